This is an optimization exercise on Yosys and OpenROAD, whose aim is small area, not a production implementation.
At most, simulation tests tie the RTL to the original design; equivalence was not proved.
The runs stand in the order in which they began. Some may have run side by side, so a run need not build on the results above it, and the first need not be the original design.
Not every run is shown, and edits may drop behaviour that the tests do not exercise.
Function not checked in runs 1 and 7 to 15: the RTL went through the layout flow alone.
In runs 26 and 28 to 31 the design's own scripts or RTL, not TritonCTS, make the clock network.
The clock input has no modelled driver; a real chip could not lean on it and would need a root buffer or a full tree.
Power and IR drop assume default switching activity.

### design.v
module crc_check(
input [56:0] in,
input start,
input clk,
input rstn,
output reg out,
output reg clr
);
parameter [7:0] poly = 8'b0000_0111;
reg [56:0]din_temp;
reg crc_en;
reg [5:0]crc_cnt;
always@(posedge clk or negedge rstn)
if(~rstn)
        din_temp <= 57'b0;
else if(start)
        din_temp <= in;
else if(crc_en)
begin
        din_temp[56:49] <= din_temp[56]? din_temp[55:48]^poly : din_temp[55:48];
        din_temp[48:0] <= { din_temp[47:0],1'b0};
end
always@(posedge clk or negedge rstn)
if(~rstn)
        crc_en <= 1'b0;
else if(start)
        crc_en <= 1'b1;
else if(crc_cnt == 6'd56)
        crc_en <= 1'b0;
always@(posedge clk or negedge rstn)
if(~rstn)
        crc_cnt <= 6'd0;
else if(start)
        crc_cnt <= 6'd0;
else if(crc_en)
        crc_cnt <= crc_cnt +1'b1;
always@(posedge clk or negedge rstn)
if(~rstn)
        out <= 1'b0;
else if(crc_en && crc_cnt == 6'd56)
        out <= (din_temp[56:49] == 8'd0);
else
        out <= 1'b0;
always@(posedge clk or negedge rstn)
if(~rstn)
        clr <= 1'b0;
else if(crc_en && crc_cnt == 6'd56)
        clr <= 1'b1;
else
        clr <= 1'b0;
endmodule
module Protocol_analysis(
input sck,
input [80:0] datain,
input vld,
input rstn,
output [40:0] payload,
output pvld
);
reg [48:0] payload_r;
reg vld_r;
wire crc_check_result;
wire clr;
always@(posedge sck or negedge rstn)
begin
if(!rstn)
    begin
    payload_r<= 49'b0;
    end
else if(vld)
    begin
    payload_r<= datain[64:16];
    end
end
always@(posedge sck or negedge rstn)
begin
if(!rstn)
    begin
    vld_r<=1'b0;
    end
else if(vld)
    begin
    vld_r<=1'b1;
    end
else if(clr)
    begin
    vld_r<=1'b0;
    end
end
crc_check u_crc_check(
.in(datain[64:8]),
.start(vld),
.clk(sck),
.rstn(rstn),
.out(crc_check_result),
.clr(clr)
);
assign payload= payload_r[40:0];
assign pvld= vld_r&&crc_check_result;
endmodule
module Spi_to_pnb_trans(
sck,
dataout,
vld,
sdo
);
input sck, dataout, vld;
output sdo;
assign sdo = 1'b0;
endmodule
module Spi_to_pnb_rev(
sck,
cs,
sdi,
datain,
vld
);
input sck,cs,sdi;
output wire [80:0] datain;
output vld;
reg [80:0] data_r;
always@(posedge sck)
begin
if(cs)
    begin
        data_r<= 81'b0;
    end
else
    begin
        data_r<= {data_r[79:0], sdi};
    end
end
assign vld = (data_r[80:65]==16'h55ab)&&(data_r[7:0]==8'haa);
assign datain = data_r;
endmodule
module Spi_to_pnb_top( 
inter_fpga_comms_cs, 
inter_fpga_comms_sdo,
inter_fpga_comms_sck,
rst_n,
inter_fpga_comms_sdi, 
payload,
pvld
);
input inter_fpga_comms_cs, inter_fpga_comms_sdo, inter_fpga_comms_sck, rst_n;
output inter_fpga_comms_sdi;
output [40:0] payload;
output pvld;
wire [80:0] datain;
wire vld;
wire dataout=1'b0;
wire vldout=1'b0;
Spi_to_pnb_rev u_spi_to_pnb_rev(
    .sck(inter_fpga_comms_sck),
    .cs(inter_fpga_comms_cs),
    .sdi(inter_fpga_comms_sdo),
    .datain(datain),
    .vld(vld)
);
Spi_to_pnb_trans u_spi_to_pnb_trans(
    .sck(inter_fpga_comms_sck),
    .dataout(dataout),
    .vld(vldout),
    .sdo(inter_fpga_comms_sdi)
);
Protocol_analysis u_protocol_analysis(
    .sck(inter_fpga_comms_sck),
    .datain(datain),
    .vld(vld),
    .rstn(rst_n),
    .payload(payload),
    .pvld(pvld)
);
endmodule
### run.sh
#!/bin/bash
# synth_recipe.tcl (not shown) runs the flow's synth.tcl, then flattens the netlist and writes it again
# the make line also repeats each setting of config.mk as NAME=value (left out here)
make -C /OpenROAD-flow-scripts/flow DESIGN_CONFIG=/design/flow/config.mk WORK_HOME=/design/flow/orfs CLKGATE_MAP_FILE= SYNTH_SCRIPT=/design/flow/synth_recipe.tcl finish
### config.mk
export PLATFORM = sky130hd
export DESIGN_NAME = Spi_to_pnb_top
export DESIGN_NICKNAME = Spi_to_pnb_top
export VERILOG_FILES = /design/flow/design.v
export SDC_FILE = /design/flow/constraint.sdc
export NUM_CORES = 4
export LEC_CHECK = 0
export CAP_MARGIN = 20
export CORE_MARGIN = 2
export CORE_UTILIZATION = 40
export SLEW_MARGIN = 20
### constraint.sdc
create_clock -name core_clock -period 10.0 [get_ports {inter_fpga_comms_sck}]
set_input_delay 2.0000 -clock core_clock [delete_from_list [all_inputs] [get_ports {inter_fpga_comms_sck}]]
set_output_delay 2.0000 -clock core_clock [all_outputs]
set_load 0.01 [all_outputs]
==> run notes, run 1 <==
* Startpoint Class: register
* Required @ worst endpoint at ~8000 ps
* Seq/Total Area, Yosys at 0.625
* Post-detail-place hpwl at 7.14 mm
* Slew Limit Fails at 0
* Commonest non-fill, non-tap cell in the layout: dfrtp_1
* Grt ovf at 0
* Port bufs at 45
* Worst clock skew at 10.6 ps
* Post-CTS Hold Buffers at 0
* Syn_area_per_cell at 11.3 sq um
* First drt pass iteration count at 4
* WL per Instance at 14.4 microns
* Die Ht at about 140 microns
* Crit-path cells: and2_1 > clkdlybuf4s50_1
* Final ANT Viol Nets at 0
* Post-synth cell types at 32
* Starting DRT DRC Count at about 220
* Total power at roughly 1.4 mW
* Via-per-instance ratio at 4.93
* FF-to-FF path depth at 5
* Initial antenna violation count at 0
* Critical path fanouts, max at 2
* GP Congestion at 0.671
* Hold path start: u_spi_to_pnb_rev.data_r[30]
* Endpoint class of the critical path: primary output
* Crit path kind: reg2out
* DRT Wirelength at approximately 13 mm
* Gates resized, CTS repair at 0
* Status: timing/DRC/antenna clean
* Nets@finish at 643
* Slew headroom at 0.283
* Vias in the first global route at approximately 4600
* Remaining DRCs at 0
* Type of the most critical hold path: reg2reg
* I/O pin total at 47
* Largest net degree at the start of global routing at 82
* Clk root buf: clkbuf_16
* CTS sink cnt at ~190
* Post-CTS setup buffers at 0
* CTS tree: yes
* Row count at 48
* Final Hold Viols at 0
* Crit path max-delay family: buffers and inverters
* Area delta synth->final at 16.5%
* Fmax at 293 MHz
* Slowest-stage cell, CP: clkdlybuf4s50_1
* Setup violations, final at 0
* Reg2Reg Setup Slack at 6990 ps
* Starting Density at 0.404
* Via count at 4311
* Syn_nets at 620
* Area of the die at 18400 sq um
* CP Launch Point: u_protocol_analysis.vld_r
* Yosys warnings at 3
* WHS Endpoint: u_spi_to_pnb_rev.data_r[31]
* Post-synthesis cell area at between 6000 and 7000 sq um
* Worst r2r dst: u_protocol_analysis.u_crc_check.din_temp[50]
* TritonCTS Buffers at 17
* Maximum VDD drop at 0.125 mV
* Clock latency at the later pin of the worst-skew pair at 430 ps
* CP arrival at 1410 ps
* CP Buf/Inv Count at 1
* Fin crit share at 0.341
* CP peak stage delay at 470 ps
* GR Util All Layers at 0.150
* Seq cells post-synth at 189
* Minimum clock period after layout at 3410 ps
* Clock transition at path regs at 70 ps
* Fillers at 1563
* RSZ-0062 raised after global routing: no
* Share of cells above drive strength 1 at 0.0631
* Dpl ws at between 6000 and 7000 ps
* Worst-Margin Slew at about 1100 ps
* Leakage power total at 3.24 nW
* Pwr dens at 175 nW/um^2
* Cell count after synthesis at 614
* R2r startpoint: u_spi_to_pnb_rev.data_r[4]
* Non-filler cells, final at slightly below 900
* Diode count at 0
* Final worst setup slack at 6590 ps
* TNS Setup at 0 ps
* # placed instances at 843
* Number of max-cap violations at 0
* WHS Path Cells at 1
* Die width at between 100 and 150 microns
* Most frequent cells in the layout: dfrtp_1, o21ai_0, nor2b_1, dfxtp_1, nand4_1
* CTS HTree Levels at 4
* Global-route wire length before repair at 22.1 mm
* CTS max path bufs at 2
* Core area at 17100 sq um
[layout make-up]
| class | count | area [sq um] | share of cell area |
|---|---|---|---|
| multi-input combinational | 333 | 2230 | 0.277 |
| timing repair buffer | 51 | 488 | 0.0606 |
| clock buffer | 23 | 468 | 0.0581 |
| tap | 225 | 282 | 0.0349 |
| clock inverter | 9 | 90.1 | 0.0112 |
| sequential | 189 | 4330 | 0.537 |
| inverter | 45 | 169 | 0.0210 |
[cells in the mapped netlist, drive strengths merged]
library cell / n / share of area
ha: 2 / 0.0036
xnor2: 5 / 0.0063
or4bb: 1 / 0.0016
mux2i: 54 / 0.078
clkbuf: 38 / 0.022
buf: 9 / 0.0090
o21ai: 94 / 0.068
a21oi: 3 / 0.0022
nor2: 10 / 0.0054
a21o: 2 / 0.0022
or4b: 1 / 0.0014
nand4b: 2 / 0.0025
nor2b: 82 / 0.074
inv: 45 / 0.024
dfxtp: 81 / 0.23
nand4: 55 / 0.050
dfrtp: 108 / 0.39
and2: 2 / 0.0018
and3: 2 / 0.0018
mux2: 4 / 0.0065
nor4: 3 / 0.0049
xor2: 3 / 0.0038
conb: 1 / 0.00054
nor4bb: 1 / 0.0014
nor3: 2 / 0.0014
nand2: 4 / 0.0022
[flip-flops by register name, summed over array words and instances (netlist names)]
register / count
u_protocol_analysis.u_crc_check.din_temp: 57
u_protocol_analysis.u_crc_check.crc_en: 1
u_protocol_analysis.vld_r: 1
u_protocol_analysis.u_crc_check.out: 1
u_protocol_analysis.payload_r: 41
u_protocol_analysis.u_crc_check.crc_cnt: 6
u_protocol_analysis.u_crc_check.clr: 1
u_spi_to_pnb_rev.data_r: 81
[where the power goes]
| group | internal (mW) | leakage [nW] | total [mW] | switching [mW] |
|---|---|---|---|---|
| logic | 0.00174 | 0.815 | 0.0157 | 0.0139 |
| clock network | 0.357 | 0.267 | 0.634 | 0.277 |
| registers | 0.760 | 2.16 | 0.760 | 0.000460 |
[per-stage QoR]
stage                     cell area (sq um)   util  hold slack [ps]
final                                  8060  0.471              461
after floorplan                        6920      -              428
after global routing                   8060  0.471              477
after detailed placement               7500  0.438              449
after CTS                              8060  0.471              463
after global placement                 7500  0.438              441
[routing by layer]
metal	vias up	track usage	wire length, microns
met5	-	0	0
met3	14	0.0363	340
li1	2124	-	-
met2	52	0.240	6000
met4	0	0.0538	154
met1	2121	0.201	6080
[cell families after synthesis]
kind of cell,after synthesis,synth area share
AOI/OAI and AO/OA,99,0.0724
and+or+nand+nor,165,0.149
muxes,58,0.0847
xor gates and xnor gates,8,0.0101
adders and majority gates,2,0.00362
DFF,189,0.625
other,1,0.000542
buffers and inverters,92,0.0550
[worst max path at each step]
stage	endpoint	slack, ps	cells past startpoint
after floorplan	u_spi_to_pnb_rev.data_r[0]	7310	3
after global placement	u_protocol_analysis.payload_r[10]	6680	2
after detailed placement	u_protocol_analysis.payload_r[10]	6630	2
after CTS	pvld	6560	2
after global routing	pvld	6540	2
final	pvld	6590	2
[worst register-to-register path: stages, from the launching register on]
cell and delay (ps):
dfxtp_1 310, or4b_1 570, nor4_4 310, and3_2 690
buf_4 600, mux2_1 390
==> inputs of run 2 (changes only) <==
==> design.v (replaced) <==
module crc_check(
input clk,
input rstn,
input start,
output done
);
reg [5:0] cnt;
wire low_zero = (cnt[4:0] == 5'd0);
wire fb = (cnt[5] ^ cnt[4]) & ~low_zero;
always @(posedge clk or negedge rstn)
if (~rstn)
    cnt <= 6'd0;
else if (start)
    cnt <= 6'b000011;
else
    cnt <= {cnt[4:0], fb};
assign done = cnt[5] & low_zero;
endmodule
module Protocol_analysis(
input sck,
input [40:0] pay_bits,
input vld,
input crc_zero,
input rstn,
output [40:0] payload,
output pvld
);
reg [40:0] payload_r;
reg ok;
reg pvld_r;
wire done;
always @(posedge sck)
if (vld) begin
    payload_r <= pay_bits;
    ok        <= crc_zero & ~done;
end
always @(posedge sck or negedge rstn)
if (!rstn)
    pvld_r <= 1'b0;
else
    pvld_r <= done & ok;
crc_check u_crc_check(
.clk(sck),
.rstn(rstn),
.start(vld),
.done(done)
);
assign payload = payload_r;
assign pvld    = pvld_r;
endmodule
module Spi_to_pnb_trans(
output sdo
);
assign sdo = 1'b0;
endmodule
module Spi_to_pnb_rev(
input sck,
input cs,
input sdi,
output [40:0] pay_bits,
output vld,
output crc_zero
);
reg [80:0] data_r;
reg [7:0]  crc_r;
always @(posedge sck) begin
    data_r[80:65] <= data_r[79:64];
    if (cs) begin
        data_r[64:0] <= 65'b0;
        crc_r        <= 8'b0;
    end else begin
        data_r[64:0] <= {data_r[63:0], sdi};
        crc_r        <= {crc_r[6:0], 1'b0}
                      ^ (crc_r[7]    ? 8'h07 : 8'h00)
                      ^ (data_r[7]   ? 8'h80 : 8'h00)
                      ^ (data_r[64]  ? 8'h13 : 8'h00);
    end
end
assign vld      = (data_r[80:65] == 16'h55ab) && (data_r[7:0] == 8'haa);
assign crc_zero = (crc_r == 8'd0);
assign pay_bits = data_r[56:16];
endmodule
module Spi_to_pnb_top(
inter_fpga_comms_cs,
inter_fpga_comms_sdo,
inter_fpga_comms_sck,
rst_n,
inter_fpga_comms_sdi,
payload,
pvld
);
input inter_fpga_comms_cs, inter_fpga_comms_sdo, inter_fpga_comms_sck, rst_n;
output inter_fpga_comms_sdi;
output [40:0] payload;
output pvld;
wire [40:0] pay_bits;
wire vld;
wire crc_zero;
Spi_to_pnb_rev u_spi_to_pnb_rev(
    .sck(inter_fpga_comms_sck),
    .cs(inter_fpga_comms_cs),
    .sdi(inter_fpga_comms_sdo),
    .pay_bits(pay_bits),
    .vld(vld),
    .crc_zero(crc_zero)
);
Spi_to_pnb_trans u_spi_to_pnb_trans(
    .sdo(inter_fpga_comms_sdi)
);
Protocol_analysis u_protocol_analysis(
    .sck(inter_fpga_comms_sck),
    .pay_bits(pay_bits),
    .vld(vld),
    .crc_zero(crc_zero),
    .rstn(rst_n),
    .payload(payload),
    .pvld(pvld)
);
endmodule
==> run 2 against run 1 <==
Still clean. Cell area decreased by 36%. Register-to-register slack improved by 720 ps. Clock-buffer cell count decreased by 5. Global-route usage decreased by 4.3 points. Sequential power decreased by 24%. Sequential share of layout area increased by 9.2 points. Critical path depth decreased by 1. Total power decreased by 18%. Area after synthesis decreased by 43%. First-iteration DRC count decreased by 62%. Routed wire length decreased by 59%. Final cell count decreased by 48%. Critical path type unchanged. Critical endpoint is now payload[39]. Largest cell class unchanged. Largest power group is now the clock network.
==> run notes, run 2 <==
* Startpoint Class: register
* Area of the die at 10700 sq um
* Type of the most critical hold path: reg2reg
* Maximum VDD drop at 0.0960 mV
* Met1 WL at 2.44 mm
* I/O pin total at between 40 and 50
* CTS sink cnt at 138
* CP Buf/Inv Count at 1
* Setup violations, final at 0
* Sw Share at 0.197
* Crit path max-delay family: buffers and inverters
* Power Internal at between 0.9 and 1 mW
* Top cells by area, synth: dfxtp_1, edfxtp_1, nor2b_1, dfrtp_1, nor4_4
* Post-synth cell types at 23
* DRT Wirelength at roughly 5 mm
* Syn_area_per_cell at between 15 and 20 sq um
* Remaining DRCs at 0
* Required @ worst endpoint at 8000 ps
* Starting DRT DRC Count at 83
* Critical path fanouts, max at 1
* Starting Density at 0.410
* Initial antenna violation count at 0
* Slowest-stage cell, CP: clkdlybuf4s50_1
* Grt ovf at 0
* CTS tree: yes
* Worst-Margin Slew at roughly 950 ps
* GP Congestion at 0.687
* Pwr dens at 226 nW/um^2
* Post-detail-place hpwl at ~3.0 mm
* Yosys top cell area share at 0.449
* Post-synth EDFFs at 42
* Slew Limit Fails at 0
* Seq cells post-synth at 138
* Fin crit share at 0.340
* Total power at 1.16 mW
* Minimum clock period after layout at 3400 ps
* Global-route wire length before repair at 8.69 mm
* Via count at 1886
* Yosys warnings at 3
* Most frequent cells in the layout: dfxtp_1, nor2b_1, clkdlybuf4s50_1, edfxtp_1, clkbuf_16
* Dominant cell type by area after synthesis: dfxtp_1
* Status: timing/DRC/antenna clean
* Core area at 9680 sq um
* Row count at 36
* Biggest register: u_spi_to_pnb_rev.data_r
* Top layer reached by signal wires: met4
* Area delta synth->final at 28.9%
* Post-synthesis cell area at around 4000 sq um
* CP peak stage delay at 540 ps
* Commonest non-fill, non-tap cell in the layout: dfxtp_1
* Commonest cells post-synth: dfxtp_1, nor2b_1, edfxtp_1, clkbuf_1, dfrtp_1
* WL per Instance at 11.4 microns
* Clock latency at the later pin of the worst-skew pair at roughly 510 ps
* WL met3 at 341 microns
* Ys async rst share at 0.0507
* Fmax at 294 MHz
* Gates resized, CTS repair at 0
* Port bufs at 45
* Crit path kind: reg2out
* Share of cells above drive strength 1 at 0.113
* Clk root buf: clkbuf_8
* Clock transition at path regs at ~60 ps
* Final ANT Viol Nets at 0
* Number of max-cap violations at 0
* Crit-path cells: clkdlybuf4s50_1
* Post-CTS Hold Buffers at 0
* CTS HTree Levels at 4
* Final Hold Viols at 0
* Fillers at 797
* Combinational Power Share at 0.006
* Top Registers: u_spi_to_pnb_rev.data_r: 81 flops, u_protocol_analysis.payload_r: 41 flops, u_spi_to_pnb_rev.crc_r: 8 flops
* CP arrival at 1400 ps
* Largest register FFs at 81
* Met2 wire len at 2.25 mm
* Syn_nets at 254
* Largest net degree at the start of global routing at 74
* Die Ht at 104 microns
* Ys flop type: dfxtp_1
* Diode count at 0
* Top-count cell post-synth: dfxtp_1
* Reg power frac at 0.496
* Via-per-instance ratio at 4.17
* TNS Setup at 0 ps
* Clk pwr share at 0.498
* Switch Pwr at 0.228 mW
* Cell count after synthesis at 250
* Nets@finish at 310
* Slew headroom at 0.366
* TritonCTS Buffers at 17
* GR Util All Layers at 0.107
* RSZ-0062 raised after global routing: no
* Die width at roughly 100 microns
* Seq/Total Area, Yosys at 0.811
* Worst clock skew at between 5 and 6 ps
* First drt pass iteration count at 4
* Leakage power total at 1.96 nW
* CTS max path bufs at 2
* Post-CTS setup buffers at 0
* Endpoint class of the critical path: primary output
* Vias in the first global route at ~1900
run 2: metrics by stage:
step	util	cells	instance area, sq um	hold slack, ps	worst slack [ps]
finish	0.528	452	5120	347	6600
global route	0.528	452	5120	358	6530
CTS	0.528	452	5120	350	6570
detailed placement	0.470	420	4550	332	7060
global placement	0.470	420	4550	331	7090
floorplan	-	250	3970	322	7280
run 2: area by class of cell:
cell class / instances / area, sq um / area share
tap: 133 / 166 / 0.0325
timing repair buffer: 46 / 453 / 0.0885
clock inverter: 14 / 146 / 0.0286
clock buffer: 18 / 418 / 0.0817
sequential: 138 / 3220 / 0.629
multi-input combinational: 103 / 716 / 0.140
run 2: power groups by stage:
stage | combinational [mW] | clock, mW | sequential (mW)
finish | 0.00662 | 0.577 | 0.575
CTS | 0.00689 | 0.591 | 0.575
detailed placement | 0.00692 | 0 | 0.587
global route | 0.00753 | 0.621 | 0.574
floorplan | 0.00490 | 0 | 0.586
global placement | 0.00684 | 0 | 0.587
run 2: kinds of logic after synthesis:
logic type                share of synthesized area
buffers and inverters                       0.00946
and+or+nand+nor                               0.155
DFF                                           0.811
AOI/OAI and AO/OA                            0.0132
other                                      0.000945
xor gates and xnor gates                     0.0110
run 2: worst paths after layout:
check / start / to / slack, ps / cells past startpoint
worst max-delay path: u_protocol_analysis.payload_r[39] / payload[39] / 6600 / 1
worst min-delay path: u_spi_to_pnb_rev.data_r[69] / u_spi_to_pnb_rev.data_r[70] / 350 / 0
worst max register to register: u_spi_to_pnb_rev.data_r[67] / u_protocol_analysis.payload_r[36] / 7710 / 3
worst min register to register: u_spi_to_pnb_rev.data_r[69] / u_spi_to_pnb_rev.data_r[70] / 350 / 0
max in group asynchronous: rst_n / u_protocol_analysis.u_crc_check.cnt[2] / 8040 / 1
min in group asynchronous: rst_n / u_protocol_analysis.u_crc_check.cnt[1] / 1730 / 1
run 2: routing by layer:
metal,up-vias,global-route usage
met4,0,0.0637
met3,13,0.0617
met1,876,0.125
li1,946,-
met2,51,0.153
met5,-,0
==> inputs of run 3 (changes only) <==
==> flow/run.sh (new file) <==
#!/bin/bash
# Standard ORFS layout (standard.sh, unchanged synthesis) with:
#  - port buffers of the smallest buffer cell instead of the default pick,
#  - clock tree built from small clock buffers, without dummy load cells.
set -euo pipefail
cd "$(dirname "$0")/.."
export BUFFER_PORTS_ARGS="-buffer_cell sky130_fd_sc_hd__buf_1"
export CTS_ARGS="-sink_clustering_enable -repair_clock_nets -dont_use_dummy_load -buf_list {sky130_fd_sc_hd__clkbuf_1 sky130_fd_sc_hd__clkbuf_2 sky130_fd_sc_hd__clkbuf_4}"
bash standard.sh > flow_standard.log 2>&1
==> standard.sh (new file) <==
#!/bin/bash
# synth_recipe.tcl (not shown) runs the flow's synth.tcl, then flattens the netlist and writes it again
# the make line also repeats each setting of config.mk as NAME=value (left out here)
make -C /OpenROAD-flow-scripts/flow DESIGN_CONFIG=/design/flow/config.mk WORK_HOME=/design/flow/orfs CLKGATE_MAP_FILE= SYNTH_SCRIPT=/design/flow/synth_recipe.tcl "${@:-finish}"
removed: run.sh
==> run 3 against run 2 <==
Utilization shrank 7.4 points. Hold slack got worse by 19 ps. Clock-buffer cell count is 1 lower. Via count shrank 2.4%. Sequential power about the same. Critical path type unchanged. Critical endpoint unchanged. Largest cell class unchanged.
==> run notes, run 3 <==
* Commonest non-fill, non-tap cell in the layout: dfxtp_1
* Post-CTS setup buffers at 0
* Ys async rst share at 0.0507
* Critical path fanouts, max at 1
* Via count at 1841
* Endpoint class of the critical path: primary output
* Initial antenna violation count at 0
* Final ANT Viol Nets at 0
* Final worst setup slack at slightly below 7000 ps
* # placed instances at 420
* Vias in the first global route at 1796
* Row count at 36
* Startpoint Class: register
* Syn_area_per_cell at 15.9 sq um
* Cell Area, Placed at ~4300 sq um
* Top cells by area, synth: dfxtp_1, edfxtp_1, nor2b_1, dfrtp_1, nor4_4
* Worst-Margin Slew at 946 ps
* Leakage power total at between 1.5 and 2 nW
* Global-route wire length before repair at 8.40 mm
* Clock latency at the later pin of the worst-skew pair at 510 ps
* RSZ-0062 raised after global routing: no
* Final Hold Viols at 0
* CP Buf/Inv Count at 1
* Cell count after synthesis at 250
* Post-synthesis cell area at 3970 sq um
* Non-filler cells, final at roughly 440
* Top-count cell post-synth: dfxtp_1
* CTS tree: yes
* Maximum VDD drop at 0.0514 mV
* Required @ worst endpoint at around 8000 ps
* Biggest register: u_spi_to_pnb_rev.data_r
* Grt ovf at 0
* Seq/Total Area, Yosys at 0.811
* Crit-path cells: buf_1
* Clk root buf: clkbuf_4
* CTS HTree Levels at 4
* Via-per-instance ratio at about 4.2
* Share of cells above drive strength 1 at 0.0757
* CTS sink cnt at ~140
* Slowest-stage cell, CP: edfxtp_1
* GR Util All Layers at 0.103
* Largest net degree at the start of global routing at 74
* Diode count at 0
* Nets@finish at 310
* Area delta synth->final at 11.0%
* Status: timing/DRC/antenna clean
* DRT Wirelength at 4.84 mm
* First drt pass iteration count at 3
* Crit path kind: reg2out
* Ys flop type: dfxtp_1
* Post-CTS Hold Buffers at 0
* WL per Instance at 11.1 microns
* GP Congestion at 0.639
* Most frequent cells in the layout: dfxtp_1, nor2b_1, buf_1, edfxtp_1, clkbuf_4
* Dominant cell type by area after synthesis: dfxtp_1
* Yosys top cell area share at 0.449
* Crit path max-delay family: flip-flops
* Fin Hold WS at between 300 and 400 ps
* Minimum clock period after layout at 3040 ps
* Fillers at between 800 and 900
* Number of max-cap violations at 0
* I/O pin total at between 40 and 50
* Type of the most critical hold path: reg2reg
* Pwr dens at about 180 nW/um^2
* CP peak stage delay at 410 ps
* Die width at a little over 100 microns
* Post-synth cell types at 23
* Syn_nets at between 200 and 300
* TNS Setup at 0 ps
* Slew headroom at 0.370
* Clock transition at path regs at 110 ps
* Area of the die at 10700 sq um
* Starting DRT DRC Count at 70
* Multi-input combinational cell area at 716 sq um
* TritonCTS Buffers at 17
* Fin crit share at 0.304
* Seq cells post-synth at 138
* Top Registers: u_spi_to_pnb_rev.data_r: 81 flops, u_protocol_analysis.payload_r: 41 flops, u_spi_to_pnb_rev.crc_r: 8 flops
* Gates resized, CTS repair at 0
* Post-synth EDFFs at 42
* Setup violations, final at 0
* Starting Density at 0.410
* Remaining DRCs at 0
* CP arrival at ~1000 ps
* CTS max path bufs at 2
* Reg area at between 3000 and 4000 sq um
* Port bufs at 45
* Fmax at 329 MHz
* Largest register FFs at 81
* Dpl ws at 7050 ps
* Worst clock skew at 38.4 ps
* Commonest cells post-synth: dfxtp_1, nor2b_1, edfxtp_1, clkbuf_1, dfrtp_1
* Slew Limit Fails at 0
* Post-detail-place hpwl at 2.91 mm
* Design area at 4410 sq um
* Yosys warnings at 3
* Die Ht at 104 microns
* Core area at between 9000 and 10000 sq um
[run 3: cell count changes in the layout (fill, tap and decap cells not counted), sizes merged]
| cell | delta |
|---|---|
| clkdlybuf4s50 | -44 |
| buf | +43 |
| clkinv | -8 |
| bufinv | -2 |
| clkinvlp | -2 |
| inv | -2 |
[run 3: report_power, final]
| part | internal, mW | total, mW | switching, mW |
|---|---|---|---|
| Clock | 0.0777 | 0.227 | 0.149 |
| Combinational | 0.00110 | 0.00609 | 0.00499 |
| Sequential | 0.573 | 0.574 | 0.000278 |
[run 3: area by class of cell]
cell class                      count  share of cell area
Sequential cell                   138               0.730
Tap cell                          133              0.0378
Multi-Input combinational cell    103               0.162
Timing Repair Buffer               46              0.0403
Clock buffer                       17              0.0290
[run 3: path summary, 6_finish.rpt]
path,startpoint,endpoint,slack (ps),cells after the start
max,u_protocol_analysis.payload_r[39],payload[39],6960,1
max reg2reg,u_spi_to_pnb_rev.data_r[71],u_protocol_analysis.payload_r[0],7730,3
max in group asynchronous,rst_n,u_protocol_analysis.u_crc_check.cnt[1],8350,1
min,u_spi_to_pnb_rev.data_r[67],u_spi_to_pnb_rev.data_r[68],330,0
min reg2reg,u_spi_to_pnb_rev.data_r[67],u_spi_to_pnb_rev.data_r[68],330,0
min in group asynchronous,rst_n,u_protocol_analysis.u_crc_check.cnt[4],1380,1
[run 3: layer usage]
metal  up-vias  share of wire  track usage
li1        939              -            -
met1       838           0.50        0.126
met2        54           0.42        0.142
met3        10          0.066       0.0592
met4         0          0.019       0.0550
met5         -              0            0
[run 3: logic make-up after synthesis]
logic type / after synthesis / synth area share
xor+xnor: 5 / 0.0110
compound gates: 7 / 0.0132
other cells: 1 / 0.000945
flops: 138 / 0.811
buf+inv: 9 / 0.00946
simple gates: 90 / 0.155
[run 3: per-stage QoR]
step                      total power, mW   util
final                               0.807  0.455
after global routing                0.842  0.455
after CTS                           0.820  0.455
after detailed placement            0.593  0.442
after global placement              0.593  0.442
after floorplan                     0.591      -
==> inputs of run 4 (changes only) <==
--- a/design.v
+++ b/design.v
@@ -64,18 +64,22 @@
 reg [80:0] data_r;
 reg [7:0]  crc_r;
+reg [5:0]  tmr;
+wire full = &tmr;
 always @(posedge sck) begin
-    data_r[80:65] <= data_r[79:64];
+    data_r[80:8] <= data_r[79:7];
     if (cs) begin
-        data_r[64:0] <= 65'b0;
-        crc_r        <= 8'b0;
+        data_r[7:0] <= 8'b0;
+        crc_r       <= 8'b0;
+        tmr         <= 6'b111000;
     end else begin
-        data_r[64:0] <= {data_r[63:0], sdi};
-        crc_r        <= {crc_r[6:0], 1'b0}
-                      ^ (crc_r[7]    ? 8'h07 : 8'h00)
-                      ^ (data_r[7]   ? 8'h80 : 8'h00)
-                      ^ (data_r[64]  ? 8'h13 : 8'h00);
+        data_r[7:0] <= {data_r[6:0], sdi};
+        crc_r       <= {crc_r[6:0], 1'b0}
+                     ^ (crc_r[7]            ? 8'h07 : 8'h00)
+                     ^ (data_r[7]           ? 8'h80 : 8'h00)
+                     ^ ((data_r[64] & full) ? 8'h13 : 8'h00);
+        tmr         <= {tmr[4:0], (tmr[5] ^ tmr[4]) | full};
     end
 end
-assign vld      = (data_r[80:65] == 16'h55ab) && (data_r[7:0] == 8'haa);
+assign vld      = full && (data_r[80:65] == 16'h55ab) && (data_r[7:0] == 8'haa);
 assign crc_zero = (crc_r == 8'd0);
 assign pay_bits = data_r[56:16];
--- a/flow/run.sh
+++ b/flow/run.sh
@@ -6,4 +6,4 @@
 cd "$(dirname "$0")/.."
 export BUFFER_PORTS_ARGS="-buffer_cell sky130_fd_sc_hd__buf_1"
-export CTS_ARGS="-sink_clustering_enable -repair_clock_nets -dont_use_dummy_load -buf_list {sky130_fd_sc_hd__clkbuf_1 sky130_fd_sc_hd__clkbuf_2 sky130_fd_sc_hd__clkbuf_4}"
+export CTS_ARGS="-sink_clustering_enable -repair_clock_nets -dont_use_dummy_load -buf_list {sky130_fd_sc_hd__clkbuf_2 sky130_fd_sc_hd__clkbuf_4 sky130_fd_sc_hd__clkbuf_8}"
 bash standard.sh > flow_standard.log 2>&1
==> run 4 against run 3 <==
Still clean on timing, DRC and antenna. First-iteration DRC count decreased by 66%. Utilization rose by 1.7 points. Sequential share of layout area grew 3.5 points. Critical path type unchanged.
==> run notes, run 4 <==
* GP Congestion at 0.730
* Diode count at 0
* CTS max path bufs at 2
* Grt ovf at 0
* Sw Share at 0.179
* Power Internal at 0.751 mW
* Reg2Reg Setup Slack at 7640 ps
* Clock latency at the later pin of the worst-skew pair at 430 ps
* Core area at 9240 sq um
* Mux cell area share after synthesis at 0
* Clk root buf: clkbuf_8
* Post-CTS setup buffers at 0
* Fin crit share at 0.295
* CTS HTree Levels at 4
* Seq cells post-synth at 144
* WHS Endpoint: u_spi_to_pnb_rev.data_r[13]
* Critical path fanouts, max at 1
* Seq/Total Area, Yosys at 0.876
* Largest net degree at the start of global routing at 43
* Simple-Gate Fraction of Synth Area at 0.0841
* Status: timing/DRC/antenna clean
* TritonCTS Buffers at 17
* Slowest-stage cell, CP: edfxtp_1
* Global-route wire length before repair at 7.34 mm
* Starting DRT DRC Count at 24
* Startpoint Class: register
* Via-per-instance ratio at 4.32
* GR Util All Layers at 0.0993
* RSZ-0062 raised after global routing: no
* Cell count after synthesis at ~210
* Port bufs at 45
* DRT Wirelength at 4.60 mm
* Biggest register: u_spi_to_pnb_rev.data_r
* Post-synthesis cell area at 3810 sq um
* Post-synthesis compound-gate area fraction at 0.0243
* Post-synth EDFFs at 42
* Largest register FFs at 81
* Number of max-cap violations at 0
* Reg power frac at 0.656
* Area of the die at 10300 sq um
* FF-to-FF path depth at 4
* Ys flop type: dfxtp_1
* Initial antenna violation count at 0
* Die Ht at 102 microns
* Leakage power total at 1.50 nW
* Yosys top cell area share at 0.499
* Setup violations, final at 0
* Syn_area_per_cell at ~18 sq um
* Vias in the first global route at 1613
* Final Hold Viols at 0
* Most frequent cells in the layout: dfxtp_1, buf_1, edfxtp_1, clkbuf_8, nor2b_1
* Post-layout util at 0.472
* Maximum VDD drop at 0.105 mV
* Required @ worst endpoint at roughly 8000 ps
* WHS Path Cells at 0
* Gates resized, CTS repair at 0
* Worst-Margin Slew at just under 1000 ps
* TNS Setup at 0 ps
* Type of the most critical hold path: reg2reg
* Commonest cells post-synth: dfxtp_1, edfxtp_1, nor2b_1, dfrtp_1
* Top Registers: u_spi_to_pnb_rev.data_r: 81 flops, u_protocol_analysis.payload_r: 41 flops, u_spi_to_pnb_rev.crc_r: 8 flops
* Cell Area, Placed at 4130 sq um
* Synth Area in Adders at 0.00329
* Clk pwr share at 0.338
* Share of cells above drive strength 1 at 0.0936
* First drt pass iteration count at 4
* Area delta synth->final at 14.5%
* Commonest non-fill, non-tap cell in the layout: dfxtp_1
* Combinational Power Share at 0.005
* CP peak stage delay at roughly 380 ps
* Switch Pwr at 0.164 mW
* Crit path max-delay family: flip-flops
* Endpoint class of the critical path: primary output
* Xor/xnor cell area share of the yosys netlist at 0.00690
* Post-detail-place hpwl at 2.83 mm
* Top-count cell post-synth: dfxtp_1
* Worst r2r dst: u_protocol_analysis.payload_r[4]
* Row count at 35
* Top cells by area, synth: dfxtp_1, edfxtp_1, dfrtp_1, nor2b_1, nand4bb_1
* Post-CTS Hold Buffers at 0
* Yosys warnings at 3
* Largest family of logic cells by synthesized area: simple AND/OR/NAND/NOR gates
* Remaining DRCs at 0
* CTS sink cnt at roughly 140
* WL per Instance at 11.6 microns
* Starting Density at 0.412
* Post-synth cell types at 29
* Pwr dens at 210 nW/um^2
* CTS tree: yes
* Slew headroom at 0.344
* CP arrival at 950 ps
* Syn_nets at 213
* Die width at 102 microns
* R2r startpoint: u_spi_to_pnb_rev.tmr[4]
* Worst clock skew at between 30 and 40 ps
* CP Buf/Inv Count at 1
* Ys async rst share at 0.0486
* Clock transition at path regs at 80 ps
* Via count at 1709
* Crit-path cells: buf_1
* Slew Limit Fails at 0
* Hold path start: u_spi_to_pnb_rev.data_r[12]
* Crit path kind: reg2out
* I/O pin total at 47
* Minimum clock period after layout at a little under 3000 ps
* Design area at 4360 sq um
* Fmax at 339 MHz
* Nets@finish at 274
* Dominant cell type by area after synthesis: dfxtp_1
* Final ANT Viol Nets at 0
-- run 4: cells by family after synthesis --
| family | after synthesis |
|---|---|
| AO/OA/AOI/OAI | 14 |
| XOR/XNOR | 3 |
| adder cells (fa/ha/maj) | 1 |
| buffers and inverters | 3 |
| flip-flops | 144 |
| other | 1 |
| AND/OR/NAND/NOR | 42 |
-- run 4: per-stage QoR --
stage          setup WS [ps]  std cells  total power, mW  hold WS (ps)
6_report                7050        396            0.915           312
4_1_cts                 7000        396            0.929           317
5_1_grt                 6980        396            0.954           320
3_5_place_dp            7090        379            0.618           313
3_3_place_gp            7120        379            0.618           313
2_1_floorplan           7430        208            0.617           310
-- run 4: worst reg2reg max path, cell delays in order (launching register included) --
cell	delay [ps]
dfxtp_1	340
ha_1	180
nand3_1	150
nor4_4	410
and2_2	870
-- run 4: per-layer routing --
| layer | vias up | GRT usage | wire length, microns |
|---|---|---|---|
| met5 | - | 0 | 0 |
| met4 | 0 | 0.0561 | 71 |
| met3 | 10 | 0.0649 | 365 |
| met2 | 66 | 0.138 | 1970 |
| met1 | 797 | 0.115 | 2200 |
| li1 | 836 | - | - |
-- run 4: worst max-delay path by stage --
stage / from / end / slack (ps) / depth (start not counted)
after floorplan: inter_fpga_comms_cs / u_spi_to_pnb_rev.tmr[3] / 7430 / 2
after global placement: inter_fpga_comms_cs / u_spi_to_pnb_rev.tmr[5] / 7120 / 2
after detailed placement: inter_fpga_comms_cs / u_spi_to_pnb_rev.tmr[5] / 7090 / 2
after CTS: u_protocol_analysis.payload_r[11] / payload[11] / 7000 / 1
after global routing: u_protocol_analysis.payload_r[11] / payload[11] / 6980 / 1
final: u_protocol_analysis.payload_r[11] / payload[11] / 7050 / 1
-- run 4: cell type report --
type	count	area, sq um
Fill cell	796	4880
Sequential cell	144	3340
Timing Repair Buffer	45	169
Tap cell	129	161
Multi-Input combinational cell	61	457
Clock buffer	17	234
-- run 4: power groups by stage --
stage / registers [mW] / logic [mW] / clock network, mW
2_1_floorplan: 0.613 / 0.00377 / 0
3_3_place_gp: 0.613 / 0.00479 / 0
3_5_place_dp: 0.613 / 0.00502 / 0
4_1_cts: 0.601 / 0.00505 / 0.323
5_1_grt: 0.601 / 0.00578 / 0.347
6_report: 0.601 / 0.00496 / 0.309
==> inputs of run 5 (changes only) <==
--- a/flow/run.sh
+++ b/flow/run.sh
@@ -6,4 +6,4 @@
 cd "$(dirname "$0")/.."
 export BUFFER_PORTS_ARGS="-buffer_cell sky130_fd_sc_hd__buf_1"
-export CTS_ARGS="-sink_clustering_enable -repair_clock_nets -dont_use_dummy_load -buf_list {sky130_fd_sc_hd__clkbuf_2 sky130_fd_sc_hd__clkbuf_4 sky130_fd_sc_hd__clkbuf_8}"
+export CTS_ARGS="-sink_clustering_enable -repair_clock_nets -dont_use_dummy_load -buf_list {sky130_fd_sc_hd__clkbuf_1 sky130_fd_sc_hd__clkbuf_2 sky130_fd_sc_hd__clkbuf_4}"
 bash standard.sh > flow_standard.log 2>&1
--- a/config.mk
+++ b/config.mk
@@ -8,4 +8,4 @@
 export CAP_MARGIN = 20
 export CORE_MARGIN = 2
-export CORE_UTILIZATION = 40
+export CORE_UTILIZATION = 60
 export SLEW_MARGIN = 20
==> run 5 against run 4 <==
Non-clock buffer count stayed put. Final cell count decreased by 13%. First-iteration DRC count grew to 2.6 times the previous value. Routed wire length grew 3.7%. Area after synthesis is the same. Sequential share of layout area increased by 3.1 points. Critical path depth stayed put. Sequential cell count did not move.
==> run notes, run 5 <==
* CP peak stage delay at 390 ps
* Clk root buf: clkbuf_4
* Commonest cells post-synth: dfxtp_1, edfxtp_1, nor2b_1, dfrtp_1
* Yosys warnings at 3
* Diode count at 0
* Largest family of logic cells by synthesized area: simple AND/OR/NAND/NOR gates
* Via-per-instance ratio at ~5.0
* Yosys top cell area share at 0.499
* Leakage power total at 1.46 nW
* Syn_nets at between 200 and 250
* Combinational Power Share at 0.006
* Final ANT Viol Nets at 0
* CTS HTree Levels at 4
* Top-count cell post-synth: dfxtp_1
* Post-CTS setup buffers at 0
* Starting DRT DRC Count at 63
* Setup violations, final at 0
* Cell count after synthesis at between 200 and 250
* Share of cells above drive strength 1 at 0.0936
* Final Hold Viols at 0
* Seq cells post-synth at 144
* Status: timing/DRC/antenna clean
* Slew Limit Fails at 0
* WL per Instance at 13.9 microns
* Commonest non-fill, non-tap cell in the layout: dfxtp_1
* Crit path kind: reg2out
* Gates resized, CTS repair at 0
* Endpoint class of the critical path: primary output
* Area delta synth->final at 9.95%
* Fin crit share at 0.302
* CTS sink cnt at 144
* Initial antenna violation count at 0
* GR Util All Layers at 0.153
* CTS tree: yes
* Pwr dens at between 150 and 200 nW/um^2
* Fmax at 331 MHz
* Worst-Margin Slew at 991 ps
* First drt pass iteration count at 4
* Simple-Gate Fraction of Synth Area at 0.0841
* Vias in the first global route at approximately 1700
* Largest net degree at the start of global routing at 43
* Seq/Total Area, Yosys at 0.876
* Grt ovf at 0
* Maximum VDD drop at around 0.12 mV
* CP arrival at ~1000 ps
* GP Congestion at 0.655
* Dominant cell type by area after synthesis: dfxtp_1
* Ys flop type: dfxtp_1
* Mux cell area share after synthesis at 0
* Post-synthesis compound-gate area fraction at 0.0243
* Post-synth EDFFs at 42
* Most frequent cells in the layout: dfxtp_1, buf_1, edfxtp_1, clkbuf_4, nor2b_1
* Reg area at 3340 sq um
* I/O pin total at 47
* Startpoint Class: register
* Switch Pwr at 0.154 mW
* Area of the die at 7000 sq um
* Synth Area in Adders at 0.00329
* Crit-path cells: buf_1
* RSZ-0062 raised after global routing: no
* Post-CTS Hold Buffers at 0
* Post-synth cell types at 29
* Nets@finish at around 270
* Remaining DRCs at 0
* Top Registers: u_spi_to_pnb_rev.data_r: 81 flops, u_protocol_analysis.payload_r: 41 flops, u_spi_to_pnb_rev.crc_r: 8 flops
* Xor/xnor cell area share of the yosys netlist at 0.00690
* Post-detail-place hpwl at 3.06 mm
* Multi-input combinational cell area at 457 sq um
* Ys async rst share at 0.0486
* Slew headroom at 0.339
* DRT Wirelength at about 4.8 mm
* Total power at 0.833 mW
* Die width at 83.7 microns
* Clk pwr share at 0.274
* Crit path max-delay family: flip-flops
* Slowest-stage cell, CP: edfxtp_1
* Reg power frac at 0.720
* Fillers at 454
* Top cells by area, synth: dfxtp_1, edfxtp_1, dfrtp_1, nor2b_1, nand4bb_1
* Biggest register: u_spi_to_pnb_rev.data_r
* Clock transition at path regs at approximately 110 ps
* Syn_area_per_cell at 18.3 sq um
* Row count at 29
* Largest register FFs at 81
* TNS Setup at 0 ps
* CP Buf/Inv Count at 1
* Type of the most critical hold path: reg2reg
* Post-synthesis cell area at 3810 sq um
* Sw Share at 0.185
* Worst clock skew at 33.2 ps
* Via count at 1713
* Clock latency at the later pin of the worst-skew pair at 480 ps
* CTS max path bufs at 2
* Power Internal at 0.679 mW
* Critical path fanouts, max at 1
* Core area at 6240 sq um
* Number of max-cap violations at 0
* Starting Density at 0.610
* Required @ worst endpoint at approximately 8000 ps
* TritonCTS Buffers at 17
* Port bufs at 45
* Minimum clock period after layout at 3020 ps
* Die Ht at 83.7 microns
* Global-route wire length before repair at approximately 8 mm
==> run 5: changes by cell type in the layout (fill, tap and decap cells not counted) <==
cell,previous run,this run
clkbuf_8,17,0
clkbuf_4,0,17
==> run 5: path summary, 6_finish.rpt <==
check / start / to / slack, ps / cells past startpoint
setup / recovery: u_protocol_analysis.payload_r[31] / payload[31] / 6980 / 1
hold / removal: u_spi_to_pnb_rev.data_r[41] / u_spi_to_pnb_rev.data_r[42] / 320 / 0
setup reg to reg: u_spi_to_pnb_rev.tmr[4] / u_protocol_analysis.payload_r[2] / 7650 / 4
hold reg to reg: u_spi_to_pnb_rev.data_r[41] / u_spi_to_pnb_rev.data_r[42] / 320 / 0
max in group asynchronous: rst_n / u_protocol_analysis.pvld_r / 8340 / 1
min in group asynchronous: rst_n / u_protocol_analysis.u_crc_check.cnt[3] / 1390 / 1
==> run 5: per-layer routing <==
metal	vias up	GRT usage	part of all wire
met5	-	0	0
met4	0	0.0806	0.013
met3	6	0.0742	0.064
met2	52	0.220	0.47
met1	814	0.194	0.45
li1	841	-	-
==> run 5: stage by stage <==
step / cells / hold WS [ps] / area, sq um / util / setup slack, ps
6_report: 344 / 323 / 4190 / 0.671 / 6980
5_1_grt: 344 / 325 / 4190 / 0.671 / 6890
4_1_cts: 344 / 325 / 4190 / 0.671 / 6920
3_5_place_dp: 327 / 312 / 4060 / 0.651 / 7120
3_3_place_gp: 327 / 313 / 4060 / 0.651 / 7190
2_1_floorplan: 208 / 310 / 3810 / - / 7430
==> run 5: kinds of logic after synthesis <==
logic type | Yosys count
AO/OA/AOI/OAI | 14
AND/OR/NAND/NOR | 42
XOR/XNOR | 3
buffers and inverters | 3
flip-flops | 144
adder cells (fa/ha/maj) | 1
other | 1
==> run 5: worst register-to-register path, cell delays in order (launching register included) <==
cell     delay (ps)
dfxtp_1         340
ha_1            180
nand3_1         130
nor4_4          420
and2_2          880
==> run 5: final cells by class <==
type	count	share of cell area
sequential	144	0.797
timing repair buffer	45	0.0403
clock buffer	17	0.0305
multi-input combinational	61	0.109
tap	77	0.0230
==> run 5: power by group through the flow <==
stage / registers (mW) / logic, mW / clock network [mW]
final: 0.600 / 0.00489 / 0.229
after global routing: 0.600 / 0.00563 / 0.258
after CTS: 0.600 / 0.00494 / 0.238
after detailed placement: 0.613 / 0.00495 / 0
after global placement: 0.613 / 0.00449 / 0
after floorplan: 0.613 / 0.00377 / 0
==> inputs of run 6 (changes only) <==
--- a/config.mk
+++ b/config.mk
@@ -6,4 +6,5 @@
 export NUM_CORES = 4
 export LEC_CHECK = 0
+export ABC_AREA = 1
 export CAP_MARGIN = 20
 export CORE_MARGIN = 2
==> run 6 against run 5 <==
Still clean. Non-clock buffer count rose by 1. Register-to-register slack improved by 380 ps. Hold slack got worse by 9.8 ps. Clock power barely moved. Routed wire length fell by 1.6%. Critical endpoint is now payload[6]. Largest power group unchanged. Highest routed layer unchanged.
==> run notes, run 6 <==
* CP arrival at 1000 ps
* Syn_area_per_cell at 14.6 sq um
* Largest net degree at the start of global routing at 41
* First drt pass iteration count at 4
* Ys async rst share at 0.0486
* Cell Area, Placed at 4140 sq um
* TritonCTS Buffers at 17
* Yosys warnings at 3
* Yosys top cell area share at 0.490
* Post-synth cell types at 23
* WL per Instance at around 12 microns
* Crit-path cells: buf_1
* CTS sink cnt at between 100 and 150
* CTS max path bufs at 2
* Crit path kind: reg2out
* Biggest register: u_spi_to_pnb_rev.data_r
* Diode count at 0
* Crit path max-delay family: flip-flops
* CP Buf/Inv Count at 1
* CP peak stage delay at 410 ps
* Post-CTS setup buffers at 0
* Seq cells post-synth at 144
* Pwr dens at around 200 nW/um^2
* Starting DRT DRC Count at 72
* Row count at 29
* Post-synth EDFFs at 42
* Fin Hold WS at 313 ps
* Cell count after synthesis at between 200 and 300
* Post-synthesis cell area at about 3900 sq um
* Nets@finish at 332
* Gates resized, CTS repair at 0
* Maximum VDD drop at 0.172 mV
* Worst clock skew at 38.8 ps
* Fin crit share at 0.300
* Core area at 6310 sq um
* Via count at 1820
* I/O pin total at 47
* Slew headroom at 0.442
* Remaining DRCs at 0
* Syn_nets at 270
* Design area at between 4000 and 5000 sq um
* Post-CTS Hold Buffers at 0
* Routing usage on met3 at 0.0777
* TNS Setup at 0 ps
* Fillers at 468
* Commonest non-fill, non-tap cell in the layout: dfxtp_1
* CTS HTree Levels at 4
* Number of max-cap violations at 0
* Vias in the first global route at 1695
* Starting Density at 0.614
* Startpoint Class: register
* Top-count cell post-synth: dfxtp_1
* Required @ worst endpoint at around 8000 ps
* Dominant cell type by area after synthesis: dfxtp_1
* Die Ht at 84.4 microns
* Via-per-instance ratio at 4.53
* Met1 GRT Util at 0.184
* Final Hold Viols at 0
* Post-detail-place hpwl at 2.88 mm
* Global-route wire length before repair at 7.65 mm
* GR Util All Layers at 0.144
* Clk root buf: clkbuf_4
* Final ANT Viol Nets at 0
* Initial antenna violation count at 0
* Type of the most critical hold path: reg2reg
* Commonest cells post-synth: dfxtp_1, edfxtp_1, nor2_1, inv_1, nand2_1
* GP Congestion at approximately 0.75
* Ys flop type: dfxtp_1
* Total power at 0.836 mW
* Port bufs at 45
* Critical path fanouts, max at 1
* Clock transition at path regs at 120 ps
* Top cells by area, synth: dfxtp_1, edfxtp_1, dfrtp_1, nor2_1, inv_1
* Status: timing/DRC/antenna clean
* Area of the die at 7120 sq um
* Slew Limit Fails at 0
* Share of cells above drive strength 1 at 0.0769
* Worst-Margin Slew at 837 ps
* Clock latency at the later pin of the worst-skew pair at 480 ps
* Grt ovf at 0
* Top Registers: u_spi_to_pnb_rev.data_r: 81 flops, u_protocol_analysis.payload_r: 41 flops, u_spi_to_pnb_rev.crc_r: 8 flops
* CTS tree: yes
* Setup violations, final at 0
* Most frequent cells in the layout: dfxtp_1, buf_1, edfxtp_1, nor2_1, inv_1
* Fmax at 333 MHz
* RSZ-0062 raised after global routing: no
* Largest register FFs at 81
* GR Layer Usage met2 at 0.200
* Seq/Total Area, Yosys at 0.861
* Top Usage Layer GRT: met2
* Minimum clock period after layout at 3000 ps
* DRT Wirelength at ~4.7 mm
* Slowest-stage cell, CP: edfxtp_1
* Leakage power total at 1.60 nW
* Area delta synth->final at 9.94%
* Die width at 84.4 microns
* Endpoint class of the critical path: primary output
==> run 6: cell types whose count changed after synthesis, moves of 3 or more <==
cell and change:
nor2_1 +34, or3_1 -3, inv_1 +29, a21boi_0 -4
nand2_1 +25, nand4bb_1 -4, nor2b_1 -15
==> run 6: cell type report <==
cell class / count / area (sq um) / share of cell area
Clock buffer: 17 / 128 / 0.0299
Inverter: 29 / 109 / 0.0255
Multi-Input combinational cell: 89 / 415 / 0.0974
Sequential cell: 144 / 3340 / 0.783
Tap cell: 77 / 96.3 / 0.0226
Timing Repair Buffer: 46 / 176 / 0.0414
==> run 6: logic make-up after synthesis <==
logic type,synth area share
AOI/OAI and AO/OA,0.00516
xor gates and xnor gates,0.00452
adders and majority gates,0.00323
buffers and inverters,0.0319
DFF,0.861
other,0.000967
and+or+nand+nor,0.0933
==> run 6: layer usage <==
metal | vias to the layer above | part of all wire
met5 | - | 0
met4 | 0 | 0.017
met3 | 7 | 0.059
met2 | 40 | 0.43
met1 | 821 | 0.50
li1 | 952 | -
==> run 6: worst paths after layout <==
path / from / to / slack [ps] / depth (start not counted)
hold reg to reg: u_spi_to_pnb_rev.data_r[25] / u_spi_to_pnb_rev.data_r[26] / 310 / 0
setup / recovery: u_protocol_analysis.payload_r[6] / payload[6] / 7000 / 1
max in group asynchronous: rst_n / u_protocol_analysis.u_crc_check.cnt[0] / 8290 / 1
min in group asynchronous: rst_n / u_protocol_analysis.u_crc_check.cnt[3] / 1430 / 1
hold / removal: u_spi_to_pnb_rev.data_r[25] / u_spi_to_pnb_rev.data_r[26] / 310 / 0
setup reg to reg: u_spi_to_pnb_rev.tmr[4] / u_protocol_analysis.payload_r[27] / 8030 / 6
==> run 6: report_power, final <==
part,switching [mW],internal [mW]
combinational,0.00347,0.00158
sequential,0.00145,0.600
clock,0.151,0.0780
==> run 6: per-stage QoR <==
stage / utilization / std cells / setup slack (ps)
4_1_cts: 0.675 / 402 / 6950
6_report: 0.675 / 402 / 7000
2_1_floorplan: - / 265 / 7430
5_1_grt: 0.675 / 402 / 6880
3_3_place_gp: 0.655 / 385 / 6990
3_5_place_dp: 0.655 / 385 / 6980
==> inputs of run 7 (changes only) <==
--- a/design.v
+++ b/design.v
@@ -19,5 +19,6 @@
 module Protocol_analysis(
 input sck,
-input [40:0] pay_bits,
+input [40:0] pay_now,
+input [40:0] pay_old,
 input vld,
 input crc_zero,
@@ -26,13 +27,13 @@
 output pvld
 );
-reg [40:0] payload_r;
 reg ok;
+reg second_r;
 reg pvld_r;
 wire done;
 always @(posedge sck)
-if (vld) begin
-    payload_r <= pay_bits;
-    ok        <= crc_zero & ~done;
-end
+if (vld)
+    ok <= crc_zero & ~done;
+always @(posedge sck)
+    second_r <= vld;
 always @(posedge sck or negedge rstn)
 if (!rstn)
@@ -46,5 +47,5 @@
 .done(done)
 );
-assign payload = payload_r;
+assign payload = second_r ? pay_now : pay_old;
 assign pvld    = pvld_r;
 endmodule
@@ -58,14 +59,15 @@
 input cs,
 input sdi,
-output [40:0] pay_bits,
+output [40:0] pay_now,
+output [40:0] pay_old,
 output vld,
 output crc_zero
 );
-reg [80:0] data_r;
+reg [114:0] data_r;
 reg [7:0]  crc_r;
 reg [5:0]  tmr;
 wire full = &tmr;
 always @(posedge sck) begin
-    data_r[80:8] <= data_r[79:7];
+    data_r[114:8] <= data_r[113:7];
     if (cs) begin
         data_r[7:0] <= 8'b0;
@@ -83,5 +85,6 @@
 assign vld      = full && (data_r[80:65] == 16'h55ab) && (data_r[7:0] == 8'haa);
 assign crc_zero = (crc_r == 8'd0);
-assign pay_bits = data_r[56:16];
+assign pay_now  = data_r[57:17];
+assign pay_old  = data_r[114:74];
 endmodule
 module Spi_to_pnb_top(
@@ -98,5 +101,6 @@
 output [40:0] payload;
 output pvld;
-wire [40:0] pay_bits;
+wire [40:0] pay_now;
+wire [40:0] pay_old;
 wire vld;
 wire crc_zero;
@@ -105,5 +109,6 @@
     .cs(inter_fpga_comms_cs),
     .sdi(inter_fpga_comms_sdo),
-    .pay_bits(pay_bits),
+    .pay_now(pay_now),
+    .pay_old(pay_old),
     .vld(vld),
     .crc_zero(crc_zero)
@@ -114,5 +119,6 @@
 Protocol_analysis u_protocol_analysis(
     .sck(inter_fpga_comms_sck),
-    .pay_bits(pay_bits),
+    .pay_now(pay_now),
+    .pay_old(pay_old),
     .vld(vld),
     .crc_zero(crc_zero),
--- a/flow/run.sh
+++ b/flow/run.sh
@@ -6,4 +6,4 @@
 cd "$(dirname "$0")/.."
 export BUFFER_PORTS_ARGS="-buffer_cell sky130_fd_sc_hd__buf_1"
-export CTS_ARGS="-sink_clustering_enable -repair_clock_nets -dont_use_dummy_load -buf_list {sky130_fd_sc_hd__clkbuf_1 sky130_fd_sc_hd__clkbuf_2 sky130_fd_sc_hd__clkbuf_4}"
+export CTS_ARGS="-sink_clustering_enable -repair_clock_nets -dont_use_dummy_load -buf_list {sky130_fd_sc_hd__clkbuf_8}"
 bash standard.sh > flow_standard.log 2>&1
--- a/config.mk
+++ b/config.mk
@@ -6,5 +6,4 @@
 export NUM_CORES = 4
 export LEC_CHECK = 0
-export ABC_AREA = 1
 export CAP_MARGIN = 20
 export CORE_MARGIN = 2
==> run 7 against run 6 <==
Largest cell class unchanged. Highest routed layer unchanged. Non-clock buffer count is 1 lower. Critical path depth is 1 higher. Clock-buffer cell count unchanged.
==> run notes, run 7 <==
* Share of cells above drive strength 1 at 0.222
* Minimum clock period after layout at 3910 ps
* Syn_area_per_cell at 15.1 sq um
* CP peak stage delay at 930 ps
* Crit-path cells: mux2_2 > buf_1
* Top Registers: u_spi_to_pnb_rev.data_r: 115 flops, u_spi_to_pnb_rev.crc_r: 8 flops
* Clock latency at the later pin of the worst-skew pair at approximately 420 ps
* Critical path fanouts, max at 41
* Clk root buf: clkbuf_8
* Setup violations, final at 0
* Simple-Gate Fraction of Synth Area at 0.0793
* TritonCTS Buffers at 17
* Worst-Margin Slew at approximately 930 ps
* Dominant cell type by area after synthesis: dfxtp_1
* Mux cell area share after synthesis at 0.123
* Required @ worst endpoint at ~8000 ps
* Row count at 28
* Yosys warnings at 3
* Initial antenna violation count at 0
* Die width at 83.0 microns
* GR Util All Layers at 0.158
* DRT Wirelength at 4.89 mm
* Via count at 1836
* Xor/xnor cell area share of the yosys netlist at 0.00703
* Commonest non-fill, non-tap cell in the layout: dfxtp_1
* Die Ht at 83.0 microns
* Core area at 5960 sq um
* Commonest cells post-synth: dfxtp_1, mux2_2, nor2b_1, dfrtp_1, clkbuf_1
* Most frequent cells in the layout: dfxtp_1, buf_1, mux2_2, clkbuf_8, nor2b_1
* CP Buf/Inv Count at 1
* Crit path max-delay family: flip-flops
* Seq/Total Area, Yosys at 0.751
* Largest register FFs at 115
* Area of the die at between 6000 and 7000 sq um
* Post-synth cell types at 33
* Grt ovf at 0
* Fillers at 433
* Ys async rst share at 0.0507
* Synth Area in Adders at 0.00335
* Top-count cell post-synth: dfxtp_1
* Largest family of logic cells by synthesized area: multiplexers
* WL per Instance at 13.0 microns
* Type of the most critical hold path: reg2reg
* Post-synthesis compound-gate area fraction at 0.0251
* Syn_nets at approximately 250
* CTS tree: yes
* Startpoint Class: register
* Final Hold Viols at 0
* Vias in the first global route at 1838
* CTS max path bufs at 2
* GP Congestion at 0.670
* Post-synthesis cell area at 3740 sq um
* Post-detail-place hpwl at 3.20 mm
* Number of max-cap violations at 0
* Slew Limit Fails at 0
* Global-route wire length before repair at 8.34 mm
* Post-CTS Hold Buffers at 0
* CTS sink cnt at between 100 and 150
* First drt pass iteration count at 4
* Remaining DRCs at 0
* Largest net degree at the start of global routing at 42
* Nets@finish at about 310
* Final ANT Viol Nets at 0
* Post-synth EDFFs at 1
* Diode count at 0
* Cell count after synthesis at about 250
* Fmax at 256 MHz
* Gates resized, CTS repair at 0
* CP arrival at 1910 ps
* Slowest-stage cell, CP: dfxtp_2
* Biggest register: u_spi_to_pnb_rev.data_r
* Seq cells post-synth at 138
* CTS HTree Levels at 4
* Yosys top cell area share at 0.696
* Via-per-instance ratio at 4.87
* Slew headroom at 0.379
* RSZ-0062 raised after global routing: no
* I/O pin total at 47
* Crit path kind: reg2out
* Worst clock skew at 21.0 ps
* Starting DRT DRC Count at 76
* Area delta synth->final at 12.4%
* Starting Density at 0.628
* Post-CTS setup buffers at 0
* Endpoint class of the critical path: primary output
* Port bufs at between 40 and 50
* Fin crit share at 0.391
* Clock transition at path regs at roughly 60 ps
* Status: timing/DRC/antenna clean
* TNS Setup at 0 ps
* Top cells by area, synth: dfxtp_1, mux2_2, dfrtp_1, nor2b_1, nor4_4
* Ys flop type: dfxtp_1
-- run 7: cell count changes in the layout (fill, tap and decap cells not counted), sizes merged, moves of 25 or more --
cell    previous run  this run
mux2               0        41
dfxtp             95       130
inv               29         1
edfxtp            42         1
nand2             27         2
nor2              40         4
-- run 7: area by class of cell --
class	count	area [sq um]	area share
Inverter	1	3.75	0.000893
Sequential cell	138	2810	0.668
Timing Repair Buffer	45	169	0.0402
Multi-Input combinational cell	101	895	0.213
Tap cell	75	93.8	0.0223
Clock buffer	17	234	0.0557
-- run 7: final timing paths --
check	from	endpoint	slack [ps]	cells after the start
min in group asynchronous	rst_n	u_protocol_analysis.u_crc_check.cnt[3]	1490	1
max	u_protocol_analysis.second_r	payload[3]	6090	2
min	u_spi_to_pnb_rev.data_r[14]	u_spi_to_pnb_rev.data_r[15]	320	0
min reg2reg	u_spi_to_pnb_rev.data_r[14]	u_spi_to_pnb_rev.data_r[15]	320	0
max in group asynchronous	rst_n	u_protocol_analysis.u_crc_check.cnt[1]	8230	1
max reg2reg	u_spi_to_pnb_rev.data_r[71]	u_protocol_analysis.ok	8180	3
-- run 7: logic make-up after synthesis --
kind of cell | count (synthesis)
multiplexers | 41
flip-flops | 138
AO/OA/AOI/OAI | 14
adder cells (fa/ha/maj) | 1
XOR/XNOR | 3
other | 1
AND/OR/NAND/NOR | 41
buffers and inverters | 9
-- run 7: metal layers --
layer  up-vias  share of wire  global-route usage
met5         -              0                   0
met4         0         0.0078              0.0760
met3         4          0.051              0.0775
met2        37           0.44               0.221
met1       851           0.50               0.203
li1        944              -                   -
-- run 7: worst register-to-register path: cells and delay by family, from the launching register on --
kind | cells | cell delay (ps)
and+or+nand+nor | 3 | 1210
DFF | 1 | 320
-- run 7: metrics by stage --
| step | std cells | setup WS [ps] | cell area [sq um] | util | hold slack, ps |
|---|---|---|---|---|---|
| 6_report | 377 | 6090 | 4200 | 0.706 | 320 |
| 5_1_grt | 377 | 5930 | 4200 | 0.706 | 325 |
| 4_1_cts | 377 | 6030 | 4200 | 0.706 | 324 |
| 3_5_place_dp | 360 | 6480 | 3970 | 0.667 | 312 |
| 3_3_place_gp | 360 | 6490 | 3970 | 0.667 | 311 |
| 2_1_floorplan | 248 | 6810 | 3740 | - | 310 |
Power of run 7 is not shown: the default activity estimate is doubtful for this run.
==> inputs of run 8 (changes only) <==
--- a/flow/run.sh
+++ b/flow/run.sh
@@ -6,4 +6,4 @@
 cd "$(dirname "$0")/.."
 export BUFFER_PORTS_ARGS="-buffer_cell sky130_fd_sc_hd__buf_1"
-export CTS_ARGS="-sink_clustering_enable -repair_clock_nets -dont_use_dummy_load -buf_list {sky130_fd_sc_hd__clkbuf_8}"
+export CTS_ARGS="-sink_clustering_enable -repair_clock_nets -dont_use_dummy_load -buf_list {sky130_fd_sc_hd__clkbuf_1 sky130_fd_sc_hd__clkbuf_2 sky130_fd_sc_hd__clkbuf_4}"
 bash standard.sh > flow_standard.log 2>&1
==> run 8 against run 7 <==
Still clean. Cell area decreased by 2.5%. Clock skew increased by 6.8 ps. Final cell count unchanged. Register-to-register slack about the same. Maximum frequency decreased by 1.9%. Synthesized cell count unchanged. Worst setup slack got worse by 76 ps. Hold slack got worse by 5.5 ps. Global-route usage about the same. Non-clock buffer count unchanged. Routed wire length decreased by 0.82%. Highest routed layer unchanged.
==> run notes, run 8 <==
* Via count at 1852
* Row count at 28
* Reg area at around 2800 sq um
* Area delta synth->final at 9.57%
* Vias in the first global route at about 1800
* I/O pin total at 47
* Seq/Total Area, Yosys at 0.751
* GP Congestion at 0.670
* Syn_area_per_cell at 15.1 sq um
* Critical path fanouts, max at 41
* FF-to-FF path depth at 3
* Remaining DRCs at 0
* Top-count cell post-synth: dfxtp_1
* Post-detail-place hpwl at 3.20 mm
* Commonest non-fill, non-tap cell in the layout: dfxtp_1
* Area of the die at 6880 sq um
* WL per Instance at 12.9 microns
* TritonCTS Buffers at 17
* Dominant cell type by area after synthesis: dfxtp_1
* CTS sink cnt at 138
* DRT Wirelength at 4.85 mm
* Fmax at around 250 MHz
* Port bufs at 45
* RSZ-0062 raised after global routing: no
* Global-route wire length before repair at 8.22 mm
* Seq cells post-synth at 138
* CTS tree: yes
* Number of max-cap violations at 0
* Status: timing/DRC/antenna clean
* Die width at 83.0 microns
* Nets@finish at ~310
* Worst clock skew at around 28 ps
* Gates resized, CTS repair at 0
* Diode count at 0
* Non-filler cells, final at roughly 380
* Ys flop type: dfxtp_1
* WHS Endpoint: u_spi_to_pnb_rev.data_r[38]
* Biggest register: u_spi_to_pnb_rev.data_r
* Minimum clock period after layout at 3990 ps
* Grt ovf at 0
* Fin crit share at 0.399
* CP arrival at 1990 ps
* Yosys top cell area share at 0.696
* Worst-Margin Slew at between 900 and 1000 ps
* Slowest-stage cell, CP: dfxtp_2
* Most frequent cells in the layout: dfxtp_1, buf_1, mux2_2, clkbuf_4, nor2b_1
* Crit-path cells: mux2_2 > buf_1
* Post-synthesis cell area at 3740 sq um
* Fillers at 450
* Required @ worst endpoint at 8000 ps
* Top Registers: u_spi_to_pnb_rev.data_r: 115 flops, u_spi_to_pnb_rev.crc_r: 8 flops
* Clock transition at path regs at 120 ps
* Worst r2r dst: u_protocol_analysis.ok
* CTS HTree Levels at 4
* Syn_nets at 253
* TNS Setup at 0 ps
* Initial antenna violation count at 0
* Starting Density at 0.628
* Post-synth EDFFs at 1
* Multi-input combinational cell area at 895 sq um
* Startpoint Class: register
* Largest register FFs at 115
* Slew Limit Fails at 0
* Starting DRT DRC Count at between 50 and 60
* GR Util All Layers at 0.158
* WHS Path Cells at 0
* Ys async rst share at 0.0507
* Cell count after synthesis at around 250
* CP peak stage delay at 940 ps
* Post-layout util at 0.688
* # placed instances at 360
* Final Hold Viols at 0
* Clock latency at the later pin of the worst-skew pair at between 400 and 500 ps
* Clk root buf: clkbuf_4
* First drt pass iteration count at 5
* Setup violations, final at 0
* Commonest cells post-synth: dfxtp_1, mux2_2, nor2b_1, dfrtp_1, clkbuf_1
* Post-CTS setup buffers at 0
* Crit path kind: reg2out
* Yosys warnings at 3
* Top cells by area, synth: dfxtp_1, mux2_2, dfrtp_1, nor2b_1, nor4_4
* Via-per-instance ratio at roughly 4.9
* Reg2Reg Setup Slack at roughly 8200 ps
* Post-synth cell types at 33
* Hold path start: u_spi_to_pnb_rev.data_r[37]
* Slew headroom at 0.384
* Type of the most critical hold path: reg2reg
* Core area at 5960 sq um
* Largest net degree at the start of global routing at 42
* Final ANT Viol Nets at 0
* R2r startpoint: u_spi_to_pnb_rev.data_r[71]
* Share of cells above drive strength 1 at 0.222
* Post-CTS Hold Buffers at 0
* Endpoint class of the critical path: primary output
* CP Launch Point: u_protocol_analysis.second_r
* Die Ht at 83.0 microns
* CTS max path bufs at 2
-- run 8: cell counts after synthesis --
Identical to the previous run, type by type.
-- run 8: layer usage --
layer,up-vias,part of all wire,global-route usage
met4,0,0.0052,0.0626
met3,2,0.055,0.0924
met5,-,0,0
met1,860,0.49,0.197
li1,947,-,-
met2,43,0.45,0.224
-- run 8: layout make-up --
cell class                 count  share of cell area
clock buffer                  17              0.0311
tap                           75              0.0229
timing repair buffer          45              0.0412
sequential                   138               0.685
multi-input combinational    101               0.218
inverter                       1            0.000916
-- run 8: worst max-delay path, delay by kind of cell, from the launching register on --
family,cells,cell delay (ps)
buf+inv,1,130
flops,1,940
mux,1,430
-- run 8: cell families after synthesis --
logic type	share of synthesized area
flip-flops	0.751
AO/OA/AOI/OAI	0.0251
AND/OR/NAND/NOR	0.0793
other	0.00100
buffers and inverters	0.0100
multiplexers	0.123
XOR/XNOR	0.00703
adder cells (fa/ha/maj)	0.00335
-- run 8: worst max path at each step --
stage	to	depth (start not counted)	slack [ps]
CTS	payload[3]	2	5930
floorplan	payload[10]	3	6810
global route	payload[25]	2	5790
finish	payload[3]	2	6010
detailed placement	payload[3]	2	6480
global placement	payload[1]	2	6490
-- run 8: stage by stage --
| stage | cell area, sq um | hold WS, ps | setup slack [ps] |
|---|---|---|---|
| floorplan | 3740 | 310 | 6810 |
| global placement | 3970 | 311 | 6490 |
| detailed placement | 3970 | 312 | 6480 |
| CTS | 4100 | 307 | 5930 |
| global route | 4100 | 314 | 5790 |
| finish | 4100 | 315 | 6010 |
Power of run 8 is not shown: the default activity estimate is doubtful for this run.
==> inputs of run 9 (changes only) <==
--- a/config.mk
+++ b/config.mk
@@ -6,4 +6,5 @@
 export NUM_CORES = 4
 export LEC_CHECK = 0
+export ABC_CLOCK_PERIOD_IN_PS = 10000
 export CAP_MARGIN = 20
 export CORE_MARGIN = 2
==> run 9 against run 8 <==
Critical endpoint unchanged. Worst setup slack unchanged. Cell area unchanged. Via count did not move. Still clean on timing, DRC and antenna. Critical path depth unchanged. Hold slack unchanged.
==> run notes, run 9 <==
* Status: timing/DRC/antenna clean
* Post-CTS setup buffers at 0
* CTS HTree Levels at 4
* Fmax at 251 MHz
* Most frequent cells in the layout: dfxtp_1, buf_1, mux2_2, clkbuf_4, nor2b_1
* Port bufs at 45
* Ys flop type: dfxtp_1
* CTS max path bufs at 2
* Die width at 83.0 microns
* Yosys warnings at 3
* Starting Density at 0.628
* Post-CTS Hold Buffers at 0
* Largest register FFs at 115
* I/O pin total at 47
* Global-route wire length before repair at 8.22 mm
* TritonCTS Buffers at 17
* WHS Endpoint: u_spi_to_pnb_rev.data_r[38]
* Biggest register: u_spi_to_pnb_rev.data_r
* Post-detail-place hpwl at about 3.2 mm
* TNS Setup at 0 ps
* Cell count after synthesis at 248
* WL per Instance at 12.9 microns
* Minimum clock period after layout at 3990 ps
* Setup violations, final at 0
* Syn_nets at ~250
* R2r startpoint: u_spi_to_pnb_rev.data_r[71]
* GP Congestion at ~0.67
* Syn_area_per_cell at 15.1 sq um
* Via-per-instance ratio at around 4.9
* Post-synthesis cell area at between 3000 and 4000 sq um
* Largest net degree at the start of global routing at 42
* RSZ-0062 raised after global routing: no
* Startpoint Class: register
* CP arrival at a little under 2000 ps
* First drt pass iteration count at 5
* Remaining DRCs at 0
* Nets@finish at 309
* Diode count at 0
* Critical path fanouts, max at 41
* CTS sink cnt at 138
* Area delta synth->final at 9.57%
* Top cells by area, synth: dfxtp_1, mux2_2, dfrtp_1, nor2b_1, nor4_4
* Row count at 28
* Via count at 1852
* Worst-Margin Slew at ~900 ps
* Dominant cell type by area after synthesis: dfxtp_1
* Initial antenna violation count at 0
* Final worst setup slack at 6010 ps
* Seq/Total Area, Yosys at 0.751
* Crit path kind: reg2out
* Ys async rst share at 0.0507
* Grt ovf at 0
* Final ANT Viol Nets at 0
* Yosys top cell area share at 0.696
* Slew Limit Fails at 0
* Core area at 5960 sq um
* Top Registers: u_spi_to_pnb_rev.data_r: 115 flops, u_spi_to_pnb_rev.crc_r: 8 flops
* Starting DRT DRC Count at 56
* Post-synth cell types at 33
* Number of max-cap violations at 0
* WHS Path Cells at 0
* Post-layout util at 0.688
* Commonest cells post-synth: dfxtp_1, mux2_2, nor2b_1, dfrtp_1, clkbuf_1
* Share of cells above drive strength 1 at 0.222
* DRT Wirelength at between 4 and 5 mm
* Fillers at 450
* Type of the most critical hold path: reg2reg
* Die Ht at 83.0 microns
* Gates resized, CTS repair at 0
* Final Hold Viols at 0
* Area of the die at 6880 sq um
* Clk root buf: clkbuf_4
* Hold path start: u_spi_to_pnb_rev.data_r[37]
* Worst clock skew at 27.8 ps
* Clock latency at the later pin of the worst-skew pair at 490 ps
* Endpoint class of the critical path: primary output
* Slew headroom at 0.384
* Worst r2r dst: u_protocol_analysis.ok
* Fin crit share at 0.399
* GR Util All Layers at 0.158
* Reg2Reg Setup Slack at 8190 ps
* Vias in the first global route at 1821
* Clock transition at path regs at 120 ps
* Dpl ws at 6480 ps
* Required @ worst endpoint at 8000 ps
* Top-count cell post-synth: dfxtp_1
* Commonest non-fill, non-tap cell in the layout: dfxtp_1
* Post-synth EDFFs at 1
* CTS tree: yes
* FF-to-FF path depth at 3
* Seq cells post-synth at 138
## run 9: cell counts in the layout (fill, tap and decap cells not counted)
Identical to the previous run, type by type.
## run 9: cell type report
type | instances | area (sq um) | share of cell area
Inverter | 1 | 3.75 | 0.000916
Sequential cell | 138 | 2810 | 0.685
Clock buffer | 17 | 128 | 0.0311
Tap cell | 75 | 93.8 | 0.0229
Timing Repair Buffer | 45 | 169 | 0.0412
Multi-Input combinational cell | 101 | 895 | 0.218
## run 9: logic make-up after synthesis
group,synth area share
compound gates,0.0251
xor+xnor,0.00703
fa+ha+maj,0.00335
buf+inv,0.0100
flops,0.751
mux,0.123
other cells,0.00100
simple gates,0.0793
## run 9: metrics by stage
stage	cells	instance area [sq um]	hold slack [ps]
6_report	377	4100	315
2_1_floorplan	248	3740	310
3_3_place_gp	360	3970	311
4_1_cts	377	4100	307
5_1_grt	377	4100	314
3_5_place_dp	360	3970	312
## run 9: how the worst max path moves through the flow
stage	startpoint	to	slack (ps)	cells after the start
2_1_floorplan	u_protocol_analysis.second_r	payload[10]	6810	3
3_3_place_gp	u_protocol_analysis.second_r	payload[1]	6490	2
3_5_place_dp	u_protocol_analysis.second_r	payload[3]	6480	2
4_1_cts	u_protocol_analysis.second_r	payload[3]	5930	2
5_1_grt	u_protocol_analysis.second_r	payload[25]	5790	2
6_report	u_protocol_analysis.second_r	payload[3]	6010	2
## run 9: critical path: stages, from the launching register on
cell and delay (ps):
dfxtp_2 940, mux2_2 430, buf_1 130
## run 9: metal layers
metal | vias up | wire, microns | global-route usage
li1 | 947 | - | -
met1 | 860 | 2350 | 0.197
met2 | 43 | 2200 | 0.224
met3 | 2 | 265 | 0.0924
met4 | 0 | 25 | 0.0626
met5 | - | 0 | 0
Power of run 9 is not shown: the default activity estimate is doubtful for this run.
==> inputs of run 10 (changes only) <==
--- a/design.v
+++ b/design.v
@@ -29,4 +29,5 @@
 reg ok;
 reg second_r;
+reg first_r;
 reg pvld_r;
 wire done;
@@ -34,6 +35,8 @@
 if (vld)
     ok <= crc_zero & ~done;
-always @(posedge sck)
+always @(posedge sck) begin
     second_r <= vld;
+    first_r  <= ~vld;
+end
 always @(posedge sck or negedge rstn)
 if (!rstn)
@@ -47,5 +50,5 @@
 .done(done)
 );
-assign payload = second_r ? pay_now : pay_old;
+assign payload = (pay_now & {41{second_r}}) | (pay_old & {41{first_r}});
 assign pvld    = pvld_r;
 endmodule
--- a/config.mk
+++ b/config.mk
@@ -6,5 +6,4 @@
 export NUM_CORES = 4
 export LEC_CHECK = 0
-export ABC_CLOCK_PERIOD_IN_PS = 10000
 export CAP_MARGIN = 20
 export CORE_MARGIN = 2
==> run 10 against run 9 <==
Utilization decreased by 0.69 points. Non-clock buffer count increased by 2. Worst setup slack improved by 250 ps. Critical endpoint is now payload[2]. Largest cell class unchanged. First-iteration DRC count grew 18%. Clock-buffer cell count unchanged.
==> run notes, run 10 <==
* Status: timing/DRC/antenna clean
* Starting DRT DRC Count at 66
* Diode count at 0
* Top-count cell post-synth: dfxtp_1
* Yosys warnings at 3
* Dpl ws at a little under 7000 ps
* Global-route wire length before repair at slightly above 8 mm
* Clock transition at path regs at 100 ps
* CP peak stage delay at 510 ps
* FF-to-FF path depth at 3
* Biggest register: u_spi_to_pnb_rev.data_r
* Seq/Total Area, Yosys at 0.768
* Crit path max-delay family: buffers and inverters
* Post-synthesis cell area at 3680 sq um
* Commonest non-fill, non-tap cell in the layout: dfxtp_1
* CP Buf/Inv Count at 2
* Grt ovf at 0
* Crit path kind: reg2out
* Post-synth EDFFs at 1
* Reg2Reg Setup Slack at 8130 ps
* Worst setup path endpoint: payload[2]
* Fmax at 268 MHz
* Worst r2r dst: u_protocol_analysis.ok
* Initial antenna violation count at 0
* Crit path depth at 3
* Yosys top cell area share at 0.713
* Top Registers: u_spi_to_pnb_rev.data_r: 115 flops, u_spi_to_pnb_rev.crc_r: 8 flops
* Required @ worst endpoint at 8000 ps
* Ys async rst share at 0.0504
* Via count at 1956
* Post-detail-place hpwl at 3.41 mm
* WL per Instance at 13.9 microns
* Crit-path cells: buf_4 > a22o_1 > buf_1
* Endpoint class of the critical path: primary output
* Die width at 82.3 microns
* Minimum clock period after layout at 3740 ps
* Fin crit share at 0.374
* Starting Density at 0.622
* Core area at between 5000 and 6000 sq um
* Top cells by area, synth: dfxtp_1, a22o_1, dfrtp_1, nor2b_1, clkbuf_1
* Seq cells post-synth at 139
* Largest register FFs at 115
* Setup violations, final at 0
* TritonCTS Buffers at 17
* GP Congestion at 0.693
* Slowest-stage cell, CP: dfxtp_1
* Syn_area_per_cell at 14.4 sq um
* Startpoint Class: register
* Die Ht at 82.3 microns
* TNS Setup at 0 ps
* Number of max-cap violations at 0
* Final worst setup slack at 6260 ps
* Via-per-instance ratio at 5.13
* Area of the die at 6780 sq um
* Final Hold Viols at 0
* Cell count after synthesis at between 200 and 300
* DRT Wirelength at 5.31 mm
* Post-synth cell types at 32
* Row count at 28
* CP Launch Point: u_protocol_analysis.second_r
* Syn_nets at 260
* Commonest cells post-synth: dfxtp_1, a22o_1, nor2b_1, clkbuf_1, dfrtp_1
* Ys flop type: dfxtp_1
* I/O pin total at 47
* Final ANT Viol Nets at 0
* Clock latency at the later pin of the worst-skew pair at 470 ps
* Port bufs at 45
* Slew Limit Fails at 0
* Most frequent cells in the layout: dfxtp_1, buf_1, a22o_1, clkbuf_4, nor2b_1
* Largest net degree at the start of global routing at 42
* RSZ-0062 raised after global routing: no
* GR Util All Layers at 0.173
* Type of the most critical hold path: reg2reg
* CP arrival at 1740 ps
* Worst-Margin Slew at around 850 ps
* Post-CTS Hold Buffers at 0
* Vias in the first global route at 1815
* CTS tree: yes
* Worst clock skew at 24.1 ps
* CTS max path bufs at 2
* Share of cells above drive strength 1 at 0.0882
* Clk root buf: clkbuf_4
* Gates resized, CTS repair at 0
* CTS HTree Levels at 4
* First drt pass iteration count at 4
* Post-CTS setup buffers at 0
* Critical path fanouts, max at 33
* Area delta synth->final at 9.59%
* Nets@finish at 313
* Slew headroom at 0.430
* Remaining DRCs at 0
* R2r startpoint: u_spi_to_pnb_rev.data_r[71]
* CTS sink cnt at 139
* WHS Path Cells at 0
* Dominant cell type by area after synthesis: dfxtp_1
## run 10: cell count changes in the layout (fill, tap and decap cells not counted), sizes merged
| cell | delta |
|---|---|
| a22o | +41 |
| mux2 | -41 |
| buf | +2 |
| dfxtp | +1 |
| nand2 | +1 |
## run 10: worst min path at each step
stage                                      start                           end  slack [ps]
detailed placement   u_spi_to_pnb_rev.data_r[60]   u_spi_to_pnb_rev.data_r[61]         310
global route        u_spi_to_pnb_rev.data_r[113]  u_spi_to_pnb_rev.data_r[114]         330
global placement     u_spi_to_pnb_rev.data_r[12]   u_spi_to_pnb_rev.data_r[13]         310
floorplan             u_spi_to_pnb_rev.data_r[9]   u_spi_to_pnb_rev.data_r[10]         310
finish              u_spi_to_pnb_rev.data_r[113]  u_spi_to_pnb_rev.data_r[114]         320
CTS                  u_spi_to_pnb_rev.data_r[35]   u_spi_to_pnb_rev.data_r[36]         320
## run 10: logic make-up (layout without fill, tap and decap cells)
group | Yosys count | after routing | synth area share
AOI/OAI and AO/OA | 55 | 55 | 0.123
xor gates and xnor gates | 3 | 3 | 0.00714
adders and majority gates | 1 | 1 | 0.00340
buffers and inverters | 14 | 65 | 0.0153
DFF | 139 | 139 | 0.768
other | 1 | 1 | 0.00102
and+or+nand+nor | 42 | 42 | 0.0816
## run 10: routing by layer
metal / global-route usage / up-vias / wire length, microns
met1: 0.226 / 906 / 2740
met4: 0.0800 / 0 / 51
li1: - / 1001 / -
met3: 0.0859 / 4 / 243
met2: 0.239 / 45 / 2280
met5: 0 / - / 0
## run 10: cell type report
| class | instances | area [sq um] |
|---|---|---|
| Sequential cell | 139 | 2830 |
| Fill cell | 451 | 1890 |
| Multi-Input combinational cell | 102 | 796 |
| Timing Repair Buffer | 47 | 184 |
| Clock buffer | 17 | 128 |
| Tap cell | 75 | 93.8 |
| Inverter | 1 | 3.75 |
## run 10: per-stage QoR
stage	cells	util	hold slack (ps)	cell area (sq um)
after floorplan	255	-	310	3680
after global placement	364	0.660	311	3910
after detailed placement	364	0.660	313	3910
after CTS	381	0.681	324	4030
after global routing	381	0.681	326	4030
final	381	0.681	325	4030
Power of run 10 is not shown: the default activity estimate is doubtful for this run.
==> inputs of run 11 (changes only) <==
--- a/flow/run.sh
+++ b/flow/run.sh
@@ -6,4 +6,4 @@
 cd "$(dirname "$0")/.."
 export BUFFER_PORTS_ARGS="-buffer_cell sky130_fd_sc_hd__buf_1"
-export CTS_ARGS="-sink_clustering_enable -repair_clock_nets -dont_use_dummy_load -buf_list {sky130_fd_sc_hd__clkbuf_1 sky130_fd_sc_hd__clkbuf_2 sky130_fd_sc_hd__clkbuf_4}"
+export CTS_ARGS="-repair_clock_nets -dont_use_dummy_load -buf_list {sky130_fd_sc_hd__clkbuf_8 sky130_fd_sc_hd__clkbuf_16}"
 bash standard.sh > flow_standard.log 2>&1
==> run 11 against run 10 <==
Final cell count is the same. Area after synthesis is the same. Critical path depth is the same. Die area is the same. Worst setup slack lost 28 ps.
==> run notes, run 11 <==
* Worst-Margin Slew at 838 ps
* GR Util All Layers at 0.178
* Top Registers: u_spi_to_pnb_rev.data_r: 115 flops, u_spi_to_pnb_rev.crc_r: 8 flops
* Top cells by area, synth: dfxtp_1, a22o_1, dfrtp_1, nor2b_1, clkbuf_1
* Post-CTS Hold Buffers at 0
* Startpoint Class: register
* Post-synthesis cell area at ~3700 sq um
* First drt pass iteration count at 4
* Initial antenna violation count at 0
* Required @ worst endpoint at about 8000 ps
* Clock latency at the later pin of the worst-skew pair at 490 ps
* I/O pin total at 47
* Top-count cell post-synth: dfxtp_1
* Post-detail-place hpwl at 3.41 mm
* Slew headroom at 0.442
* Most frequent cells in the layout: dfxtp_1, buf_1, a22o_1, clkbuf_16, nor2b_1
* Seq/Total Area, Yosys at 0.768
* Crit path kind: reg2out
* Gates resized, CTS repair at 0
* Critical path fanouts, max at 33
* Largest net degree at the start of global routing at 42
* Syn_nets at 260
* Port bufs at between 40 and 50
* Post-synth EDFFs at 1
* Via-per-instance ratio at 5.16
* Minimum clock period after layout at 3760 ps
* Diode count at 0
* Ys async rst share at 0.0504
* R2r startpoint: u_spi_to_pnb_rev.data_r[71]
* Yosys warnings at 3
* Hold path start: u_spi_to_pnb_rev.data_r[12]
* Final Hold Viols at 0
* Vias in the first global route at between 1500 and 2000
* RSZ-0062 raised after global routing: no
* Seq cells post-synth at 139
* Global-route wire length before repair at 8.53 mm
* Ys flop type: dfxtp_1
* CP arrival at 1760 ps
* Biggest register: u_spi_to_pnb_rev.data_r
* Reg2Reg Setup Slack at 8130 ps
* Fin crit share at 0.376
* WHS Endpoint: u_spi_to_pnb_rev.data_r[13]
* Starting Density at 0.622
* Area delta synth->final at 17.4%
* Dominant cell type by area after synthesis: dfxtp_1
* Clk root buf: clkbuf_8
* CTS HTree Levels at 4
* Worst clock skew at 12.3 ps
* Core area at 5920 sq um
* Share of cells above drive strength 1 at 0.0882
* Nets@finish at 313
* Fmax at 266 MHz
* Die width at 82.3 microns
* Via count at 1967
* Number of max-cap violations at 0
* GP Congestion at 0.693
* Final ANT Viol Nets at 0
* Worst r2r dst: u_protocol_analysis.ok
* Commonest cells post-synth: dfxtp_1, a22o_1, nor2b_1, clkbuf_1, dfrtp_1
* TritonCTS Buffers at 17
* Slew Limit Fails at 0
* Die Ht at roughly 80 microns
* Commonest non-fill, non-tap cell in the layout: dfxtp_1
* Row count at 28
* CTS sink cnt at 139
* Largest register FFs at 115
* TNS Setup at 0 ps
* Status: timing/DRC/antenna clean
* Setup violations, final at 0
* Area of the die at 6780 sq um
* DRT Wirelength at between 5 and 6 mm
* WL per Instance at ~15 microns
* Post-synth cell types at 32
* FF-to-FF path depth at 3
* Yosys top cell area share at 0.713
* Cell count after synthesis at 255
* Endpoint class of the critical path: primary output
* CTS tree: yes
* Grt ovf at 0
* Post-CTS setup buffers at 0
* Type of the most critical hold path: reg2reg
* Starting DRT DRC Count at 72
* Remaining DRCs at 0
* WHS Path Cells at 0
* Syn_area_per_cell at roughly 14 sq um
* Clock transition at path regs at ~50 ps
* CTS max path bufs at 2
==> run 11: cell count changes in the layout (fill, tap and decap cells not counted) <==
| cell | change |
|---|---|
| clkbuf_8 | +1 |
| clkbuf_16 | +16 |
| clkbuf_4 | -17 |
==> run 11: how the worst max path moves through the flow <==
stage                       end  depth (start not counted)                          from
global placement     payload[2]                          3  u_protocol_analysis.second_r
CTS                  payload[2]                          3  u_protocol_analysis.second_r
floorplan           payload[28]                          3  u_protocol_analysis.second_r
finish               payload[2]                          3  u_protocol_analysis.second_r
global route         payload[7]                          3  u_protocol_analysis.second_r
detailed placement   payload[2]                          3  u_protocol_analysis.second_r
==> run 11: logic make-up (layout without fill, tap and decap cells) <==
kind of cell,after synthesis,after routing,synth area share
AO/OA/AOI/OAI,55,55,0.123
flip-flops,139,139,0.768
adder cells (fa/ha/maj),1,1,0.00340
XOR/XNOR,3,3,0.00714
other,1,1,0.00102
buffers and inverters,14,65,0.0153
AND/OR/NAND/NOR,42,42,0.0816
==> run 11: through the flow <==
| step | hold slack [ps] | setup WS, ps | instances | area [sq um] | utilization |
|---|---|---|---|---|---|
| final | 325 | 6240 | 381 | 4320 | 0.730 |
| after global routing | 333 | 6120 | 381 | 4320 | 0.730 |
| after CTS | 327 | 6210 | 381 | 4320 | 0.730 |
| after detailed placement | 313 | 6760 | 364 | 3910 | 0.660 |
| after global placement | 311 | 6770 | 364 | 3910 | 0.660 |
| after floorplan | 310 | 7060 | 255 | 3680 | - |
==> run 11: per-layer routing <==
metal | track usage | share of wire | vias up
met3 | 0.0793 | 0.037 | 6
met1 | 0.225 | 0.50 | 939
li1 | - | - | 989
met4 | 0.0950 | 0.011 | 0
met5 | 0 | 0 | -
met2 | 0.256 | 0.45 | 33
==> run 11: worst max-delay path: stages (launching register included) <==
cell and delay [ps]:
dfxtp_1 500, buf_4 390, a22o_1 220, buf_1 150
==> run 11: cell type report <==
type | count | area [sq um]
multi-input cells | 102 | 796
fillers | 408 | 1600
flip-flops and latches | 139 | 2830
clock buffers | 17 | 414
well taps | 75 | 93.8
inverters | 1 | 3.75
repair buffers | 47 | 184
Power of run 11 is not shown: the default activity estimate is doubtful for this run.
==> inputs of run 12 (changes only) <==
--- a/flow/run.sh
+++ b/flow/run.sh
@@ -6,4 +6,4 @@
 cd "$(dirname "$0")/.."
 export BUFFER_PORTS_ARGS="-buffer_cell sky130_fd_sc_hd__buf_1"
-export CTS_ARGS="-repair_clock_nets -dont_use_dummy_load -buf_list {sky130_fd_sc_hd__clkbuf_8 sky130_fd_sc_hd__clkbuf_16}"
+export CTS_ARGS="-sink_clustering_enable -repair_clock_nets -dont_use_dummy_load -sink_clustering_size 40 -sink_clustering_max_diameter 200 -buf_list {sky130_fd_sc_hd__clkbuf_4 sky130_fd_sc_hd__clkbuf_8 sky130_fd_sc_hd__clkbuf_16}"
 bash standard.sh > flow_standard.log 2>&1
==> run 12 against run 11 <==
Still clean on timing, DRC and antenna. Routed wire length did not move. Register-to-register slack barely moved. Hold slack did not move. Global-route usage did not move. Final cell count did not move. Cell area did not move. Sequential share of layout area did not move. First-iteration DRC count did not move. Critical path depth did not move. Sequential cell count did not move. Critical path type unchanged. Largest cell class unchanged.
==> run notes, run 12 <==
* Met2 wire len at 2.48 mm
* Met1 WL at 2.78 mm
* Startpoint Class: register
* Fin crit share at 0.376
* CP Buf/Inv Count at 2
* CTS tree: yes
* WL per Instance at 14.5 microns
* Post-CTS Hold Buffers at 0
* CP peak stage delay at 500 ps
* Commonest non-fill, non-tap cell in the layout: dfxtp_1
* Slew Limit Fails at 0
* Yosys top cell area share at 0.713
* Status: timing/DRC/antenna clean
* Diode count at 0
* Most frequent cells in the layout: dfxtp_1, buf_1, a22o_1, clkbuf_16, nor2b_1
* WL met3 at 202 microns
* Remaining DRCs at 0
* Top Registers: u_spi_to_pnb_rev.data_r: 115 flops, u_spi_to_pnb_rev.crc_r: 8 flops
* I/O pin total at 47
* Nets@finish at 313
* Vias in the first global route at 1857
* Core area at around 5900 sq um
* Area of the die at roughly 6800 sq um
* Via count at 1967
* Starting Density at 0.622
* Required @ worst endpoint at 8000 ps
* Biggest register: u_spi_to_pnb_rev.data_r
* Endpoint class of the critical path: primary output
* Die Ht at 82.3 microns
* Clk root buf: clkbuf_8
* Largest net degree at the start of global routing at 42
* Ys async rst share at 0.0504
* Minimum clock period after layout at 3760 ps
* Seq/Total Area, Yosys at 0.768
* Post-CTS setup buffers at 0
* Post-detail-place hpwl at 3.41 mm
* GR Util All Layers at 0.178
* Ys flop type: dfxtp_1
* Final Hold Viols at 0
* Fmax at approximately 270 MHz
* Global-route wire length before repair at 8.53 mm
* Syn_area_per_cell at approximately 14 sq um
* Commonest cells post-synth: dfxtp_1, a22o_1, nor2b_1, clkbuf_1, dfrtp_1
* Starting DRT DRC Count at 72
* Final ANT Viol Nets at 0
* Number of max-cap violations at 0
* Crit path max-delay family: buffers and inverters
* CTS HTree Levels at 4
* First drt pass iteration count at 4
* Setup violations, final at 0
* Via-per-instance ratio at 5.16
* TNS Setup at 0 ps
* Cell count after synthesis at 255
* Critical path fanouts, max at 33
* Top-count cell post-synth: dfxtp_1
* Slew headroom at 0.442
* Crit path kind: reg2out
* GP Congestion at 0.693
* Area delta synth->final at 17.4%
* Worst-Margin Slew at 838 ps
* DRT Wirelength at 5.53 mm
* RSZ-0062 raised after global routing: no
* Yosys warnings at 3
* Worst clock skew at 12.3 ps
* Dominant cell type by area after synthesis: dfxtp_1
* Port bufs at 45
* Top cells by area, synth: dfxtp_1, a22o_1, dfrtp_1, nor2b_1, clkbuf_1
* Clock latency at the later pin of the worst-skew pair at between 400 and 500 ps
* Row count at 28
* Post-synth EDFFs at 1
* Gates resized, CTS repair at 0
* Largest register FFs at 115
* Slowest-stage cell, CP: dfxtp_1
* Grt ovf at 0
* Crit-path cells: buf_4 > a22o_1 > buf_1
* Initial antenna violation count at 0
* Die width at 82.3 microns
* CP arrival at 1760 ps
* Share of cells above drive strength 1 at 0.0882
* Clock transition at path regs at ~50 ps
* CTS max path bufs at 2
* Top layer reached by signal wires: met4
* TritonCTS Buffers at 17
* Seq cells post-synth at 139
* CTS sink cnt at 139
* Syn_nets at 260
* Type of the most critical hold path: reg2reg
* Post-synth cell types at 32
* Post-synthesis cell area at 3680 sq um
==> run 12: cell counts in the layout (fill, tap and decap cells not counted) <==
No cell type changed its count.
==> run 12: kinds of logic after synthesis <==
| logic type | Yosys count | synth area share |
|---|---|---|
| buffers and inverters | 14 | 0.0153 |
| AO/OA/AOI/OAI | 55 | 0.123 |
| adder cells (fa/ha/maj) | 1 | 0.00340 |
| XOR/XNOR | 3 | 0.00714 |
| other | 1 | 0.00102 |
| AND/OR/NAND/NOR | 42 | 0.0816 |
| flip-flops | 139 | 0.768 |
==> run 12: stage by stage <==
step	hold slack, ps	std cells	setup WS (ps)	area, sq um	utilization
4_1_cts	327	381	6210	4320	0.730
6_report	325	381	6240	4320	0.730
5_1_grt	333	381	6120	4320	0.730
3_5_place_dp	313	364	6760	3910	0.660
3_3_place_gp	311	364	6770	3910	0.660
2_1_floorplan	310	255	7060	3680	-
==> run 12: worst paths after layout <==
path / startpoint / to / slack [ps] / cells after the start
worst max-delay path: u_protocol_analysis.second_r / payload[2] / 6240 / 3
worst min-delay path: u_spi_to_pnb_rev.data_r[12] / u_spi_to_pnb_rev.data_r[13] / 330 / 0
worst max register to register: u_spi_to_pnb_rev.data_r[71] / u_protocol_analysis.ok / 8130 / 3
worst min register to register: u_spi_to_pnb_rev.data_r[12] / u_spi_to_pnb_rev.data_r[13] / 330 / 0
max in group asynchronous: rst_n / u_protocol_analysis.u_crc_check.cnt[4] / 8350 / 1
min in group asynchronous: rst_n / u_protocol_analysis.u_crc_check.cnt[2] / 1390 / 1
==> run 12: final cells by class <==
cell class	instances	area [sq um]
Tap cell	75	93.8
Sequential cell	139	2830
Fill cell	408	1600
Clock buffer	17	414
Multi-Input combinational cell	102	796
Inverter	1	3.75
Timing Repair Buffer	47	184
==> run 12: worst reg2reg max path, delay by kind of cell, from the launching register on <==
family	cells	cell delay, ps
AND/OR/NAND/NOR	3	1280
flip-flops	1	310
==> run 12: routing by layer <==
layer,GRT usage,up-vias
met5,0,-
met4,0.0950,0
met3,0.0793,6
met2,0.256,33
met1,0.225,939
li1,-,989
Power of run 12 is not shown: the default activity estimate is doubtful for this run.
==> inputs of run 13 (changes only) <==
==> flow/run.sh (replaced) <==
#!/bin/bash
# Standard ORFS layout (standard.sh, unchanged synthesis) with:
#  - port buffers of the smallest buffer cell instead of the default pick,
#  - clock tree built from small clock buffers, without dummy load cells.
set -euo pipefail
cd "$(dirname "$0")/.."
export BUFFER_PORTS_ARGS="-buffer_cell sky130_fd_sc_hd__buf_1"
export CTS_ARGS="-sink_clustering_enable -repair_clock_nets -dont_use_dummy_load -sink_buffer_max_cap_derate 1.0 -buf_list {sky130_fd_sc_hd__clkbuf_1 sky130_fd_sc_hd__clkbuf_2 sky130_fd_sc_hd__clkbuf_4}"
bash standard.sh > flow_standard.log 2>&1
==> run 13 against run 12 <==
Die area unchanged. Final cell count unchanged. Hold slack better by 1.7 ps. Non-clock buffer count unchanged. First-iteration DRC count unchanged. Still clean. Cell area down 6.7%. Highest routed layer unchanged. Worst setup slack worse by 450 ps. Utilization down 4.9 points. Sequential cell count unchanged. Sequential share of layout area up 4.7 points.
==> run notes, run 13 <==
* Diode count at 0
* Slew Limit Fails at 0
* Ys flop type: dfxtp_1
* Ys async rst share at 0.0504
* TritonCTS Buffers at 17
* Startpoint Class: register
* Row count at 28
* Post-CTS Hold Buffers at 0
* Clock latency at the later pin of the worst-skew pair at 930 ps
* Slew headroom at 0.430
* Post-synthesis cell area at 3680 sq um
* Most frequent cells in the layout: dfxtp_1, buf_1, a22o_1, clkbuf_4, nor2b_1
* Syn_area_per_cell at 14.4 sq um
* Post-synth cell types at 32
* Crit path kind: reg2out
* Type of the most critical hold path: reg2reg
* Status: timing/DRC/antenna clean
* Vias in the first global route at about 1800
* Largest register FFs at 115
* Final Hold Viols at 0
* First drt pass iteration count at 4
* Reg2Reg Setup Slack at 8130 ps
* Commonest cells post-synth: dfxtp_1, a22o_1, nor2b_1, clkbuf_1, dfrtp_1
* Post-synth EDFFs at 1
* Clock transition at path regs at approximately 110 ps
* Grt ovf at 0
* Area of the die at 6780 sq um
* CTS HTree Levels at 4
* Seq/Total Area, Yosys at 0.768
* Cell count after synthesis at 255
* Via count at 1947
* Largest net degree at the start of global routing at 42
* WL per Instance at 14.0 microns
* CTS sink cnt at 139
* Hold path start: u_spi_to_pnb_rev.data_r[113]
* CP arrival at roughly 2200 ps
* R2r startpoint: u_spi_to_pnb_rev.data_r[71]
* Final ANT Viol Nets at 0
* RSZ-0062 raised after global routing: no
* Post-CTS setup buffers at 0
* Fin crit share at 0.421
* CTS tree: yes
* Nets@finish at 313
* Starting Density at 0.622
* Syn_nets at 260
* Seq cells post-synth at between 100 and 150
* Top Registers: u_spi_to_pnb_rev.data_r: 115 flops, u_spi_to_pnb_rev.crc_r: 8 flops
* Commonest non-fill, non-tap cell in the layout: dfxtp_1
* TNS Setup at 0 ps
* WHS Path Cells at 0
* Worst-Margin Slew at around 850 ps
* Top-count cell post-synth: dfxtp_1
* Starting DRT DRC Count at a little over 70
* Die Ht at 82.3 microns
* Required @ worst endpoint at 8000 ps
* Die width at 82.3 microns
* Worst clock skew at 24.9 ps
* Endpoint class of the critical path: primary output
* Post-detail-place hpwl at 3.41 mm
* Area delta synth->final at 9.49%
* Worst r2r dst: u_protocol_analysis.ok
* Gates resized, CTS repair at 0
* I/O pin total at 47
* Dominant cell type by area after synthesis: dfxtp_1
* CTS max path bufs at 2
* Share of cells above drive strength 1 at 0.0850
* Via-per-instance ratio at around 5.1
* Reg area at 2830 sq um
* Top cells by area, synth: dfxtp_1, a22o_1, dfrtp_1, nor2b_1, clkbuf_1
* Port bufs at 45
* Yosys warnings at 3
* Multi-input combinational cell area at ~800 sq um
* FF-to-FF path depth at 3
* Biggest register: u_spi_to_pnb_rev.data_r
* Fillers at 451
* Core area at 5920 sq um
* Yosys top cell area share at 0.713
* DRT Wirelength at 5.35 mm
* WHS Endpoint: u_spi_to_pnb_rev.data_r[114]
* Initial antenna violation count at 0
* GR Util All Layers at 0.173
* Critical path fanouts, max at 33
* Minimum clock period after layout at 4210 ps
* Global-route wire length before repair at 8.30 mm
* Remaining DRCs at 0
* Fmax at between 200 and 250 MHz
* Setup violations, final at 0
* Number of max-cap violations at 0
* GP Congestion at 0.693
* Clk root buf: clkbuf_1
==> run 13: cell count changes in the layout (fill, tap and decap cells not counted) <==
cell       delta
clkbuf_16    -16
clkbuf_8      -1
clkbuf_1      +1
clkbuf_4     +16
==> run 13: cells by family after synthesis <==
| family | synth area share |
|---|---|
| XOR/XNOR | 0.00714 |
| adder cells (fa/ha/maj) | 0.00340 |
| AO/OA/AOI/OAI | 0.123 |
| AND/OR/NAND/NOR | 0.0816 |
| buffers and inverters | 0.0153 |
| other | 0.00102 |
| flip-flops | 0.768 |
==> run 13: worst max-delay path by stage <==
stage / end / depth (start not counted) / start
6_report: payload[2] / 3 / u_protocol_analysis.second_r
5_1_grt: payload[7] / 3 / u_protocol_analysis.second_r
4_1_cts: payload[2] / 3 / u_protocol_analysis.second_r
3_5_place_dp: payload[2] / 3 / u_protocol_analysis.second_r
3_3_place_gp: payload[2] / 3 / u_protocol_analysis.second_r
2_1_floorplan: payload[28] / 3 / u_protocol_analysis.second_r
==> run 13: layout make-up <==
cell class                 instances  share of cell area
tap                               75              0.0233
clock buffer                      17              0.0307
timing repair buffer              47              0.0457
inverter                           1            0.000932
sequential                       139               0.702
multi-input combinational        102               0.198
==> run 13: metrics by stage <==
step / setup slack [ps] / instances / cell area, sq um / utilization / hold WS (ps)
after floorplan: 7060 / 255 / 3680 / - / 310
after global placement: 6770 / 364 / 3910 / 0.660 / 311
after detailed placement: 6760 / 364 / 3910 / 0.660 / 313
after CTS: 5690 / 381 / 4030 / 0.680 / 326
after global routing: 5490 / 381 / 4030 / 0.680 / 327
final: 5790 / 381 / 4030 / 0.680 / 327
==> run 13: layer usage <==
metal	vias to the layer above	part of all wire	GRT usage
li1	997	-	-
met2	46	0.43	0.239
met1	900	0.52	0.226
met4	0	0.0095	0.0800
met3	4	0.046	0.0891
met5	-	0	0
==> run 13: worst max-delay path, cell delays in order, from the launching register on <==
cell and delay (ps):
dfxtp_1 520, buf_4 380, a22o_1 220, buf_1 150
Power of run 13 is not shown: the default activity estimate is doubtful for this run.
==> inputs of run 14 (changes only) <==
--- a/config.mk
+++ b/config.mk
@@ -6,4 +6,5 @@
 export NUM_CORES = 4
 export LEC_CHECK = 0
+export ABC_AREA = 1
 export CAP_MARGIN = 20
 export CORE_MARGIN = 2
==> run 14 against run 13 <==
Area after synthesis is 3.3% higher. Sequential share of layout area is 2.0 points lower. Cell area up 3.0%. Final cell count increased by 19%. Clock skew up 12 ps. Utilization is 1.6 points lower. Maximum frequency decreased by 0.63%. Non-clock buffer count unchanged. Critical path depth is 1 higher. Clock-buffer cell count is the same. Global-route usage decreased by 0.18 points.
==> run notes, run 14 <==
* Worst-Margin Slew at between 800 and 900 ps
* TritonCTS Buffers at 17
* TNS Setup at 0 ps
* Core area at 6240 sq um
* Largest register FFs at ~120
* Slowest-stage cell, CP: buf_4
* CP arrival at approximately 2200 ps
* Commonest cells post-synth: dfxtp_1, nor2_1, a22o_1, inv_1, nand2_1
* Ys async rst share at 0.0504
* Top Registers: u_spi_to_pnb_rev.data_r: 115 flops, u_spi_to_pnb_rev.crc_r: 8 flops
* Worst clock skew at 37.0 ps
* Status: timing/DRC/antenna clean
* Post-synth cell types at 22
* Top Usage Layer GRT: met2
* Type of the most critical hold path: reg2reg
* Starting Density at 0.609
* Clock latency at the later pin of the worst-skew pair at 970 ps
* Cell count after synthesis at about 320
* Most frequent cells in the layout: dfxtp_1, buf_1, nor2_1, a22o_1, inv_1
* Biggest register: u_spi_to_pnb_rev.data_r
* CTS max path bufs at 2
* Number of max-cap violations at 0
* Gates resized, CTS repair at 0
* Clk root buf: clkbuf_1
* Maximum VDD drop at 0.113 mV
* Post-CTS Hold Buffers at 0
* Vias in the first global route at 2065
* Slew headroom at 0.448
* CTS sink cnt at 139
* Post-detail-place hpwl at ~3.5 mm
* Die width at ~84 microns
* Clock transition at path regs at roughly 120 ps
* Minimum clock period after layout at 4240 ps
* Commonest non-fill, non-tap cell in the layout: dfxtp_1
* GP Congestion at 0.737
* Post-CTS setup buffers at 0
* Final ANT Viol Nets at 0
* CP peak stage delay at between 300 and 400 ps
* Required @ worst endpoint at around 8000 ps
* Row count at 29
* CTS tree: yes
* Yosys warnings at 3
* CTS HTree Levels at 4
* Post-synth EDFFs at 1
* Diode count at 0
* Share of cells above drive strength 1 at 0.0718
* Syn_area_per_cell at about 12 sq um
* Fin Hold WS at roughly 320 ps
* Final Hold Viols at 0
* Crit-path cells: buf_4 > inv_1 > o21ai_0 > buf_1
* Pwr dens at 190 nW/um^2
* RSZ-0062 raised after global routing: no
* I/O pin total at 47
* Port bufs at between 40 and 50
* Slew Limit Fails at 0
* Via-per-instance ratio at 4.81
* Reg2Reg Setup Slack at 8650 ps
* Initial antenna violation count at 0
* Fin crit share at 0.424
* WL per Instance at about 12 microns
* First drt pass iteration count at 4
* GR Layer Usage met2 at 0.255
* Post-synthesis cell area at 3800 sq um
* Startpoint Class: register
* Starting DRT DRC Count at 71
* Top cells by area, synth: dfxtp_1, a22o_1, dfrtp_1, nor2_1, inv_1
* Met1 GRT Util at 0.209
* Yosys top cell area share at 0.690
* Global-route wire length before repair at around 9.2 mm
* Syn_nets at 329
* Post-layout util at 0.665
* Via count at roughly 2200
* Ys flop type: dfxtp_1
* Seq cells post-synth at 139
* Routing usage on met3 at 0.0791
* Leakage power total at 1.65 nW
* Seq/Total Area, Yosys at 0.744
* DRT Wirelength at 5.38 mm
* Area of the die at 6990 sq um
* Area delta synth->final at 9.08%
* Die Ht at 83.6 microns
* Setup violations, final at 0
* Crit path kind: reg2out
* Dominant cell type by area after synthesis: dfxtp_1
* Nets@finish at between 300 and 400
* Fmax at 236 MHz
* Remaining DRCs at 0
* Total power at just under 0.8 mW
* Critical path fanouts, max at 38
* Largest net degree at the start of global routing at 42
* Top-count cell post-synth: dfxtp_1
* GR Util All Layers at 0.172
* Grt ovf at 0
* Endpoint class of the critical path: primary output
run 14: cell families (layout without fill, tap and decap cells):
kind of cell    Yosys count  count (layout)  share of synthesized area
flops                   139             139                      0.744
simple gates             87              87                     0.0994
buf+inv                  48             100                     0.0510
compound gates           46              46                     0.0971
xor+xnor                  2               2                    0.00461
fa+ha+maj                 1               1                    0.00329
other cells               1               1                   0.000986
run 14: path summary, 6_finish.rpt:
kind	startpoint	endpoint	cells after the start
worst min-delay path	u_spi_to_pnb_rev.data_r[13]	u_spi_to_pnb_rev.data_r[14]	0
max in group asynchronous	rst_n	u_protocol_analysis.u_crc_check.cnt[0]	1
worst max-delay path	u_protocol_analysis.first_r	payload[4]	4
worst max register to register	u_spi_to_pnb_rev.tmr[4]	u_protocol_analysis.ok	5
min in group asynchronous	rst_n	u_protocol_analysis.u_crc_check.cnt[5]	1
worst min register to register	u_spi_to_pnb_rev.data_r[13]	u_spi_to_pnb_rev.data_r[14]	0
run 14: metrics by stage:
stage | area (sq um) | instances | setup WS, ps
after floorplan | 3800 | 324 | 7160
after global placement | 4020 | 436 | 6740
after detailed placement | 4020 | 436 | 6720
after CTS | 4150 | 453 | 5580
after global routing | 4150 | 453 | 5460
final | 4150 | 453 | 5760
run 14: worst max-delay path, delay by kind of cell (launching register included):
family	cells	cell delay, ps
AO/OA/AOI/OAI	1	300
flip-flops	1	310
buffers and inverters	3	690
run 14: layout make-up:
| cell class | count | area (sq um) |
|---|---|---|
| Sequential cell | 139 | 2830 |
| Fill cell | 540 | 2090 |
| Multi-Input combinational cell | 137 | 781 |
| Timing Repair Buffer | 47 | 184 |
| Inverter | 36 | 135 |
| Clock buffer | 17 | 124 |
| Tap cell | 77 | 96.3 |
run 14: power breakdown:
| part | switching [mW] | internal, mW | total [mW] |
|---|---|---|---|
| clock network | 0.150 | 0.0746 | 0.224 |
| logic | 0.00335 | 0.00163 | 0.00497 |
| registers | 0.00144 | 0.557 | 0.559 |
| total | 0.154 | 0.633 | 0.788 |
run 14: routing by layer:
metal | up-vias | routed length [microns]
li1 | 1135 | -
met1 | 997 | 2510
met2 | 42 | 2540
met3 | 6 | 267
met4 | 0 | 54
met5 | - | 0
==> inputs of run 15 (changes only) <==
--- a/flow/run.sh
+++ b/flow/run.sh
@@ -6,4 +6,5 @@
 cd "$(dirname "$0")/.."
 export BUFFER_PORTS_ARGS="-buffer_cell sky130_fd_sc_hd__buf_1"
+export RECOVER_POWER=100
 export CTS_ARGS="-sink_clustering_enable -repair_clock_nets -dont_use_dummy_load -sink_buffer_max_cap_derate 1.0 -buf_list {sky130_fd_sc_hd__clkbuf_1 sky130_fd_sc_hd__clkbuf_2 sky130_fd_sc_hd__clkbuf_4}"
 bash standard.sh > flow_standard.log 2>&1
--- a/config.mk
+++ b/config.mk
@@ -6,5 +6,4 @@
 export NUM_CORES = 4
 export LEC_CHECK = 0
-export ABC_AREA = 1
 export CAP_MARGIN = 20
 export CORE_MARGIN = 2
==> run 15 against run 14 <==
The layout now fails its checks (capacitance limit, slew limit). Non-clock buffer count did not move. Via count down 11%. Die area is 3.1% lower. Utilization increased by 1.3 points. Critical endpoint is now payload[39]. Largest cell class unchanged. Highest routed layer unchanged.
==> run notes, run 15 <==
* Commonest non-fill, non-tap cell in the layout: dfxtp_1
* Post-detail-place hpwl at 3.41 mm
* Fail Reasons: capacitance limit, slew limit
* Yosys top cell area share at 0.713
* Required @ worst endpoint at 8000 ps
* Via count at between 1500 and 2000
* Critical path fanouts, max at 41
* Largest register FFs at 115
* Ys async rst share at 0.0504
* WL per Instance at around 14 microns
* CP arrival at 3010 ps
* Type of the most critical hold path: reg2reg
* Diode count at 0
* RSZ-0062 raised after global routing: no
* Seq cells post-synth at 139
* Grt ovf at 0
* TritonCTS Buffers at 17
* Startpoint Class: register
* Worst-Margin Slew at ~1800 ps
* Clk root buf: clkbuf_1
* Fin crit share at 0.501
* GP Congestion at 0.693
* Share of cells above drive strength 1 at 0.0784
* Yosys warnings at 3
* Post-synthesis cell area at 3680 sq um
* Final Hold Viols at 0
* Post-CTS Hold Buffers at 0
* Largest net degree at the start of global routing at 42
* Cell Area, Placed at 3910 sq um
* Setup violations, final at 0
* Number of max-cap violations at 1
* Syn_nets at 260
* Crit path max-delay family: buffers and inverters
* First drt pass iteration count at 4
* Port bufs at between 40 and 50
* Slowest-stage cell, CP: clkbuf_1
* Dpl ws at 6760 ps
* Worst clock skew at 24.9 ps
* Syn_area_per_cell at 14.4 sq um
* Core area at 5920 sq um
* Top cells by area, synth: dfxtp_1, a22o_1, dfrtp_1, nor2b_1, clkbuf_1
* DRT Wirelength at ~5.3 mm
* Crit path kind: reg2out
* Row count at 28
* Crit-path cells: clkbuf_1 > a22o_1 > buf_1
* Starting Density at 0.622
* GR Util All Layers at 0.173
* Post-synth EDFFs at 1
* Initial antenna violation count at 0
* CTS tree: yes
* Post-CTS setup buffers at 0
* I/O pin total at between 40 and 50
* Dominant cell type by area after synthesis: dfxtp_1
* Final worst setup slack at 4990 ps
* Seq/Total Area, Yosys at 0.768
* Global-route wire length before repair at between 8 and 9 mm
* CP Buf/Inv Count at 2
* CP peak stage delay at approximately 1300 ps
* Endpoint class of the critical path: primary output
* Post-synth cell types at 32
* Cell count after synthesis at ~260
* Minimum clock period after layout at roughly 5000 ps
* Biggest register: u_spi_to_pnb_rev.data_r
* Nets@finish at 313
* Final ANT Viol Nets at 0
* Area delta synth->final at 8.98%
* Slew headroom at -0.197
* Remaining DRCs at 0
* Clock latency at the later pin of the worst-skew pair at 930 ps
* Commonest cells post-synth: dfxtp_1, a22o_1, nor2b_1, clkbuf_1, dfrtp_1
* CTS max path bufs at 2
* Die width at between 80 and 90 microns
* Ys flop type: dfxtp_1
* CTS sink cnt at 139
* Area of the die at about 6800 sq um
* Design area at around 4000 sq um
* Top Registers: u_spi_to_pnb_rev.data_r: 115 flops, u_spi_to_pnb_rev.crc_r: 8 flops
* Slew Limit Fails at 42
* Top-count cell post-synth: dfxtp_1
* Via-per-instance ratio at 5.10
* TNS Setup at 0 ps
* Most frequent cells in the layout: dfxtp_1, buf_1, a22o_1, clkbuf_4, nor2b_1
* Clock transition at path regs at 110 ps
* Vias in the first global route at 1810
* Die Ht at 82.3 microns
* Starting DRT DRC Count at 76
* Gates resized, CTS repair at 0
* Status: complete, but fails checks
* Fmax at 200 MHz
* CTS HTree Levels at 4
## run 15: cell families after synthesis
kind of cell	after synthesis	synth area share
AOI/OAI and AO/OA	55	0.123
adders and majority gates	1	0.00340
and+or+nand+nor	42	0.0816
xor gates and xnor gates	3	0.00714
DFF	139	0.768
buffers and inverters	14	0.0153
other	1	0.00102
## run 15: routing by layer
metal | vias up | GRT usage | wire length, microns
met5 | - | 0 | 0
met4 | 0 | 0.0800 | 51
met3 | 4 | 0.0891 | 249
met2 | 46 | 0.239 | 2290
met1 | 897 | 0.226 | 2750
li1 | 997 | - | -
## run 15: final timing paths
check,start,endpoint,slack [ps],depth (start not counted)
max,u_protocol_analysis.first_r,payload[39],4990,3
min,u_spi_to_pnb_rev.data_r[113],u_spi_to_pnb_rev.data_r[114],330,0
max reg2reg,u_spi_to_pnb_rev.data_r[74],u_protocol_analysis.ok,7640,3
max in group asynchronous,rst_n,u_protocol_analysis.u_crc_check.cnt[4],8810,1
min in group asynchronous,rst_n,u_protocol_analysis.u_crc_check.cnt[2],940,1
min reg2reg,u_spi_to_pnb_rev.data_r[113],u_spi_to_pnb_rev.data_r[114],330,0
## run 15: area by class of cell
class	instances	area, sq um
timing repair buffer	47	180
fill	455	1910
sequential	139	2830
multi-input combinational	102	781
clock buffer	17	124
tap	75	93.8
inverter	1	3.75
## run 15: stage by stage
| step | hold slack, ps | utilization | cells |
|---|---|---|---|
| 6_report | 327 | 0.677 | 381 |
| 5_1_grt | 327 | 0.677 | 381 |
| 2_1_floorplan | 310 | - | 255 |
| 3_3_place_gp | 311 | 0.660 | 364 |
| 3_5_place_dp | 313 | 0.660 | 364 |
| 4_1_cts | 326 | 0.680 | 381 |
Power of run 15 is not shown: the default activity estimate is doubtful for this run.
==> inputs of run 16 (changes only) <==
==> design.v (replaced) <==
module crc_check(
input clk,
input rstn,
input start,
input in,
output done,
output crc_ok
);
reg [7:0] rem;
reg [5:0] cnt;
wire low_zero = (cnt[4:0] == 5'd0);
wire fb = (cnt[5] ^ cnt[4]) & ~low_zero;
always @(posedge clk)
if (start)
    rem <= {7'b0, in};
else
    rem <= {rem[6:0], in} ^ (rem[7] ? 8'h07 : 8'h00);
always @(posedge clk or negedge rstn)
if (~rstn)
    cnt <= 6'd0;
else if (start)
    cnt <= 6'b000011;
else
    cnt <= {cnt[4:0], fb};
assign done   = cnt[5] & low_zero;
assign crc_ok = (rem == 8'd0);
endmodule
module Protocol_analysis(
input sck,
input [40:0] pay_now,
input [40:0] pay_old,
input crc_bit,
input vld,
input rstn,
output [40:0] payload,
output pvld
);
reg live;
reg second_r;
reg first_r;
reg pvld_r;
wire done;
wire crc_ok;
always @(posedge sck)
if (vld)
    live <= ~done;
always @(posedge sck) begin
    second_r <= vld;
    first_r  <= ~vld;
end
always @(posedge sck or negedge rstn)
if (!rstn)
    pvld_r <= 1'b0;
else
    pvld_r <= done & live & crc_ok;
crc_check u_crc_check(
.clk(sck),
.rstn(rstn),
.start(vld),
.in(crc_bit),
.done(done),
.crc_ok(crc_ok)
);
assign payload = (pay_now & {41{second_r}}) | (pay_old & {41{first_r}});
assign pvld    = pvld_r;
endmodule
module Spi_to_pnb_trans(
output sdo
);
assign sdo = 1'b0;
endmodule
module Spi_to_pnb_rev(
input sck,
input cs,
input sdi,
output [40:0] pay_now,
output [40:0] pay_old,
output crc_bit,
output vld
);
reg [114:0] data_r;
reg [5:0]   tmr;
wire full = &tmr;
always @(posedge sck) begin
    data_r[114:4] <= data_r[113:3];
    data_r[2]     <= data_r[1];
    if (cs) begin
        data_r[3]   <= 1'b0;
        data_r[1:0] <= 2'b0;
        tmr         <= 6'b111110;
    end else begin
        data_r[3]   <= data_r[2];
        data_r[1:0] <= {data_r[0], sdi};
        tmr         <= {tmr[4:0], (tmr[5] ^ tmr[4]) | full};
    end
end
assign vld     = full && (data_r[80:65] == 16'h55ab) && (data_r[7:0] == 8'haa);
assign crc_bit = data_r[64];
assign pay_now = data_r[57:17];
assign pay_old = data_r[114:74];
endmodule
module Spi_to_pnb_top(
inter_fpga_comms_cs,
inter_fpga_comms_sdo,
inter_fpga_comms_sck,
rst_n,
inter_fpga_comms_sdi,
payload,
pvld
);
input inter_fpga_comms_cs, inter_fpga_comms_sdo, inter_fpga_comms_sck, rst_n;
output inter_fpga_comms_sdi;
output [40:0] payload;
output pvld;
wire [40:0] pay_now;
wire [40:0] pay_old;
wire vld;
wire crc_bit;
Spi_to_pnb_rev u_spi_to_pnb_rev(
    .sck(inter_fpga_comms_sck),
    .cs(inter_fpga_comms_cs),
    .sdi(inter_fpga_comms_sdo),
    .pay_now(pay_now),
    .pay_old(pay_old),
    .crc_bit(crc_bit),
    .vld(vld)
);
Spi_to_pnb_trans u_spi_to_pnb_trans(
    .sdo(inter_fpga_comms_sdi)
);
Protocol_analysis u_protocol_analysis(
    .sck(inter_fpga_comms_sck),
    .pay_now(pay_now),
    .pay_old(pay_old),
    .crc_bit(crc_bit),
    .vld(vld),
    .rstn(rst_n),
    .payload(payload),
    .pvld(pvld)
);
endmodule
--- a/flow/run.sh
+++ b/flow/run.sh
@@ -6,5 +6,4 @@
 cd "$(dirname "$0")/.."
 export BUFFER_PORTS_ARGS="-buffer_cell sky130_fd_sc_hd__buf_1"
-export RECOVER_POWER=100
 export CTS_ARGS="-sink_clustering_enable -repair_clock_nets -dont_use_dummy_load -sink_buffer_max_cap_derate 1.0 -buf_list {sky130_fd_sc_hd__clkbuf_1 sky130_fd_sc_hd__clkbuf_2 sky130_fd_sc_hd__clkbuf_4}"
 bash standard.sh > flow_standard.log 2>&1
--- a/config.mk
+++ b/config.mk
@@ -8,4 +8,4 @@
 export CAP_MARGIN = 20
 export CORE_MARGIN = 2
-export CORE_UTILIZATION = 60
+export CORE_UTILIZATION = 80
 export SLEW_MARGIN = 20
==> run 16 against run 15 <==
The run now finishes clean. Critical path depth stayed put. Worst setup slack better by 480 ps. First-iteration DRC count is 38% higher. Synthesized cell count is 6.3% lower. Hold slack worse by 0.99 ps. Sequential share of layout area is 1.9 points higher. Cell area is 2.6% lower. Register-to-register slack better by 160 ps. Clock-buffer cell count stayed put.
==> run notes, run 16 <==
* Slowest-stage cell, CP: dfxtp_1
* Crit-path cells: buf_4 > a22o_1 > buf_1
* Starting Density at 0.830
* Minimum clock period after layout at ~4500 ps
* Top-count cell post-synth: dfxtp_1
* Most frequent cells in the layout: dfxtp_1, buf_1, a22o_1, clkbuf_4, nor2b_1
* Syn_area_per_cell at 15.0 sq um
* Final ANT Viol Nets at 0
* Pwr dens at between 200 and 250 nW/um^2
* DRT Wirelength at 6.68 mm
* Post-layout util at 0.903
* RSZ-0062 raised after global routing: no
* Required @ worst endpoint at 8000 ps
* Commonest cells post-synth: dfxtp_1, a22o_1, clkbuf_1, nor2b_1, dfrtp_1
* Final worst setup slack at roughly 5500 ps
* Commonest non-fill, non-tap cell in the layout: dfxtp_1
* CP peak stage delay at about 670 ps
* Slew Limit Fails at 0
* Top cells by area, synth: dfxtp_1, a22o_1, dfrtp_1, nor2b_1, clkbuf_1
* Seq cells post-synth at 139
* Endpoint class of the critical path: primary output
* Worst-Margin Slew at 916 ps
* Post-CTS setup buffers at 0
* Area delta synth->final at 8.82%
* Yosys warnings at 3
* Post-detail-place hpwl at 4.15 mm
* Clock latency at the later pin of the worst-skew pair at 1040 ps
* Grt ovf at 0
* Ys async rst share at 0.0504
* Multi-input combinational cell area at approximately 700 sq um
* Via-per-instance ratio at 5.99
* CP Buf/Inv Count at 2
* Share of cells above drive strength 1 at 0.0893
* Fin crit share at 0.453
* First drt pass iteration count at 5
* Seq/Total Area, Yosys at 0.788
* Slew headroom at 0.389
* Status: timing/DRC/antenna clean
* CTS HTree Levels at 4
* CP arrival at 2530 ps
* Ys flop type: dfxtp_1
* Fmax at about 220 MHz
* Cell Area, Placed at 3780 sq um
* Die width at 71.0 microns
* Die Ht at 71.0 microns
* Maximum VDD drop at 0.154 mV
* CTS tree: yes
* CTS sink cnt at 139
* Reg area at roughly 2800 sq um
* GR Util All Layers at 0.297
* Post-synthesis cell area at 3590 sq um
* Worst clock skew at 33.3 ps
* Fillers at 168
* Syn_nets at 244
* # placed instances at 326
* Post-CTS Hold Buffers at 0
* Row count at 24
* Design area at 3910 sq um
* Final Hold Viols at 0
* Post-synth cell types at 31
* Yosys top cell area share at 0.731
* Area of the die at just over 5000 sq um
* CTS max path bufs at 2
* Dominant cell type by area after synthesis: dfxtp_1
* Crit path max-delay family: flip-flops
* Largest register FFs at 115
* Core area at 4320 sq um
* Clock transition at path regs at 120 ps
* Global-route wire length before repair at 10.5 mm
* Setup violations, final at 0
* TritonCTS Buffers at 17
* Diode count at 0
* WL per Instance at 19.5 microns
* Via count at 2056
* Critical path fanouts, max at 26
* Remaining DRCs at 0
* Top Registers: u_spi_to_pnb_rev.data_r: 115 flops, u_protocol_analysis.u_crc_check.rem: 8 flops
* Startpoint Class: register
* GR Layer Usage met2 at 0.477
* Biggest register: u_spi_to_pnb_rev.data_r
* Gates resized, CTS repair at 0
* Largest net degree at the start of global routing at 42
* Clk root buf: clkbuf_1
* GP Congestion at ~0.76
* Starting DRT DRC Count at roughly 110
* Number of max-cap violations at 0
* Non-filler cells, final at 343
* Cell count after synthesis at 239
* Initial antenna violation count at 0
* Leakage power total at between 1.5 and 2 nW
* Vias in the first global route at 2048
* Routing usage on met3 at 0.120
* I/O pin total at 47
* Met1 GRT Util at 0.331
* Crit path kind: reg2out
* Type of the most critical hold path: reg2reg
* Dpl ws at approximately 6600 ps
* Port bufs at 45
* Top Usage Layer GRT: met2
* TNS Setup at 0 ps
* Nets@finish at 298
* Post-synth EDFFs at 1
-- run 16: through the flow --
step	power (mW)	hold WS [ps]
2_1_floorplan	0.577	310
3_3_place_gp	0.579	312
3_5_place_dp	0.580	315
4_1_cts	0.800	334
5_1_grt	0.823	335
6_report	0.795	326
-- run 16: cells by family (layout without fill, tap and decap cells) --
logic type,after synthesis,in the layout,share of synthesized area
xor+xnor,3,3,0.00732
fa+ha+maj,1,1,0.00349
flops,139,139,0.788
simple gates,37,37,0.0760
other cells,1,1,0.00105
buf+inv,14,66,0.0178
compound gates,44,44,0.106
-- run 16: area by class of cell --
class                           instances  share of cell area
Clock buffer                           17              0.0317
Timing Repair Buffer                   47              0.0471
Sequential cell                       139               0.724
Tap cell                               52              0.0167
Multi-Input combinational cell         86               0.178
Inverter                                2             0.00192
-- run 16: final timing paths --
kind                                              start                                      to  slack (ps)  depth (start not counted)
hold / removal              u_spi_to_pnb_rev.data_r[60]             u_spi_to_pnb_rev.data_r[61]         330                          0
setup reg to reg            u_spi_to_pnb_rev.data_r[77]  u_protocol_analysis.u_crc_check.rem[5]        7800                          4
max in group asynchronous                         rst_n  u_protocol_analysis.u_crc_check.cnt[4]        8870                          1
min in group asynchronous                         rst_n  u_protocol_analysis.u_crc_check.cnt[5]         850                          1
hold reg to reg             u_spi_to_pnb_rev.data_r[60]             u_spi_to_pnb_rev.data_r[61]         330                          0
setup / recovery           u_protocol_analysis.second_r                             payload[33]        5470                          3
-- run 16: per-layer routing --
metal / wire (microns) / up-vias
met5: 0 / -
met4: 236 / 0
met3: 387 / 22
met2: 3380 / 93
met1: 2670 / 1002
li1: - / 939
-- run 16: report_power, final --
part           total [mW]  internal [mW]  leakage, nW  switching, mW
combinational     0.00343        0.00143        0.316        0.00200
sequential          0.564          0.561         1.17        0.00336
clock               0.227         0.0747       0.0748          0.153
-- run 16: worst reg2reg max path: stages (launching register included) --
cell and delay (ps):
dfxtp_1 390, nor4bb_1 400, nand4_1 250, nor4_4 790
and2b_1 280
==> inputs of run 17 (changes only) <==
--- a/config.mk
+++ b/config.mk
@@ -8,4 +8,4 @@
 export CAP_MARGIN = 20
 export CORE_MARGIN = 2
-export CORE_UTILIZATION = 80
+export CORE_UTILIZATION = 70
 export SLEW_MARGIN = 20
==> run 17 against run 16 <==
First-iteration DRC count shrank 39%. Sequential share of layout area shrank 0.42 points. Via count shrank 10%. Clock power shrank 2%. Hold slack lost 7.4 ps. Still clean on timing, DRC and antenna. Sequential cell count is the same. Maximum frequency grew 0.98%. Largest cell class unchanged.
==> run notes, run 17 <==
* I/O pin total at 47
* Vias in the first global route at 1670
* Yosys warnings at 3
* Seq cells post-synth at roughly 140
* Combinational Power Share at 0.004
* Clk root buf: clkbuf_1
* Area delta synth->final at 9.45%
* Number of max-cap violations at 0
* # placed instances at 344
* CP arrival at 2490 ps
* CTS HTree Levels at 4
* Power Internal at between 0.6 and 0.7 mW
* Clock latency at the later pin of the worst-skew pair at 940 ps
* DRT Wirelength at 4.97 mm
* Hold path start: u_spi_to_pnb_rev.data_r[14]
* Syn_nets at 244
* WL per Instance at 13.8 microns
* Share of cells above drive strength 1 at 0.0893
* Ys async rst share at 0.0504
* Endpoint class of the critical path: primary output
* Most frequent cells in the layout: dfxtp_1, buf_1, a22o_1, clkbuf_4, nor2b_1
* R2r startpoint: u_spi_to_pnb_rev.data_r[77]
* CTS tree: yes
* Fmax at around 220 MHz
* Top-count cell post-synth: dfxtp_1
* FF-to-FF path depth at 4
* Crit path kind: reg2out
* Worst clock skew at roughly 25 ps
* Sw Share at 0.193
* Via count at 1849
* Reg power frac at 0.715
* Final ANT Viol Nets at 0
* Status: timing/DRC/antenna clean
* RSZ-0062 raised after global routing: no
* Dominant cell type by area after synthesis: dfxtp_1
* First drt pass iteration count at 4
* CP peak stage delay at approximately 830 ps
* Global-route wire length before repair at 7.58 mm
* Diode count at 0
* Total power at 0.789 mW
* Non-filler cells, final at 361
* Fin crit share at 0.449
* Ys flop type: dfxtp_1
* Cell count after synthesis at about 240
* Grt ovf at 0
* Via-per-instance ratio at 5.12
* Area of the die at approximately 5700 sq um
* Yosys top cell area share at 0.731
* Setup violations, final at 0
* Minimum clock period after layout at 4490 ps
* Startpoint Class: register
* CTS max path bufs at 2
* Post-synthesis cell area at 3590 sq um
* Largest net degree at the start of global routing at 24
* Clk pwr share at 0.281
* TritonCTS Buffers at 17
* Core area at 5040 sq um
* Nets@finish at 298
* Port bufs at 45
* CP Launch Point: u_protocol_analysis.second_r
* Type of the most critical hold path: reg2reg
* Gates resized, CTS repair at 0
* Clock transition at path regs at 110 ps
* Required @ worst endpoint at about 8000 ps
* Slew Limit Fails at 0
* Post-synth cell types at 31
* Post-CTS Hold Buffers at 0
* TNS Setup at 0 ps
* Starting DRT DRC Count at 64
* Starting Density at 0.712
* Top cells by area, synth: dfxtp_1, a22o_1, dfrtp_1, nor2b_1, clkbuf_1
* GR Util All Layers at 0.190
* Commonest cells post-synth: dfxtp_1, a22o_1, clkbuf_1, nor2b_1, dfrtp_1
* Commonest non-fill, non-tap cell in the layout: dfxtp_1
* Slew headroom at 0.460
* Multi-input combinational cell area at between 600 and 700 sq um
* Seq/Total Area, Yosys at 0.788
* Biggest register: u_spi_to_pnb_rev.data_r
* Switch Pwr at 0.152 mW
* Reg area at roughly 2800 sq um
* Crit-path cells: buf_4 > a22o_1 > buf_1
* Largest register FFs at 115
* Post-detail-place hpwl at 3.20 mm
* Remaining DRCs at 0
* Fillers at 316
* Initial antenna violation count at 0
* GP Congestion at 0.741
* Post-synth EDFFs at 1
* Post-CTS setup buffers at 0
* WHS Path Cells at 0
* Pwr dens at ~200 nW/um^2
* Maximum VDD drop at between 0.15 and 0.2 mV
* Die Ht at 75.6 microns
* Leakage power total at 1.56 nW
* Slowest-stage cell, CP: dfxtp_1
* Row count at 26
* Worst-Margin Slew at ~800 ps
* Die width at 75.6 microns
* Critical path fanouts, max at 22
* Top Registers: u_spi_to_pnb_rev.data_r: 115 flops, u_protocol_analysis.u_crc_check.rem: 8 flops
* Syn_area_per_cell at between 15 and 20 sq um
* Final Hold Viols at 0
* CTS sink cnt at 139
-- run 17: layout make-up --
type                    count  area share
flip-flops and latches    139       0.720
clock buffers              17      0.0315
multi-input cells          86       0.177
well taps                  70      0.0223
repair buffers             47      0.0468
inverters                   2     0.00191
-- run 17: logic make-up after synthesis --
kind of cell,Yosys count,synth area share
AO/OA/AOI/OAI,44,0.106
XOR/XNOR,3,0.00732
adder cells (fa/ha/maj),1,0.00349
buffers and inverters,14,0.0178
flip-flops,139,0.788
other,1,0.00105
AND/OR/NAND/NOR,37,0.0760
-- run 17: power by group through the flow --
| stage | combinational (mW) | sequential (mW) | clock [mW] |
|---|---|---|---|
| after floorplan | 0.00199 | 0.575 | 0 |
| after global placement | 0.00302 | 0.576 | 0 |
| after detailed placement | 0.00311 | 0.576 | 0 |
| after CTS | 0.00313 | 0.564 | 0.233 |
| after global routing | 0.00366 | 0.565 | 0.253 |
| final | 0.00311 | 0.564 | 0.222 |
-- run 17: per-stage QoR --
step | setup WS, ps | instance area [sq um] | utilization | hold WS [ps]
floorplan | 7060 | 3590 | - | 310
global placement | 6560 | 3800 | 0.754 | 312
detailed placement | 6480 | 3800 | 0.754 | 315
CTS | 5360 | 3930 | 0.779 | 327
global route | 5260 | 3930 | 0.779 | 328
finish | 5510 | 3930 | 0.779 | 319
-- run 17: per-layer routing --
| metal | track usage | routed length [microns] |
|---|---|---|
| met1 | 0.244 | 2470 |
| met2 | 0.265 | 2240 |
| met3 | 0.0913 | 211 |
| met4 | 0.105 | 56 |
| met5 | 0 | 0 |
-- run 17: path summary, 6_finish.rpt --
kind | endpoint | slack, ps
max | payload[16] | 5510
min in group asynchronous | u_protocol_analysis.u_crc_check.cnt[2] | 930
min reg2reg | u_spi_to_pnb_rev.data_r[15] | 320
max reg2reg | u_protocol_analysis.u_crc_check.rem[3] | 8010
min | u_spi_to_pnb_rev.data_r[15] | 320
max in group asynchronous | u_protocol_analysis.u_crc_check.cnt[4] | 8800
-- run 17: critical path, delay by kind of cell, from the launching register on --
kind / cells / cell delay, ps
buffers and inverters: 2 / 520
AO/OA/AOI/OAI: 1 / 190
flip-flops: 1 / 830
==> inputs of run 18 (changes only) <==
--- a/design.v
+++ b/design.v
@@ -28,7 +28,7 @@
 module Protocol_analysis(
 input sck,
-input [40:0] pay_now,
-input [40:0] pay_old,
-input crc_bit,
+input [40:0] pay_now_n,
+input [40:0] pay_old_n,
+input crc_bit_n,
 input vld,
 input rstn,
@@ -58,9 +58,9 @@
 .rstn(rstn),
 .start(vld),
-.in(crc_bit),
+.in(~crc_bit_n),
 .done(done),
 .crc_ok(crc_ok)
 );
-assign payload = (pay_now & {41{second_r}}) | (pay_old & {41{first_r}});
+assign payload = ~((pay_old_n | {41{second_r}}) & (pay_now_n | {41{first_r}}));
 assign pvld    = pvld_r;
 endmodule
@@ -74,7 +74,7 @@
 input cs,
 input sdi,
-output [40:0] pay_now,
-output [40:0] pay_old,
-output crc_bit,
+output [40:0] pay_now_n,
+output [40:0] pay_old_n,
+output crc_bit_n,
 output vld
 );
@@ -83,5 +83,7 @@
 wire full = &tmr;
 always @(posedge sck) begin
-    data_r[114:4] <= data_r[113:3];
+    data_r[114:18] <= data_r[113:17];
+    data_r[17]     <= ~data_r[16];
+    data_r[16:4]   <= data_r[15:3];
     data_r[2]     <= data_r[1];
     if (cs) begin
@@ -95,8 +97,8 @@
     end
 end
-assign vld     = full && (data_r[80:65] == 16'h55ab) && (data_r[7:0] == 8'haa);
-assign crc_bit = data_r[64];
-assign pay_now = data_r[57:17];
-assign pay_old = data_r[114:74];
+assign vld     = full && (data_r[80:65] == ~16'h55ab) && (data_r[7:0] == 8'haa);
+assign crc_bit_n = data_r[64];
+assign pay_now_n = data_r[57:17];
+assign pay_old_n = data_r[114:74];
 endmodule
 module Spi_to_pnb_top(
@@ -113,15 +115,15 @@
 output [40:0] payload;
 output pvld;
-wire [40:0] pay_now;
-wire [40:0] pay_old;
+wire [40:0] pay_now_n;
+wire [40:0] pay_old_n;
 wire vld;
-wire crc_bit;
+wire crc_bit_n;
 Spi_to_pnb_rev u_spi_to_pnb_rev(
     .sck(inter_fpga_comms_sck),
     .cs(inter_fpga_comms_cs),
     .sdi(inter_fpga_comms_sdo),
-    .pay_now(pay_now),
-    .pay_old(pay_old),
-    .crc_bit(crc_bit),
+    .pay_now_n(pay_now_n),
+    .pay_old_n(pay_old_n),
+    .crc_bit_n(crc_bit_n),
     .vld(vld)
 );
@@ -131,7 +133,7 @@
 Protocol_analysis u_protocol_analysis(
     .sck(inter_fpga_comms_sck),
-    .pay_now(pay_now),
-    .pay_old(pay_old),
-    .crc_bit(crc_bit),
+    .pay_now_n(pay_now_n),
+    .pay_old_n(pay_old_n),
+    .crc_bit_n(crc_bit_n),
     .vld(vld),
     .rstn(rst_n),
==> run 18 against run 17 <==
First-iteration DRC count fell by 38%. Clock power is essentially flat. Final cell count down 0.28%. Critical path depth stayed put. Global-route usage increased by 1.9 points. Sequential cell count unchanged. Clock skew is essentially flat. Sequential power hardly changed. Non-clock buffer count unchanged. Cell area is 2.3% lower. Highest routed layer unchanged.
==> run notes, run 18 <==
* Status: timing/DRC/antenna clean
* CTS sink cnt at 139
* Post-CTS setup buffers at 0
* Top Registers: u_spi_to_pnb_rev.data_r: 115 flops, u_protocol_analysis.u_crc_check.rem: 8 flops
* Slew Limit Fails at 0
* Clock transition at path regs at 110 ps
* Starting Density at 0.732
* Maximum VDD drop at 0.143 mV
* Dominant cell type by area after synthesis: dfxtp_1
* Vias in the first global route at 1731
* Final ANT Viol Nets at 0
* Die width at between 70 and 80 microns
* Gates resized, CTS repair at 0
* Port bufs at 45
* Critical path fanouts, max at 27
* Row count at 25
* Seq/Total Area, Yosys at 0.807
* Leakage power total at 1.50 nW
* Yosys warnings at 3
* GP Congestion at 0.750
* Post-synth EDFFs at 1
* Fmax at 233 MHz
* Final Hold Viols at 0
* Largest register FFs at 115
* TritonCTS Buffers at 17
* Startpoint Class: register
* Fillers at 313
* Die Ht at ~75 microns
* Diode count at 0
* I/O pin total at 47
* TNS Setup at 0 ps
* Ys async rst share at 0.0504
* Commonest non-fill, non-tap cell in the layout: dfxtp_1
* CTS HTree Levels at 4
* Commonest cells post-synth: dfxtp_1, o22ai_1, clkbuf_1, nor2b_1, dfrtp_1
* Type of the most critical hold path: reg2reg
* Required @ worst endpoint at 8000 ps
* Ys flop type: dfxtp_1
* Worst clock skew at 25.4 ps
* Grt ovf at 0
* Post-synthesis cell area at about 3500 sq um
* Biggest register: u_spi_to_pnb_rev.data_r
* Post-layout util at 0.802
* Post-CTS Hold Buffers at 0
* Endpoint class of the critical path: primary output
* CP arrival at approximately 2300 ps
* Nets@finish at 300
* First drt pass iteration count at 4
* Pwr dens at 206 nW/um^2
* CP peak stage delay at roughly 640 ps
* DRT Wirelength at between 5 and 6 mm
* Crit path kind: reg2out
* Top cells by area, synth: dfxtp_1, o22ai_1, dfrtp_1, nor2b_1, clkbuf_1
* Initial antenna violation count at 0
* Top-count cell post-synth: dfxtp_1
* Cell count after synthesis at 241
* Area of the die at between 5000 and 6000 sq um
* Seq cells post-synth at 139
* Fin crit share at 0.429
* WL per Instance at 14.3 microns
* Slowest-stage cell, CP: dfxtp_1
* Clk root buf: clkbuf_1
* Via-per-instance ratio at 5.27
* Starting DRT DRC Count at 40
* Setup violations, final at 0
* Remaining DRCs at 0
* CTS max path bufs at 2
* Largest net degree at the start of global routing at 30
* Post-synth cell types at 34
* Number of max-cap violations at 0
* Share of cells above drive strength 1 at 0.0956
* Post-detail-place hpwl at 3.27 mm
* Core area at approximately 4800 sq um
* RSZ-0062 raised after global routing: no
* Clock latency at the later pin of the worst-skew pair at 960 ps
* Yosys top cell area share at 0.749
* Most frequent cells in the layout: dfxtp_1, buf_1, o22ai_1, clkbuf_4, nor2b_1
* Global-route wire length before repair at 8.05 mm
* GR Util All Layers at 0.209
* Slew headroom at 0.448
* Syn_area_per_cell at 14.5 sq um
* CTS tree: yes
* Syn_nets at 246
* Crit-path cells: buf_4 > o22ai_1 > buf_1
* Worst-Margin Slew at 828 ps
* Via count at 1897
* Area delta synth->final at 9.57%
* Minimum clock period after layout at between 4000 and 5000 ps
## run 18: final timing paths
check	start	endpoint	slack [ps]	cells after the start
min in group asynchronous	rst_n	u_protocol_analysis.u_crc_check.cnt[4]	900	1
min	u_spi_to_pnb_rev.data_r[9]	u_spi_to_pnb_rev.data_r[10]	320	0
max	u_protocol_analysis.second_r	payload[3]	5710	3
max reg2reg	u_spi_to_pnb_rev.data_r[2]	u_protocol_analysis.u_crc_check.rem[7]	8310	4
max in group asynchronous	rst_n	u_protocol_analysis.u_crc_check.cnt[0]	8840	1
min reg2reg	u_spi_to_pnb_rev.data_r[9]	u_spi_to_pnb_rev.data_r[10]	320	0
## run 18: through the flow
stage	std cells	total power [mW]	area (sq um)	hold slack, ps	setup slack, ps
after detailed placement	343	0.580	3710	314	6740
after global placement	343	0.580	3710	311	6750
after floorplan	241	0.578	3500	310	7110
final	360	0.790	3840	317	5710
after global routing	360	0.824	3840	326	5410
after CTS	360	0.800	3840	311	5540
## run 18: layout make-up
type / instances / area, sq um / area share
Multi-Input combinational cell: 87 / 607 / 0.158
Tap cell: 67 / 83.8 / 0.0218
Sequential cell: 139 / 2830 / 0.737
Inverter: 3 / 11.3 / 0.00293
Timing Repair Buffer: 47 / 184 / 0.0479
Clock buffer: 17 / 124 / 0.0323
## run 18: per-layer routing
layer  vias up  share of wire  global-route usage
met5         -              0                   0
met4         0          0.012              0.0952
met3         6          0.051               0.122
met2        43           0.44               0.293
met1       908           0.49               0.261
li1        940              -                   -
## run 18: logic make-up after synthesis
logic type,synth area share
buffers and inverters,0.0193
DFF,0.807
adders and majority gates,0.00357
other,0.00107
xor gates and xnor gates,0.00750
and+or+nand+nor,0.0818
AOI/OAI and AO/OA,0.0793
## run 18: power breakdown
part | switching (mW) | internal (mW)
sequential | 0.00286 | 0.561
combinational | 0.00161 | 0.00170
clock | 0.149 | 0.0745
total | 0.153 | 0.637
## run 18: worst max-delay path: cells and delay by family, from the launching register on
kind	cells	cell delay, ps
buf+inv	2	520
flops	1	640
compound gates	1	160
==> inputs of run 19 (changes only) <==
==> design.v (replaced) <==
module crc_check(
input clk,
input rstn,
input start,
input in,
output done,
output crc_ok,
output idle,
output restarted
);
localparam [7:0] R_INV = 8'b1010_1000;
reg  [7:0] rem_r;
wire [7:0] rem = rem_r ^ R_INV;
reg  [5:0] cnt;
wire low_zero = (cnt[4:0] == 5'd0);
wire fb = (cnt[5] ^ cnt[4]) & ~low_zero;
always @(posedge clk)
if (start)
    rem_r <= {7'b0, in} ^ R_INV;
else
    rem_r <= ({rem[6:0], in} ^ (rem[7] ? 8'h07 : 8'h00)) ^ R_INV;
always @(posedge clk or negedge rstn)
if (~rstn)
    cnt <= 6'd0;
else if (start)
    cnt <= 6'b000011;
else
    cnt <= {cnt[4:0], fb};
assign done      = cnt[5] & low_zero;
assign crc_ok    = (rem == 8'd0);
assign idle      = (cnt == 6'b000000);
assign restarted = (cnt == 6'b000011);
endmodule
module Protocol_analysis(
input sck,
input [40:0] pay_now_n,
input [40:0] pay_old_n,
input crc_bit,
input vld,
input rstn,
output [40:0] payload,
output pvld
);
reg live;
reg pvld_r;
wire done;
wire crc_ok;
wire idle;
wire restarted;
always @(posedge sck)
if (vld)
    live <= ~done;
always @(posedge sck or negedge rstn)
if (!rstn)
    pvld_r <= 1'b0;
else
    pvld_r <= done & live & crc_ok;
crc_check u_crc_check(
.clk(sck),
.rstn(rstn),
.start(vld),
.in(crc_bit),
.done(done),
.crc_ok(crc_ok),
.idle(idle),
.restarted(restarted)
);
assign payload = ~((pay_old_n | {41{restarted}}) & (pay_now_n | {41{idle}}));
assign pvld    = pvld_r;
endmodule
module Spi_to_pnb_trans(
output sdo
);
assign sdo = 1'b0;
endmodule
module Spi_to_pnb_rev(
input sck,
input cs,
input sdi,
output [40:0] pay_now_n,
output [40:0] pay_old_n,
output crc_bit,
output vld
);
localparam [114:0] S_INV = {{112{1'b1}}, 3'b001};
localparam [5:0]   T_INV = 6'b101010;
reg  [114:0] data_r;
reg  [5:0]   tmr_r;
wire [114:0] s = data_r ^ S_INV;
wire [5:0]   t = tmr_r ^ T_INV;
wire full = &t;
always @(posedge sck) begin
    data_r[114:4] <= data_r[113:3];
    data_r[2]     <= data_r[1];
    if (cs) begin
        data_r[3] <= S_INV[3];
        data_r[1] <= S_INV[1];
        data_r[0] <= S_INV[0];
        tmr_r     <= 6'b111110 ^ T_INV;
    end else begin
        data_r[3] <= s[2] ^ S_INV[3];
        data_r[1] <= s[0] ^ S_INV[1];
        data_r[0] <= sdi ^ S_INV[0];
        tmr_r     <= {t[4:0], (t[5] ^ t[4]) | full} ^ T_INV;
    end
end
assign vld     = full && (s[80:65] == 16'h55ab) && (s[7:0] == 8'haa);
assign crc_bit = s[64];
assign pay_now_n = data_r[57:17];
assign pay_old_n = data_r[114:74];
endmodule
module Spi_to_pnb_top(
inter_fpga_comms_cs,
inter_fpga_comms_sdo,
inter_fpga_comms_sck,
rst_n,
inter_fpga_comms_sdi,
payload,
pvld
);
input inter_fpga_comms_cs, inter_fpga_comms_sdo, inter_fpga_comms_sck, rst_n;
output inter_fpga_comms_sdi;
output [40:0] payload;
output pvld;
wire [40:0] pay_now_n;
wire [40:0] pay_old_n;
wire vld;
wire crc_bit;
Spi_to_pnb_rev u_spi_to_pnb_rev(
    .sck(inter_fpga_comms_sck),
    .cs(inter_fpga_comms_cs),
    .sdi(inter_fpga_comms_sdo),
    .pay_now_n(pay_now_n),
    .pay_old_n(pay_old_n),
    .crc_bit(crc_bit),
    .vld(vld)
);
Spi_to_pnb_trans u_spi_to_pnb_trans(
    .sdo(inter_fpga_comms_sdi)
);
Protocol_analysis u_protocol_analysis(
    .sck(inter_fpga_comms_sck),
    .pay_now_n(pay_now_n),
    .pay_old_n(pay_old_n),
    .crc_bit(crc_bit),
    .vld(vld),
    .rstn(rst_n),
    .payload(payload),
    .pvld(pvld)
);
endmodule
==> run 19 against run 18 <==
Via count increased by 0.69%. Clock skew is 7.7 ps higher. Total power fell by 1.4%. Largest power group unchanged. Largest cell class unchanged. Clock-buffer cell count stayed put. Die area fell by 0.84%. Area after synthesis is 0.89% lower. Critical path type unchanged. Utilization rose by 0.11 points. Critical endpoint is now payload[9]. Routed wire length rose by 2.1%.
==> run notes, run 19 <==
* Status: timing/DRC/antenna clean
* CP peak stage delay at 370 ps
* CTS sink cnt at 137
* Reg2Reg Setup Slack at between 8000 and 9000 ps
* Pwr dens at roughly 200 nW/um^2
* Vias in the first global route at 1825
* Slew headroom at 0.460
* Port bufs at 45
* RSZ-0062 raised after global routing: no
* Final Hold Viols at 0
* WHS Path Cells at 0
* Starting DRT DRC Count at 58
* GP Congestion at around 0.76
* First drt pass iteration count at 4
* Worst-Margin Slew at 810 ps
* Top Registers: u_spi_to_pnb_rev.data_r: 115 flops, u_protocol_analysis.u_crc_check.rem_r: 8 flops
* Ys flop type: dfxtp_1
* Remaining DRCs at 0
* Area of the die at 5540 sq um
* Row count at 25
* Ys async rst share at 0.0511
* Hold path start: u_spi_to_pnb_rev.data_r[63]
* Crit-path cells: inv_1 > ha_1 > nand2_1 > nor2_2 > buf_4 > o22ai_1 > buf_1
* Largest register FFs at 115
* Top-count cell post-synth: dfxtp_1
* Seq cells post-synth at 137
* Slew Limit Fails at 0
* WL per Instance at 14.4 microns
* Final ANT Viol Nets at 0
* Multi-input combinational cell area at around 620 sq um
* Crit path kind: reg2out
* Number of max-cap violations at 0
* Initial antenna violation count at 0
* FF-to-FF path depth at 4
* Clk root buf: clkbuf_1
* Commonest cells post-synth: dfxtp_1, o22ai_1, nor2_1, clkbuf_1, nand2b_1
* Reg area at 2790 sq um
* Post-CTS Hold Buffers at 0
* Biggest register: u_spi_to_pnb_rev.data_r
* Most frequent cells in the layout: dfxtp_1, buf_1, o22ai_1, clkbuf_4, nor2_1
* Crit path max-delay family: buffers and inverters
* Syn_nets at 251
* Post-detail-place hpwl at between 3 and 4 mm
* TritonCTS Buffers at 17
* Yosys warnings at 3
* Critical path fanouts, max at 41
* Post-synthesis cell area at 3470 sq um
* Type of the most critical hold path: reg2reg
* Slowest-stage cell, CP: dfrtp_1
* CTS tree: yes
* Area delta synth->final at 9.99%
* Maximum VDD drop at 0.163 mV
* Via-per-instance ratio at around 5.2
* Fillers at 299
* Syn_area_per_cell at about 14 sq um
* Share of cells above drive strength 1 at 0.0836
* Routing usage on met3 at 0.110
* Setup violations, final at 0
* Minimum clock period after layout at 4450 ps
* Leakage power total at 1.48 nW
* Startpoint Class: register
* Global-route wire length before repair at 8.31 mm
* Fin crit share at 0.445
* Clock transition at path regs at 100 ps
* Top Usage Layer GRT: met2
* TNS Setup at 0 ps
* Fmax at 225 MHz
* Worst clock skew at 33.1 ps
* CP Buf/Inv Count at 3
* Seq/Total Area, Yosys at 0.803
* GR Util All Layers at 0.210
* Core area at 4750 sq um
* WHS Endpoint: u_spi_to_pnb_rev.data_r[64]
* Endpoint class of the critical path: primary output
* Largest net degree at the start of global routing at 42
* Diode count at 0
* Required @ worst endpoint at 8000 ps
* CP arrival at 2450 ps
* Die width at 74.4 microns
* Clock latency at the later pin of the worst-skew pair at 960 ps
* Yosys top cell area share at 0.744
* Via count at roughly 1900
* CTS max path bufs at 2
* Die Ht at between 70 and 80 microns
* Starting Density at 0.730
* R2r startpoint: u_spi_to_pnb_rev.data_r[6]
* Commonest non-fill, non-tap cell in the layout: dfxtp_1
* Nets@finish at 306
* Post-CTS setup buffers at 0
* DRT Wirelength at about 5.3 mm
* Top cells by area, synth: dfxtp_1, o22ai_1, dfrtp_1, nand2b_1, nor4bb_1
* Fin Hold WS at 325 ps
* Grt ovf at 0
* Post-synth cell types at 28
* Cell count after synthesis at approximately 250
* GR Layer Usage met2 at 0.305
* Dominant cell type by area after synthesis: dfxtp_1
* CTS HTree Levels at 4
* Worst r2r dst: u_protocol_analysis.u_crc_check.cnt[4]
* Met1 GRT Util at 0.266
* I/O pin total at 47
* Post-synth EDFFs at 1
* Gates resized, CTS repair at 0
run 19: changes by cell type in the layout (fill, tap and decap cells not counted), moves of 3 or more:
cell      previous run  this run
or2_2                5         1
nor2_1               3        12
nand2b_1             0         8
nor2b_1             10         0
nand2_1              1         4
nor4bb_1             1         5
run 19: area by class of cell:
type                    instances  area share
flip-flops and latches        137       0.730
multi-input cells              94       0.163
repair buffers                 47      0.0482
clock buffers                  17      0.0324
well taps                      67      0.0220
inverters                       4     0.00393
run 19: kinds of logic (layout without fill, tap and decap cells):
group | count (synthesis) | count (layout) | synth area share
xor+xnor | 3 | 3 | 0.00757
other cells | 1 | 1 | 0.00108
fa+ha+maj | 1 | 1 | 0.00360
simple gates | 44 | 44 | 0.0804
buf+inv | 15 | 68 | 0.0195
compound gates | 45 | 45 | 0.0847
flops | 137 | 137 | 0.803
run 19: worst max path at each step:
stage,slack [ps],from,cells past startpoint,to
finish,5550,u_protocol_analysis.u_crc_check.cnt[4],7,payload[9]
global route,5260,u_protocol_analysis.u_crc_check.cnt[4],7,payload[19]
CTS,5440,u_protocol_analysis.u_crc_check.cnt[4],7,payload[26]
detailed placement,6510,u_protocol_analysis.u_crc_check.cnt[4],7,payload[26]
global placement,6560,u_protocol_analysis.u_crc_check.cnt[4],7,payload[40]
floorplan,6610,u_protocol_analysis.u_crc_check.cnt[4],6,payload[0]
run 19: power by group:
group | internal (mW) | switching [mW]
Sequential | 0.553 | 0.00315
Clock | 0.0745 | 0.145
Combinational | 0.00140 | 0.00185
Total | 0.629 | 0.150
run 19: worst register-to-register path: stages (launching register included):
cell and delay (ps):
dfxtp_1 350, nor4bb_1 340, nand4_1 250, nor4_4 670, and2b_1 260
run 19: routing by layer:
layer  share of wire  vias to the layer above
met5               0                        -
met4           0.011                        0
met1            0.47                      893
met3           0.049                        6
li1                -                      962
met2            0.47                       49
run 19: through the flow:
step | utilization | area (sq um) | setup WS [ps] | total power, mW | instances
after floorplan | - | 3470 | 6610 | 0.570 | 246
after global placement | 0.777 | 3690 | 6560 | 0.572 | 349
after detailed placement | 0.777 | 3690 | 6510 | 0.572 | 349
after CTS | 0.803 | 3820 | 5440 | 0.787 | 366
after global routing | 0.803 | 3820 | 5260 | 0.810 | 366
final | 0.803 | 3820 | 5550 | 0.779 | 366
==> inputs of run 20 (changes only) <==
--- a/config.mk
+++ b/config.mk
@@ -6,4 +6,5 @@
 export NUM_CORES = 4
 export LEC_CHECK = 0
+export ABC_AREA = 1
 export CAP_MARGIN = 20
 export CORE_MARGIN = 2
==> run 20 against run 19 <==
Clock skew fell by 10 ps. Cell area increased by 8.7%. Hold slack improved by 4.5 ps. Area after synthesis is 9.7% higher. Worst setup slack worse by 140 ps. Global-route usage is essentially flat. Sequential share of layout area shrank 5.8 points. Utilization shrank 0.10 points. Critical path depth shrank 2. Critical endpoint is now payload[22]. Largest power group unchanged. Highest routed layer unchanged.
==> run notes, run 20 <==
* Status: timing/DRC/antenna clean
* Post-CTS setup buffers at 0
* Ys async rst share at 0.0511
* Combinational Power Share at 0.005
* Pwr dens at 188 nW/um^2
* Slowest-stage cell, CP: and3_2
* Most frequent cells in the layout: dfxtp_1, nand2_1, inv_1, buf_1, o21ai_0
* Ys flop type: dfxtp_1
* Share of cells above drive strength 1 at 0.0590
* Top Registers: u_spi_to_pnb_rev.data_r: 115 flops, u_protocol_analysis.u_crc_check.rem_r: 8 flops
* R2r startpoint: u_spi_to_pnb_rev.data_r[77]
* Row count at 26
* GP Congestion at between 0.8 and 0.9
* Worst-Margin Slew at 815 ps
* Diode count at 0
* Hold path start: u_spi_to_pnb_rev.data_r[104]
* DRT Wirelength at 5.49 mm
* Grt ovf at 0
* WHS Path Cells at 0
* Reg2Reg Setup Slack at 8710 ps
* Crit-path cells: inv_1 > ha_1 > and3_2 > o21ai_0 > buf_1
* Endpoint class of the critical path: primary output
* FF-to-FF path depth at 8
* Area of the die at 6050 sq um
* CTS max path bufs at 2
* Clk pwr share at 0.282
* Post-synth cell types at 26
* Crit path kind: reg2out
* GR Util All Layers at 0.210
* Dpl ws at 5960 ps
* Via count at 2317
* Critical path fanouts, max at 41
* CP peak stage delay at 590 ps
* WL per Instance at 11.1 microns
* Power Internal at 0.629 mW
* Initial antenna violation count at 0
* Top-count cell post-synth: dfxtp_1
* Largest net degree at the start of global routing at 42
* Fin Hold WS at about 330 ps
* CTS sink cnt at 137
* Leakage power total at 1.58 nW
* Final ANT Viol Nets at 0
* TNS Setup at 0 ps
* Final worst setup slack at 5400 ps
* Switch Pwr at 0.151 mW
* Worst clock skew at 22.6 ps
* Gates resized, CTS repair at 0
* Nets@finish at 431
* Starting Density at 0.736
* Minimum clock period after layout at 4600 ps
* TritonCTS Buffers at 17
* Core area at 5170 sq um
* Post-CTS Hold Buffers at 0
* Starting DRT DRC Count at 81
* Fmax at 218 MHz
* Seq/Total Area, Yosys at 0.732
* CP arrival at about 2600 ps
* Commonest cells post-synth: dfxtp_1, nand2_1, inv_1, o21ai_0, nor2_1
* Maximum VDD drop at 0.179 mV
* WHS Endpoint: u_spi_to_pnb_rev.data_r[105]
* RSZ-0062 raised after global routing: no
* Cell count after synthesis at 370
* Syn_area_per_cell at between 10 and 15 sq um
* Post-synthesis cell area at 3810 sq um
* Via-per-instance ratio at 4.69
* Type of the most critical hold path: reg2reg
* Reg power frac at 0.713
* Global-route wire length before repair at ~9.6 mm
* Post-layout util at 0.802
* Clock transition at path regs at 110 ps
* Yosys warnings at 3
* Port bufs at 45
* CTS tree: yes
* Slew Limit Fails at 0
* Commonest non-fill, non-tap cell in the layout: dfxtp_1
* Die width at between 70 and 80 microns
* Biggest register: u_spi_to_pnb_rev.data_r
* Yosys top cell area share at 0.678
* Die Ht at 77.8 microns
* CTS HTree Levels at 4
* Startpoint Class: register
* Clock latency at the later pin of the worst-skew pair at roughly 950 ps
* Slew headroom at 0.456
* Syn_nets at between 300 and 400
* Final Hold Viols at 0
* Seq cells post-synth at 137
* Worst r2r dst: u_protocol_analysis.u_crc_check.cnt[3]
* Area delta synth->final at 8.90%
* Required @ worst endpoint at 8000 ps
* Sw Share at 0.194
* Setup violations, final at 0
* Post-detail-place hpwl at 3.79 mm
* Largest register FFs at 115
* Vias in the first global route at 2257
* Fin crit share at 0.460
* Number of max-cap violations at 0
* Post-synth EDFFs at 1
* Dominant cell type by area after synthesis: dfxtp_1
* Remaining DRCs at 0
* Top cells by area, synth: dfxtp_1, nand2_1, inv_1, dfrtp_1, o21ai_0
* I/O pin total at 47
* Clk root buf: clkbuf_1
* First drt pass iteration count at 4
[run 20: changes by cell type after synthesis, sizes merged, moves of 8 or more]
cell	previous run	this run
inv	4	63
nand2	4	72
clkbuf	9	0
nor2	13	27
o21ai	0	41
o22ai	41	0
nand2b	8	0
[run 20: routing by layer]
metal / wire length [microns] / global-route usage / part of all wire / vias up
met2: 2570 / 0.331 / 0.47 / 39
met5: 0 / 0 / 0 / -
met4: 80 / 0.0964 / 0.015 / 0
met1: 2590 / 0.246 / 0.47 / 1051
met3: 253 / 0.0930 / 0.046 / 7
li1: - / - / - / 1220
[run 20: worst max path at each step]
stage,cells past startpoint,endpoint,slack (ps),start
CTS,5,payload[22],4790,u_protocol_analysis.u_crc_check.cnt[4]
finish,5,payload[22],5400,u_protocol_analysis.u_crc_check.cnt[4]
detailed placement,5,payload[22],5960,u_protocol_analysis.u_crc_check.cnt[4]
global placement,5,payload[22],6030,u_protocol_analysis.u_crc_check.cnt[4]
global route,4,payload[38],5070,u_protocol_analysis.u_crc_check.cnt[0]
floorplan,5,payload[7],6800,u_protocol_analysis.u_crc_check.cnt[4]
[run 20: area by class of cell]
class	count	area, sq um
timing repair buffer	46	176
fill	368	1020
inverter	64	241
sequential	137	2790
tap	70	87.6
clock buffer	17	124
multi-input combinational	160	731
[run 20: kinds of logic (layout without fill, tap and decap cells)]
kind of cell / after synthesis / count (layout) / share of synthesized area
other: 1 / 1 / 0.000985
buffers and inverters: 73 / 127 / 0.0765
adder cells (fa/ha/maj): 1 / 1 / 0.00328
AO/OA/AOI/OAI: 42 / 42 / 0.0552
XOR/XNOR: 4 / 4 / 0.00920
flip-flops: 137 / 137 / 0.732
AND/OR/NAND/NOR: 112 / 112 / 0.123
[run 20: worst max-delay path, delay by kind of cell (launching register included)]
| family | cells | cell delay, ps |
|---|---|---|
| compound gates | 1 | 210 |
| simple gates | 1 | 590 |
| fa+ha+maj | 1 | 180 |
| flops | 1 | 370 |
| buf+inv | 2 | 280 |
[run 20: power groups by stage]
stage,Clock (mW),Sequential (mW),Combinational [mW]
CTS,0.231,0.556,0.00365
global placement,0,0.568,0.00345
global route,0.254,0.557,0.00418
detailed placement,0,0.569,0.00363
floorplan,0,0.568,0.00236
finish,0.220,0.556,0.00353
[run 20: stage by stage]
step	cells	total power, mW	instance area (sq um)
6_report	494	0.780	4150
5_1_grt	494	0.815	4150
4_1_cts	494	0.791	4150
3_5_place_dp	477	0.572	4020
3_3_place_gp	477	0.572	4020
2_1_floorplan	370	0.570	3810
==> inputs of run 21 (changes only) <==
==> flow/run.sh (replaced) <==
#!/bin/bash
# Standard ORFS layout (standard.sh, unchanged synthesis) with:
#  - port buffers of the smallest buffer cell instead of the default pick,
#  - clock tree built from small clock buffers, without dummy load cells.
set -euo pipefail
cd "$(dirname "$0")/.."
export BUFFER_PORTS_ARGS="-buffer_cell sky130_fd_sc_hd__buf_1"
export CTS_ARGS="-sink_clustering_enable -sink_clustering_levels 2 -sink_clustering_size 12 -repair_clock_nets -dont_use_dummy_load -buf_list {sky130_fd_sc_hd__clkbuf_2 sky130_fd_sc_hd__clkbuf_4}"
bash standard.sh > flow_standard.log 2>&1
--- a/config.mk
+++ b/config.mk
@@ -6,5 +6,4 @@
 export NUM_CORES = 4
 export LEC_CHECK = 0
-export ABC_AREA = 1
 export CAP_MARGIN = 20
 export CORE_MARGIN = 2
==> run 21 against run 20 <==
Critical path type unchanged. Global-route usage about the same. Largest cell class unchanged. Worst setup slack improved by 630 ps. Maximum frequency increased by 16%. Routed wire length fell by 5.0%. First-iteration DRC count shrank 44%. Highest routed layer unchanged. Largest power group unchanged. Utilization up 0.18 points.
==> run notes, run 21 <==
* Fin Hold WS at 322 ps
* Biggest register: u_spi_to_pnb_rev.data_r
* CP arrival at roughly 2000 ps
* Required @ worst endpoint at about 8000 ps
* Top Registers: u_spi_to_pnb_rev.data_r: 115 flops, u_protocol_analysis.u_crc_check.rem_r: 8 flops
* Die width at approximately 74 microns
* Grt ovf at 0
* Minimum clock period after layout at 3970 ps
* GR Util All Layers at 0.210
* Met1 WL at 2.44 mm
* Seq/Total Area, Yosys at 0.803
* Commonest cells post-synth: dfxtp_1, o22ai_1, nor2_1, clkbuf_1, nand2b_1
* Dpl ws at 6510 ps
* Remaining DRCs at 0
* CTS HTree Levels at 4
* Post-synthesis cell area at 3470 sq um
* Via-per-instance ratio at between 5 and 6
* CTS max path bufs at 2
* Row count at 25
* Fmax at 252 MHz
* WL met3 at 294 microns
* Ys async rst share at 0.0511
* Vias in the first global route at 1831
* CTS sink cnt at between 100 and 150
* Diode count at 0
* Via count at 1925
* Type of the most critical hold path: reg2reg
* Post-CTS Hold Buffers at 0
* WL per Instance at 14.3 microns
* I/O pin total at 47
* Yosys top cell area share at 0.744
* Post-synth EDFFs at 1
* Largest register FFs at ~120
* Most frequent cells in the layout: dfxtp_1, buf_1, o22ai_1, clkbuf_4, nor2_1
* FF-to-FF path depth at 4
* TNS Setup at 0 ps
* Slew headroom at 0.571
* Clock latency at the later pin of the worst-skew pair at around 480 ps
* Slew Limit Fails at 0
* Port bufs at 45
* Crit path kind: reg2out
* Final Hold Viols at 0
* Critical path fanouts, max at 41
* Setup violations, final at 0
* Dominant cell type by area after synthesis: dfxtp_1
* Leakage power total at 1.49 nW
* Cell count after synthesis at about 250
* Fin crit share at 0.397
* Syn_area_per_cell at 14.1 sq um
* CTS tree: yes
* Top-count cell post-synth: dfxtp_1
* WHS Path Cells at 0
* Largest net degree at the start of global routing at 42
* Worst clock skew at between 30 and 40 ps
* Status: timing/DRC/antenna clean
* Core area at around 4800 sq um
* Post-CTS setup buffers at 0
* Share of cells above drive strength 1 at 0.0870
* Clk root buf: clkbuf_4
* Starting Density at 0.730
* Ys flop type: dfxtp_1
* Area delta synth->final at 10.1%
* Nets@finish at 306
* GP Congestion at between 0.7 and 0.8
* Crit-path cells: inv_1 > ha_1 > nand2_1 > nor2_2 > buf_4 > o22ai_1 > buf_1
* First drt pass iteration count at 4
* Yosys warnings at 3
* TritonCTS Buffers at 17
* Global-route wire length before repair at 8.32 mm
* Endpoint class of the critical path: primary output
* Post-synth cell types at 28
* Number of max-cap violations at 0
* Maximum VDD drop at 0.163 mV
* Syn_nets at between 200 and 300
* Final ANT Viol Nets at 0
* Final worst setup slack at roughly 6000 ps
* Gates resized, CTS repair at 0
* Clock transition at path regs at ~90 ps
* Met2 wire len at 2.42 mm
* Commonest non-fill, non-tap cell in the layout: dfxtp_1
* Worst-Margin Slew at 638 ps
* Seq cells post-synth at roughly 140
* Startpoint Class: register
* Area of the die at around 5500 sq um
* Die Ht at roughly 74 microns
* Starting DRT DRC Count at 45
* RSZ-0062 raised after global routing: no
* Top cells by area, synth: dfxtp_1, o22ai_1, dfrtp_1, nand2b_1, nor4bb_1
* Post-detail-place hpwl at 3.36 mm
* CP peak stage delay at 360 ps
* Pwr dens at 205 nW/um^2
* DRT Wirelength at 5.22 mm
* Initial antenna violation count at 0
* Slowest-stage cell, CP: dfrtp_1
* Top layer reached by signal wires: met4
[run 21: cell types whose count changed in the layout (fill, tap and decap cells not counted), sizes merged, moves of 3 or more]
| cell | change |
|---|---|
| nand2 | -68 |
| inv | -59 |
| o21ai | -41 |
| o22ai | +41 |
| nor2 | -14 |
| nand2b | +8 |
| nor4bb | +5 |
| nand4 | -4 |
| and2b | +3 |
[run 21: metrics by stage]
| stage | area [sq um] | instances | power (mW) | util |
|---|---|---|---|---|
| 3_3_place_gp | 3690 | 349 | 0.572 | 0.777 |
| 3_5_place_dp | 3690 | 349 | 0.572 | 0.777 |
| 4_1_cts | 3820 | 366 | 0.790 | 0.804 |
| 6_report | 3820 | 366 | 0.782 | 0.804 |
| 2_1_floorplan | 3470 | 246 | 0.570 | - |
| 5_1_grt | 3820 | 366 | 0.812 | 0.804 |
[run 21: routing by layer]
| metal | global-route usage | vias to the layer above |
|---|---|---|
| met5 | 0 | - |
| met1 | 0.266 | 901 |
| li1 | - | 965 |
| met2 | 0.305 | 54 |
| met3 | 0.102 | 5 |
| met4 | 0.101 | 0 |
[run 21: cells by family after synthesis]
family,Yosys count,share of synthesized area
other cells,1,0.00108
flops,137,0.803
xor+xnor,3,0.00757
fa+ha+maj,1,0.00360
buf+inv,15,0.0195
compound gates,45,0.0847
simple gates,44,0.0804
[run 21: final timing paths]
| path | end | startpoint | slack [ps] |
|---|---|---|---|
| max | payload[26] | u_protocol_analysis.u_crc_check.cnt[4] | 6030 |
| min | u_spi_to_pnb_rev.data_r[64] | u_spi_to_pnb_rev.data_r[63] | 320 |
| max reg2reg | u_protocol_analysis.u_crc_check.cnt[4] | u_spi_to_pnb_rev.data_r[6] | 8010 |
| min reg2reg | u_spi_to_pnb_rev.data_r[64] | u_spi_to_pnb_rev.data_r[63] | 320 |
| max in group asynchronous | u_protocol_analysis.u_crc_check.cnt[4] | rst_n | 8300 |
| min in group asynchronous | u_protocol_analysis.u_crc_check.cnt[5] | rst_n | 1410 |
[run 21: report_power, final]
part	leakage (nW)	internal [mW]	switching, mW
Clock	0.0782	0.0779	0.145
Combinational	0.248	0.00140	0.00185
Sequential	1.16	0.553	0.00317
Total	1.49	0.632	0.150
[run 21: cell type report]
type | count | area, sq um
Clock buffer | 17 | 128
Multi-Input combinational cell | 94 | 623
Tap cell | 67 | 83.8
Timing Repair Buffer | 47 | 184
Sequential cell | 137 | 2790
Inverter | 4 | 15.0
Fill cell | 299 | 933
[run 21: critical path: cells and delay by family, from the launching register on]
kind / cells / cell delay (ps)
buffers and inverters: 3 / 610
DFF: 1 / 360
and+or+nand+nor: 2 / 190
AOI/OAI and AO/OA: 1 / 170
adders and majority gates: 1 / 160
==> inputs of run 22 (changes only) <==
==> flow/run.sh (replaced) <==
#!/bin/bash
# Standard ORFS layout (standard.sh, unchanged synthesis) with:
#  - port buffers of the smallest buffer cell instead of the default pick,
#  - clock tree built from small clock buffers, without dummy load cells.
set -euo pipefail
cd "$(dirname "$0")/.."
export BUFFER_PORTS_ARGS="-buffer_cell sky130_fd_sc_hd__buf_1"
export CTS_ARGS="-sink_clustering_enable -sink_clustering_levels 1 -sink_clustering_size 30 -sink_clustering_max_diameter 100 -repair_clock_nets -dont_use_dummy_load -buf_list {sky130_fd_sc_hd__clkbuf_4 sky130_fd_sc_hd__clkbuf_8}"
bash standard.sh > flow_standard.log 2>&1
==> run 22 against run 21 <==
Register-to-register slack is essentially flat. Worst setup slack improved by 74 ps. Cell area is 2.8% higher. Still clean. First-iteration DRC count grew 36%. Clock skew shrank 12 ps. Sequential cell count unchanged. Hold slack got worse by 2.4 ps. Global-route usage increased by 0.058 points. Critical endpoint unchanged. Routed wire length grew 0.40%.
==> run notes, run 22 <==
* Area delta synth->final at 13.2%
* CTS sink cnt at roughly 140
* Endpoint class of the critical path: primary output
* I/O pin total at 47
* Post-synth cell types at 28
* Diode count at 0
* Clk root buf: clkbuf_8
* # placed instances at 349
* Maximum VDD drop at between 0.15 and 0.2 mV
* CTS tree: yes
* Initial antenna violation count at 0
* Largest register FFs at 115
* Clock transition at path regs at approximately 60 ps
* WHS Endpoint: u_spi_to_pnb_rev.data_r[64]
* Commonest non-fill, non-tap cell in the layout: dfxtp_1
* Via count at 1934
* CTS max path bufs at 2
* Cell count after synthesis at 246
* Yosys top cell area share at 0.744
* Fin Hold WS at 319 ps
* FF-to-FF path depth at 4
* Leakage power total at around 1.5 nW
* Post-CTS Hold Buffers at 0
* Design area at 3930 sq um
* Remaining DRCs at 0
* Reg power frac at 0.644
* WHS Path Cells at 0
* Biggest register: u_spi_to_pnb_rev.data_r
* Post-layout util at 0.826
* Non-filler cells, final at about 370
* GR Util All Layers at 0.211
* Largest net degree at the start of global routing at 42
* TNS Setup at 0 ps
* Row count at 25
* Cell Area, Placed at 3690 sq um
* Fillers at 282
* Seq cells post-synth at 137
* Commonest cells post-synth: dfxtp_1, o22ai_1, nor2_1, clkbuf_1, nand2b_1
* Via-per-instance ratio at 5.28
* Total power at 0.865 mW
* Required @ worst endpoint at 8000 ps
* TritonCTS Buffers at 17
* Dpl ws at 6510 ps
* Slew headroom at 0.565
* WL per Instance at 14.3 microns
* Slew Limit Fails at 0
* Final Hold Viols at 0
* Nets@finish at 306
* Starting DRT DRC Count at 61
* Grt ovf at 0
* Worst clock skew at 19.0 ps
* Top Registers: u_spi_to_pnb_rev.data_r: 115 flops, u_protocol_analysis.u_crc_check.rem_r: 8 flops
* Dominant cell type by area after synthesis: dfxtp_1
* Ys flop type: dfxtp_1
* R2r startpoint: u_spi_to_pnb_rev.data_r[6]
* Syn_area_per_cell at approximately 14 sq um
* Reg2Reg Setup Slack at between 8000 and 9000 ps
* CP Launch Point: u_protocol_analysis.u_crc_check.cnt[4]
* Post-synth EDFFs at 1
* Worst r2r dst: u_protocol_analysis.u_crc_check.cnt[4]
* Pwr dens at 220 nW/um^2
* Seq/Total Area, Yosys at 0.803
* Share of cells above drive strength 1 at 0.0870
* Syn_nets at 251
* First drt pass iteration count at 4
* Worst-Margin Slew at 648 ps
* Startpoint Class: register
* Vias in the first global route at 1838
* Starting Density at 0.730
* CP arrival at approximately 1900 ps
* DRT Wirelength at 5.24 mm
* Minimum clock period after layout at 3890 ps
* Type of the most critical hold path: reg2reg
* Final worst setup slack at between 6000 and 7000 ps
* CTS HTree Levels at 4
* Ys async rst share at 0.0511
* Yosys warnings at 3
* Crit path kind: reg2out
* GP Congestion at 0.759
* Global-route wire length before repair at 8.36 mm
* Die width at 74.4 microns
* Status: timing/DRC/antenna clean
* Post-synthesis cell area at 3470 sq um
* Clock latency at the later pin of the worst-skew pair at about 400 ps
* Top cells by area, synth: dfxtp_1, o22ai_1, dfrtp_1, nand2b_1, nor4bb_1
* Most frequent cells in the layout: dfxtp_1, buf_1, o22ai_1, clkbuf_8, nor2_1
* Port bufs at 45
* Switch Pwr at roughly 0.16 mW
* Setup violations, final at 0
* Core area at 4750 sq um
* Critical path fanouts, max at 41
* Number of max-cap violations at 0
* Post-detail-place hpwl at 3.36 mm
* Area of the die at 5540 sq um
* RSZ-0062 raised after global routing: no
* Top-count cell post-synth: dfxtp_1
* Gates resized, CTS repair at 0
* Die Ht at 74.4 microns
* Combinational Power Share at 0.004
* Fmax at 257 MHz
* Power Internal at 0.705 mW
* Clk pwr share at 0.352
* Fin crit share at 0.389
* Hold path start: u_spi_to_pnb_rev.data_r[63]
* Final ANT Viol Nets at 0
* Post-CTS setup buffers at 0
* Sw Share at 0.185
run 22: cell counts after synthesis:
No cell type changed its count.
run 22: how the worst max path moves through the flow:
stage	slack [ps]	to	depth (start not counted)
after floorplan	6610	payload[0]	6
after detailed placement	6510	payload[26]	7
after global routing	5940	payload[19]	7
after global placement	6560	payload[40]	7
after CTS	6060	payload[26]	7
final	6110	payload[26]	7
run 22: kinds of logic after synthesis:
kind of cell | synth area share
flops | 0.803
compound gates | 0.0847
simple gates | 0.0804
buf+inv | 0.0195
xor+xnor | 0.00757
fa+ha+maj | 0.00360
other cells | 0.00108
run 22: critical path: stages (launching register included):
cell	delay, ps
dfrtp_1	350
inv_1	100
ha_1	160
nand2_1	80
nor2_2	110
buf_4	350
o22ai_1	170
buf_1	160
run 22: layout make-up:
cell class	instances	area (sq um)	area share
timing repair buffer	47	184	0.0468
multi-input combinational	94	623	0.159
tap	67	83.8	0.0213
clock buffer	17	234	0.0596
sequential	137	2790	0.710
inverter	4	15.0	0.00382
run 22: per-layer routing:
layer	vias up	wire (microns)	track usage
met3	7	219	0.0976
met4	0	74	0.107
met1	917	2530	0.271
li1	964	-	-
met5	-	0	0
met2	46	2410	0.301
run 22: power groups by stage:
stage	sequential, mW	clock, mW	combinational, mW
6_report	0.557	0.304	0.00323
5_1_grt	0.557	0.333	0.00365
4_1_cts	0.557	0.313	0.00329
3_5_place_dp	0.569	0	0.00327
3_3_place_gp	0.568	0	0.00313
2_1_floorplan	0.568	0	0.00240
==> inputs of run 23 (changes only) <==
--- a/design.v
+++ b/design.v
@@ -87,23 +87,18 @@
 reg  [114:0] data_r;
 reg  [5:0]   tmr_r;
+reg          vld_r;
 wire [114:0] s = data_r ^ S_INV;
 wire [5:0]   t = tmr_r ^ T_INV;
 wire full = &t;
+wire [114:0] s_nx = cs ? {s[113:3], 1'b0, s[1], 2'b00}
+                       : {s[113:0], sdi};
+wire [5:0]   t_nx = cs ? 6'b111110
+                       : {t[4:0], (t[5] ^ t[4]) | full};
 always @(posedge sck) begin
-    data_r[114:4] <= data_r[113:3];
-    data_r[2]     <= data_r[1];
-    if (cs) begin
-        data_r[3] <= S_INV[3];
-        data_r[1] <= S_INV[1];
-        data_r[0] <= S_INV[0];
-        tmr_r     <= 6'b111110 ^ T_INV;
-    end else begin
-        data_r[3] <= s[2] ^ S_INV[3];
-        data_r[1] <= s[0] ^ S_INV[1];
-        data_r[0] <= sdi ^ S_INV[0];
-        tmr_r     <= {t[4:0], (t[5] ^ t[4]) | full} ^ T_INV;
-    end
+    data_r <= s_nx ^ S_INV;
+    tmr_r  <= t_nx ^ T_INV;
+    vld_r  <= (&t_nx) && (s_nx[80:65] == 16'h55ab) && (s_nx[7:0] == 8'haa);
 end
-assign vld     = full && (s[80:65] == 16'h55ab) && (s[7:0] == 8'haa);
+assign vld     = vld_r;
 assign crc_bit = s[64];
 assign pay_now_n = data_r[57:17];
==> flow/run.sh (replaced) <==
#!/bin/bash
# Standard ORFS layout (standard.sh, unchanged synthesis) with:
#  - port buffers of the smallest buffer cell instead of the default pick,
#  - clock tree built from small clock buffers, without dummy load cells.
set -euo pipefail
cd "$(dirname "$0")/.."
export BUFFER_PORTS_ARGS="-buffer_cell sky130_fd_sc_hd__buf_1"
export CTS_ARGS="-sink_clustering_enable -repair_clock_nets -dont_use_dummy_load -sink_buffer_max_cap_derate 1.0 -buf_list {sky130_fd_sc_hd__clkbuf_1 sky130_fd_sc_hd__clkbuf_2 sky130_fd_sc_hd__clkbuf_4}"
bash standard.sh > flow_standard.log 2>&1
==> run 23 against run 22 <==
Still clean. Hold slack worse by 0.58 ps. Clock skew rose by 8.6 ps. Sequential cell count grew 1. Maximum frequency is 12% lower. Clock power shrank 27%.
==> run notes, run 23 <==
* Post-synth EDFFs at 1
* Post-layout util at 0.800
* Number of max-cap violations at 0
* Area delta synth->final at 9.79%
* Clock latency at the later pin of the worst-skew pair at approximately 910 ps
* Biggest register: u_spi_to_pnb_rev.data_r
* Diode count at 0
* Startpoint Class: register
* Commonest non-fill, non-tap cell in the layout: dfxtp_1
* Post-detail-place hpwl at 3.17 mm
* Post-synthesis cell area at about 3500 sq um
* Dominant cell type by area after synthesis: dfxtp_1
* RSZ-0062 raised after global routing: no
* WHS Path Cells at 0
* WL per Instance at 13.7 microns
* Post-CTS Hold Buffers at 0
* Top Registers: u_spi_to_pnb_rev.data_r: 115 flops, u_protocol_analysis.u_crc_check.rem_r: 8 flops
* Final ANT Viol Nets at 0
* Final worst setup slack at 5570 ps
* Total power at 0.783 mW
* Slew headroom at 0.490
* # placed instances at 348
* Via-per-instance ratio at a little over 5
* Post-CTS setup buffers at 0
* Area of the die at 5530 sq um
* GP Congestion at roughly 0.8
* GR Util All Layers at 0.206
* Yosys warnings at 3
* Syn_area_per_cell at approximately 14 sq um
* Seq/Total Area, Yosys at 0.811
* Fmax at 226 MHz
* Vias in the first global route at approximately 1700
* DRT Wirelength at 5.00 mm
* Slowest-stage cell, CP: dfrtp_1
* Cell Area, Placed at 3680 sq um
* Slew Limit Fails at 0
* Post-synth cell types at 34
* Pwr dens at 206 nW/um^2
* Grt ovf at 0
* First drt pass iteration count at 4
* Nets@finish at 305
* Crit path kind: reg2out
* Core area at 4750 sq um
* CP arrival at 2430 ps
* Yosys top cell area share at 0.751
* Row count at 25
* Initial antenna violation count at 0
* Fin Hold WS at 319 ps
* Commonest cells post-synth: dfxtp_1, o22ai_1, nor2_1, clkbuf_1, dfrtp_1
* Endpoint class of the critical path: primary output
* TNS Setup at 0 ps
* Gates resized, CTS repair at 0
* Die width at 74.3 microns
* Die Ht at 74.3 microns
* CTS sink cnt at 138
* Minimum clock period after layout at 4430 ps
* Largest register FFs at 115
* Via count at approximately 1900
* Top-count cell post-synth: dfxtp_1
* Design area at 3800 sq um
* Ys flop type: dfxtp_1
* Status: timing/DRC/antenna clean
* Type of the most critical hold path: reg2reg
* Setup violations, final at 0
* Crit-path cells: inv_1 > ha_1 > and4_1 > buf_4 > o22ai_1 > buf_1
* Required @ worst endpoint at 8000 ps
* CTS max path bufs at 2
* Worst clock skew at 27.5 ps
* CTS tree: yes
* Fin crit share at 0.443
* Syn_nets at approximately 250
* CTS HTree Levels at 4
* Share of cells above drive strength 1 at 0.0671
* FF-to-FF path depth at 3
* Worst-Margin Slew at 764 ps
* Clk root buf: clkbuf_1
* Seq cells post-synth at ~140
* I/O pin total at 47
* Final Hold Viols at 0
* Leakage power total at roughly 1.5 nW
* Non-filler cells, final at 365
* Cell count after synthesis at 247
* Dpl ws at ~6500 ps
* Top cells by area, synth: dfxtp_1, o22ai_1, dfrtp_1, nor2_1, clkbuf_1
* Most frequent cells in the layout: dfxtp_1, buf_1, o22ai_1, clkbuf_4, nor2_1
* Starting DRT DRC Count at 86
* Maximum VDD drop at roughly 0.13 mV
* Critical path fanouts, max at 41
* Clock transition at path regs at 110 ps
* CP peak stage delay at just under 400 ps
* Starting Density at 0.728
* TritonCTS Buffers at 17
* Ys async rst share at 0.0507
* Remaining DRCs at 0
* Global-route wire length before repair at 8.00 mm
* Port bufs at 45
* Largest net degree at the start of global routing at 42
-- run 23: cell types whose count changed after synthesis, moves of 2 or more --
cell      before  now
inv_1          4    2
nor2_1        13   15
or4_1          0    2
buf_1          0    2
and2b_1        3    0
nor4bb_1       5    2
nand2_1        4    1
nor2b_1        0    5
nand2b_1       8    6
-- run 23: power by group --
| group | total (mW) | internal [mW] | switching [mW] |
|---|---|---|---|
| clock network | 0.221 | 0.0744 | 0.146 |
| logic | 0.00296 | 0.00118 | 0.00178 |
| registers | 0.560 | 0.557 | 0.00289 |
-- run 23: cells by family after synthesis --
| logic type | Yosys count | synth area share |
|---|---|---|
| flip-flops | 138 | 0.811 |
| AND/OR/NAND/NOR | 46 | 0.0813 |
| AO/OA/AOI/OAI | 43 | 0.0784 |
| buffers and inverters | 15 | 0.0173 |
| XOR/XNOR | 3 | 0.00759 |
| adder cells (fa/ha/maj) | 1 | 0.00361 |
| other | 1 | 0.00108 |
-- run 23: final timing paths --
kind,start,end,slack (ps)
max reg2reg,u_spi_to_pnb_rev.data_r[67],u_spi_to_pnb_rev.vld_r,8570
max in group asynchronous,rst_n,u_protocol_analysis.u_crc_check.cnt[3],8730
min reg2reg,u_spi_to_pnb_rev.data_r[8],u_spi_to_pnb_rev.data_r[9],320
min in group asynchronous,rst_n,u_protocol_analysis.u_crc_check.cnt[1],960
min,u_spi_to_pnb_rev.data_r[8],u_spi_to_pnb_rev.data_r[9],320
max,u_protocol_analysis.u_crc_check.cnt[4],payload[29],5570
-- run 23: critical path: cells and delay by family, from the launching register on --
family	cells	cell delay, ps
AND/OR/NAND/NOR	1	180
adder cells (fa/ha/maj)	1	180
buffers and inverters	3	600
flip-flops	1	390
AO/OA/AOI/OAI	1	180
-- run 23: metal layers --
layer  track usage  share of wire
met2         0.288           0.43
met3        0.0935          0.052
met1         0.275           0.51
met5             0              0
met4         0.101          0.010
-- run 23: area by class of cell --
class | count | area (sq um)
flip-flops and latches | 138 | 2810
well taps | 67 | 83.8
inverters | 2 | 7.51
clock buffers | 17 | 124
multi-input cells | 94 | 596
repair buffers | 47 | 184
fillers | 305 | 952
==> inputs of run 24 (changes only) <==
--- a/design.v
+++ b/design.v
@@ -12,5 +12,7 @@
 reg  [7:0] rem_r;
 wire [7:0] rem = rem_r ^ R_INV;
-reg  [5:0] cnt;
+localparam [5:0] C_INV = 6'b000010;
+reg  [5:0] cnt_r;
+wire [5:0] cnt = cnt_r ^ C_INV;
 wire low_zero = (cnt[4:0] == 5'd0);
 wire fb = (cnt[5] ^ cnt[4]) & ~low_zero;
@@ -22,13 +24,13 @@
 always @(posedge clk or negedge rstn)
 if (~rstn)
-    cnt <= 6'd0;
+    cnt_r <= C_INV;
 else if (start)
-    cnt <= 6'b000011;
+    cnt_r <= 6'b000011 ^ C_INV;
 else
-    cnt <= {cnt[4:0], fb};
+    cnt_r <= {cnt[4:0], fb} ^ C_INV;
 assign done      = cnt[5] & low_zero;
 assign crc_ok    = (rem == 8'd0);
-assign idle      = (cnt == 6'b000000);
-assign restarted = (cnt == 6'b000011);
+assign idle      = cnt_r[1];
+assign restarted = cnt_r[0];
 endmodule
 module Protocol_analysis(
--- a/config.mk
+++ b/config.mk
@@ -8,4 +8,4 @@
 export CAP_MARGIN = 20
 export CORE_MARGIN = 2
-export CORE_UTILIZATION = 70
+export CORE_UTILIZATION = 85
 export SLEW_MARGIN = 20
==> run 24 against run 23 <==
Highest routed layer unchanged. Clock-buffer cell count is the same. Total power grew 1.8%. Clock power grew 5%. Clock skew up 3.0 ps. Largest power group unchanged. Die area down 18%. Maximum frequency is 2.8% lower. Critical path depth down 4. Sequential cell count unchanged. Synthesized cell count is 2.0% lower. Cell area is 1.7% lower. Largest cell class unchanged. Worst setup slack got worse by 130 ps. Sequential power is essentially flat. Critical path type unchanged.
==> run notes, run 24 <==
* Status: timing/DRC/antenna clean
* Crit path kind: reg2out
* Post-synth EDFFs at 1
* Ys flop type: dfxtp_1
* Final Hold Viols at 0
* Maximum VDD drop at ~0.16 mV
* CTS max path bufs at 2
* Startpoint Class: register
* Critical path fanouts, max at 43
* Yosys warnings at 3
* Top-count cell post-synth: dfxtp_1
* Commonest cells post-synth: dfxtp_1, o22ai_1, nor2_1, clkbuf_1
* DRT Wirelength at 8.50 mm
* Dominant cell type by area after synthesis: dfxtp_1
* GP Congestion at around 0.8
* Die Ht at 67.5 microns
* Grt ovf at 0
* Starting DRT DRC Count at 206
* First drt pass iteration count at 5
* R2r startpoint: u_protocol_analysis.u_crc_check.cnt_r[1]
* Final ANT Viol Nets at 0
* Clock transition at path regs at 110 ps
* Worst clock skew at between 30 and 40 ps
* CTS tree: yes
* Core area at just under 4000 sq um
* Post-CTS Hold Buffers at 0
* Final worst setup slack at 5440 ps
* Nets@finish at 298
* I/O pin total at 47
* Via count at 2157
* Row count at 23
* Post-synthesis cell area at 3430 sq um
* Initial antenna violation count at 0
* Die width at 67.5 microns
* Diode count at 0
* Leakage power total at about 1.4 nW
* WL per Instance at 24.9 microns
* Top Registers: u_spi_to_pnb_rev.data_r: 115 flops, u_protocol_analysis.u_crc_check.rem_r: 8 flops
* Largest register FFs at 115
* Post-detail-place hpwl at 4.63 mm
* Design area at 3740 sq um
* Area delta synth->final at 9.05%
* Remaining DRCs at 0
* Via-per-instance ratio at 6.31
* Biggest register: u_spi_to_pnb_rev.data_r
* Fin crit share at 0.456
* Post-CTS setup buffers at 0
* Slew headroom at 0.421
* Required @ worst endpoint at 8000 ps
* Cell Area, Placed at 3610 sq um
* Number of max-cap violations at 0
* CTS HTree Levels at 4
* Setup violations, final at 0
* CP Launch Point: u_protocol_analysis.u_crc_check.cnt_r[1]
* Share of cells above drive strength 1 at 0.0651
* Type of the most critical hold path: reg2reg
* # placed instances at 325
* Syn_nets at 246
* CTS sink cnt at 138
* Seq/Total Area, Yosys at 0.820
* Yosys top cell area share at 0.759
* Minimum clock period after layout at 4560 ps
* Worst-Margin Slew at 868 ps
* Endpoint class of the critical path: primary output
* Vias in the first global route at 2309
* Hold path start: u_spi_to_pnb_rev.data_r[63]
* Clk root buf: clkbuf_1
* TNS Setup at 0 ps
* Reg2Reg Setup Slack at 7730 ps
* Post-synth cell types at 29
* GR Util All Layers at 0.407
* Largest net degree at the start of global routing at 44
* Dpl ws at 6570 ps
* Pwr dens at 213 nW/um^2
* RSZ-0062 raised after global routing: no
* Top cells by area, synth: dfxtp_1, o22ai_1, dfrtp_1, nor2_1, clkbuf_1
* Commonest non-fill, non-tap cell in the layout: dfxtp_1
* Ys async rst share at 0.0507
* TritonCTS Buffers at 17
* Fin Hold WS at about 330 ps
* Port bufs at 45
* CP arrival at 2560 ps
* Global-route wire length before repair at 12.3 mm
* Cell count after synthesis at 242
* Syn_area_per_cell at 14.2 sq um
* Seq cells post-synth at 138
* Clock latency at the later pin of the worst-skew pair at 990 ps
* Gates resized, CTS repair at 0
* Slew Limit Fails at 0
* Area of the die at 4560 sq um
* Starting Density at 0.869
* Fmax at between 200 and 250 MHz
* Total power at between 0.7 and 0.8 mW
* Non-filler cells, final at 342
* Most frequent cells in the layout: dfxtp_1, buf_1, o22ai_1, clkbuf_4, nor2_1
* Post-layout util at 0.948
==> run 24: path summary, 6_finish.rpt <==
path | cells past startpoint | to
worst min register to register | 0 | u_spi_to_pnb_rev.data_r[64]
max in group asynchronous | 1 | u_protocol_analysis.pvld_r
worst min-delay path | 0 | u_spi_to_pnb_rev.data_r[64]
worst max-delay path | 2 | payload[9]
min in group asynchronous | 1 | u_protocol_analysis.u_crc_check.cnt_r[3]
worst max register to register | 3 | u_protocol_analysis.pvld_r
==> run 24: critical path, cell delays in order, from the launching register on <==
cell and delay, ps:
dfstp_2 1100, o22ai_1 250, buf_1 210
==> run 24: power breakdown <==
group	switching, mW	total, mW	internal (mW)
clock	0.157	0.232	0.0747
sequential	0.00425	0.561	0.557
combinational	0.00250	0.00396	0.00146
==> run 24: final cells by class <==
type	instances	area [sq um]
Inverter	1	3.75
Tap cell	50	62.6
Clock buffer	17	124
Fill cell	102	205
Sequential cell	138	2810
Multi-Input combinational cell	90	562
Timing Repair Buffer	46	176
==> run 24: per-layer routing <==
metal,global-route usage,vias up,wire (microns)
li1,-,941,-
met1,0.424,1041,3010
met2,0.662,133,4410
met3,0.160,42,624
met4,0.301,0,454
met5,0,-,0
==> run 24: logic make-up (layout without fill, tap and decap cells) <==
| kind of cell | after synthesis | in the layout | share of synthesized area |
|---|---|---|---|
| DFF | 138 | 138 | 0.820 |
| AOI/OAI and AO/OA | 44 | 44 | 0.0807 |
| and+or+nand+nor | 42 | 42 | 0.0745 |
| buffers and inverters | 14 | 64 | 0.0164 |
| xor gates and xnor gates | 3 | 3 | 0.00767 |
| other | 1 | 1 | 0.00109 |
==> inputs of run 25 (changes only) <==
--- a/config.mk
+++ b/config.mk
@@ -8,4 +8,4 @@
 export CAP_MARGIN = 20
 export CORE_MARGIN = 2
-export CORE_UTILIZATION = 85
+export CORE_UTILIZATION = 75
 export SLEW_MARGIN = 20
==> run 25 against run 24 <==
Still clean. Synthesized cell count stayed put. Non-clock buffer count stayed put. Clock skew is 8.8 ps lower. Critical path type unchanged.
==> run notes, run 25 <==
* Port bufs at 45
* Post-synth cell types at 29
* DRT Wirelength at 5.59 mm
* Yosys warnings at 3
* Post-CTS setup buffers at 0
* Clock latency at the later pin of the worst-skew pair at 940 ps
* RSZ-0062 raised after global routing: no
* Endpoint class of the critical path: primary output
* Dominant cell type by area after synthesis: dfxtp_1
* Worst r2r dst: u_protocol_analysis.pvld_r
* Final ANT Viol Nets at 0
* Commonest cells post-synth: dfxtp_1, o22ai_1, nor2_1, clkbuf_1
* GR Util All Layers at 0.238
* CP Launch Point: u_protocol_analysis.u_crc_check.cnt_r[1]
* Clock transition at path regs at 110 ps
* Largest register FFs at 115
* CTS HTree Levels at 4
* Crit path kind: reg2out
* Worst clock skew at between 20 and 25 ps
* Gates resized, CTS repair at 0
* Nets@finish at 298
* Vias in the first global route at 1911
* Via-per-instance ratio at 5.68
* Multi-input combinational cell area at approximately 560 sq um
* Syn_area_per_cell at between 10 and 15 sq um
* Most frequent cells in the layout: dfxtp_1, buf_1, o22ai_1, clkbuf_4, nor2_1
* Post-CTS Hold Buffers at 0
* Status: timing/DRC/antenna clean
* TNS Setup at 0 ps
* CTS tree: yes
* Area of the die at ~5100 sq um
* Fillers at roughly 220
* Reg area at roughly 2800 sq um
* WL per Instance at 16.2 microns
* Top cells by area, synth: dfxtp_1, o22ai_1, dfrtp_1, nor2_1, clkbuf_1
* Area delta synth->final at 9.13%
* Slew Limit Fails at 0
* Fin crit share at 0.442
* Required @ worst endpoint at 8000 ps
* CTS sink cnt at 138
* I/O pin total at 47
* Diode count at 0
* Critical path fanouts, max at 43
* Starting Density at 0.782
* Seq cells post-synth at 138
* Core area at 4380 sq um
* Type of the most critical hold path: reg2reg
* Fmax at 226 MHz
* Cell count after synthesis at 242
* Die Ht at 71.6 microns
* Worst setup path endpoint: payload[22]
* Remaining DRCs at 0
* Die width at 71.6 microns
* Largest net degree at the start of global routing at 44
* GP Congestion at 0.732
* Slew headroom at 0.466
* Clk root buf: clkbuf_1
* Seq/Total Area, Yosys at 0.820
* First drt pass iteration count at 5
* CTS max path bufs at 2
* Leakage power total at 1.45 nW
* Syn_nets at around 250
* Maximum VDD drop at 0.155 mV
* Number of max-cap violations at 0
* R2r startpoint: u_protocol_analysis.u_crc_check.cnt_r[1]
* Biggest register: u_spi_to_pnb_rev.data_r
* Commonest non-fill, non-tap cell in the layout: dfxtp_1
* Yosys top cell area share at 0.759
* Pwr dens at 211 nW/um^2
* CP arrival at 2420 ps
* FF-to-FF path depth at 3
* Worst-Margin Slew at 800 ps
* Share of cells above drive strength 1 at 0.0651
* Top Registers: u_spi_to_pnb_rev.data_r: 115 flops, u_protocol_analysis.u_crc_check.rem_r: 8 flops
* Top-count cell post-synth: dfxtp_1
* Minimum clock period after layout at 4420 ps
* Initial antenna violation count at 0
* Startpoint Class: register
* Ys async rst share at 0.0507
* TritonCTS Buffers at 17
* Starting DRT DRC Count at 60
* Global-route wire length before repair at 8.85 mm
* Via count at 1955
* Row count at 24
* Post-synthesis cell area at roughly 3400 sq um
* Grt ovf at 0
* Final Hold Viols at 0
* Setup violations, final at 0
* Post-detail-place hpwl at between 3 and 4 mm
* Reg2Reg Setup Slack at 8020 ps
* Ys flop type: dfxtp_1
* Post-synth EDFFs at 1
* Post-layout util at 0.853
==> run 25: cell counts in the layout (fill, tap and decap cells not counted) <==
Identical to the previous run, type by type.
==> run 25: worst min-delay path by stage <==
stage / start / endpoint / slack, ps / cells past startpoint
floorplan: u_spi_to_pnb_rev.data_r[9] / u_spi_to_pnb_rev.data_r[10] / 310 / 0
global placement: u_spi_to_pnb_rev.data_r[10] / u_spi_to_pnb_rev.data_r[11] / 310 / 0
detailed placement: u_spi_to_pnb_rev.data_r[59] / u_spi_to_pnb_rev.data_r[60] / 310 / 0
CTS: u_spi_to_pnb_rev.data_r[10] / u_spi_to_pnb_rev.data_r[11] / 330 / 0
global route: u_spi_to_pnb_rev.data_r[62] / u_spi_to_pnb_rev.data_r[63] / 340 / 0
finish: u_spi_to_pnb_rev.data_r[10] / u_spi_to_pnb_rev.data_r[11] / 320 / 0
==> run 25: through the flow <==
step / cell area [sq um] / setup slack [ps] / power (mW) / hold slack [ps] / cells
after floorplan: 3430 / 6880 / 0.574 / 310 / 242
after global placement: 3620 / 6620 / 0.576 / 310 / 327
after detailed placement: 3620 / 6570 / 0.576 / 312 / 327
after CTS: 3740 / 5470 / 0.793 / 331 / 344
after global routing: 3740 / 5340 / 0.817 / 339 / 344
final: 3740 / 5580 / 0.788 / 322 / 344
==> run 25: logic make-up after synthesis <==
group,Yosys count,synth area share
AOI/OAI and AO/OA,44,0.0807
xor gates and xnor gates,3,0.00767
buffers and inverters,14,0.0164
DFF,138,0.820
other,1,0.00109
and+or+nand+nor,42,0.0745
==> run 25: final cells by class <==
| type | instances | share of cell area |
|---|---|---|
| flip-flops and latches | 138 | 0.751 |
| well taps | 52 | 0.0174 |
| clock buffers | 17 | 0.0331 |
| inverters | 1 | 0.00100 |
| multi-input cells | 90 | 0.150 |
| repair buffers | 46 | 0.0472 |
==> run 25: power breakdown <==
group          internal, mW  switching [mW]  total (mW)
Combinational       0.00146         0.00176     0.00322
Sequential            0.557         0.00316       0.560
Clock                0.0745           0.150       0.224
==> run 25: per-layer routing <==
metal  global-route usage  part of all wire  up-vias
li1                     -                 -      938
met1                0.293              0.44      932
met2                0.360              0.49       67
met3                0.103             0.054       18
met4                0.119             0.023        0
met5                    0                 0        -
==> run 25: critical path, stage by stage (launching register included) <==
cell and delay [ps]:
dfstp_2 1060, o22ai_1 220, buf_1 180
==> inputs of run 26 (changes only) <==
==> flow/run.sh (replaced) <==
#!/bin/bash
# Standard ORFS layout (standard.sh, unchanged synthesis) with:
#  - port buffers of the smallest buffer cell instead of the default pick,
#  - a clock tree of a few leaf buffers, one per k-means cluster of
#    flip-flops (flow/my_cts.tcl), in place of TritonCTS.
set -euo pipefail
cd "$(dirname "$0")/.."
export BUFFER_PORTS_ARGS="-buffer_cell sky130_fd_sc_hd__buf_1"
bash standard.sh place > flow_place.log 2>&1
PLATFORM_DIR="$FLOW_HOME/platforms/sky130hd" RESULTS_DIR="$PWD/orfs/results/sky130hd/Spi_to_pnb_top/base" \
MYCTS_NLEAF=8 MYCTS_LEAF=sky130_fd_sc_hd__clkbuf_8 MYCTS_ROOT=sky130_fd_sc_hd__clkbuf_2 \
  openroad -no_init -exit flow/my_cts.tcl > flow_cts.log 2>&1
bash standard.sh finish > flow_finish.log 2>&1
==> flow/my_cts.tcl (new file) <==
# Clock tree: one root clock buffer fed by the clock port, driving NLEAF leaf
# clock buffers, each placed at the centre of a k-means cluster of the
# flip-flops and driving that cluster's clock pins.
set platform $::env(PLATFORM_DIR)
set res $::env(RESULTS_DIR)
set nleaf $::env(MYCTS_NLEAF)
set leaf_cell $::env(MYCTS_LEAF)
set root_cell $::env(MYCTS_ROOT)

read_liberty $platform/lib/sky130_fd_sc_hd__tt_025C_1v80.lib
read_db $res/3_place.odb
read_sdc $res/3_place.sdc
source $platform/setRC.tcl

set db [ord::get_db]
set block [ord::get_db_block]
set clk_port [lindex [get_property [lindex [all_clocks] 0] sources] 0]
set clk_name [get_full_name $clk_port]
set clk_net [$block findNet $clk_name]

# sinks: every instance pin on the clock net
set sinks {}
foreach it [$clk_net getITerms] {
  set inst [$it getInst]
  set bb [$inst getBBox]
  set x [expr {([$bb xMin] + [$bb xMax]) / 2.0}]
  set y [expr {([$bb yMin] + [$bb yMax]) / 2.0}]
  lappend sinks [list $it $x $y]
}
set n [llength $sinks]
puts "mycts: $n sinks, $nleaf leaves"

# k-means, seeded by splitting the sinks sorted by x then y
set sorted [lsort -real -index 1 $sinks]
set cent {}
for {set k 0} {$k < $nleaf} {incr k} {
  set i [expr {int(($k + 0.5) * $n / $nleaf)}]
  lappend cent [list [lindex $sorted $i 1] [lindex $sorted $i 2]]
}
for {set iter 0} {$iter < 50} {incr iter} {
  set sx {}; set sy {}; set sc {}
  for {set k 0} {$k < $nleaf} {incr k} { lappend sx 0.0; lappend sy 0.0; lappend sc 0 }
  set assign {}
  foreach s $sinks {
    set best -1; set bd 1e30
    for {set k 0} {$k < $nleaf} {incr k} {
      set dx [expr {[lindex $s 1] - [lindex $cent $k 0]}]
      set dy [expr {[lindex $s 2] - [lindex $cent $k 1]}]
      set d [expr {abs($dx) + abs($dy)}]
      if {$d < $bd} { set bd $d; set best $k }
    }
    lappend assign $best
    lset sx $best [expr {[lindex $sx $best] + [lindex $s 1]}]
    lset sy $best [expr {[lindex $sy $best] + [lindex $s 2]}]
    lset sc $best [expr {[lindex $sc $best] + 1}]
  }
  for {set k 0} {$k < $nleaf} {incr k} {
    if {[lindex $sc $k] > 0} {
      lset cent $k [list [expr {[lindex $sx $k] / [lindex $sc $k]}] [expr {[lindex $sy $k] / [lindex $sc $k]}]]
    }
  }
}

set leaf_master [$db findMaster $leaf_cell]
set root_master [$db findMaster $root_cell]
set root_net [odb::dbNet_create $block clknet_root]
$root_net setSigType CLOCK
set root [odb::dbInst_create $block $root_master clkbuf_root]
set rx 0.0; set ry 0.0
for {set k 0} {$k < $nleaf} {incr k} {
  set rx [expr {$rx + [lindex $cent $k 0]}]
  set ry [expr {$ry + [lindex $cent $k 1]}]
}
$root setLocation [expr {int($rx / $nleaf)}] [expr {int($ry / $nleaf)}]
$root setPlacementStatus PLACED
[$root findITerm A] connect $clk_net
[$root findITerm X] connect $root_net

for {set k 0} {$k < $nleaf} {incr k} {
  set net [odb::dbNet_create $block clknet_leaf_$k]
  $net setSigType CLOCK
  set b [odb::dbInst_create $block $leaf_master clkbuf_leaf_$k]
  $b setLocation [expr {int([lindex $cent $k 0])}] [expr {int([lindex $cent $k 1])}]
  $b setPlacementStatus PLACED
  [$b findITerm A] connect $root_net
  [$b findITerm X] connect $net
}
set i 0
foreach s $sinks {
  set k [lindex $assign $i]
  set it [lindex $s 0]
  $it disconnect
  $it connect [$block findNet clknet_leaf_$k]
  incr i
}
for {set k 0} {$k < $nleaf} {incr k} { puts "mycts: leaf $k drives [lindex $sc $k] sinks" }

detailed_placement
check_placement -verbose
set_propagated_clock [all_clocks]
estimate_parasitics -placement
report_clock_skew
report_check_types -max_slew -max_capacitance -violators
repair_timing -hold -hold_margin 0
detailed_placement
check_placement -verbose
estimate_parasitics -placement
report_worst_slack -min
report_worst_slack -max
# worst clock-pin slew of the flip-flops
set worst 0
foreach pin [get_pins -of_objects [get_nets clknet_leaf_*]] {
  if {[get_property $pin direction] != "input"} { continue }
  set s [get_property $pin slew_max]
  if {$s > $worst} { set worst $s }
}
puts "mycts: worst sink slew $worst"
write_db $res/4_1_cts.odb
write_sdc $res/4_cts.sdc
==> run 26 against run 25 <==
Routed wire length down 0.14%. Highest routed layer unchanged. Sequential cell count did not move. Worst setup slack improved by 430 ps. Clock skew is 0.98 ps lower. Global-route usage decreased by 2.0 points. Area after synthesis unchanged. Via count fell by 2.7%. Sequential share of layout area is 0.18 points higher. Final cell count down 2.3%. Hold slack got worse by 6.0 ps.
==> run notes, run 26 <==
* Seq cells post-synth at 138
* Grt ovf at 0
* Type of the most critical hold path: reg2reg
* Area delta synth->final at 8.87%
* CP arrival at 1990 ps
* Fmax at ~250 MHz
* Share of cells above drive strength 1 at 0.0423
* Slew Limit Fails at 0
* Minimum clock period after layout at 3990 ps
* Multi-input combinational cell area at 562 sq um
* Initial antenna violation count at 0
* Top-count cell post-synth: dfxtp_1
* Die width at around 70 microns
* Slowest-stage cell, CP: dfstp_2
* Port bufs at 45
* Top Registers: u_spi_to_pnb_rev.data_r: 115 flops, u_protocol_analysis.u_crc_check.rem_r: 8 flops
* # placed instances at 327
* Post-detail-place hpwl at 3.48 mm
* CP Launch Point: u_protocol_analysis.u_crc_check.cnt_r[1]
* GR Util All Layers at 0.218
* Post-synth EDFFs at 1
* Commonest non-fill, non-tap cell in the layout: dfxtp_1
* Number of max-cap violations at 0
* Post-synth cell types at 29
* Most frequent cells in the layout: dfxtp_1, buf_1, o22ai_1, nor2_1, clkbuf_8
* Setup violations, final at 0
* Critical path fanouts, max at 43
* Starting Density at 0.782
* Final Hold Viols at 0
* GP Congestion at 0.732
* Seq/Total Area, Yosys at 0.820
* Crit-path cells: o22ai_1 > buf_1
* Leakage power total at 1.44 nW
* Dominant cell type by area after synthesis: dfxtp_1
* Via count at 1903
* R2r startpoint: u_protocol_analysis.u_crc_check.cnt_r[1]
* Crit path kind: reg2out
* Starting DRT DRC Count at 90
* Global-route wire length before repair at roughly 8.9 mm
* RSZ-0062 raised after global routing: no
* Status: timing/DRC/antenna clean
* Ys async rst share at 0.0507
* Die Ht at 71.6 microns
* Endpoint class of the critical path: primary output
* TNS Setup at 0 ps
* Ys flop type: dfxtp_1
* Via-per-instance ratio at ~5.7
* Nets@finish at 290
* Worst-Margin Slew at 790 ps
* WL per Instance at about 17 microns
* Diode count at 0
* First drt pass iteration count at 4
* Final ANT Viol Nets at 0
* Largest register FFs at 115
* Yosys warnings at 3
* Biggest register: u_spi_to_pnb_rev.data_r
* Syn_area_per_cell at roughly 14 sq um
* DRT Wirelength at ~5.6 mm
* Top cells by area, synth: dfxtp_1, o22ai_1, dfrtp_1, nor2_1, clkbuf_1
* Yosys top cell area share at 0.759
* Startpoint Class: register
* Slew headroom at 0.473
* Post-synthesis cell area at 3430 sq um
* Clock transition at path regs at ~110 ps
* Remaining DRCs at 0
* Pwr dens at 209 nW/um^2
* I/O pin total at 47
* Syn_nets at 246
* Cell count after synthesis at 242
* Area of the die at 5130 sq um
* Clock latency at the later pin of the worst-skew pair at around 540 ps
* Vias in the first global route at 1881
* Fillers at 216
* Worst clock skew at just over 20 ps
* Fin crit share at 0.399
* Reg area at 2810 sq um
* Row count at 24
* Largest net degree at the start of global routing at 44
* Non-filler cells, final at between 300 and 400
* CP peak stage delay at 1060 ps
* Core area at 4380 sq um
* Post-layout util at 0.851
* Commonest cells post-synth: dfxtp_1, o22ai_1, nor2_1, clkbuf_1
* Hold path start: u_spi_to_pnb_rev.data_r[7]
* Required @ worst endpoint at 8000 ps
* Maximum VDD drop at between 0.1 and 0.15 mV
run 26: cell families (layout without fill, tap and decap cells):
kind of cell / after synthesis / in the layout / synth area share
other: 1 / 1 / 0.00109
xor gates and xnor gates: 3 / 3 / 0.00767
AOI/OAI and AO/OA: 44 / 44 / 0.0807
DFF: 138 / 138 / 0.820
buffers and inverters: 14 / 56 / 0.0164
and+or+nand+nor: 42 / 42 / 0.0745
run 26: through the flow:
step | cell area [sq um] | hold WS [ps] | setup WS (ps) | total power, mW
floorplan | 3430 | 310 | 6880 | 0.574
global route | 3730 | 326 | 5900 | 0.804
detailed placement | 3620 | 312 | 6570 | 0.576
global placement | 3620 | 310 | 6620 | 0.576
finish | 3730 | 316 | 6010 | 0.779
run 26: worst paths after layout:
check	end	slack [ps]	cells after the start
hold / removal	u_spi_to_pnb_rev.data_r[8]	320	0
max in group asynchronous	u_protocol_analysis.u_crc_check.cnt_r[1]	8350	1
min in group asynchronous	u_protocol_analysis.pvld_r	1350	1
setup / recovery	payload[22]	6010	2
hold reg to reg	u_spi_to_pnb_rev.data_r[8]	320	0
setup reg to reg	u_protocol_analysis.pvld_r	7920	3
run 26: final cells by class:
type                            instances  area share
Sequential cell                       138       0.753
Timing Repair Buffer                   46      0.0473
Tap cell                               52      0.0174
Inverter                                1     0.00101
Buffer                                  9      0.0309
Multi-Input combinational cell         90       0.151
run 26: layer usage:
layer | global-route usage | vias to the layer above | wire [microns]
met2 | 0.373 | 55 | 2750
li1 | - | 916 | -
met3 | 0.0239 | 15 | 243
met4 | 0.0524 | 0 | 132
met5 | 0 | - | 0
met1 | 0.303 | 917 | 2450
run 26: worst max-delay path, delay by kind of cell (launching register included):
kind,cells,cell delay [ps]
buffers and inverters,1,180
flip-flops,1,1060
AO/OA/AOI/OAI,1,220
run 26: where the power goes:
group / internal (mW) / total [mW] / switching (mW)
registers: 0.557 / 0.560 / 0.00316
clock network: 0.0733 / 0.215 / 0.142
logic: 0.00146 / 0.00324 / 0.00178
total: 0.632 / 0.779 / 0.147
==> inputs of run 27 (changes only) <==
--- a/design.v
+++ b/design.v
@@ -57,5 +57,5 @@
     pvld_r <= 1'b0;
 else
-    pvld_r <= done & live & crc_ok;
+    pvld_r <= done & crc_ok & (live | vld);
 crc_check u_crc_check(
 .clk(sck),
==> flow/run.sh (replaced) <==
#!/bin/bash
# Standard ORFS layout (standard.sh, unchanged synthesis) with:
#  - port buffers of the smallest buffer cell instead of the default pick,
#  - clock tree built from small clock buffers, without dummy load cells.
set -euo pipefail
cd "$(dirname "$0")/.."
export BUFFER_PORTS_ARGS="-buffer_cell sky130_fd_sc_hd__buf_1"
export CTS_ARGS="-sink_clustering_enable -repair_clock_nets -dont_use_dummy_load -sink_buffer_max_cap_derate 1.0 -buf_list {sky130_fd_sc_hd__clkbuf_1 sky130_fd_sc_hd__clkbuf_2 sky130_fd_sc_hd__clkbuf_4}"
bash standard.sh > flow_standard.log 2>&1
removed: flow/my_cts.tcl
==> run 27 against run 26 <==
Clock skew down 1.7 ps. Critical endpoint is now payload[25]. Largest cell class unchanged. First-iteration DRC count down 50%. Still clean. Worst setup slack worse by 350 ps. Synthesized cell count down 0.41%. Global-route usage up 0.61 points.
==> run notes, run 27 <==
* First drt pass iteration count at 4
* Gates resized, CTS repair at 0
* Fin crit share at 0.434
* Core area at 4380 sq um
* Largest register FFs at 115
* CTS sink cnt at 138
* Yosys top cell area share at 0.759
* Final ANT Viol Nets at 0
* Fin Hold WS at 324 ps
* CP peak stage delay at 1060 ps
* Top cells by area, synth: dfxtp_1, o22ai_1, dfrtp_1, nor2_1, clkbuf_1
* Post-CTS Hold Buffers at 0
* Final worst setup slack at 5660 ps
* GR Util All Layers at 0.224
* Cell count after synthesis at 241
* Critical path fanouts, max at between 40 and 50
* Nets@finish at 297
* CTS max path bufs at 2
* Worst-Margin Slew at 777 ps
* Fillers at 222
* Endpoint class of the critical path: primary output
* Startpoint Class: register
* Most frequent cells in the layout: dfxtp_1, buf_1, o22ai_1, clkbuf_4, nor2_1
* Sw Share at 0.193
* Syn_nets at 245
* Leakage power total at 1.45 nW
* Crit path kind: reg2out
* Power Internal at ~0.63 mW
* Die Ht at 71.6 microns
* RSZ-0062 raised after global routing: no
* TNS Setup at 0 ps
* GP Congestion at ~0.73
* Total power at 0.785 mW
* Syn_area_per_cell at 14.2 sq um
* I/O pin total at 47
* Seq cells post-synth at 138
* Combinational Power Share at 0.004
* Grt ovf at 0
* Yosys warnings at 3
* Slew Limit Fails at 0
* WL per Instance at approximately 15 microns
* Share of cells above drive strength 1 at 0.0687
* Design area at around 3700 sq um
* Pwr dens at 210 nW/um^2
* Clock transition at path regs at roughly 110 ps
* Biggest register: u_spi_to_pnb_rev.data_r
* TritonCTS Buffers at 17
* Final Hold Viols at 0
* Starting Density at 0.782
* Area delta synth->final at 9.12%
* Row count at 24
* Setup violations, final at 0
* CTS HTree Levels at 4
* Minimum clock period after layout at 4340 ps
* Die width at between 70 and 80 microns
* DRT Wirelength at between 5 and 6 mm
* CP Buf/Inv Count at 1
* Via-per-instance ratio at 5.56
* Largest net degree at the start of global routing at between 40 and 50
* Commonest cells post-synth: dfxtp_1, o22ai_1, nor2_1, clkbuf_1
* Top Registers: u_spi_to_pnb_rev.data_r: 115 flops, u_protocol_analysis.u_crc_check.rem_r: 8 flops
* Crit path max-delay family: flip-flops
* Dominant cell type by area after synthesis: dfxtp_1
* Fmax at 230 MHz
* Initial antenna violation count at 0
* Slowest-stage cell, CP: dfstp_2
* Commonest non-fill, non-tap cell in the layout: dfxtp_1
* Clock latency at the later pin of the worst-skew pair at a little over 900 ps
* Top-count cell post-synth: dfxtp_1
* Number of max-cap violations at 0
* Reg power frac at 0.714
* Type of the most critical hold path: reg2reg
* Worst clock skew at 19.0 ps
* CP arrival at approximately 2300 ps
* Ys flop type: dfxtp_1
* Ys async rst share at 0.0507
* Global-route wire length before repair at 8.38 mm
* Cell Area, Placed at 3620 sq um
* Maximum VDD drop at 0.167 mV
* Remaining DRCs at 0
* Switch Pwr at 0.152 mW
* Post-detail-place hpwl at 3.32 mm
* Status: timing/DRC/antenna clean
* Post-CTS setup buffers at 0
* Diode count at 0
* Port bufs at 45
* CTS tree: yes
* Post-synth cell types at 29
* Via count at 1907
* Dpl ws at 6620 ps
* Required @ worst endpoint at around 8000 ps
* Crit-path cells: o22ai_1 > buf_1
* Starting DRT DRC Count at 45
* Clk pwr share at 0.282
* Area of the die at 5130 sq um
* Post-synth EDFFs at 1
* Slew headroom at 0.482
* Vias in the first global route at 1831
* Seq/Total Area, Yosys at 0.819
* Clk root buf: clkbuf_1
* Post-synthesis cell area at around 3400 sq um
[run 27: cell count changes after synthesis, sizes merged]
cell     delta
nor4b       -1
o2111ai     +1
or4b        +1
nand2       -1
nand3       -1
[run 27: logic make-up (layout without fill, tap and decap cells)]
kind of cell / count (synthesis) / after routing / synth area share
DFF: 138 / 138 / 0.819
AOI/OAI and AO/OA: 45 / 45 / 0.0832
and+or+nand+nor: 40 / 40 / 0.0723
buffers and inverters: 14 / 64 / 0.0164
xor gates and xnor gates: 3 / 3 / 0.00767
other: 1 / 1 / 0.00109
[run 27: path summary, 6_finish.rpt]
kind / from / end / slack, ps / depth (start not counted)
min in group asynchronous: rst_n / u_protocol_analysis.u_crc_check.cnt_r[4] / 960 / 1
max in group asynchronous: rst_n / u_protocol_analysis.u_crc_check.cnt_r[1] / 8730 / 1
worst min-delay path: u_spi_to_pnb_rev.data_r[7] / u_spi_to_pnb_rev.data_r[8] / 320 / 0
worst min register to register: u_spi_to_pnb_rev.data_r[7] / u_spi_to_pnb_rev.data_r[8] / 320 / 0
worst max register to register: u_protocol_analysis.u_crc_check.cnt_r[1] / u_protocol_analysis.live / 7910 / 2
worst max-delay path: u_protocol_analysis.u_crc_check.cnt_r[1] / payload[25] / 5660 / 2
[run 27: per-stage QoR]
| stage | cells | utilization |
|---|---|---|
| 3_3_place_gp | 326 | 0.825 |
| 2_1_floorplan | 241 | - |
| 6_report | 343 | 0.853 |
| 3_5_place_dp | 326 | 0.825 |
| 5_1_grt | 343 | 0.853 |
| 4_1_cts | 343 | 0.853 |
[run 27: cell type report]
class                      count  area (sq um)  area share
inverter                       1          3.75     0.00100
tap                           52          65.1      0.0174
multi-input combinational     89           563       0.151
clock buffer                  17           124      0.0331
timing repair buffer          46           176      0.0472
sequential                   138          2810       0.751
[run 27: metal layers]
metal | global-route usage | vias to the layer above | routed length [microns]
met5 | 0 | - | 0
met4 | 0.0985 | 0 | 51
met3 | 0.0999 | 7 | 235
met2 | 0.322 | 51 | 2350
met1 | 0.298 | 909 | 2480
li1 | - | 940 | -
[run 27: power groups by stage]
stage	Sequential [mW]	Clock [mW]	Combinational, mW
after floorplan	0.572	0	0.00237
after global placement	0.573	0	0.00313
after CTS	0.560	0.227	0.00323
final	0.560	0.221	0.00317
after detailed placement	0.573	0	0.00321
after global routing	0.561	0.249	0.00370
==> inputs of run 28 (changes only) <==
==> flow/run.sh (replaced) <==
#!/bin/bash
# Standard ORFS layout (standard.sh, unchanged synthesis) with:
#  - port buffers of the smallest buffer cell instead of the default pick,
#  - a clock tree of a few leaf buffers, one per k-means cluster of
#    flip-flops (flow/my_cts.tcl), in place of TritonCTS.
set -euo pipefail
cd "$(dirname "$0")/.."
export BUFFER_PORTS_ARGS="-buffer_cell sky130_fd_sc_hd__buf_1"
bash standard.sh place > flow_place.log 2>&1
PLATFORM_DIR="$FLOW_HOME/platforms/sky130hd" RESULTS_DIR="$PWD/orfs/results/sky130hd/Spi_to_pnb_top/base" \
MYCTS_NLEAF=14 MYCTS_LEAF=sky130_fd_sc_hd__clkbuf_4 MYCTS_ROOT=sky130_fd_sc_hd__clkbuf_2 \
  openroad -no_init -exit flow/my_cts.tcl > flow_cts.log 2>&1
bash standard.sh finish > flow_finish.log 2>&1
==> flow/my_cts.tcl: back to that of run 26 <==
==> run 28 against run 27 <==
Worst setup slack better by 320 ps. Die area unchanged. Register-to-register slack improved by 30 ps. Via count is 0.42% lower. Hold slack worse by 2.7 ps. Critical path depth unchanged. Cell area is 0.37% lower. Final cell count decreased by 0.58%. Highest routed layer unchanged.
==> run notes, run 28 <==
* Starting DRT DRC Count at between 90 and 100
* CP arrival at 2020 ps
* Commonest cells post-synth: dfxtp_1, o22ai_1, nor2_1, clkbuf_1
* Seq cells post-synth at 138
* Syn_nets at ~250
* Required @ worst endpoint at 8000 ps
* Status: timing/DRC/antenna clean
* Final Hold Viols at 0
* Area of the die at 5130 sq um
* Clock transition at path regs at 110 ps
* Area delta synth->final at 8.72%
* First drt pass iteration count at 4
* Share of cells above drive strength 1 at 0.0657
* RSZ-0062 raised after global routing: no
* Routing usage on met3 at 0.0211
* Syn_area_per_cell at ~14 sq um
* Row count at 24
* Number of max-cap violations at 0
* Grt ovf at 0
* GP Congestion at 0.734
* GR Util All Layers at 0.207
* Type of the most critical hold path: reg2reg
* Post-detail-place hpwl at 3.32 mm
* WL per Instance at 15.3 microns
* Minimum clock period after layout at roughly 4000 ps
* Worst-Margin Slew at 786 ps
* Maximum VDD drop at 0.153 mV
* Fmax at roughly 250 MHz
* Slowest-stage cell, CP: dfstp_2
* Setup violations, final at 0
* Starting Density at 0.782
* CP peak stage delay at 1060 ps
* Largest register FFs at 115
* Crit path kind: reg2out
* Via-per-instance ratio at 5.57
* Top Registers: u_spi_to_pnb_rev.data_r: 115 flops, u_protocol_analysis.u_crc_check.rem_r: 8 flops
* Top Usage Layer GRT: met2
* CP Buf/Inv Count at 1
* Final worst setup slack at 5980 ps
* Nets@finish at 295
* Top cells by area, synth: dfxtp_1, o22ai_1, dfrtp_1, nor2_1, clkbuf_1
* Crit path max-delay family: flip-flops
* Global-route wire length before repair at 8.46 mm
* Slew Limit Fails at 0
* Fin crit share at 0.402
* Met1 GRT Util at 0.296
* Fin Hold WS at between 300 and 400 ps
* Clock latency at the later pin of the worst-skew pair at ~570 ps
* Core area at roughly 4400 sq um
* Crit-path cells: o22ai_1 > buf_1
* Worst clock skew at 26.1 ps
* Leakage power total at 1.44 nW
* DRT Wirelength at 5.21 mm
* TNS Setup at 0 ps
* Final ANT Viol Nets at 0
* Die width at 71.6 microns
* Cell count after synthesis at ~240
* Biggest register: u_spi_to_pnb_rev.data_r
* Remaining DRCs at 0
* Largest net degree at the start of global routing at between 40 and 50
* Endpoint class of the critical path: primary output
* Post-synth EDFFs at 1
* Slew headroom at 0.476
* Pwr dens at ~210 nW/um^2
* Post-synthesis cell area at between 3000 and 4000 sq um
* Ys async rst share at 0.0507
* Diode count at 0
* Yosys warnings at 3
* Dominant cell type by area after synthesis: dfxtp_1
* Critical path fanouts, max at 43
* Vias in the first global route at 1869
* Yosys top cell area share at 0.759
* Die Ht at 71.6 microns
* Via count at 1899
* Fillers at 230
* Post-synth cell types at 29
* Seq/Total Area, Yosys at 0.819
* Ys flop type: dfxtp_1
* I/O pin total at 47
* Startpoint Class: register
* Top-count cell post-synth: dfxtp_1
* Port bufs at 45
* Dpl ws at 6620 ps
* Most frequent cells in the layout: dfxtp_1, buf_1, o22ai_1, nor2_1, clkbuf_4
* Initial antenna violation count at 0
* GR Layer Usage met2 at 0.344
* Commonest non-fill, non-tap cell in the layout: dfxtp_1
[run 28: cell counts after synthesis]
Identical to the previous run, type by type.
[run 28: final timing paths]
kind,start,endpoint,slack (ps),cells past startpoint
setup reg to reg,u_protocol_analysis.u_crc_check.cnt_r[1],u_protocol_analysis.pvld_r,7940,3
max in group asynchronous,rst_n,u_protocol_analysis.u_crc_check.cnt_r[1],8370,1
setup / recovery,u_protocol_analysis.u_crc_check.cnt_r[1],payload[25],5980,2
hold / removal,u_spi_to_pnb_rev.data_r[3],u_spi_to_pnb_rev.data_r[4],320,0
hold reg to reg,u_spi_to_pnb_rev.data_r[3],u_spi_to_pnb_rev.data_r[4],320,0
min in group asynchronous,rst_n,u_protocol_analysis.u_crc_check.cnt_r[4],1320,1
[run 28: metal layers]
metal	up-vias	wire length [microns]
li1	933	-
met3	6	168
met4	0	70
met1	922	2460
met5	-	0
met2	38	2510
[run 28: area by class of cell]
type / count / area [sq um] / area share
timing repair buffer: 46 / 176 / 0.0473
multi-input combinational: 89 / 563 / 0.151
inverter: 1 / 3.75 / 0.00101
tap: 52 / 65.1 / 0.0175
buffer: 15 / 110 / 0.0295
sequential: 138 / 2810 / 0.754
[run 28: logic make-up after synthesis]
family	count (synthesis)	synth area share
AO/OA/AOI/OAI	45	0.0832
XOR/XNOR	3	0.00767
buffers and inverters	14	0.0164
flip-flops	138	0.819
other	1	0.00109
AND/OR/NAND/NOR	40	0.0723
[run 28: report_power, final]
| part | leakage, nW | switching [mW] | internal, mW |
|---|---|---|---|
| clock | 0.0686 | 0.140 | 0.0661 |
| sequential | 1.14 | 0.00324 | 0.557 |
| combinational | 0.228 | 0.00175 | 0.00146 |
[run 28: stage by stage]
step	utilization	instance area (sq um)	power, mW	instances
floorplan	-	3430	0.574	241
global placement	0.825	3620	0.576	326
detailed placement	0.825	3620	0.576	326
finish	0.850	3730	0.770	341
global route	0.850	3730	0.798	341
==> inputs of run 29 (changes only) <==
--- a/flow/run.sh
+++ b/flow/run.sh
@@ -2,6 +2,7 @@
 # Standard ORFS layout (standard.sh, unchanged synthesis) with:
 #  - port buffers of the smallest buffer cell instead of the default pick,
-#  - a clock tree of a few leaf buffers, one per k-means cluster of
-#    flip-flops (flow/my_cts.tcl), in place of TritonCTS.
+#  - a clock tree of 14 clkbuf_4 leaf buffers, one per k-means cluster of
+#    flip-flops, under one root buffer (flow/my_cts.tcl), in place of
+#    TritonCTS; the standard flow's place and route steps run unchanged.
 set -euo pipefail
 cd "$(dirname "$0")/.."
--- a/flow/my_cts.tcl
+++ b/flow/my_cts.tcl
@@ -1,5 +1,9 @@
-# Clock tree: one root clock buffer fed by the clock port, driving NLEAF leaf
-# clock buffers, each placed at the centre of a k-means cluster of the
-# flip-flops and driving that cluster's clock pins.
+# Clock tree in place of TritonCTS, which always builds a 16-leaf H-tree
+# here: one root clock buffer fed by the clock port, driving MYCTS_NLEAF leaf
+# clock buffers (MYCTS_LEAF), each placed at the centre of a k-means cluster
+# of the flip-flops and driving that cluster's clock pins.  The buffers are
+# then legalised, hold is repaired, and the result is written where ORFS's
+# cts step leaves it (4_1_cts.odb, 4_cts.sdc), so that the standard flow
+# goes on from there.
 set platform $::env(PLATFORM_DIR)
 set res $::env(RESULTS_DIR)
@@ -78,4 +82,5 @@
 
 for {set k 0} {$k < $nleaf} {incr k} {
+  if {[lindex $sc $k] == 0} { continue }
   set net [odb::dbNet_create $block clknet_leaf_$k]
   $net setSigType CLOCK
==> run 29 against run 28 <==
Worst setup slack stayed put. Die area did not move. Synthesized cell count is the same. Total power did not move. Register-to-register slack about the same. Via count is the same. Utilization unchanged.
==> run notes, run 29 <==
* Initial antenna violation count at 0
* Endpoint class of the critical path: primary output
* # placed instances at between 300 and 400
* WL per Instance at 15.3 microns
* Slew headroom at 0.476
* Post-synth cell types at 29
* Via-per-instance ratio at 5.57
* Setup violations, final at 0
* Most frequent cells in the layout: dfxtp_1, buf_1, o22ai_1, nor2_1, clkbuf_4
* Fin Hold WS at 322 ps
* Worst-Margin Slew at 786 ps
* RSZ-0062 raised after global routing: no
* Non-filler cells, final at between 300 and 400
* Top Registers: u_spi_to_pnb_rev.data_r: 115 flops, u_protocol_analysis.u_crc_check.rem_r: 8 flops
* Cell Area, Placed at ~3600 sq um
* Ys async rst share at 0.0507
* Largest net degree at the start of global routing at 44
* Cell count after synthesis at 241
* Syn_area_per_cell at approximately 14 sq um
* Global-route wire length before repair at roughly 8.5 mm
* Starting Density at 0.782
* Largest register FFs at 115
* Slew Limit Fails at 0
* Number of max-cap violations at 0
* Leakage power total at 1.44 nW
* Post-layout util at 0.850
* CP peak stage delay at 1060 ps
* Vias in the first global route at 1869
* Required @ worst endpoint at about 8000 ps
* TNS Setup at 0 ps
* DRT Wirelength at 5.21 mm
* Top-count cell post-synth: dfxtp_1
* Status: timing/DRC/antenna clean
* CP Buf/Inv Count at 1
* Clock latency at the later pin of the worst-skew pair at 570 ps
* Biggest register: u_spi_to_pnb_rev.data_r
* GR Util All Layers at 0.207
* Startpoint Class: register
* Die width at 71.6 microns
* Nets@finish at 295
* Slowest-stage cell, CP: dfstp_2
* Final ANT Viol Nets at 0
* Post-detail-place hpwl at 3.32 mm
* Ys flop type: dfxtp_1
* Maximum VDD drop at 0.153 mV
* Crit path kind: reg2out
* Seq cells post-synth at 138
* Post-synth EDFFs at 1
* Fin crit share at 0.402
* Seq/Total Area, Yosys at 0.819
* Die Ht at roughly 70 microns
* Critical path fanouts, max at 43
* First drt pass iteration count at 4
* Worst clock skew at between 20 and 30 ps
* Yosys warnings at 3
* Top cells by area, synth: dfxtp_1, o22ai_1, dfrtp_1, nor2_1, clkbuf_1
* Crit path max-delay family: flip-flops
* I/O pin total at 47
* Port bufs at 45
* Grt ovf at 0
* Post-synthesis cell area at 3430 sq um
* Core area at 4380 sq um
* GP Congestion at between 0.7 and 0.8
* Commonest cells post-synth: dfxtp_1, o22ai_1, nor2_1, clkbuf_1
* Syn_nets at 245
* Starting DRT DRC Count at 97
* Area of the die at 5130 sq um
* Remaining DRCs at 0
* Fmax at 249 MHz
* CP arrival at 2020 ps
* Share of cells above drive strength 1 at 0.0657
* Row count at 24
* Diode count at 0
* Pwr dens at 207 nW/um^2
* Clock transition at path regs at 110 ps
* Yosys top cell area share at 0.759
* Design area at 3730 sq um
* Type of the most critical hold path: reg2reg
* Final Hold Viols at 0
* Minimum clock period after layout at 4020 ps
* Commonest non-fill, non-tap cell in the layout: dfxtp_1
* Via count at 1899
* Crit-path cells: o22ai_1 > buf_1
* Area delta synth->final at 8.72%
* Dominant cell type by area after synthesis: dfxtp_1
run 29: cell counts after synthesis:
No cell type changed its count.
run 29: path summary, 6_finish.rpt:
check                                                            to                                startpoint  cells after the start  slack, ps
setup / recovery                                        payload[25]  u_protocol_analysis.u_crc_check.cnt_r[1]                      2       5980
hold / removal                           u_spi_to_pnb_rev.data_r[4]                u_spi_to_pnb_rev.data_r[3]                      0        320
setup reg to reg                         u_protocol_analysis.pvld_r  u_protocol_analysis.u_crc_check.cnt_r[1]                      3       7940
hold reg to reg                          u_spi_to_pnb_rev.data_r[4]                u_spi_to_pnb_rev.data_r[3]                      0        320
max in group asynchronous  u_protocol_analysis.u_crc_check.cnt_r[1]                                     rst_n                      1       8370
min in group asynchronous  u_protocol_analysis.u_crc_check.cnt_r[4]                                     rst_n                      1       1320
run 29: cell families (layout without fill, tap and decap cells):
| group | Yosys count | in the layout | share of synthesized area |
|---|---|---|---|
| other | 1 | 1 | 0.00109 |
| and+or+nand+nor | 40 | 40 | 0.0723 |
| DFF | 138 | 138 | 0.819 |
| xor gates and xnor gates | 3 | 3 | 0.00767 |
| AOI/OAI and AO/OA | 45 | 45 | 0.0832 |
| buffers and inverters | 14 | 62 | 0.0164 |
run 29: area by class of cell:
| type | instances | area, sq um |
|---|---|---|
| sequential | 138 | 2810 |
| fill | 230 | 657 |
| multi-input combinational | 89 | 563 |
| timing repair buffer | 46 | 176 |
| buffer | 15 | 110 |
| tap | 52 | 65.1 |
| inverter | 1 | 3.75 |
run 29: metal layers:
metal / up-vias / wire length, microns / global-route usage
li1: 933 / - / -
met5: - / 0 / 0
met2: 38 / 2510 / 0.344
met1: 922 / 2460 / 0.296
met3: 6 / 168 / 0.0211
met4: 0 / 70 / 0.0545
run 29: report_power, final:
| group | switching [mW] | internal [mW] |
|---|---|---|
| Combinational | 0.00175 | 0.00146 |
| Sequential | 0.00324 | 0.557 |
| Clock | 0.140 | 0.0661 |
| Total | 0.145 | 0.625 |
run 29: metrics by stage:
stage | worst slack [ps] | total power, mW
2_1_floorplan | 6880 | 0.574
5_1_grt | 5870 | 0.798
3_5_place_dp | 6620 | 0.576
3_3_place_gp | 6660 | 0.576
6_report | 5980 | 0.770
run 29: worst register-to-register path, delay by kind of cell, from the launching register on:
kind	cells	cell delay [ps]
and+or+nand+nor	3	910
DFF	1	1060
==> inputs of run 30 (changes only) <==
==> flow/run.sh (replaced) <==
#!/bin/bash
# Standard ORFS layout (standard.sh, unchanged synthesis) with:
#  - port buffers of the smallest buffer cell instead of the default pick,
#  - a clock tree of 13 clkbuf_4 leaf buffers, one per balanced k-means cluster of
#    flip-flops, under one root buffer (flow/my_cts.tcl), in place of
#    TritonCTS; the standard flow's place and route steps run unchanged.
set -euo pipefail
cd "$(dirname "$0")/.."
export BUFFER_PORTS_ARGS="-buffer_cell sky130_fd_sc_hd__buf_1"
bash standard.sh place > flow_place.log 2>&1
PLATFORM_DIR="$FLOW_HOME/platforms/sky130hd" RESULTS_DIR="$PWD/orfs/results/sky130hd/Spi_to_pnb_top/base" \
MYCTS_NLEAF=13 MYCTS_LEAF=sky130_fd_sc_hd__clkbuf_4 MYCTS_ROOT=sky130_fd_sc_hd__clkbuf_2 \
  openroad -no_init -exit flow/my_cts.tcl > flow_cts.log 2>&1
bash standard.sh finish > flow_finish.log 2>&1
--- a/flow/my_cts.tcl
+++ b/flow/my_cts.tcl
@@ -66,4 +66,42 @@
 }
 
+# Balance the clusters: assign sinks to centres in order of distance, each
+# centre taking at most cap sinks, then recompute the centres.
+set cap [expr {($n + $nleaf - 1) / $nleaf}]
+for {set iter 0} {$iter < 10} {incr iter} {
+  set pairs {}
+  set i 0
+  foreach s $sinks {
+    for {set k 0} {$k < $nleaf} {incr k} {
+      set d [expr {abs([lindex $s 1] - [lindex $cent $k 0]) + abs([lindex $s 2] - [lindex $cent $k 1])}]
+      lappend pairs [list $d $i $k]
+    }
+    incr i
+  }
+  set pairs [lsort -real -index 0 $pairs]
+  set assign [lrepeat $n -1]
+  set sc [lrepeat $nleaf 0]
+  foreach p $pairs {
+    lassign $p d i k
+    if {[lindex $assign $i] >= 0} { continue }
+    if {[lindex $sc $k] >= $cap} { continue }
+    lset assign $i $k
+    lset sc $k [expr {[lindex $sc $k] + 1}]
+  }
+  set sx [lrepeat $nleaf 0.0]; set sy [lrepeat $nleaf 0.0]
+  set i 0
+  foreach s $sinks {
+    set k [lindex $assign $i]
+    lset sx $k [expr {[lindex $sx $k] + [lindex $s 1]}]
+    lset sy $k [expr {[lindex $sy $k] + [lindex $s 2]}]
+    incr i
+  }
+  for {set k 0} {$k < $nleaf} {incr k} {
+    if {[lindex $sc $k] > 0} {
+      lset cent $k [list [expr {[lindex $sx $k] / [lindex $sc $k]}] [expr {[lindex $sy $k] / [lindex $sc $k]}]]
+    }
+  }
+}
+
 set leaf_master [$db findMaster $leaf_cell]
 set root_master [$db findMaster $root_cell]
==> run 30 against run 29 <==
Largest power group unchanged. Worst setup slack got worse by 8.0 ps. Critical endpoint is now payload[24]. Critical path depth unchanged. Cell area fell by 0.20%. Clock power about the same. Critical path type unchanged. Highest routed layer unchanged.
==> run notes, run 30 <==
* Die width at 71.6 microns
* Type of the most critical hold path: reg2reg
* Crit path max-delay family: flip-flops
* Sw Share at 0.193
* Syn_nets at 245
* Commonest non-fill, non-tap cell in the layout: dfxtp_1
* Via count at 1914
* Top cells by area, synth: dfxtp_1, o22ai_1, dfrtp_1, nor2_1, clkbuf_1
* Core area at 4380 sq um
* Maximum VDD drop at ~0.17 mV
* CP arrival at 2030 ps
* WL per Instance at 15.1 microns
* Global-route wire length before repair at 8.42 mm
* Syn_area_per_cell at about 14 sq um
* Worst-Margin Slew at 791 ps
* Seq cells post-synth at between 100 and 150
* Grt ovf at 0
* Top Registers: u_spi_to_pnb_rev.data_r: 115 flops, u_protocol_analysis.u_crc_check.rem_r: 8 flops
* Post-detail-place hpwl at ~3.3 mm
* Area delta synth->final at 8.50%
* GP Congestion at roughly 0.73
* Starting DRT DRC Count at 62
* Diode count at 0
* Critical path fanouts, max at 43
* Reg power frac at 0.729
* Clock transition at path regs at 100 ps
* Share of cells above drive strength 1 at 0.0625
* Multi-input combinational cell area at approximately 560 sq um
* Clk pwr share at 0.267
* Post-synthesis cell area at roughly 3400 sq um
* Post-synth EDFFs at 1
* Row count at 24
* Slew headroom at 0.473
* Slowest-stage cell, CP: dfstp_2
* Largest net degree at the start of global routing at 44
* Reg area at between 2000 and 3000 sq um
* RSZ-0062 raised after global routing: no
* Minimum clock period after layout at 4030 ps
* CP Buf/Inv Count at 1
* Die Ht at a little over 70 microns
* Design area at roughly 3700 sq um
* Crit path kind: reg2out
* Combinational Power Share at 0.004
* Total power at 0.768 mW
* Leakage power total at 1.44 nW
* Dominant cell type by area after synthesis: dfxtp_1
* Yosys top cell area share at 0.759
* Port bufs at 45
* I/O pin total at 47
* TNS Setup at 0 ps
* GR Util All Layers at 0.205
* Fmax at 248 MHz
* Ys async rst share at 0.0507
* Switch Pwr at between 0.1 and 0.15 mW
* First drt pass iteration count at 4
* Final Hold Viols at 0
* Slew Limit Fails at 0
* Endpoint class of the critical path: primary output
* Most frequent cells in the layout: dfxtp_1, buf_1, o22ai_1, nor2_1, clkbuf_4
* Ys flop type: dfxtp_1
* Cell count after synthesis at 241
* DRT Wirelength at 5.14 mm
* Starting Density at 0.782
* Initial antenna violation count at 0
* Area of the die at 5130 sq um
* Worst clock skew at 21.7 ps
* Seq/Total Area, Yosys at 0.819
* Fillers at 228
* Nets@finish at 294
* Fin crit share at 0.403
* Startpoint Class: register
* Number of max-cap violations at 0
* Required @ worst endpoint at roughly 8000 ps
* Power Internal at 0.620 mW
* Yosys warnings at 3
* Top-count cell post-synth: dfxtp_1
* Remaining DRCs at 0
* Setup violations, final at 0
* Post-synth cell types at 29
* Cell Area, Placed at ~3600 sq um
* CP peak stage delay at 1060 ps
* Pwr dens at approximately 210 nW/um^2
* Largest register FFs at between 100 and 150
* Via-per-instance ratio at 5.63
* Biggest register: u_spi_to_pnb_rev.data_r
* Final ANT Viol Nets at 0
* Commonest cells post-synth: dfxtp_1, o22ai_1, nor2_1, clkbuf_1
* Clock latency at the later pin of the worst-skew pair at 580 ps
* Vias in the first global route at approximately 1800
* Crit-path cells: o22ai_1 > buf_1
* Status: timing/DRC/antenna clean
run 30: cell type report:
class / instances / area share
flip-flops and latches: 138 / 0.755
multi-input cells: 89 / 0.151
repair buffers: 46 / 0.0474
plain buffers: 14 / 0.0276
well taps: 52 / 0.0175
inverters: 1 / 0.00101
run 30: cell families after synthesis:
family                 share of synthesized area
AO/OA/AOI/OAI                             0.0832
AND/OR/NAND/NOR                           0.0723
XOR/XNOR                                 0.00767
buffers and inverters                     0.0164
flip-flops                                 0.819
other                                    0.00109
run 30: routing by layer:
metal	vias to the layer above	routed length, microns	global-route usage
met1	934	2440	0.293
met4	0	34	0.0335
met3	6	242	0.0309
met2	43	2420	0.343
met5	-	0	0
li1	931	-	-
run 30: worst paths after layout:
path	startpoint	end	slack, ps	depth (start not counted)
worst max-delay path	u_protocol_analysis.u_crc_check.cnt_r[1]	payload[24]	5970	2
worst min-delay path	u_spi_to_pnb_rev.data_r[59]	u_spi_to_pnb_rev.data_r[60]	330	0
worst max register to register	u_protocol_analysis.u_crc_check.cnt_r[1]	u_protocol_analysis.live	7960	2
worst min register to register	u_spi_to_pnb_rev.data_r[59]	u_spi_to_pnb_rev.data_r[60]	330	0
max in group asynchronous	rst_n	u_protocol_analysis.u_crc_check.cnt_r[1]	8380	1
min in group asynchronous	rst_n	u_protocol_analysis.pvld_r	1300	1
run 30: worst register-to-register path, cell delays in order, from the launching register on:
cell and delay [ps]:
dfstp_2 1060, nor4b_1 520, nand3b_1 180
run 30: power groups by stage:
stage | sequential, mW | clock (mW) | combinational (mW)
2_1_floorplan | 0.572 | 0 | 0.00237
3_3_place_gp | 0.573 | 0 | 0.00313
3_5_place_dp | 0.573 | 0 | 0.00321
5_1_grt | 0.561 | 0.233 | 0.00369
6_report | 0.560 | 0.205 | 0.00319
run 30: stage by stage:
stage / util / worst slack (ps) / cells / hold WS (ps)
global placement: 0.825 / 6660 / 326 / 312
detailed placement: 0.825 / 6620 / 326 / 312
floorplan: - / 6880 / 241 / 310
finish: 0.848 / 5970 / 340 / 333
global route: 0.848 / 5840 / 340 / 348
==> inputs of run 31 (changes only) <==
==> flow/run.sh (replaced) <==
#!/bin/bash
# Standard ORFS layout (standard.sh, unchanged synthesis) with:
#  - port buffers of the smallest buffer cell instead of the default pick,
#  - a clock tree of 12 clkbuf_4 leaf buffers, one per balanced k-means cluster of
#    flip-flops, under one root buffer (flow/my_cts.tcl), in place of
#    TritonCTS; the standard flow's place and route steps run unchanged.
set -euo pipefail
cd "$(dirname "$0")/.."
export BUFFER_PORTS_ARGS="-buffer_cell sky130_fd_sc_hd__buf_1"
bash standard.sh place > flow_place.log 2>&1
PLATFORM_DIR="$FLOW_HOME/platforms/sky130hd" RESULTS_DIR="$PWD/orfs/results/sky130hd/Spi_to_pnb_top/base" \
MYCTS_NLEAF=12 MYCTS_LEAF=sky130_fd_sc_hd__clkbuf_4 MYCTS_ROOT=sky130_fd_sc_hd__clkbuf_2 \
  openroad -no_init -exit flow/my_cts.tcl > flow_cts.log 2>&1
bash standard.sh finish > flow_finish.log 2>&1
==> run 31 against run 30 <==
Total power fell by 0.77%. Maximum frequency increased by 1.0%. Global-route usage decreased by 0.27 points. Sequential power about the same. Critical endpoint unchanged.
==> run notes, run 31 <==
* Status: timing/DRC/antenna clean
* Maximum VDD drop at 0.149 mV
* RSZ-0062 raised after global routing: no
* Commonest cells post-synth: dfxtp_1, o22ai_1, nor2_1, clkbuf_1
* DRT Wirelength at 5.08 mm
* Required @ worst endpoint at 8000 ps
* Top Registers: u_spi_to_pnb_rev.data_r: 115 flops, u_protocol_analysis.u_crc_check.rem_r: 8 flops
* Final ANT Viol Nets at 0
* Remaining DRCs at 0
* Area of the die at between 5000 and 6000 sq um
* Leakage power total at 1.43 nW
* Top-count cell post-synth: dfxtp_1
* Largest register FFs at ~120
* Fmax at 251 MHz
* Syn_nets at roughly 250
* Number of max-cap violations at 0
* Starting DRT DRC Count at 64
* Vias in the first global route at 1829
* Clock latency at the later pin of the worst-skew pair at 560 ps
* Slowest-stage cell, CP: dfstp_2
* Type of the most critical hold path: reg2reg
* Minimum clock period after layout at 3990 ps
* Final worst setup slack at 6010 ps
* Share of cells above drive strength 1 at 0.0592
* Fin crit share at 0.399
* Design area at about 3700 sq um
* Biggest register: u_spi_to_pnb_rev.data_r
* Pwr dens at 205 nW/um^2
* Crit-path cells: o22ai_1 > buf_1
* Area delta synth->final at 8.28%
* Die Ht at 71.6 microns
* Initial antenna violation count at 0
* GP Congestion at between 0.7 and 0.8
* Largest net degree at the start of global routing at 44
* Post-synthesis cell area at 3430 sq um
* Seq/Total Area, Yosys at 0.819
* Global-route wire length before repair at 8.35 mm
* First drt pass iteration count at 4
* TNS Setup at 0 ps
* Die width at just over 70 microns
* Setup violations, final at 0
* Most frequent cells in the layout: dfxtp_1, buf_1, o22ai_1, nor2_1, clkbuf_4
* Grt ovf at 0
* Post-synth EDFFs at 1
* Seq cells post-synth at 138
* Dpl ws at 6620 ps
* CP peak stage delay at 1050 ps
* Via count at 1883
* Startpoint Class: register
* Crit path kind: reg2out
* Post-synth cell types at 29
* Ys flop type: dfxtp_1
* Core area at 4380 sq um
* WL per Instance at around 15 microns
* Ys async rst share at 0.0507
* Total power at 0.762 mW
* Row count at 24
* I/O pin total at 47
* Slew Limit Fails at 0
* Slew headroom at 0.497
* Final Hold Viols at 0
* Top cells by area, synth: dfxtp_1, o22ai_1, dfrtp_1, nor2_1, clkbuf_1
* Port bufs at 45
* Yosys top cell area share at 0.759
* Endpoint class of the critical path: primary output
* Syn_area_per_cell at 14.2 sq um
* Dominant cell type by area after synthesis: dfxtp_1
* Post-detail-place hpwl at 3.32 mm
* Worst clock skew at 17.1 ps
* Cell Area, Placed at 3620 sq um
* Yosys warnings at 3
* Cell count after synthesis at between 200 and 250
* Via-per-instance ratio at 5.55
* Clock transition at path regs at 110 ps
* Nets@finish at 293
* Starting Density at 0.782
* Fillers at about 240
* Commonest non-fill, non-tap cell in the layout: dfxtp_1
* CP arrival at 1990 ps
* Critical path fanouts, max at 43
* GR Util All Layers at 0.202
* Worst-Margin Slew at 755 ps
* Post-layout util at 0.847
* Diode count at 0
==> run 31: logic make-up (layout without fill, tap and decap cells) <==
group                  count (synthesis)  in the layout  share of synthesized area
buffers and inverters                 14             60                     0.0164
flip-flops                           138            138                      0.819
AND/OR/NAND/NOR                       40             40                     0.0723
AO/OA/AOI/OAI                         45             45                     0.0832
XOR/XNOR                               3              3                    0.00767
other                                  1              1                    0.00109
==> run 31: worst paths after layout <==
kind / startpoint / to / slack [ps] / cells after the start
max: u_protocol_analysis.u_crc_check.cnt_r[1] / payload[24] / 6010 / 2
min: u_spi_to_pnb_rev.data_r[13] / u_spi_to_pnb_rev.data_r[14] / 340 / 0
max reg2reg: u_protocol_analysis.u_crc_check.cnt_r[1] / u_protocol_analysis.live / 7970 / 2
min reg2reg: u_spi_to_pnb_rev.data_r[13] / u_spi_to_pnb_rev.data_r[14] / 340 / 0
max in group asynchronous: rst_n / u_protocol_analysis.u_crc_check.cnt_r[1] / 8370 / 1
min in group asynchronous: rst_n / u_protocol_analysis.u_crc_check.cnt_r[2] / 1320 / 1
==> run 31: area by class of cell <==
class	count	area, sq um	share of cell area
Timing Repair Buffer	46	176	0.0475
Buffer	13	95.1	0.0256
Tap cell	52	65.1	0.0175
Inverter	1	3.75	0.00101
Multi-Input combinational cell	89	563	0.152
Sequential cell	138	2810	0.757
==> run 31: routing by layer <==
layer / global-route usage / vias up / share of wire
met2: 0.325 / 46 / 0.46
met4: 0.0461 / 0 / 0.013
met5: 0 / - / 0
li1: - / 931 / -
met3: 0.0338 / 8 / 0.049
met1: 0.293 / 898 / 0.48
==> run 31: worst max-delay path, delay by kind of cell, from the launching register on <==
family | cells | cell delay [ps]
compound gates | 1 | 190
buf+inv | 1 | 180
flops | 1 | 1050
==> run 31: where the power goes <==
part	internal, mW	switching [mW]
clock	0.0573	0.141
combinational	0.00146	0.00174
sequential	0.557	0.00318
==> run 31: per-stage QoR <==
stage          hold WS [ps]  cells
6_report                338    339
5_1_grt                 342    339
3_5_place_dp            312    326
3_3_place_gp            312    326
2_1_floorplan           310    241

[what the ideal ports hide]
In the flow no input, the clock included, has a driving cell. The finished layouts below were timed again as built, in two steps.
Step 1 assumes that a clkbuf_16 drives the clock port and a buf_2 every other input.
Step 2 also shifts input and output timing later by t, the mid clock arrival at the registers, as if the neighbouring blocks saw the same clock.
Slacks: ideal / step 1 / step 2; pairs: ideal / step 1.
run | t (ns) | setup WS [ns] | clock arrival spread, ns | pins driven straight from the clock port
run 1 | 0.460 | 6.591 / 6.552 / 6.754 | 0.012 / 0.012 | 1
run 2 | 0.540 | 6.604 / 6.573 / 7.067 | 0.005 / 0.005 | 1
run 3 | 0.521 | 6.960 / 6.931 / 7.086 | 0.038 / 0.038 | 1
run 4 | 0.439 | 7.050 / 7.021 / 7.078 | 0.040 / 0.040 | 1
run 5 | 0.491 | 6.983 / 6.956 / 7.080 | 0.042 / 0.042 | 1
run 6 | 0.488 | 6.998 / 6.971 / 6.976 | 0.039 / 0.038 | 1
run 7 | 0.429 | 6.087 / 6.059 / 6.488 | 0.032 / 0.032 | 1
run 8 | 0.496 | 6.011 / 5.984 / 6.480 | 0.045 / 0.045 | 1
run 9 | 0.496 | 6.011 / 5.984 / 6.480 | 0.045 / 0.045 | 1
run 10 | 0.484 | 6.265 / 6.234 / 6.718 | 0.033 / 0.032 | 1
run 11 | 0.512 | 6.237 / 6.207 / 6.719 | 0.017 / 0.017 | 1
run 12 | 0.512 | 6.237 / 6.207 / 6.719 | 0.017 / 0.017 | 1
run 13 | 0.949 | 5.791 / 5.758 / 6.706 | 0.035 / 0.035 | 1
run 14 | 0.984 | 5.765 / 5.735 / 6.720 | 0.041 / 0.041 | 1
run 15 | 0.951 | 4.989 / 4.956 / 5.907 | 0.036 / 0.036 | 1
run 16 | 1.053 | 5.467 / 5.436 / 6.489 | 0.034 / 0.034 | 1
run 17 | 0.966 | 5.511 / 5.482 / 6.448 | 0.039 / 0.039 | 1
run 18 | 0.978 | 5.706 / 5.677 / 6.656 | 0.026 / 0.025 | 1
run 19 | 0.970 | 5.546 / 5.515 / 6.485 | 0.034 / 0.033 | 1
run 20 | 0.974 | 5.404 / 5.372 / 6.347 | 0.023 / 0.023 | 1
run 21 | 0.488 | 6.033 / 6.005 / 6.493 | 0.032 / 0.032 | 1
run 22 | 0.421 | 6.107 / 6.077 / 6.498 | 0.020 / 0.020 | 1
run 23 | 0.929 | 5.566 / 5.537 / 6.466 | 0.037 / 0.037 | 1
run 24 | 1.018 | 5.440 / 5.404 / 6.422 | 0.043 / 0.042 | 1
run 25 | 0.958 | 5.577 / 5.550 / 6.508 | 0.022 / 0.022 | 1
run 26 | 0.543 | 6.009 / 5.987 / 6.530 | 0.030 / 0.030 | 1
run 27 | 0.932 | 5.659 / 5.631 / 6.564 | 0.027 / 0.027 | 1
run 28 | 0.581 | 5.983 / 5.957 / 6.539 | 0.027 / 0.027 | 1
run 29 | 0.581 | 5.983 / 5.957 / 6.539 | 0.027 / 0.027 | 1
run 30 | 0.591 | 5.975 / 5.952 / 6.542 | 0.023 / 0.023 | 1
run 31 | 0.577 | 6.015 / 5.989 / 6.565 | 0.025 / 0.025 | 1
For run 6, which loses most, drivers alone change the setup slack by -0.027 ns; drivers and shift together by -0.022 ns. Setup slack includes reset recovery checks.
